Context: an optimization exercise on an open-source flow, tuned for small area. The choices shown serve that exercise and are no tape-out recipe. Where RTL was checked, it was by simulation tests only, not by an equivalence proof against the original. The runs stand in the order in which they began. Some may have run side by side, so a run need not build on the results above it, and the first need not be the original design. Some runs may be left out. An edit can pass the tests and still lose a function that they never use. For runs 2 to 5, only the layout was checked, not whether the RTL still works. In runs 7 to 12 the design's own scripts or RTL, not TritonCTS, make the clock network. No driver is modelled on the clock port, so clock power and skew are understated where the tree is cut down; a real chip needs a root buffer or a tree. Power and IR drop assume default switching activity.

$ cat flow/config.mk
export PLATFORM = sky130hd
export DESIGN_NAME = parking_meter
export DESIGN_NICKNAME = parking_meter
export VERILOG_FILES = /design/flow/design.v
export SDC_FILE = /design/flow/constraint.sdc
export NUM_CORES = 4
export LEC_CHECK = 0
export CAP_MARGIN = 20
export CORE_MARGIN = 2
export CORE_UTILIZATION = 40
export SLEW_MARGIN = 20
$ cat flow/constraint.sdc
create_clock -name core_clock -period 20.0 [get_ports {clk}]
set_input_delay 4.0000 -clock core_clock [delete_from_list [all_inputs] [get_ports {clk}]]
set_output_delay 4.0000 -clock core_clock [all_outputs]
set_load 0.01 [all_outputs]
$ cat flow/design.v
module DFF(d,clk,rst,q,qn);
	input d;
	input clk;
	input rst;
	output reg q;
	output reg qn;
	always@(posedge clk)
	begin
	  if (rst) begin
	    q<=1'b0;
	    qn<=1'b1;
	  end
	  else begin
	    q<=d;
	    qn<=~d;
	  end
	end
endmodule
module debounce(clk,rst,in,out);
	input clk;
	input rst;
	input in;
	output out;
	wire q1;   
	wire q1n;  
	wire q2;   
	wire q2n;  
	DFF firstFlop(in,clk,rst,q1,q1n);
	DFF secondFlop(q1,clk,rst,q2,q2n);
	assign out = q2;
endmodule
module state_machine(f_clk, rst, s_clk, btnU, btnL, btnR, btnD, sw0, sw1, select);
	input btnU, btnL, btnR, btnD, sw0, sw1;
	input s_clk, f_clk;
	input rst;
	output wire [2:0] select;
	reg [3:0] state;
	assign select = state[2:0];
	always @ (posedge f_clk) begin
		if (rst) begin
			state <= 4'b0000;
		end
		else case(state)
		4'b0000:begin
			if(s_clk == 1 & !(btnU || btnL || btnR || btnD || sw0 || sw1)) begin 
				state <= 4'b0001;
			end
			else if(btnU == 1 & !(s_clk || btnL || btnR || btnD || sw0 || sw1)) begin 
				state <= 4'b0010;
			end
			else if(btnL == 1 & !(btnU || s_clk || btnR || btnD || sw0 || sw1)) begin 
				state <= 4'b0011;
			end
			else if(btnR == 1 & !(btnU || btnL || s_clk || btnD || sw0 || sw1)) begin 
				state <= 4'b0100;
			end
			else if(btnD == 1 & !(btnU || btnL || btnR || s_clk || sw0 || sw1)) begin 
				state <= 4'b0101;
			end
			else if(sw0 == 1  & !(btnU || btnL || btnR || btnD || s_clk || sw1)) begin 
				state <= 4'b0110;
			end
			else if(sw1 == 1 & !(btnU || btnL || btnR || btnD || sw0 || s_clk)) begin 
				state <= 4'b0111;
			end
			else begin
				state <= 4'b0000;
			end
		end
		4'b0001:begin
			state <= 4'b1000;
		end
		4'b0010:begin
			state <= 4'b1000;
		end
		4'b0011:begin
			state <= 4'b1000;
		end
		4'b0100:begin
			state <= 4'b1000;
		end
		4'b0101:begin
			state <= 4'b1000;
		end
		4'b0110:begin
			if(sw0 == 1) begin
				state <= 4'b0110;
			end 
			else begin
				state <= 4'b1000;
			end
		end
		4'b0111:begin
			if(sw1 == 1) begin
				state <= 4'b0111;
			end 
			else begin
				state <= 4'b1000;
			end
		end
		4'b1000:begin
			if(sw0 == 1 & !(btnU||btnL||btnR||btnD||s_clk)) begin
				state <= 4'b0110;
			end 
			else if(sw1 == 1 & !(btnU||btnL||btnR||btnD||s_clk)) begin
				state <= 4'b0111;
			end
			else if(btnU||btnL||btnR||btnD||s_clk) begin
				state <= 4'b1000;
			end
			else begin
				state <= 4'b0000;
			end
		end
		default: begin
			state <= 4'b1000;
		end
		endcase
	end
endmodule
module controller(f_clk, rst, s_clk,btnU,btnL,btnR,btnD,sw0,sw1,mode,times);
	input s_clk;
	input f_clk;
	input rst;
	input btnU;             
	input btnL;             
	input btnR;             
	input btnD;             
	input sw0;              
	input sw1;              
	output reg [1:0] mode;      
	output reg [15:0]times;   
	wire [2:0] select;
	wire btnUstable;         
	wire btnLstable;
	wire btnRstable;
	wire btnDstable;
	wire sw0;
	wire sw1;
	debounce up(f_clk,rst,btnU,btnUstable);
	debounce left(f_clk,rst,btnL,btnLstable);
	debounce right(f_clk,rst,btnR,btnRstable);
	debounce down(f_clk,rst,btnD,btnDstable);
    state_machine sm(f_clk, rst, s_clk, btnUstable, btnLstable, btnRstable, btnDstable, sw0, sw1, select);
    always @ (posedge f_clk) begin
        if (rst) begin
            times <= 0;
        end
        else case(select) 
        0:  begin
                times <= times;
            end
        1:  begin
                if(times == 0) begin
                    times <= 0;
                end
                else begin
                    times <= times - 1;  
                end
            end
        2:  begin
                times <= (times + 50) - ((times + 50)/9999)*((times + 50)%9999);
            end
        3:  begin
                times <= (times + 150) - ((times + 150)/9999)*((times + 150)%9999);
            end
        4:  begin
                times <= (times + 200) - ((times + 200)/9999)*((times + 200)%9999);
            end
        5:  begin
                times <= (times + 500) - ((times + 500)/9999)*((times + 500)%9999);
            end
        6:  begin
                times <= 10;
            end
        7:  begin
                times <= 205;
            end
        endcase
    end
	always @ (*) begin
		if(times == 0) begin
			mode = 2'b10;
		end
		else if((times<=200)&&(times>0)) begin
			mode=2'b11;  
		end
		else if(times>200) begin
			mode=2'b01;  
		end
		else begin  
			mode=2'b00;
		end
	end
endmodule
module binToBCD(timer,digit1,digit2,digit3,digit4);
	input [15:0]timer;
	output reg [3:0]digit1;
	output reg [3:0]digit2;
	output reg [3:0]digit3;
	output reg [3:0]digit4;
	integer i;
	always@(timer)
	begin
        digit4=0;  
        digit3=0;  
        digit2=0;  
        digit1=0;  
        for(i=15; i>=0; i=i-1)	begin
            if(digit4 >=5)
                digit4=digit4+3;
            else
                digit4=digit4;
            if(digit3>=5)
                digit3=digit3+3;
            else
                digit3=digit3;
            if(digit2>=5)
                digit2=digit2+3;
            else
                digit2=digit2;
            if(digit1>=5)
                digit1=digit1+3;
            else
                digit1=digit1;
            digit4={digit4[2:0], digit3[3]};
            digit3={digit3[2:0], digit2[3]};
            digit2={digit2[2:0], digit1[3]};
            digit1={digit1[2:0], timer[i]};
        end
	end
endmodule
module seven_seg_display(s_clk, f_clk, rst, mode, seg1, seg2, seg3, seg4, anode, cathodes);
	input s_clk, f_clk;
	input rst;
	input [1:0] mode;
	input [3:0] seg1, seg2, seg3, seg4;  
	output wire [3:0] anode;  
	output reg [6:0] cathodes;  
	reg [1:0] sequence_count;  
	reg s_clk_prev;  
	wire [3:0] seq_1Hz, seq_05Hz;  
	reg anode_seq_output;  
	reg [3:0] anode_cycle_output;  
	reg [2:0] anode_cycle;
	wire [2:0] anode_cycle_next = anode_cycle + 3'd1;
	function [6:0] seg_ROM;
		input [3:0] digit;
		begin
			case(digit)
			4'd0: seg_ROM = 7'b1000000;
			4'd1: seg_ROM = 7'b1111001;
			4'd2: seg_ROM = 7'b0100100;
			4'd3: seg_ROM = 7'b0110000;
			4'd4: seg_ROM = 7'b0011001;
			4'd5: seg_ROM = 7'b0010010;
			4'd6: seg_ROM = 7'b0000010;
			4'd7: seg_ROM = 7'b1111000;
			4'd8: seg_ROM = 7'b0000000;
			4'd9: seg_ROM = 7'b0011000;
			default: seg_ROM = 7'b0000000;
			endcase
		end
	endfunction
	assign seq_1Hz = 4'b0101;
	assign seq_05Hz = 4'b0011;
	always @ (posedge f_clk) begin
		if (rst) begin
			sequence_count <= 2'b00;
			s_clk_prev <= 1'b0;
		end
		else begin
			s_clk_prev <= s_clk;
			if (s_clk && !s_clk_prev)
				sequence_count <= sequence_count + 1;  
		end
	end
	always @ (*) begin
		case(mode) 
			2'b00: begin 
				anode_seq_output = 1'b1;
			end
			2'b01: begin 
				anode_seq_output = 1'b0;
			end
			2'b10: begin
				anode_seq_output = seq_05Hz[sequence_count];
			end
			default: begin
				anode_seq_output = seq_1Hz[sequence_count];
			end
		endcase
	end
	always @ (posedge f_clk) begin
		if (rst) begin
			anode_cycle <= 3'b000;
			anode_cycle_output <= 4'b0000;
			cathodes <= 7'b1111111;
		end
		else begin
			case(anode_cycle_next)
			0: begin
				cathodes <= seg_ROM(seg1);
				anode_cycle_output <= 4'b1111;
			end
			1: begin
				anode_cycle_output <= 4'b1110;
			end
			2: begin
				cathodes <= seg_ROM(seg2);
				anode_cycle_output <= 4'b1111;
			end
			3: begin
				anode_cycle_output <= 4'b1101;
			end
			4: begin
				cathodes <= seg_ROM(seg3);
				anode_cycle_output <= 4'b1111;
			end
			5: begin
				anode_cycle_output <= 4'b1011;
			end
			6: begin
				cathodes <= seg_ROM(seg4);
				anode_cycle_output <= 4'b1111;
			end
			default: begin
				anode_cycle_output <= 4'b0111;
			end
			endcase
			anode_cycle <= anode_cycle_next;
		end
	end
    assign anode[0] = anode_seq_output || anode_cycle_output[0];
    assign anode[1] = anode_seq_output || anode_cycle_output[1];
    assign anode[2] = anode_seq_output || anode_cycle_output[2];
    assign anode[3] = anode_seq_output || anode_cycle_output[3];
endmodule
module parking_meter(clk, rst, buttonU, buttonR, buttonL, buttonD, switch0, switch1, s_clk, seg_anode, seg_cathodes);
	input clk, rst;
	input buttonU, buttonR, buttonL, buttonD, switch0, switch1, s_clk;
	output wire [3:0] seg_anode;
	output wire [6:0] seg_cathodes;
	wire [1:0] mode;
	wire [15:0] counter;
	wire [3:0] digit1, digit2, digit3, digit4;
	controller main(clk, rst, s_clk, buttonU, buttonL, buttonR, buttonD, switch0, switch1, mode, counter);
	binToBCD convert(counter, digit1, digit2, digit3, digit4);
	seven_seg_display seg(s_clk, clk, rst, mode, digit1, digit2, digit3, digit4, seg_anode, seg_cathodes);
endmodule
$ cat flow/run.sh
#!/bin/bash
# synth_recipe.tcl (not shown) runs the flow's synth.tcl, then flattens the netlist and writes it again
# the make line also repeats each setting of config.mk as NAME=value (left out here)
make -C /OpenROAD-flow-scripts/flow DESIGN_CONFIG=/design/flow/config.mk WORK_HOME=/design/flow/orfs CLKGATE_MAP_FILE= SYNTH_SCRIPT=/design/flow/synth_recipe.tcl finish
==> reports/results.tsv, run 1 <==
stage	metric	value	unit
synth	netlist_instances	3479	
critical_path	arrival	17.17	ns
critical_path	crit-reg2reg-launch	main.times[14]$_SDFFE_PP0P_	
run	max_cap_violations	0	
timing	final.setup.tns	0	ns
critical_path	endpoint_kind	flip-flop	
placement	place.gp.congestion	0.933	
finish	layout_commonest_cell	inv_1	
route	routed_wl	73800	microns
clock_network	cts_tree	yes	
critical_path	worstSetupPathType	flip-flop to flip-flop	
min_path	hold_end	main.left.secondFlop.q$_SDFF_PP0_	
placement	hpwl	60600	microns
finish	fin_cells	4304	
floorplan	fp-row-count	93	
timing	period_share	84.9	%
global_routing	grt_pass1_wl	120000	microns
critical_path	reg2reg_slack	3.02	ns
finish	final_area	0.0274	sq mm
global_routing	grt_pass1_vias	22700	
clock_network	clk_pin_slew	0.07	ns
route	drt-wirelength-per-cell	17.1	microns
global_routing	gr-total-overflow	0	
floorplan	core-area	0.0645	sq mm
timing	max_freq	58.9	MHz
route	vias_per_cell	5.59	
timing	worst_pin_slew	1.09	ns
synth	syn_area	0.0261	sq mm
critical_path	crit_top_cell	ha_1	
timing	finalHoldViolations	0	
timing	rsz0062_at_grt	false	
min_path	hold_path_depth	1	
floorplan	ioPinCount	20	
critical_path	startpoint	main.times[14]$_SDFFE_PP0P_	
critical_path	required	20.19	ns
synth	synth-edff-count	0	
timing	fin_worst_skew	0.00755	ns
floorplan	die_x	259	microns
critical_path	cpPeakStageDelay	0.66	ns
min_path	hold_path_class	flip-flop to flip-flop	
finish	nets	3997	
clock_network	post_cts_buffers	0	
synth	synth.distinct_cells	128	
clock_network	htreeDepth	2	
finish	num_antenna_cells	0	
clock_network	clock_latency	0.30	ns
global_routing	grt_usage	21.7	%
timing	slew_headroom	26.7	%
timing	setup_viol	0	
min_path	hp-start	main.left.firstFlop.q$_SDFF_PP0_	
finish	drive_gt1_share	6.26	%
clock_network	postCtsHoldBufs	0	
critical_path	path_max_fanout	11	
placement	port_buffers	19	
route	drc_errors	0	
finish	final_cell_mix	437 x inv_1, 392 x ha_1, 376 x nor2_1	
finish	num-fill-cells	6689	
clock_network	cts_made_buffers	5	
critical_path	start_kind	flip-flop	
synth	yosysWarnings	5	
timing	slew_violations	0	
global_routing	grt_max_degree	45	
clock_network	cts_resized	0	
synth	synthArstFlopShare	0	%
finish	multiInputGateArea	0.0231	sq mm
synth	ys_seq_elements	45	
synth	syn-num-nets	4028	
floorplan	die_h	259	microns
timing	fin_hold_ws	0.432	ns
synth	yosys_most_used_dff	dfxtp_1	
floorplan	die_area	0.0673	sq mm
route	drtPass1Iterations	7	
timing	min_period	16.98	ns
route	drtIter0Drc	1682	
critical_path	reg2regPathDepth	73	
run_status	status	finished clean	
placement	dpl_cell_area	0.0272	sq mm
placement	dp.cells	4296	
clock_network	clk_path_buf_depth	2	
floorplan	initial_core_util	40.5	%
synth	yosysSeqAreaShare	3.45	%
route	ant_nets	0	
global_routing	grt_antenna_before_repair	0	
synth	syn_avg_cell_area	7.50	sq um
critical_path	crit_slowest_cell	mux2i_1	
finish	seqCellArea	901	sq um
clock_network	root_buffer	clkbuf_16	
clock_network	clock_sinks	45	
route	route.vias.total	24000	
critical_path	r2r-end	seg.cathodes[6]$_SDFFE_PP1P_	
finish	area_delta_synth_final	5.00	%
layer usage:
layer,up-vias,global-route usage [%],routed length [microns]
met5,-,0,0
met4,0,5.40,1990
met3,128,2.98,4510
met2,672,35.3,32700
met1,11300,30.1,34600
li1,12000,-,-
state kept, by name, summed over array words and instances, names as in the netlist:
name,flops
seg.anode_cycle_output,4
main.right.secondFlop.q,1
seg.cathodes,7
seg.s_clk_prev,1
seg.sequence_count,2
main.up.firstFlop.q,1
main.times,16
main.sm.state,4
main.up.secondFlop.q,1
main.left.secondFlop.q,1
main.left.firstFlop.q,1
main.down.secondFlop.q,1
main.right.firstFlop.q,1
main.down.firstFlop.q,1
seg.anode_cycle,3
per-stage QoR:
step,worst slack (ns),util (%)
2_1_floorplan,5.61,-
3_3_place_gp,3.74,42.2
3_5_place_dp,3.27,42.2
4_1_cts,3.18,42.5
5_1_grt,1.37,42.5
6_report,3.02,42.5
layout make-up:
cell class	count	share of cell area, %
clock inverter	2	0.137
inverter	456	6.25
multi-input combinational	2887	84.3
sequential	45	3.29
clock buffer	6	0.507
tap	855	3.91
timing repair buffer	53	1.61
critical path: cells and delay by family, from the launching register on:
| family | cells | cell delay (ns) |
|---|---|---|
| mux | 1 | 0.66 |
| xor+xnor | 6 | 1.82 |
| compound gates | 24 | 5.96 |
| buf+inv | 8 | 0.92 |
| simple gates | 22 | 3.83 |
| fa+ha+maj | 12 | 3.03 |
| flops | 1 | 0.61 |
worst max path at each step:
stage,endpoint,slack [ns],cells after the start
global route,seg.cathodes[6]$_SDFFE_PP1P_,1.37,73
global placement,seg.cathodes[6]$_SDFFE_PP1P_,3.74,73
finish,seg.cathodes[6]$_SDFFE_PP1P_,3.02,73
detailed placement,seg.cathodes[6]$_SDFFE_PP1P_,3.27,73
floorplan,seg.cathodes[6]$_SDFFE_PP1P_,5.61,71
CTS,seg.cathodes[6]$_SDFFE_PP1P_,3.18,73
cells by family (layout without fill, tap and decap cells):
family                     Yosys count  in the layout  share of synthesized area (%)
AOI/OAI and AO/OA                  760            760                           20.7
DFF                                 45             45                           3.45
adders and majority gates          542            542                           30.2
xor gates and xnor gates           378            378                           12.9
muxes                               79             79                           3.36
buffers and inverters              547            517                           8.08
and+or+nand+nor                   1128           1128                           21.2
synthesized netlist by cell type, types with 21 or more instances:
cell type  instances  area [sq um]
ha_1             392          4900
nor2b_1           51           319
a21o_1            48           360
nand2b_1          75           469
dfxtp_1           45           901
o211ai_1          33           248
mux2_2            29           327
fa_1             148          2960
o21a_1            32           240
nand3_1           75           375
clkbuf_1          57           214
nor4_1            21           131
nor3_1            84           420
inv_1            437          1640
or3_1             34           213
o21ai_0          111           556
nor2_1           376          1410
mux2i_1           40           400
xor2_1            94           823
xnor2_1          279          2440
a21oi_1          163           816
nand2_1          223           837
and2_1            42           263
and3_1            22           138
or2_2             40           250
a211oi_1          44           330
o21bai_1          28           210
a31oi_1           38           238
Power of run 1 is not shown: default switching activity piles up to over one toggle a cycle in this logic, so the estimate is an artifact.
==> inputs of run 2 (changes only) <==
==> flow/design.v (replaced) <==
module parking_meter(clk, rst, buttonU, buttonR, buttonL, buttonD, switch0, switch1, s_clk, seg_anode, seg_cathodes);
	input clk, rst;
	input buttonU, buttonR, buttonL, buttonD, switch0, switch1, s_clk;
	output wire [3:0] seg_anode;
	output wire [6:0] seg_cathodes;
	reg [3:0] b1, b2;            
	always @(posedge clk) begin
		if (rst) begin
			b1 <= 4'd0;
			b2 <= 4'd0;
		end else begin
			b1 <= {buttonD, buttonR, buttonL, buttonU};
			b2 <= b1;
		end
	end
	wire U = b2[0], L = b2[1], R = b2[2], D = b2[3];
	wire s = s_clk, w0 = switch0, w1 = switch1;
	reg [3:0] st;
	wire bs = U | L | R | D | s;
	reg [3:0] st_n;
	always @(*) begin
		case (st)
		4'd0: begin
			if (s & ~(U|L|R|D|w0|w1)) st_n = 4'd1;
			else if (U & ~(s|L|R|D|w0|w1)) st_n = 4'd2;
			else if (L & ~(U|s|R|D|w0|w1)) st_n = 4'd3;
			else if (R & ~(U|L|s|D|w0|w1)) st_n = 4'd4;
			else if (D & ~(U|L|R|s|w0|w1)) st_n = 4'd5;
			else if (w0 & ~(U|L|R|D|s|w1)) st_n = 4'd6;
			else if (w1 & ~(U|L|R|D|w0|s)) st_n = 4'd7;
			else st_n = 4'd0;
		end
		4'd6: st_n = w0 ? 4'd6 : 4'd8;
		4'd7: st_n = w1 ? 4'd7 : 4'd8;
		4'd8: begin
			if (w0 & ~bs) st_n = 4'd6;
			else if (w1 & ~bs) st_n = 4'd7;
			else if (bs) st_n = 4'd8;
			else st_n = 4'd0;
		end
		default: st_n = 4'd8;
		endcase
	end
	always @(posedge clk) begin
		if (rst) st <= 4'd0;
		else st <= st_n;
	end
	reg [3:0] t0, t1, t2, t3;
	wire [2:0] sel = st[2:0];
	wire zero = (t0 == 4'd0) & (t1 == 4'd0) & (t2 == 4'd0) & (t3 == 4'd0);
	wire [3:0] k1 = (sel == 3'd2 || sel == 3'd3) ? 4'd5 : 4'd0;
	wire [3:0] k2 = (sel == 3'd3) ? 4'd1 : (sel == 3'd4) ? 4'd2 : (sel == 3'd5) ? 4'd5 : 4'd0;
	wire [4:0] s1 = t1 + k1;
	wire c2 = s1 >= 5'd10;
	wire [3:0] a1 = c2 ? s1 - 5'd10 : s1[3:0];
	wire [4:0] s2 = t2 + k2 + c2;
	wire c3 = s2 >= 5'd10;
	wire [3:0] a2 = c3 ? s2 - 5'd10 : s2[3:0];
	wire c4 = c3 & (t3 == 4'd9);
	wire [3:0] a3 = t3 + c3;
	wire z0 = t0 == 4'd0, z1 = t1 == 4'd0, z2 = t2 == 4'd0;
	wire [3:0] d0 = z0 ? 4'd9 : t0 - 4'd1;
	wire [3:0] d1 = z0 ? (z1 ? 4'd9 : t1 - 4'd1) : t1;
	wire [3:0] d2 = (z0 & z1) ? (z2 ? 4'd9 : t2 - 4'd1) : t2;
	wire [3:0] d3 = (z0 & z1 & z2) ? t3 - 4'd1 : t3;
	always @(posedge clk) begin
		if (rst) begin
			t0 <= 4'd0; t1 <= 4'd0; t2 <= 4'd0; t3 <= 4'd0;
		end else case (sel)
		3'd0: ;
		3'd1: if (!zero) begin
			t0 <= d0; t1 <= d1; t2 <= d2; t3 <= d3;
		end
		3'd6: begin
			t0 <= 4'd0; t1 <= 4'd1; t2 <= 4'd0; t3 <= 4'd0;
		end
		3'd7: begin
			t0 <= 4'd5; t1 <= 4'd0; t2 <= 4'd2; t3 <= 4'd0;
		end
		default: begin
			if (c4) begin
				t0 <= 4'd9; t1 <= 4'd9; t2 <= 4'd9; t3 <= 4'd9;
			end else begin
				t1 <= a1; t2 <= a2; t3 <= a3;
			end
		end
		endcase
	end
	reg [1:0] seq;
	reg sp;
	always @(posedge clk) begin
		if (rst) begin
			seq <= 2'd0;
			sp <= 1'b0;
		end else begin
			sp <= s;
			if (s & ~sp) seq <= seq + 2'd1;
		end
	end
	wire le200 = (t3 == 4'd0) & ((t2 < 4'd2) | ((t2 == 4'd2) & (t1 == 4'd0) & (t0 == 4'd0)));
	wire blank = zero ? ~seq[1] : le200 ? ~seq[0] : 1'b0;
	reg [2:0] ac;
	reg [3:0] hd;       
	reg [3:0] dsel;
	always @(*) begin
		case (ac[2:1])
		2'd0: dsel = t1;
		2'd1: dsel = t2;
		2'd2: dsel = t3;
		default: dsel = t0;
		endcase
	end
	always @(posedge clk) begin
		if (rst) begin
			ac <= 3'd0;
			hd <= 4'd15;
		end else begin
			ac <= ac + 3'd1;
			if (ac[0]) hd <= dsel;
		end
	end
	assign seg_anode[0] = blank | ~(ac[0] & (ac[2:1] == 2'd0));
	assign seg_anode[1] = blank | ~(ac[0] & (ac[2:1] == 2'd1));
	assign seg_anode[2] = blank | ~(ac[0] & (ac[2:1] == 2'd2));
	assign seg_anode[3] = blank | ~(ac[0] & (ac[2:1] == 2'd3));
	reg [6:0] cat;
	always @(*) begin
		case (hd)
		4'd0: cat = 7'b1000000;
		4'd1: cat = 7'b1111001;
		4'd2: cat = 7'b0100100;
		4'd3: cat = 7'b0110000;
		4'd4: cat = 7'b0011001;
		4'd5: cat = 7'b0010010;
		4'd6: cat = 7'b0000010;
		4'd7: cat = 7'b1111000;
		4'd8: cat = 7'b0000000;
		4'd9: cat = 7'b0011000;
		4'd15: cat = 7'b1111111;
		default: cat = 7'bxxxxxxx;
		endcase
	end
	assign seg_cathodes = cat;
endmodule
==> run 2 against run 1 <==
Effect of this change:
- area after synthesis down 89%
- global-route usage down 3.3 points
- via count down 89%
- cell count down 89%
- worst hold slack better by 0.0089 ns
- setup slack better by 10 ns
- utilization up 4.0 points
- maximum frequency up 150%
- sequential cell count unchanged
- critical path depth down 64
- clock skew up 0.00076 ns
- final area down 88%
==> reports/results.tsv, run 2 <==
stage	metric	value	unit	change
run_status	status	finished clean		unchanged
run	max_cap_violations	0		unchanged
floorplan	ioPinCount	20		unchanged
critical_path	reg2regPathDepth	22		was 73
timing	slew_headroom	53.2	%	was 26.7%
power_and_ir_drop	power_density	91.2	mW/mm^2	
timing	rsz0062_at_grt	false		unchanged
synth	yosysTopAreaCell	dfxtp_1		was ha_1
critical_path	endpoint_kind	output pin		was flip-flop
placement	port_buffers	19		unchanged
finish	drive_gt1_share	9.47	%	was 6.26%
finish	nets	390		was 3997
timing	max_freq	145	MHz	was 58.9 MHz
critical_path	path_max_fanout	7		was 11
timing	setup_viol	0		unchanged
synth	ys_seq_elements	45		unchanged
power_and_ir_drop	irDropWorstVdd	0.0000309	V	
finish	final_area	0.00336	sq mm	was 0.0274 sq mm
timing	fin_worst_skew	0.00831	ns	was 0.00755 ns
route	routed_wl	7260	microns	was 73800 microns
floorplan	core-area	0.00721	sq mm	was 0.0645 sq mm
timing	final.setup.tns	0	ns	unchanged
finish	area_delta_synth_final	13.2	%	was 5.00%
finish	num_antenna_cells	0		unchanged
finish	final_core_util	46.5	%	was 42.5%
critical_path	worstSetupPathType	flip-flop to output pin		was flip-flop to flip-flop
timing	finalHoldViolations	0		unchanged
synth	synth-edff-count	0		unchanged
synth	synth.cells.most_frequent	45 x dfxtp_1, 26 x nor2_1, 25 x nand2_1		was 437 x inv_1, 392 x ha_1, 376 x nor2_1
floorplan	die_area	0.00812	sq mm	was 0.0673 sq mm
finish	final_cell_mix	45 x dfxtp_1, 26 x nor2_1, 25 x nand2_1		was 437 x inv_1, 392 x ha_1, 376 x nor2_1
synth	yosysWarnings	1		was 5
power_and_ir_drop	p_total	0.306	mW	
route	vias_per_cell	5.63		was 5.59
synth	netlist_instances	349		was 3479
critical_path	required	16.00	ns	was 20.19 ns
finish	layout_commonest_cell	dfxtp_1		was inv_1
synth	synth_area_leaders	dfxtp_1 30%, ha_1 8.9%, o21ai_0 3.9%, nor2b_1 3.8%, nor2_1 3.3%		was ha_1 19%, fa_1 11%, xnor2_1 9.4%, inv_1 6.3%, nor2_1 5.4%
min_path	hold_path_class	flip-flop to flip-flop		unchanged
critical_path	arrival	2.87	ns	was 17.17 ns
clock_network	cts_tree	yes		unchanged
global_routing	grt_pass1_vias	2469		was 22700
timing	layout_setup_ws	13.13	ns	was 3.02 ns
synth	syn_avg_cell_area	8.50	sq um	was 7.50 sq um
clock_network	cts_made_buffers	5		unchanged
timing	fin_hold_ws	0.441	ns	was 0.432 ns
synth	synth.distinct_cells	66		was 128
synth	synth_most_common_cell	dfxtp_1		was inv_1
placement	hpwl	5350	microns	was 60600 microns
clock_network	post_cts_buffers	0		unchanged
floorplan	fp-row-count	31		was 93
timing	min_period	6.87	ns	was 16.98 ns
placement	dp.cells	450		was 4296
synth	synth_top_area_share	30.4	%	was 18.8%
route	route.vias.total	2579		was 24000
clock_network	clock_latency	0.30	ns	about the same
floorplan	initial_core_util	41.1	%	was 40.5%
floorplan	die_x	90.1	microns	was 259 microns
min_path	hold_path_depth	1		unchanged
synth	yosysSeqAreaShare	30.4	%	was 3.45%
synth	syn-num-nets	381		was 4028
synth	synthArstFlopShare	0	%	unchanged
global_routing	grt_pass1_wl	12300	microns	was 120000 microns
timing	worst_pin_slew	0.698	ns	was 1.09 ns
route	drt-wirelength-per-cell	15.8	microns	was 17.1 microns
finish	largest_reg_flops	7		was 16
clock_network	root_buffer	clkbuf_8		was clkbuf_16
global_routing	grt_usage	18.4	%	was 21.7%
global_routing	grt_max_degree	32		was 45
clock_network	clock_sinks	45		unchanged
floorplan	die_h	90.1	microns	was 259 microns
critical_path	start_kind	flip-flop		unchanged
global_routing	gr-total-overflow	0		unchanged
synth	syn_area	0.00297	sq mm	was 0.0261 sq mm
clock_network	htreeDepth	2		unchanged
synth	yosys_most_used_dff	dfxtp_1		unchanged
clock_network	clk_pin_slew	0.09	ns	was 0.07 ns
power_and_ir_drop	p_leak	1.33	nW	
clock_network	clk_path_buf_depth	2		unchanged
route	drtPass1Iterations	4		was 7
placement	place.gp.congestion	0.856		was 0.933
timing	period_share	34.4	%	was 84.9%
global_routing	grt_antenna_before_repair	0		unchanged
timing	slew_violations	0		unchanged
route	drc_errors	0		unchanged
route	drtIter0Drc	226		was 1682
clock_network	postCtsHoldBufs	0		unchanged
placement	dp_slack	13.51	ns	was 3.27 ns
clock_network	cts_resized	0		unchanged
finish	fin_cells	458		was 4304
route	ant_nets	0		unchanged
placement	dpl_cell_area	0.00322	sq mm	was 0.0272 sq mm
## run 2: cell types whose count changed after synthesis, moves of 48 or more
| cell | before | now |
|---|---|---|
| a21o_1 | 48 | 0 |
| a21oi_1 | 163 | 18 |
| fa_1 | 148 | 2 |
| ha_1 | 392 | 21 |
| inv_1 | 437 | 20 |
| nand2_1 | 223 | 25 |
| nand2b_1 | 75 | 3 |
| nand3_1 | 75 | 5 |
| nor2_1 | 376 | 26 |
| nor3_1 | 84 | 13 |
| o21ai_0 | 111 | 23 |
| xnor2_1 | 279 | 8 |
| xor2_1 | 94 | 5 |
## run 2: final timing paths
| path | start | endpoint | slack (ns) |
|---|---|---|---|
| worst max-delay path | t1[0]$_SDFFE_PP0P_ | seg_anode[0] | 13.13 |
| worst min-delay path | b1[2]$_SDFF_PP0_ | b2[2]$_SDFF_PP0_ | 0.44 |
| worst max register to register | st[1]$_SDFF_PP0_ | t3[2]$_SDFFE_PP0P_ | 15.10 |
| worst min register to register | b1[2]$_SDFF_PP0_ | b2[2]$_SDFF_PP0_ | 0.44 |
## run 2: kinds of logic after synthesis
logic type / share of synthesized area, %
mux: 5.82
flops: 30.4
compound gates: 21.8
simple gates: 22.4
buf+inv: 5.10
fa+ha+maj: 10.2
xor+xnor: 4.39
## run 2: critical path, stage by stage, from the launching register on
cell             delay, ns
dfxtp_1               0.36
inv_1                 0.12
ha_1                  0.21
nor3b_2               0.38
nand2_1               0.13
nor2_1                0.14
xnor2_1               0.07
a31oi_1               0.29
or3b_1                0.38
clkdlybuf4s50_1       0.49
## run 2: power breakdown
group / leakage [nW] / internal [mW] / total [mW] / switching [mW]
sequential: 0.371 / 0.0999 / 0.116 / 0.0160
combinational: 0.885 / 0.0494 / 0.107 / 0.0574
clock: 0.0687 / 0.0503 / 0.0835 / 0.0332
total: 1.33 / 0.200 / 0.306 / 0.107
## run 2: metal layers
metal / global-route usage [%] / wire, microns / vias to the layer above
met5: 0 / 0 / -
met4: 4.10 / 114 / 0
met3: 3.02 / 316 / 10
met2: 29.9 / 3290 / 59
met1: 25.6 / 3540 / 1231
li1: - / - / 1279
## run 2: final cells by class
type	instances	area (sq um)
Clock buffer	5	68.8
Clock inverter	3	68.8
Fill cell	719	3860
Inverter	22	82.6
Multi-Input combinational cell	264	1910
Sequential cell	45	901
Tap cell	99	124
Timing Repair Buffer	20	198
==> inputs of run 3 (changes only) <==
==> flow/design.v (replaced) <==
module parking_meter(clk, rst, buttonU, buttonR, buttonL, buttonD, switch0, switch1, s_clk, seg_anode, seg_cathodes);
	input clk, rst;
	input buttonU, buttonR, buttonL, buttonD, switch0, switch1, s_clk;
	output wire [3:0] seg_anode;
	output wire [6:0] seg_cathodes;
	function [3:0] bcd_dec;    
		input [3:0] x;
		bcd_dec = {(~x[0] & ~x[1] & ~x[2] & ~x[3]) | (x[0] & x[3]),
		           (~x[0] & x[3]) | (x[0] & x[2]) | (x[1] & x[2]),
		           (~x[0] & x[3]) | (x[0] & x[1]) | (~x[0] & ~x[1] & x[2]),
		           ~x[0]};
	endfunction
	function [3:0] bcd_inc;    
		input [3:0] x;
		bcd_inc = {(~x[0] & x[3]) | (x[0] & x[1] & x[2]),
		           (x[0] & x[1] & ~x[2]) | (~x[1] & x[2]) | (~x[0] & x[2]),
		           (x[0] & ~x[1] & ~x[3]) | (~x[0] & x[1]),
		           ~x[0]};
	endfunction
	function [3:0] bcd_add2;   
		input [3:0] x;
		bcd_add2 = {x[1] & x[2], x[1] ^ x[2], ~x[1] & ~x[3], x[0]};
	endfunction
	function [3:0] bcd_add5;   
		input [3:0] x;
		bcd_add5 = {(x[0] & x[1] & ~x[2]) | (~x[0] & ~x[1] & x[2]),
		            (~x[0] & ~x[2] & ~x[3]) | (x[0] & ~x[1] & ~x[2]),
		            (~x[0] & x[3]) | (x[0] & ~x[1] & ~x[2] & ~x[3]) | (~x[0] & x[1] & ~x[2]) | (x[0] & x[1] & x[2]),
		            ~x[0]};
	endfunction
	reg [3:0] b1, b2;            
	always @(posedge clk) begin
		if (rst) begin
			b1 <= 4'd0;
			b2 <= 4'd0;
		end else begin
			b1 <= {buttonD, buttonR, buttonL, buttonU};
			b2 <= b1;
		end
	end
	wire U = b2[0], L = b2[1], R = b2[2], D = b2[3];
	wire s = s_clk, w0 = switch0, w1 = switch1;
	reg [3:0] st;
	wire bs = U | L | R | D | s;
	reg [3:0] st_n;
	always @(*) begin
		case (st)
		4'd0: begin
			if (s & ~(U|L|R|D|w0|w1)) st_n = 4'd1;
			else if (U & ~(s|L|R|D|w0|w1)) st_n = 4'd2;
			else if (L & ~(U|s|R|D|w0|w1)) st_n = 4'd3;
			else if (R & ~(U|L|s|D|w0|w1)) st_n = 4'd4;
			else if (D & ~(U|L|R|s|w0|w1)) st_n = 4'd5;
			else if (w0 & ~(U|L|R|D|s|w1)) st_n = 4'd6;
			else if (w1 & ~(U|L|R|D|w0|s)) st_n = 4'd7;
			else st_n = 4'd0;
		end
		4'd6: st_n = w0 ? 4'd6 : 4'd8;
		4'd7: st_n = w1 ? 4'd7 : 4'd8;
		4'd8: begin
			if (w0 & ~bs) st_n = 4'd6;
			else if (w1 & ~bs) st_n = 4'd7;
			else if (bs) st_n = 4'd8;
			else st_n = 4'd0;
		end
		default: st_n = 4'd8;
		endcase
	end
	always @(posedge clk) begin
		if (rst) st <= 4'd0;
		else st <= st_n;
	end
	reg [3:0] t0, t1, t2, t3;
	wire [2:0] sel = st[2:0];
	wire z0 = ~|t0, z1 = ~|t1, z2 = ~|t2, z3 = ~|t3;
	wire zero = z0 & z1 & z2 & z3;
	wire e_dec = sel == 3'd1;
	wire e_50 = sel == 3'd2;
	wire e_150 = sel == 3'd3;
	wire e_200 = sel == 3'd4;
	wire e_500 = sel == 3'd5;
	wire e_10 = sel == 3'd6;
	wire e_205 = sel == 3'd7;
	wire c2 = (e_50 | e_150) & (t1[3] | (t1[2] & (t1[1] | t1[0])));    
	wire [3:0] a1 = (e_50 | e_150) ? bcd_add5(t1) : t1;
	wire m1 = (e_50 & c2) | (e_150 & ~c2);
	wire m2 = e_200 | (e_150 & c2);
	wire m5 = e_500;
	wire c3 = (m1 & t2[3] & t2[0]) | (m2 & t2[3]) | (m5 & (t2[3] | (t2[2] & (t2[1] | t2[0]))));
	wire [3:0] a2 = m1 ? bcd_inc(t2) : m2 ? bcd_add2(t2) : m5 ? bcd_add5(t2) : t2;
	wire sat = c3 & t3[3] & t3[0];
	wire [3:0] a3 = c3 ? bcd_inc(t3) : t3;
	wire dn = e_dec & ~zero;
	always @(posedge clk) begin
		if (rst) begin
			t0 <= 4'd0; t1 <= 4'd0; t2 <= 4'd0; t3 <= 4'd0;
		end else if (dn) begin
			t0 <= bcd_dec(t0);
			if (z0) t1 <= bcd_dec(t1);
			if (z0 & z1) t2 <= bcd_dec(t2);
			if (z0 & z1 & z2) t3 <= bcd_dec(t3);
		end else if (e_10) begin
			t0 <= 4'd0; t1 <= 4'd1; t2 <= 4'd0; t3 <= 4'd0;
		end else if (e_205) begin
			t0 <= 4'd5; t1 <= 4'd0; t2 <= 4'd2; t3 <= 4'd0;
		end else if (sat) begin
			t0 <= 4'd9; t1 <= 4'd9; t2 <= 4'd9; t3 <= 4'd9;
		end else begin
			t1 <= a1; t2 <= a2; t3 <= a3;
		end
	end
	reg [1:0] seq;
	reg sp;
	always @(posedge clk) begin
		if (rst) begin
			seq <= 2'd0;
			sp <= 1'b0;
		end else begin
			sp <= s;
			if (s & ~sp) seq <= {seq[1] ^ seq[0], ~seq[0]};
		end
	end
	wire le200 = z3 & ((~t2[3] & ~t2[2] & ~t2[1]) | (~t2[3] & ~t2[2] & t2[1] & ~t2[0] & z1 & z0));
	wire blank = zero ? ~seq[1] : le200 ? ~seq[0] : 1'b0;
	reg [2:0] ac;
	reg [3:0] hd;       
	reg [3:0] dsel;
	always @(*) begin
		case (ac[2:1])
		2'd0: dsel = t1;
		2'd1: dsel = t2;
		2'd2: dsel = t3;
		default: dsel = t0;
		endcase
	end
	always @(posedge clk) begin
		if (rst) begin
			ac <= 3'd0;
			hd <= 4'd15;
		end else begin
			ac <= {ac[2] ^ (ac[1] & ac[0]), ac[1] ^ ac[0], ~ac[0]};
			if (ac[0]) hd <= dsel;
		end
	end
	assign seg_anode[0] = blank | ~(ac[0] & ~ac[1] & ~ac[2]);
	assign seg_anode[1] = blank | ~(ac[0] & ac[1] & ~ac[2]);
	assign seg_anode[2] = blank | ~(ac[0] & ~ac[1] & ac[2]);
	assign seg_anode[3] = blank | ~(ac[0] & ac[1] & ac[2]);
	wire h0 = hd[0], h1 = hd[1], h2 = hd[2], h3 = hd[3];
	assign seg_cathodes[0] = (h0 & ~h1 & ~h2 & ~h3) | (~h0 & ~h1 & h2) | (h2 & h3);
	assign seg_cathodes[1] = (h0 & ~h1 & h2) | (~h0 & h1 & h2) | (h1 & h3);
	assign seg_cathodes[2] = (~h0 & h1 & ~h2) | (h1 & h3);
	assign seg_cathodes[3] = (h0 & ~h1 & ~h2) | (~h0 & ~h1 & h2) | (h0 & h1 & h2);
	assign seg_cathodes[4] = h0 | (~h1 & h2);
	assign seg_cathodes[5] = (h0 & ~h2 & ~h3) | (h1 & ~h2) | (h0 & h1);
	assign seg_cathodes[6] = (~h1 & ~h2 & ~h3) | (h0 & h1 & h2);
endmodule
--- a/flow/config.mk
+++ b/flow/config.mk
@@ -8,4 +8,6 @@
 export CAP_MARGIN = 20
 export CORE_MARGIN = 2
-export CORE_UTILIZATION = 40
+export CORE_UTILIZATION = 70
+export CTS_CLUSTER_DIAMETER = 300
+export CTS_CLUSTER_SIZE = 50
 export SLEW_MARGIN = 20
==> run 3 against run 2 <==
Effect of this change:
- utilization rose by 34 points
- sequential share of layout area fell by 1.4 points
- non-clock buffer count did not move
- worst hold slack improved by 0.020 ns
- wire length fell by 3.7%
- setup slack improved by 0.0026 ns
- total power fell by 27%
- critical path type unchanged
==> reports/results.tsv, run 3 <==
stage	metric	value	unit	change
clock_network	root_buffer	clkbuf_8		unchanged
floorplan	initial_core_util	73.8	%	was 41.1%
timing	finalHoldViolations	0		unchanged
floorplan	die_area	0.00441	sq mm	was 0.00812 sq mm
run	max_cap_violations	0		unchanged
min_path	hold_path_depth	1		unchanged
critical_path	worstSetupPathType	flip-flop to output pin		unchanged
timing	rsz0062_at_grt	false		unchanged
floorplan	die_x	66.4	microns	was 90.1 microns
run_status	status	finished clean		unchanged
finish	num_antenna_cells	0		unchanged
synth	yosys.area_share.adder	2.30	%	was 10.2%
route	vias_per_cell	6.69		was 5.63
route	route.vias.total	2717		was 2579
power_and_ir_drop	intPower	0.155	mW	was 0.200 mW
clock_network	clk_path_buf_depth	2		unchanged
finish	area_delta_synth_final	9.65	%	was 13.2%
synth	syn-num-nets	371		was 381
synth	synthMuxAreaShare	6.61	%	was 5.82%
synth	ys_seq_elements	38		was 45
floorplan	fp-row-count	22		was 31
clock_network	clock_sinks	38		was 45
clock_network	postCtsHoldBufs	0		unchanged
global_routing	grt_usage	34.3	%	was 18.4%
timing	final.setup.tns	0	ns	unchanged
placement	place.gp.congestion	0.933		was 0.856
clock_network	cts_tree	yes		unchanged
global_routing	grt_pass1_wl	11600	microns	was 12300 microns
min_path	hold_path_class	flip-flop to flip-flop		unchanged
clock_network	cts_resized	0		unchanged
finish	final_cell_mix	38 x nor2_1, 38 x dfxtp_1, 34 x nand2_1		was 45 x dfxtp_1, 26 x nor2_1, 25 x nand2_1
clock_network	clk_pin_slew	0.08	ns	was 0.09 ns
timing	max_freq	146	MHz	was 145 MHz
finish	num-fill-cells	265		was 719
global_routing	grt_pass1_vias	2419		was 2469
clock_network	cts_made_buffers	5		unchanged
critical_path	required	16.00	ns	about the same
placement	hpwl	4770	microns	was 5350 microns
synth	synthArstFlopShare	0	%	unchanged
synth	yosys_most_used_dff	dfxtp_1		unchanged
timing	setup_viol	0		unchanged
critical_path	crit_slowest_cell	or4_1		was clkdlybuf4s50_1
route	routed_wl	6990	microns	was 7260 microns
critical_path	start_kind	flip-flop		unchanged
synth	synth.cells.most_frequent	38 x dfxtp_1, 38 x nor2_1, 34 x nand2_1		was 45 x dfxtp_1, 26 x nor2_1, 25 x nand2_1
power_and_ir_drop	swShare	30.8	%	was 34.8%
synth	synth_area_leaders	dfxtp_1 28%, a21oi_1 5.5%, nor2_1 5.2%, o21ai_0 5.1%, nand2_1 4.7%		was dfxtp_1 30%, ha_1 8.9%, o21ai_0 3.9%, nor2b_1 3.8%, nor2_1 3.3%
route	drt-wirelength-per-cell	17.2	microns	was 15.8 microns
power_and_ir_drop	irDropWorstVdd	0.0000597	V	was 0.0000309 V
synth	yosysWarnings	1		unchanged
power_and_ir_drop	seqPwrFrac	41.1	%	was 37.8%
synth	yosysTopAreaCell	dfxtp_1		unchanged
synth	synth_xor_area_share	1.61	%	was 4.39%
floorplan	ioPinCount	20		unchanged
min_path	hold_end	b2[2]$_SDFF_PP0_		unchanged
power_and_ir_drop	switchingPower	0.0689	mW	was 0.107 mW
power_and_ir_drop	p_comb_share	22.9	%	was 34.9%
synth	synth_top_area_share	27.9	%	was 30.4%
finish	nets	371		was 390
synth	synth-edff-count	0		unchanged
timing	fin_worst_skew	0.00922	ns	was 0.00831 ns
power_and_ir_drop	clock_power_share	36.0	%	was 27.3%
synth	netlist_instances	357		was 349
global_routing	grt_max_degree	30		was 32
timing	min_period	6.87	ns	about the same
synth	syn_area	0.00272	sq mm	was 0.00297 sq mm
finish	drive_gt1_share	8.38	%	was 9.47%
route	drtPass1Iterations	5		was 4
critical_path	r2r-end	t2[2]$_SDFFE_PP0P_		was t3[2]$_SDFFE_PP0P_
synth	synth.distinct_cells	61		was 66
timing	slew_headroom	52.9	%	was 53.2%
critical_path	cpPeakStageDelay	0.59	ns	was 0.49 ns
timing	slew_violations	0		unchanged
synth	syn_avg_cell_area	7.63	sq um	was 8.50 sq um
critical_path	startpoint	t1[0]$_SDFFE_PP0P_		unchanged
synth	yosysSeqAreaShare	27.9	%	was 30.4%
timing	worst_pin_slew	0.703	ns	was 0.698 ns
route	ant_nets	0		unchanged
critical_path	reg2regPathDepth	6		was 22
route	drtIter0Drc	349		was 226
synth	synth-compound-area-share	27.9	%	was 21.8%
min_path	hp-start	b1[2]$_SDFF_PP0_		unchanged
synth	synth_top_family_by_area	compound AO/OA/AOI/OAI gates		was simple AND/OR/NAND/NOR gates
power_and_ir_drop	p_leak	1.09	nW	was 1.33 nW
route	drc_errors	0		unchanged
clock_network	clock_latency	0.30	ns	about the same
clock_network	post_cts_buffers	0		unchanged
critical_path	arrival	2.87	ns	about the same
critical_path	reg2reg_slack	16.94	ns	was 15.10 ns
placement	port_buffers	19		unchanged
global_routing	grt_antenna_before_repair	0		unchanged
power_and_ir_drop	power_density	74.9	mW/mm^2	was 91.2 mW/mm^2
clock_network	htreeDepth	2		unchanged
timing	period_share	34.4	%	about the same
critical_path	crit-reg2reg-launch	st[0]$_SDFF_PP0_		was st[1]$_SDFF_PP0_
floorplan	die_h	66.4	microns	was 90.1 microns
critical_path	path_max_fanout	17		was 7
critical_path	cp_cell_sequence	or4_1 > nor3_1 > xor2_1 > o21ai_0 > nand4_1 > nand2_1 > clkdlybuf4s50_1		was inv_1 > ha_1 > nor3b_2 > nand2_1 > nor2_1 > xnor2_1 > a31oi_1 > or3b_1 > clkdlybuf4s50_1
floorplan	core-area	0.00369	sq mm	was 0.00721 sq mm
critical_path	endpoint_kind	output pin		unchanged
synth	synth-simple-area-share	26.9	%	was 22.4%
global_routing	gr-total-overflow	0		unchanged
power_and_ir_drop	p_total	0.224	mW	was 0.306 mW
## run 3: cell types whose count changed in the layout (fill, tap and decap cells not counted), sizes merged, moves of 6 or more
cell	delta
xnor2	-6
dfxtp	-7
nor2	+12
nand3	+7
nand2	+8
inv	-9
nor3b	-6
ha	-16
a21oi	+14
## run 3: per-stage QoR
step                cell area, sq um  worst slack (ns)  cells  hold WS (ns)  utilization [%]
global placement                2850             13.63    398         0.423             77.2
global route                    2990             12.96    406         0.466             81.0
floorplan                       2720             14.23    357         0.414                -
finish                          2990             13.13    406         0.461             81.0
detailed placement              2850             13.58    398         0.438             77.2
CTS                             2990             13.17    406         0.461             81.0
## run 3: final cells by class
cell class / count / area [sq um] / area share [%]
Multi-Input combinational cell: 278 / 1780 / 59.5
Sequential cell: 38 / 761 / 25.5
Timing Repair Buffer: 20 / 198 / 6.62
Clock buffer: 5 / 68.8 / 2.30
Clock inverter: 3 / 68.8 / 2.30
Tap cell: 48 / 60.1 / 2.01
Inverter: 14 / 52.6 / 1.76
## run 3: worst max path at each step
| stage | end | slack, ns |
|---|---|---|
| floorplan | seg_anode[0] | 14.23 |
| global placement | seg_anode[2] | 13.63 |
| detailed placement | seg_anode[2] | 13.58 |
| CTS | seg_anode[1] | 13.17 |
| global route | seg_anode[1] | 12.96 |
| finish | seg_anode[1] | 13.13 |
## run 3: metal layers
metal / global-route usage (%) / part of all wire (%)
met1: 44.8 / 43
met2: 53.8 / 46
met3: 10.1 / 8.9
met4: 12.0 / 2.3
met5: 0 / 0
## run 3: cell families (layout without fill, tap and decap cells)
| family | after synthesis | in the layout |
|---|---|---|
| AND/OR/NAND/NOR | 142 | 142 |
| adder cells (fa/ha/maj) | 5 | 5 |
| AO/OA/AOI/OAI | 113 | 113 |
| buffers and inverters | 41 | 42 |
| XOR/XNOR | 5 | 5 |
| multiplexers | 13 | 13 |
| flip-flops | 38 | 38 |
## run 3: power groups by stage
| stage | logic, mW | registers [mW] | clock network [mW] |
|---|---|---|---|
| 5_1_grt | 0.0562 | 0.0931 | 0.0839 |
| 2_1_floorplan | 0.0436 | 0.0852 | 0 |
| 4_1_cts | 0.0507 | 0.0914 | 0.0799 |
| 3_5_place_dp | 0.0498 | 0.0933 | 0 |
| 3_3_place_gp | 0.0484 | 0.0928 | 0 |
| 6_report | 0.0513 | 0.0919 | 0.0804 |
## run 3: worst max-delay path, delay by kind of cell, from the launching register on
family                 cells  cell delay (ns)
AND/OR/NAND/NOR            4             1.23
buffers and inverters      1             0.56
XOR/XNOR                   1             0.13
flip-flops                 1             0.47
AO/OA/AOI/OAI              1             0.19
==> inputs of run 4 (changes only) <==
==> flow/design.v (replaced) <==
module parking_meter(clk, rst, buttonU, buttonR, buttonL, buttonD, switch0, switch1, s_clk, seg_anode, seg_cathodes);
	input clk, rst;
	input buttonU, buttonR, buttonL, buttonD, switch0, switch1, s_clk;
	output wire [3:0] seg_anode;
	output wire [6:0] seg_cathodes;
	function [2:0] rinc;  input [2:0] x; rinc = {(x[1]), (x[0]), (~x[1] & ~x[2])}; endfunction
	function [2:0] rinc2; input [2:0] x; rinc2 = {(x[0]), (~x[1] & ~x[2]), (~x[0] & ~x[1])}; endfunction
	function [2:0] rdec;  input [2:0] x; rdec = {(~x[0] & ~x[1]), (x[2]), (x[1])}; endfunction
	function ris0; input [2:0] x; ris0 = (~x[0] & ~x[2]); endfunction
	function ris4; input [2:0] x; ris4 = (~x[1] & x[2]); endfunction
	function rge3; input [2:0] x; rge3 = (x[2]); endfunction
	function rle1; input [2:0] x; rle1 = (~x[1] & ~x[2]); endfunction
	function ris2; input [2:0] x; ris2 = (x[1] & ~x[2]); endfunction
	reg [3:0] b1, b2;            
	always @(posedge clk) begin
		if (rst) begin
			b1 <= 4'd0;
			b2 <= 4'd0;
		end else begin
			b1 <= {buttonD, buttonR, buttonL, buttonU};
			b2 <= b1;
		end
	end
	wire U = b2[0], L = b2[1], R = b2[2], D = b2[3];
	wire s = s_clk, w0 = switch0, w1 = switch1;
	reg [3:0] st;
	wire bs = U | L | R | D | s;
	reg [3:0] st_n;
	always @(*) begin
		case (st)
		4'd0: begin
			if (s & ~(U|L|R|D|w0|w1)) st_n = 4'd1;
			else if (U & ~(s|L|R|D|w0|w1)) st_n = 4'd2;
			else if (L & ~(U|s|R|D|w0|w1)) st_n = 4'd3;
			else if (R & ~(U|L|s|D|w0|w1)) st_n = 4'd4;
			else if (D & ~(U|L|R|s|w0|w1)) st_n = 4'd5;
			else if (w0 & ~(U|L|R|D|s|w1)) st_n = 4'd6;
			else if (w1 & ~(U|L|R|D|w0|s)) st_n = 4'd7;
			else st_n = 4'd0;
		end
		4'd6: st_n = w0 ? 4'd6 : 4'd8;
		4'd7: st_n = w1 ? 4'd7 : 4'd8;
		4'd8: begin
			if (w0 & ~bs) st_n = 4'd6;
			else if (w1 & ~bs) st_n = 4'd7;
			else if (bs) st_n = 4'd8;
			else st_n = 4'd0;
		end
		default: st_n = 4'd8;
		endcase
	end
	always @(posedge clk) begin
		if (rst) st <= 4'd0;
		else st <= st_n;
	end
	wire [2:0] sel = st[2:0];
	wire e_dec = sel == 3'd1;
	wire e_50 = sel == 3'd2;
	wire e_150 = sel == 3'd3;
	wire e_200 = sel == 3'd4;
	wire e_500 = sel == 3'd5;
	wire e_10 = sel == 3'd6;
	wire e_205 = sel == 3'd7;
	reg q0, q1, q2, q3;
	reg [2:0] r0, r1, r2, r3;
	wire z0 = ~q0 & ris0(r0), z1 = ~q1 & ris0(r1), z2 = ~q2 & ris0(r2), z3 = ~q3 & ris0(r3);
	wire zero = z0 & z1 & z2 & z3;
	wire dn = e_dec & ~zero;
	wire add1 = (e_50 & q1) | (e_150 & ~q1);
	wire add2 = e_200 | (e_150 & q1);
	wire c3 = q2 & ((add1 & ris4(r2)) | (add2 & rge3(r2)) | e_500);
	wire sat = c3 & q3 & ris4(r3);
	always @(posedge clk) begin
		if (rst) begin
			q0 <= 1'b0; r0 <= 3'd0; q1 <= 1'b0; r1 <= 3'd0;
			q2 <= 1'b0; r2 <= 3'd0; q3 <= 1'b0; r3 <= 3'd0;
		end else if (dn) begin
			r0 <= rdec(r0); q0 <= q0 ^ ris0(r0);
			if (z0) begin r1 <= rdec(r1); q1 <= q1 ^ ris0(r1); end
			if (z0 & z1) begin r2 <= rdec(r2); q2 <= q2 ^ ris0(r2); end
			if (z0 & z1 & z2) begin r3 <= rdec(r3); q3 <= q3 ^ ris0(r3); end
		end else if (e_10) begin
			q0 <= 1'b0; r0 <= 3'd0; q1 <= 1'b0; r1 <= 3'd1;
			q2 <= 1'b0; r2 <= 3'd0; q3 <= 1'b0; r3 <= 3'd0;
		end else if (e_205) begin
			q0 <= 1'b1; r0 <= 3'd0; q1 <= 1'b0; r1 <= 3'd0;
			q2 <= 1'b0; r2 <= 3'd3; q3 <= 1'b0; r3 <= 3'd0;
		end else if (sat) begin
			q0 <= 1'b1; r0 <= 3'd4; q1 <= 1'b1; r1 <= 3'd4;
			q2 <= 1'b1; r2 <= 3'd4; q3 <= 1'b1; r3 <= 3'd4;
		end else begin
			if (e_50 | e_150) q1 <= ~q1;
			if (add1) begin r2 <= rinc(r2); q2 <= q2 ^ ris4(r2); end
			if (add2) begin r2 <= rinc2(r2); q2 <= q2 ^ rge3(r2); end
			if (e_500) q2 <= ~q2;
			if (c3) begin r3 <= rinc(r3); q3 <= q3 ^ ris4(r3); end
		end
	end
	reg [1:0] seq;
	reg sp;
	always @(posedge clk) begin
		if (rst) begin
			seq <= 2'd0;
			sp <= 1'b0;
		end else begin
			sp <= s;
			if (s & ~sp) seq <= {seq[1] ^ seq[0], ~seq[0]};
		end
	end
	wire le200 = z3 & ~q2 & (rle1(r2) | (ris2(r2) & z1 & z0));
	wire blank = zero ? ~seq[1] : le200 ? ~seq[0] : 1'b0;
	reg [2:0] ac;
	reg [3:0] hd;       
	reg [3:0] dsel;
	always @(*) begin
		case (ac[2:1])
		2'd0: dsel = {q1, r1};
		2'd1: dsel = {q2, r2};
		2'd2: dsel = {q3, r3};
		default: dsel = {q0, r0};
		endcase
	end
	always @(posedge clk) begin
		if (rst) begin
			ac <= 3'd0;
			hd <= 4'd5;
		end else begin
			ac <= {ac[2] ^ (ac[1] & ac[0]), ac[1] ^ ac[0], ~ac[0]};
			if (ac[0]) hd <= dsel;
		end
	end
	assign seg_anode[0] = blank | ~(ac[0] & ~ac[1] & ~ac[2]);
	assign seg_anode[1] = blank | ~(ac[0] & ac[1] & ~ac[2]);
	assign seg_anode[2] = blank | ~(ac[0] & ~ac[1] & ac[2]);
	assign seg_anode[3] = blank | ~(ac[0] & ac[1] & ac[2]);
	wire h0 = hd[0], h1 = hd[1], h2 = hd[2], h3 = hd[3];
	assign seg_cathodes[0] = ~((~h0 & ~h2) | (h1) | (h3));
	assign seg_cathodes[1] = (h0 & h2) | (~h1 & ~h2 & h3);
	assign seg_cathodes[2] = (h0 & h2) | (h1 & ~h2 & ~h3);
	assign seg_cathodes[3] = (h0 & ~h1 & ~h3) | (~h1 & h2) | (h1 & ~h2 & h3);
	assign seg_cathodes[4] = (h0 & ~h1 & ~h3) | (h2 & ~h3) | (~h0 & ~h1 & h3) | (h1 & ~h2 & h3);
	assign seg_cathodes[5] = (h0 & ~h3) | (h1 & ~h3) | (h1 & ~h2);
	assign seg_cathodes[6] = ~((h1 & ~h3) | (~h0 & h2) | (~h1 & h3));
endmodule
==> flow/flow/run.sh (new file) <==
#!/bin/bash
export BUFFER_PORTS_ARGS="-buffer_cell sky130_fd_sc_hd__buf_1"
export CTS_ARGS="-sink_clustering_enable -repair_clock_nets -dont_use_dummy_load -sink_clustering_size 40 -sink_clustering_max_diameter 200"
export RECOVER_POWER=100
bash standard.sh > standard.log 2>&1
==> flow/standard.sh (new file) <==
#!/bin/bash
# synth_recipe.tcl (not shown) runs the flow's synth.tcl, then flattens the netlist and writes it again
# the make line also repeats each setting of config.mk as NAME=value (left out here)
make -C /OpenROAD-flow-scripts/flow DESIGN_CONFIG=/design/flow/config.mk WORK_HOME=/design/flow/orfs CLKGATE_MAP_FILE= SYNTH_SCRIPT=/design/flow/synth_recipe.tcl "${@:-finish}"
--- a/flow/config.mk
+++ b/flow/config.mk
@@ -9,5 +9,3 @@
 export CORE_MARGIN = 2
 export CORE_UTILIZATION = 70
-export CTS_CLUSTER_DIAMETER = 300
-export CTS_CLUSTER_SIZE = 50
 export SLEW_MARGIN = 20
removed: flow/run.sh
==> run 4 against run 3 <==
Effect of this change:
- non-clock buffer count is the same
- utilization fell by 7.3 points
- critical path type unchanged
- clock power is 58% lower
- sequential cell count is the same
- sequential share of layout area is 6.0 points higher
- highest routed layer unchanged
- critical endpoint is now seg_anode[2]
- sequential power increased by 4.7%
==> reports/results.tsv, run 4 <==
stage	metric	value	unit	change
run_status	status	finished clean		unchanged
synth	yosysWarnings	1		unchanged
timing	fin_worst_skew	0.0281	ns	was 0.00922 ns
finish	layout_commonest_cell	nor2_1		
finish	num_antenna_cells	0		unchanged
route	routed_wl	4970	microns	was 6990 microns
synth	netlist_instances	280		was 357
route	drtPass1Iterations	4		was 5
critical_path	startpoint	r0[2]$_SDFFE_PP0P_		was t1[0]$_SDFFE_PP0P_
synth	synth-edff-count	0		unchanged
clock_network	clock_latency	0.35	ns	was 0.30 ns
synth	synth_most_common_cell	nor2_1		
placement	hpwl	3750	microns	was 4770 microns
floorplan	ioPinCount	20		unchanged
placement	dp_slack	14.44	ns	was 13.58 ns
synth	syn_area	0.00235	sq mm	was 0.00272 sq mm
critical_path	required	16.00	ns	about the same
finish	final_area	0.00242	sq mm	was 0.00299 sq mm
synth	synth.cells.most_frequent	40 x nor2_1, 38 x dfxtp_1, 25 x nand2_1		was 38 x dfxtp_1, 38 x nor2_1, 34 x nand2_1
route	vias_per_cell	6.10		was 6.69
critical_path	arrival	2.07	ns	was 2.87 ns
route	drt-wirelength-per-cell	14.8	microns	was 17.2 microns
min_path	hold_path_depth	1		unchanged
timing	layout_setup_ws	13.93	ns	was 13.13 ns
power_and_ir_drop	p_leak	0.880	nW	was 1.09 nW
global_routing	grt_pass1_vias	1695		was 2419
min_path	hold_path_class	flip-flop to flip-flop		unchanged
synth	yosysTopAreaCell	dfxtp_1		unchanged
timing	fin_hold_ws	0.454	ns	was 0.461 ns
finish	drive_gt1_share	8.28	%	was 8.38%
critical_path	reg2reg_slack	17.45	ns	was 16.94 ns
clock_network	root_buffer	clkbuf_4		was clkbuf_8
clock_network	htreeDepth	2		unchanged
min_path	hp-start	b1[1]$_SDFF_PP0_		was b1[2]$_SDFF_PP0_
power_and_ir_drop	power_density	85.7	mW/mm^2	was 74.9 mW/mm^2
timing	finalHoldViolations	0		unchanged
route	route.vias.total	2048		was 2717
placement	place.gp.congestion	0.993		was 0.933
synth	yosysSeqAreaShare	32.4	%	was 27.9%
route	drtIter0Drc	162		was 349
synth	ys_seq_elements	38		unchanged
global_routing	gr-total-overflow	0		unchanged
critical_path	crit-reg2reg-launch	r0[2]$_SDFFE_PP0P_		was st[0]$_SDFF_PP0_
critical_path	cpPeakStageDelay	0.38	ns	was 0.59 ns
timing	slew_violations	0		unchanged
placement	port_buffers	19		unchanged
global_routing	grt_max_degree	22		was 30
critical_path	r2r-end	r1[0]$_SDFFE_PP0P_		was t2[2]$_SDFFE_PP0P_
clock_network	cts_tree	yes		unchanged
power_and_ir_drop	irDropWorstVdd	0.0000636	V	was 0.0000597 V
finish	final_cell_mix	40 x nor2_1, 38 x dfxtp_1, 25 x nand2_1		was 38 x nor2_1, 38 x dfxtp_1, 34 x nand2_1
clock_network	clock_sinks	38		unchanged
global_routing	grt_antenna_before_repair	0		unchanged
critical_path	crit_slowest_cell	a31oi_1		was or4_1
global_routing	grt_pass1_wl	7940	microns	was 11600 microns
critical_path	start_kind	flip-flop		unchanged
min_path	hold_end	b2[1]$_SDFF_PP0_		was b2[2]$_SDFF_PP0_
critical_path	cp_cell_sequence	nor2_1 > ha_1 > nand4_1 > a31oi_1 > nand3_1 > buf_1		was or4_1 > nor3_1 > xor2_1 > o21ai_0 > nand4_1 > nand2_1 > clkdlybuf4s50_1
floorplan	initial_core_util	71.5	%	was 73.8%
synth	synth_area_leaders	dfxtp_1 32%, nor2_1 6.4%, ha_1 4.3%, nand2_1 4.0%, mux4_2 3.8%		was dfxtp_1 28%, a21oi_1 5.5%, nor2_1 5.2%, o21ai_0 5.1%, nand2_1 4.7%
clock_network	post_cts_buffers	0		unchanged
timing	worst_pin_slew	0.910	ns	was 0.703 ns
route	drc_errors	0		unchanged
floorplan	fp-row-count	21		was 22
synth	synth.distinct_cells	58		was 61
finish	final_core_util	73.7	%	was 81.0%
timing	period_share	30.3	%	was 34.4%
floorplan	die_h	61.9	microns	was 66.4 microns
floorplan	die_x	61.9	microns	was 66.4 microns
clock_network	cts_made_buffers	5		unchanged
run	max_cap_violations	0		unchanged
clock_network	cts_resized	0		unchanged
timing	setup_viol	0		unchanged
clock_network	postCtsHoldBufs	0		unchanged
critical_path	worstSetupPathType	flip-flop to output pin		unchanged
timing	min_period	6.07	ns	was 6.87 ns
clock_network	clk_path_buf_depth	2		unchanged
clock_network	clk_pin_slew	0.12	ns	was 0.08 ns
synth	syn_avg_cell_area	8.39	sq um	was 7.63 sq um
finish	area_delta_synth_final	3.04	%	was 9.65%
placement	dpl_cell_area	0.00241	sq mm	was 0.00285 sq mm
global_routing	grt_usage	28.7	%	was 34.3%
timing	max_freq	165	MHz	was 146 MHz
finish	nets	309		was 371
critical_path	endpoint_kind	output pin		unchanged
synth	synthArstFlopShare	0	%	unchanged
floorplan	core-area	0.00328	sq mm	was 0.00369 sq mm
floorplan	die_area	0.00383	sq mm	was 0.00441 sq mm
timing	slew_headroom	39.4	%	was 52.9%
synth	synth_top_area_share	32.4	%	was 27.9%
timing	rsz0062_at_grt	false		unchanged
route	ant_nets	0		unchanged
critical_path	path_max_fanout	8		was 17
synth	yosys_most_used_dff	dfxtp_1		unchanged
timing	final.setup.tns	0	ns	unchanged
synth	syn-num-nets	297		was 371
critical_path	reg2regPathDepth	8		was 6
-- run 4: cell types whose count changed after synthesis, moves of 5 or more --
cell,delta
a21oi_1,-14
clkbuf_1,-9
nand2_1,-9
o21ai_0,-13
mux2i_1,-5
nor3_1,-6
nand3_1,-6
-- run 4: per-stage QoR --
step	cells	total power, mW
2_1_floorplan	280	0.159
3_3_place_gp	331	0.174
3_5_place_dp	331	0.175
4_1_cts	336	0.209
5_1_grt	336	0.221
6_report	336	0.207
-- run 4: critical path, delay by kind of cell, from the launching register on --
kind,cells,cell delay [ns]
AND/OR/NAND/NOR,3,0.56
AO/OA/AOI/OAI,1,0.38
flip-flops,1,0.34
adder cells (fa/ha/maj),1,0.32
buffers and inverters,1,0.14
-- run 4: worst max path at each step --
| stage | cells past startpoint | end |
|---|---|---|
| floorplan | 7 | seg_anode[0] |
| global placement | 7 | seg_anode[2] |
| detailed placement | 6 | seg_anode[2] |
| CTS | 7 | seg_anode[2] |
| global route | 6 | seg_anode[0] |
| finish | 6 | seg_anode[2] |
-- run 4: cell families (layout without fill, tap and decap cells) --
family	count (synthesis)	in the layout	synth area share (%)
muxes	8	8	5.54
buffers and inverters	28	38	5.38
DFF	38	38	32.4
xor gates and xnor gates	7	7	2.61
adders and majority gates	8	8	4.26
AOI/OAI and AO/OA	78	78	25.7
and+or+nand+nor	113	113	24.1
-- run 4: per-layer routing --
layer  share of wire [%]  GRT usage (%)
met1                  47           41.1
met3                 6.2           6.00
met4                 1.4           9.42
met2                  46           43.3
met5                   0              0
-- run 4: power by group --
group	internal, mW	switching, mW
clock	0.0117	0.0224
combinational	0.0319	0.0450
sequential	0.0833	0.0128
-- run 4: cell type report --
cell class	instances	area, sq um
inverter	13	48.8
multi-input combinational	214	1440
fill	276	865
tap	46	57.6
sequential	38	761
timing repair buffer	20	75.1
clock buffer	5	37.5
==> inputs of run 5 (changes only) <==
==> flow/flow/run.sh (replaced) <==
#!/bin/bash
export BUFFER_PORTS_ARGS="-buffer_cell sky130_fd_sc_hd__buf_1"
export CTS_ARGS="-sink_clustering_enable -repair_clock_nets -dont_use_dummy_load"
export RECOVER_POWER=100
bash standard.sh > standard.log 2>&1
==> run 5 against run 4 <==
Effect of this change:
- still clean
- setup slack did not move
- sequential cell count stayed put
- sequential share of layout area is the same
- cell count stayed put
- final area unchanged
- via count is the same
- register-to-register slack about the same
- area after synthesis did not move
- critical path depth is the same
- die area did not move
- non-clock buffer count is the same
- worst hold slack did not move
- largest power group unchanged
==> reports/results.tsv, run 5 <==
stage	metric	value	unit	change
run_status	status	finished clean		unchanged
placement	dpl_cell_area	0.00241	sq mm	unchanged
route	ant_nets	0		unchanged
min_path	hold_path_depth	1		unchanged
synth	synth_area_leaders	dfxtp_1 32%, nor2_1 6.4%, ha_1 4.3%, nand2_1 4.0%, mux4_2 3.8%		unchanged
clock_network	post_cts_buffers	0		unchanged
route	dr_wl_met2	2260	microns	unchanged
clock_network	postCtsHoldBufs	0		unchanged
critical_path	path_max_fanout	8		unchanged
clock_network	cts_resized	0		unchanged
timing	worst_pin_slew	0.910	ns	unchanged
route	met3_length	308	microns	unchanged
synth	synth-simple-area-share	24.1	%	unchanged
clock_network	htreeDepth	2		unchanged
route	drtPass1Iterations	4		unchanged
placement	place.gp.congestion	0.993		unchanged
global_routing	grt_usage	28.7	%	unchanged
synth	yosysTopAreaCell	dfxtp_1		unchanged
floorplan	initial_core_util	71.5	%	unchanged
synth	synthMuxAreaShare	5.54	%	unchanged
critical_path	worstSetupPathType	flip-flop to output pin		unchanged
finish	num_antenna_cells	0		unchanged
min_path	hp-start	b1[1]$_SDFF_PP0_		unchanged
synth	synth_most_common_cell	nor2_1		unchanged
synth	synth-compound-area-share	25.7	%	unchanged
synth	yosysSeqAreaShare	32.4	%	unchanged
timing	period_share	30.3	%	unchanged
finish	multiInputGateArea	0.00144	sq mm	unchanged
critical_path	arrival	2.07	ns	about the same
critical_path	crit_slowest_cell	a31oi_1		unchanged
route	highest_layer	met4		unchanged
synth	synth.distinct_cells	58		unchanged
placement	port_buffers	19		unchanged
floorplan	die_h	61.9	microns	unchanged
synth	yosys.area_share.adder	4.26	%	unchanged
synth	syn_avg_cell_area	8.39	sq um	unchanged
timing	min_period	6.07	ns	unchanged
critical_path	crit-reg2reg-launch	r0[2]$_SDFFE_PP0P_		unchanged
critical_path	r2r-end	r1[0]$_SDFFE_PP0P_		unchanged
timing	max_freq	165	MHz	unchanged
timing	slew_headroom	39.4	%	unchanged
synth	synth.cells.most_frequent	40 x nor2_1, 38 x dfxtp_1, 25 x nand2_1		unchanged
min_path	hold_path_class	flip-flop to flip-flop		unchanged
global_routing	grt_antenna_before_repair	0		unchanged
route	vias_per_cell	6.10		unchanged
route	drc_errors	0		unchanged
min_path	hold_end	b2[1]$_SDFF_PP0_		unchanged
clock_network	clock_sinks	38		unchanged
route	routed_wl	4970	microns	unchanged
floorplan	die_area	0.00383	sq mm	unchanged
route	drt-wirelength-per-cell	14.8	microns	unchanged
placement	hpwl	3750	microns	unchanged
synth	synthArstFlopShare	0	%	unchanged
timing	fin_hold_ws	0.454	ns	unchanged
finish	final_cell_mix	40 x nor2_1, 38 x dfxtp_1, 25 x nand2_1		unchanged
power_and_ir_drop	p_leak	0.880	nW	unchanged
floorplan	die_x	61.9	microns	unchanged
critical_path	cp_top_family	simple AND/OR/NAND/NOR gates		unchanged
critical_path	start_kind	flip-flop		unchanged
finish	area_delta_synth_final	3.04	%	unchanged
floorplan	ioPinCount	20		unchanged
timing	final.setup.tns	0	ns	unchanged
route	route.vias.total	2048		unchanged
power_and_ir_drop	power_density	85.7	mW/mm^2	unchanged
synth	yosysWarnings	1		unchanged
timing	rsz0062_at_grt	false		unchanged
synth	yosys_most_used_dff	dfxtp_1		unchanged
finish	final_core_util	73.7	%	unchanged
route	met1_length	2330	microns	unchanged
synth	synth_top_family_by_area	compound AO/OA/AOI/OAI gates		unchanged
finish	layout_commonest_cell	nor2_1		unchanged
synth	synth-edff-count	0		unchanged
timing	layout_setup_ws	13.93	ns	unchanged
finish	nets	309		unchanged
critical_path	required	16.00	ns	about the same
finish	drive_gt1_share	8.28	%	unchanged
finish	num-fill-cells	276		unchanged
synth	netlist_instances	280		unchanged
clock_network	root_buffer	clkbuf_4		unchanged
critical_path	cpPeakStageDelay	0.38	ns	about the same
global_routing	grt_pass1_wl	7940	microns	unchanged
synth	syn-num-nets	297		unchanged
timing	fin_worst_skew	0.0281	ns	unchanged
timing	slew_violations	0		unchanged
synth	synth_top_area_share	32.4	%	unchanged
synth	synth_xor_area_share	2.61	%	unchanged
timing	setup_viol	0		unchanged
finish	final_area	0.00242	sq mm	unchanged
run	max_cap_violations	0		unchanged
synth	syn_area	0.00235	sq mm	unchanged
finish	seqCellArea	761	sq um	unchanged
clock_network	cts_made_buffers	5		unchanged
floorplan	fp-row-count	21		unchanged
clock_network	cts_tree	yes		unchanged
critical_path	reg2regPathDepth	8		unchanged
clock_network	clk_path_buf_depth	2		unchanged
global_routing	grt_max_degree	22		unchanged
global_routing	grt_pass1_vias	1695		unchanged
power_and_ir_drop	irDropWorstVdd	0.0000636	V	unchanged
critical_path	path_buf_inv	1		unchanged
critical_path	reg2reg_slack	17.45	ns	about the same
clock_network	clk_pin_slew	0.12	ns	about the same
synth	ys_seq_elements	38		unchanged
floorplan	core-area	0.00328	sq mm	unchanged
timing	finalHoldViolations	0		unchanged
placement	dp_slack	14.44	ns	unchanged
critical_path	endpoint_kind	output pin		unchanged
global_routing	gr-total-overflow	0		unchanged
route	drtIter0Drc	162		unchanged
critical_path	cp_cell_sequence	nor2_1 > ha_1 > nand4_1 > a31oi_1 > nand3_1 > buf_1		unchanged
clock_network	clock_latency	0.35	ns	about the same
run 5: kinds of logic (layout without fill, tap and decap cells):
kind of cell | count (synthesis) | in the layout
AO/OA/AOI/OAI | 78 | 78
XOR/XNOR | 7 | 7
adder cells (fa/ha/maj) | 8 | 8
flip-flops | 38 | 38
multiplexers | 8 | 8
buffers and inverters | 28 | 38
AND/OR/NAND/NOR | 113 | 113
run 5: worst max path at each step:
stage,startpoint,endpoint,slack [ns],cells past startpoint
6_report,r0[2]$_SDFFE_PP0P_,seg_anode[2],13.93,6
5_1_grt,r0[2]$_SDFFE_PP0P_,seg_anode[0],13.72,6
3_5_place_dp,r0[2]$_SDFFE_PP0P_,seg_anode[2],14.44,6
4_1_cts,q2$_SDFFE_PP0P_,seg_anode[2],14.02,7
2_1_floorplan,r2[2]$_SDFFE_PP0P_,seg_anode[0],14.61,7
3_3_place_gp,q2$_SDFFE_PP0P_,seg_anode[2],14.48,7
run 5: metrics by stage:
| step | power (mW) | instances |
|---|---|---|
| 2_1_floorplan | 0.159 | 280 |
| 3_3_place_gp | 0.174 | 331 |
| 3_5_place_dp | 0.175 | 331 |
| 4_1_cts | 0.209 | 336 |
| 5_1_grt | 0.221 | 336 |
| 6_report | 0.207 | 336 |
run 5: power breakdown:
group	internal (mW)	switching [mW]
Clock	0.0117	0.0224
Combinational	0.0319	0.0450
Sequential	0.0833	0.0128
Total	0.127	0.0803
run 5: metal layers:
metal	track usage, %	vias to the layer above
met3	6.00	5
li1	-	1029
met4	9.42	0
met2	43.3	68
met5	0	-
met1	41.1	946
run 5: final cells by class:
type                            count  share of cell area (%)
Inverter                           13                    2.02
Clock buffer                        5                    1.55
Sequential cell                    38                    31.4
Timing Repair Buffer               20                    3.10
Tap cell                           46                    2.38
Multi-Input combinational cell    214                    59.5
run 5: worst reg2reg max path, cell delays in order (launching register included):
cell,delay (ns)
dfxtp_1,0.34
nor2_1,0.12
ha_1,0.32
nand4_1,0.32
and2_1,0.38
a21oi_2,0.42
o21ai_0,0.24
a21oi_1,0.19
a311oi_1,0.06
==> inputs of run 6 (changes only) <==
--- a/flow/design.v
+++ b/flow/design.v
@@ -12,29 +12,30 @@
 	function rle1; input [2:0] x; rle1 = (~x[1] & ~x[2]); endfunction
 	function ris2; input [2:0] x; ris2 = (x[1] & ~x[2]); endfunction
-	reg [3:0] b1, b2;            
+	reg [2:0] b1, b2;
+	wire [2:0] benc = {(buttonU & buttonL) | buttonR | buttonD,
+	                   buttonU | buttonL | (buttonR & buttonD),
+	                   buttonL | buttonD};
 	always @(posedge clk) begin
 		if (rst) begin
-			b1 <= 4'd0;
-			b2 <= 4'd0;
+			b1 <= 3'd0;
+			b2 <= 3'd0;
 		end else begin
-			b1 <= {buttonD, buttonR, buttonL, buttonU};
+			b1 <= benc;
 			b2 <= b1;
 		end
 	end
-	wire U = b2[0], L = b2[1], R = b2[2], D = b2[3];
 	wire s = s_clk, w0 = switch0, w1 = switch1;
+	wire b_any = |b2;                   
+	wire b_one = b2[2] ^ b2[1];         
 	reg [3:0] st;
-	wire bs = U | L | R | D | s;
+	wire bs = b_any | s;
 	reg [3:0] st_n;
 	always @(*) begin
 		case (st)
 		4'd0: begin
-			if (s & ~(U|L|R|D|w0|w1)) st_n = 4'd1;
-			else if (U & ~(s|L|R|D|w0|w1)) st_n = 4'd2;
-			else if (L & ~(U|s|R|D|w0|w1)) st_n = 4'd3;
-			else if (R & ~(U|L|s|D|w0|w1)) st_n = 4'd4;
-			else if (D & ~(U|L|R|s|w0|w1)) st_n = 4'd5;
-			else if (w0 & ~(U|L|R|D|s|w1)) st_n = 4'd6;
-			else if (w1 & ~(U|L|R|D|w0|s)) st_n = 4'd7;
+			if (s & ~(b_any|w0|w1)) st_n = 4'd1;
+			else if (b_one & ~(s|w0|w1)) st_n = {1'b0, b2};
+			else if (w0 & ~(b_any|s|w1)) st_n = 4'd6;
+			else if (w1 & ~(b_any|s|w0)) st_n = 4'd7;
 			else st_n = 4'd0;
 		end
==> flow/flow/run.sh (replaced) <==
#!/bin/bash
# Own layout flow: the standard synthesis, then the combinational logic
# re-mapped for area with ABC (registers untouched; several random seeds,
# smallest kept), then the standard ORFS steps with 1x port buffers, no
# dummy clock loads and area (power) recovery after global routing.
set -euo pipefail
here=$(pwd)
res=$here/orfs/results/$FLOW_PLATFORM/parking_meter/base
lib=$FLOW_HOME/platforms/$FLOW_PLATFORM/lib/sky130_fd_sc_hd__tt_025C_1v80.lib

bash standard.sh synth > synth.log 2>&1

cp $res/1_2_yosys.v $here/standard_1_2_yosys.v
du=$(grep -o -- '-dont_use [a-z0-9_]*' orfs/logs/$FLOW_PLATFORM/parking_meter/base/1_2_yosys.log | sort -u | tr '\n' ' ')
mkdir -p remap
for s in 1 2 3 4; do
  printf 'strash\n&get -n\n&deepsyn -T 60 -S %s\n&put\ndch -f\namap\n' $s > remap/s$s.abc
  sed -e "s#{LIB}#$lib#g" -e "s#{NETLIST_IN}#$here/standard_1_2_yosys.v#" \
      -e "s#{NETLIST_OUT}#$here/remap/s$s.v#" -e "s#{TOP}#$FLOW_TOP#" \
      -e "s#{ABC_SCRIPT}#$here/remap/s$s.abc#" -e "s#{DONT_USE}#$du#" \
      -e "s#{STAT}#$here/remap/s$s.stat#" flow/remap.ys > remap/s$s.ys
  (yosys -s remap/s$s.ys > remap_s$s.log 2>&1 || true) &
done
wait
best=""; barea=""
for s in 1 2 3 4; do
  a=$(grep -s 'Chip area' remap/s$s.stat | awk '{print $NF}') || true
  [[ -n "$a" && -s remap/s$s.v ]] || continue
  if [[ -z "$barea" ]] || awk "BEGIN{exit !($a < $barea)}"; then best=$s; barea=$a; fi
done
echo "remap: best seed $best area $barea" | tee remap.log
if [[ -n "$best" ]]; then
  cp remap/s$best.v $res/1_2_yosys.v
  rm -f $res/1_synth.odb $res/1_synth.sdc
fi

export BUFFER_PORTS_ARGS="-buffer_cell sky130_fd_sc_hd__buf_1"
export CTS_ARGS="-sink_clustering_enable -repair_clock_nets -dont_use_dummy_load"
export RECOVER_POWER=100
bash standard.sh > standard.log 2>&1
==> flow/flow/remap.ys (new file) <==
# Re-map the combinational logic of the standard synthesis for area.
# Flip-flops are kept as black boxes, so every register keeps its name and cell.
read_liberty -ignore_miss_func {LIB}
read_verilog {NETLIST_IN}
hierarchy -top {TOP}
setattr -mod -set blackbox 1 sky130_fd_sc_hd__df*
flatten
opt_clean
abc -script {ABC_SCRIPT} -liberty {LIB} {DONT_USE}
opt_clean -purge
tee -o {STAT} stat -liberty {LIB}
write_verilog -noattr -nohex -nodec {NETLIST_OUT}
--- a/flow/config.mk
+++ b/flow/config.mk
@@ -8,4 +8,4 @@
 export CAP_MARGIN = 20
 export CORE_MARGIN = 2
-export CORE_UTILIZATION = 70
+export CORE_UTILIZATION = 40
 export SLEW_MARGIN = 20
==> run 6 against run 5 <==
Effect of this change:
- setup slack worse by 0.046 ns
- sequential cell count shrank 2
- clock power is 31% higher
- total power fell by 22%
- global-route usage down 10 points
- synthesized cell count shrank 11%
- register-to-register slack lost 0.57 ns
- still clean
- wire length is 19% lower
- maximum frequency down 0.75%
- first-iteration DRC count down 31%
- worst hold slack lost 0.014 ns
- cell count fell by 3.3%
==> reports/results.tsv, run 6 <==
stage	metric	value	unit	change
run_status	status	finished clean		unchanged
timing	final.setup.tns	0	ns	unchanged
floorplan	die_area	0.00496	sq mm	was 0.00383 sq mm
min_path	hold_path_class	flip-flop to flip-flop		unchanged
timing	setup_viol	0		unchanged
finish	num-fill-cells	459		was 276
power_and_ir_drop	p_total	0.162	mW	was 0.207 mW
route	vias_per_cell	5.38		was 6.10
route	drc_errors	0		unchanged
clock_network	clk_path_buf_depth	2		unchanged
floorplan	die_h	70.5	microns	was 61.9 microns
route	drtPass1Iterations	4		unchanged
finish	num_antenna_cells	0		unchanged
synth	syn-num-nets	258		was 297
floorplan	fp-row-count	24		was 21
placement	place.gp.congestion	0.856		was 0.993
finish	multiInputGateArea	911	sq um	was 0.00144 sq mm
clock_network	postCtsHoldBufs	0		unchanged
floorplan	die_x	70.5	microns	was 61.9 microns
floorplan	ioPinCount	20		unchanged
placement	hpwl	3210	microns	was 3750 microns
synth	syn_area	0.00177	sq mm	was 0.00235 sq mm
power_and_ir_drop	p_leak	0.695	nW	was 0.880 nW
finish	nets	284		was 309
timing	fin_hold_ws	0.440	ns	was 0.454 ns
timing	max_freq	164	MHz	was 165 MHz
global_routing	grt_pass1_wl	7240	microns	was 7940 microns
finish	seqCellArea	721	sq um	was 761 sq um
placement	dp.cells	320		was 331
timing	finalHoldViolations	0		unchanged
critical_path	worstSetupPathType	flip-flop to output pin		unchanged
timing	fin_worst_skew	0.0105	ns	was 0.0281 ns
finish	final_cell_mix	60 x nor2_1, 36 x clkinv_1, 36 x dfxtp_1		was 40 x nor2_1, 38 x dfxtp_1, 25 x nand2_1
finish	layout_commonest_cell	nor2_1		unchanged
critical_path	start_kind	flip-flop		unchanged
finish	top_regs	hd x4, st x4		
clock_network	clock_latency	0.29	ns	was 0.35 ns
route	drtIter0Drc	112		was 162
clock_network	root_buffer	clkbuf_8		was clkbuf_4
route	drt-wirelength-per-cell	12.4	microns	was 14.8 microns
clock_network	cts_resized	0		unchanged
power_and_ir_drop	irDropWorstVdd	0.0000374	V	was 0.0000636 V
finish	area_delta_synth_final	11.6	%	was 3.04%
clock_network	post_cts_buffers	0		unchanged
global_routing	grt_pass1_vias	1612		was 1695
finish	fin_cells	325		was 336
floorplan	initial_core_util	41.1	%	was 71.5%
placement	port_buffers	19		unchanged
timing	worst_pin_slew	0.853	ns	was 0.910 ns
critical_path	path_max_fanout	4		was 8
timing	slew_headroom	43.1	%	was 39.4%
timing	period_share	30.6	%	was 30.3%
timing	slew_violations	0		unchanged
critical_path	required	16.00	ns	about the same
global_routing	grt_max_degree	19		was 22
global_routing	gr-total-overflow	0		unchanged
synth	yosysWarnings	1		unchanged
clock_network	clock_sinks	36		was 38
timing	min_period	6.11	ns	was 6.07 ns
critical_path	endpoint_kind	output pin		unchanged
clock_network	clk_pin_slew	0.07	ns	was 0.12 ns
floorplan	core-area	0.00429	sq mm	was 0.00328 sq mm
finish	drive_gt1_share	1.83	%	was 8.28%
global_routing	grt_antenna_before_repair	0		unchanged
route	route.vias.total	1747		was 2048
clock_network	htreeDepth	2		unchanged
critical_path	arrival	2.11	ns	was 2.07 ns
run	max_cap_violations	0		unchanged
power_and_ir_drop	power_density	82.0	mW/mm^2	was 85.7 mW/mm^2
global_routing	grt_usage	18.3	%	was 28.7%
route	ant_nets	0		unchanged
timing	rsz0062_at_grt	false		unchanged
synth	netlist_instances	249		was 280
route	routed_wl	4040	microns	was 4970 microns
clock_network	cts_made_buffers	5		unchanged
clock_network	cts_tree	yes		unchanged
synth	syn_avg_cell_area	7.10	sq um	was 8.39 sq um
==> run 6: critical path: stages, from the launching register on <==
cell and delay (ns):
dfxtp_1 0.35, nor2_1 0.14, clkinv_1 0.10, nor3_1 0.29, nand2_1 0.15, o22a_1 0.17, o31ai_1 0.32, or3_1 0.16
buf_1 0.14
==> run 6: cell type report <==
type / instances / area share (%)
Sequential cell: 36 / 36.5
Multi-Input combinational cell: 177 / 46.2
Tap cell: 52 / 3.30
Clock buffer: 5 / 3.49
Inverter: 36 / 6.85
Timing Repair Buffer: 19 / 3.62
==> run 6: through the flow <==
step	setup slack [ns]	utilization, %	instance area, sq um
finish	13.89	45.9	1970
global route	13.65	45.9	1970
CTS	13.89	45.9	1970
detailed placement	14.21	44.3	1900
global placement	14.26	44.3	1900
floorplan	14.48	-	1770
==> run 6: final timing paths <==
| path | from | to | slack (ns) | cells after the start |
|---|---|---|---|---|
| min reg2reg | b1[2]$_SDFF_PP0_ | b2[2]$_SDFF_PP0_ | 0.44 | 1 |
| min | b1[2]$_SDFF_PP0_ | b2[2]$_SDFF_PP0_ | 0.44 | 1 |
| max reg2reg | st[0]$_SDFF_PP0_ | q0$_SDFFE_PP0P_ | 16.88 | 12 |
| max | r1[2]$_SDFFE_PP0P_ | seg_anode[2] | 13.89 | 8 |
==> run 6: power by group <==
| part | switching [mW] | total (mW) | internal [mW] |
|---|---|---|---|
| combinational | 0.0229 | 0.0356 | 0.0127 |
| sequential | 0.00430 | 0.0813 | 0.0770 |
| clock | 0.0223 | 0.0447 | 0.0224 |
| total | 0.0494 | 0.162 | 0.112 |
==> run 6: layer usage <==
layer	part of all wire, %	wire length, microns	track usage (%)
met2	44	1760	28.0
met3	6.8	275	4.33
met4	0.89	36	5.98
met5	0	0	0
met1	49	1970	25.2
==> inputs of run 7 (changes only) <==
==> flow/flow/run.sh (replaced) <==
#!/bin/bash
# Own layout flow: the standard synthesis, then the combinational logic
# re-mapped for area with ABC (registers untouched; several random seeds,
# smallest kept), then the standard ORFS steps with 1x port buffers, a
# small clock distribution of its own and area (power) recovery after
# global routing.
set -euo pipefail
here=$(pwd)
res=$here/orfs/results/$FLOW_PLATFORM/parking_meter/base
lib=$FLOW_HOME/platforms/$FLOW_PLATFORM/lib/sky130_fd_sc_hd__tt_025C_1v80.lib

bash standard.sh synth > synth.log 2>&1

cp $res/1_2_yosys.v $here/standard_1_2_yosys.v
du=$(grep -o -- '-dont_use [a-z0-9_]*' orfs/logs/$FLOW_PLATFORM/parking_meter/base/1_2_yosys.log | sort -u | tr '\n' ' ')
mkdir -p remap
runs=""
for s in 1 2 3 4; do
  printf 'strash\n&get -n\n&deepsyn -T 60 -S %s\n&put\ndch -f\namap\n' $s > remap/a$s.abc
  printf 'strash\n&get -n\n&deepsyn -T 60 -S %s\n&put\n&get -n\n&dch -f\n&nf -R 1000\n&put\n' $s > remap/n$s.abc
  runs="$runs a$s n$s"
done
for r in $runs; do
  sed -e "s#{LIB}#$lib#g" -e "s#{NETLIST_IN}#$here/standard_1_2_yosys.v#" \
      -e "s#{NETLIST_OUT}#$here/remap/$r.v#" -e "s#{TOP}#$FLOW_TOP#" \
      -e "s#{ABC_SCRIPT}#$here/remap/$r.abc#" -e "s#{DONT_USE}#$du#" \
      -e "s#{STAT}#$here/remap/$r.stat#" flow/remap.ys > remap/$r.ys
done
for s in 1 2 3 4; do
  ( (yosys -s remap/a$s.ys > remap_a$s.log 2>&1 || true); (yosys -s remap/n$s.ys > remap_n$s.log 2>&1 || true) ) &
done
wait
best=""; barea=""
for r in $runs; do
  a=$(grep -s 'Chip area' remap/$r.stat | awk '{print $NF}') || true
  [[ -n "$a" && -s remap/$r.v ]] || continue
  if [[ -z "$barea" ]] || awk "BEGIN{exit !($a < $barea)}"; then best=$r; barea=$a; fi
done
echo "remap: best run $best area $barea" | tee remap.log
if [[ -n "$best" ]]; then
  cp remap/$best.v $res/1_2_yosys.v
  rm -f $res/1_synth.odb $res/1_synth.sdc
fi

export BUFFER_PORTS_ARGS="-buffer_cell sky130_fd_sc_hd__buf_1"
export RECOVER_POWER=100
bash standard.sh place > place.log 2>&1

export OWN_CTS_TCL=$here/flow/owncts.tcl
export FLOW_CLK=$(grep -o 'create_clock.*get_ports {*[A-Za-z0-9_]*' constraint.sdc | sed 's/.*get_ports {*//')
export PROBE_ODB=$res/3_place.odb PROBE_SDC=$res/3_place.sdc
chosen=""
for cand in "sky130_fd_sc_hd__clkbuf_4 3" "sky130_fd_sc_hd__clkbuf_16 1" "sky130_fd_sc_hd__clkbuf_8 2" \
            "sky130_fd_sc_hd__clkbuf_4 4" "sky130_fd_sc_hd__clkbuf_8 3" "sky130_fd_sc_hd__clkbuf_8 4"; do
  set -- $cand
  log=cts_probe_${1##*__}_$2.log
  OWN_CTS_CELL=$1 OWN_CTS_K=$2 openroad -no_init -exit flow/cts_probe.tcl > $log 2>&1 || true
  w=$(grep -o 'PROBE_WORST_SLEW [0-9.e-]*' $log | awk '{print $2}') || true
  echo "cts probe $cand: worst slew $w" >> cts_choice.log
  if [[ -n "$w" ]] && awk "BEGIN{exit !($w <= 0.100)}"; then chosen="$cand"; break; fi
done
echo "chosen: $chosen" >> cts_choice.log
if [[ -n "$chosen" ]]; then
  set -- $chosen
  export OWN_CTS_CELL=$1 OWN_CTS_K=$2
  rm -rf $here/scripts_own
  cp -r $FLOW_HOME/scripts $here/scripts_own
  python3 - $here/scripts_own/cts.tcl <<'PY'
import sys
p = sys.argv[1]
s = open(p).read()
old = "log_cmd clock_tree_synthesis {*}$cts_args"
assert old in s
s = s.replace(old, "source $::env(OWN_CTS_TCL)\nown_clock_tree $::env(OWN_CTS_CELL) $::env(OWN_CTS_K)\nset_propagated_clock [all_clocks]")
open(p, "w").write(s)
PY
  bash standard.sh SCRIPTS_DIR=$here/scripts_own cts > cts.log 2>&1
else
  export CTS_ARGS="-sink_clustering_enable -repair_clock_nets -dont_use_dummy_load"
fi
bash standard.sh > standard.log 2>&1
==> flow/flow/cts_probe.tcl (new file) <==
# Try one clock-buffer choice on the placed design; print the worst
# register clock-pin slew (placement parasitics).
set P $::env(FLOW_HOME)/platforms/$::env(FLOW_PLATFORM)
read_lef $P/lef/sky130_fd_sc_hd.tlef
read_lef $P/lef/sky130_fd_sc_hd_merged.lef
read_liberty $P/lib/sky130_fd_sc_hd__tt_025C_1v80.lib
read_db $::env(PROBE_ODB)
read_sdc $::env(PROBE_SDC)
source $P/setRC.tcl
source $::env(OWN_CTS_TCL)
own_clock_tree $::env(OWN_CTS_CELL) $::env(OWN_CTS_K)
detailed_placement
set_propagated_clock [all_clocks]
estimate_parasitics -placement
set worst 0
foreach p [get_pins -hierarchical */CLK] {
  set v [get_property $p slew_max]
  if { $v > $worst } { set worst $v }
}
puts "PROBE_WORST_SLEW $worst"
==> flow/flow/owncts.tcl (new file) <==
# Own clock distribution: K buffers, each driving one geometric cluster of
# register clock pins, all driven straight from the clock port.
proc own_clock_tree { cell k } {
  set block [ord::get_db_block]
  set port_net [get_nets [[[$block findBTerm $::env(FLOW_CLK)] getNet] getName]]
  set pins {}
  foreach p [get_pins -of_objects $port_net] {
    if { [get_property $p direction] == "input" } { lappend pins $p }
  }
  set pts {}
  foreach p $pins {
    set inst [[sta::sta_to_db_pin $p] getInst]
    set b [$inst getBBox]
    lappend pts [list $p [expr {([$b xMin] + [$b xMax]) / 2.0}] [expr {([$b yMin] + [$b yMax]) / 2.0}]]
  }
  # k-means, seeded by sorting on x
  set sorted [lsort -real -index 1 $pts]
  set n [llength $sorted]
  set cents {}
  for {set i 0} {$i < $k} {incr i} {
    set q [lindex $sorted [expr {int(($i + 0.5) * $n / $k)}]]
    lappend cents [list [lindex $q 1] [lindex $q 2]]
  }
  for {set it 0} {$it < 50} {incr it} {
    set groups {}
    for {set i 0} {$i < $k} {incr i} { lappend groups {} }
    foreach q $pts {
      set bi 0; set bd 1e30
      for {set i 0} {$i < $k} {incr i} {
        set c [lindex $cents $i]
        set d [expr {abs([lindex $q 1] - [lindex $c 0]) + abs([lindex $q 2] - [lindex $c 1])}]
        if { $d < $bd } { set bd $d; set bi $i }
      }
      lset groups $bi [concat [lindex $groups $bi] [list $q]]
    }
    set cents {}
    foreach g $groups {
      set sx 0; set sy 0
      foreach q $g { set sx [expr {$sx + [lindex $q 1]}]; set sy [expr {$sy + [lindex $q 2]}] }
      set m [llength $g]
      if { $m == 0 } { set m 1 }
      lappend cents [list [expr {$sx / $m}] [expr {$sy / $m}]]
    }
  }
  set dbu [$block getDbUnitsPerMicron]
  for {set i 0} {$i < $k} {incr i} {
    set g [lindex $groups $i]
    if { [llength $g] == 0 } { continue }
    set lp {}
    foreach q $g { lappend lp [lindex $q 0] }
    set c [lindex $cents $i]
    puts "own_clock_tree: buffer $i ($cell) drives [llength $lp] clock pins"
    insert_buffer -buffer_cell $cell -net [get_full_name $port_net] -load_pins $lp \
      -location [list [expr {[lindex $c 0] / $dbu}] [expr {[lindex $c 1] / $dbu}]] \
      -buffer_name clkbuf_own_$i -net_name clknet_own_$i
  }
}
==> run 7 against run 6 <==
Effect of this change:
- critical path depth unchanged
- area after synthesis fell by 1.9%
- cell count shrank 10%
- clock skew grew 0.0095 ns
- combinational power rose by 33%
- sequential cell count unchanged
==> reports/results.tsv, run 7 <==
stage	metric	value	unit	change
floorplan	ioPinCount	20		unchanged
floorplan	die_h	69.8	microns	was 70.5 microns
critical_path	reg2reg_slack	16.99	ns	was 16.88 ns
critical_path	endpoint	seg_anode[3]		was seg_anode[2]
power_and_ir_drop	irDropWorstVdd	0.0000361	V	was 0.0000374 V
finish	drive_gt1_share	1.65	%	was 1.83%
critical_path	worstSetupPathType	flip-flop to output pin		unchanged
critical_path	arrival	1.77	ns	was 2.11 ns
clock_network	clk_pin_slew	0.09	ns	was 0.07 ns
timing	setup_viol	0		unchanged
critical_path	startpoint	r0[0]$_SDFFE_PP0P_		was r1[2]$_SDFFE_PP0P_
critical_path	path_max_fanout	6		was 4
global_routing	grt_pass1_vias	1483		was 1612
floorplan	initial_core_util	42.4	%	was 41.1%
finish	final_cell_mix	37 x nor2_1, 36 x dfxtp_1, 24 x a21oi_1		was 60 x nor2_1, 36 x clkinv_1, 36 x dfxtp_1
placement	hpwl	2980	microns	was 3210 microns
min_path	hp-start	b1[2]$_SDFF_PP0_		unchanged
critical_path	crit_slowest_cell	nor4_1		was dfxtp_1
placement	dpl_cell_area	0.00187	sq mm	was 0.00190 sq mm
timing	max_freq	173	MHz	was 164 MHz
floorplan	core-area	0.00409	sq mm	was 0.00429 sq mm
floorplan	fp-row-count	23		was 24
synth	syn_area	0.00173	sq mm	was 0.00177 sq mm
clock_network	post_cts_buffers	0		unchanged
timing	period_share	28.9	%	was 30.6%
run_status	status	finished clean		unchanged
critical_path	crit_top_cell	nand2_1		
timing	fin_worst_skew	0.0200	ns	was 0.0105 ns
finish	final_area	0.00192	sq mm	was 0.00197 sq mm
critical_path	required	16.00	ns	about the same
placement	port_buffers	19		unchanged
timing	finalHoldViolations	0		unchanged
route	ant_nets	0		unchanged
finish	final_core_util	46.9	%	was 45.9%
power_and_ir_drop	power_density	89.3	mW/mm^2	was 82.0 mW/mm^2
finish	layout_commonest_cell	nor2_1		unchanged
global_routing	gr-total-overflow	0		unchanged
timing	slew_headroom	39.0	%	was 43.1%
route	drtIter0Drc	128		was 112
critical_path	cp_cell_sequence	nor4_1 > nand2_1 > nor2_1 > nand2_1 > o21ai_0 > a21oi_1 > nand3_1 > buf_1		was nor2_1 > clkinv_1 > nor3_1 > nand2_1 > o22a_1 > o31ai_1 > or3_1 > buf_1
critical_path	start_kind	flip-flop		unchanged
synth	netlist_instances	219		was 249
route	routed_wl	3940	microns	was 4040 microns
route	route.vias.total	1655		was 1747
synth	syn-num-nets	228		was 258
timing	final.setup.tns	0	ns	unchanged
route	drt-wirelength-per-cell	13.5	microns	was 12.4 microns
global_routing	grt_usage	15.9	%	was 18.3%
timing	worst_pin_slew	0.915	ns	was 0.853 ns
global_routing	grt_pass1_wl	6830	microns	was 7240 microns
min_path	hold_path_class	flip-flop to flip-flop		unchanged
floorplan	die_area	0.00487	sq mm	was 0.00496 sq mm
route	drc_errors	0		unchanged
synth	yosysWarnings	1		unchanged
critical_path	endpoint_kind	output pin		unchanged
global_routing	grt_max_degree	23		was 19
finish	area_delta_synth_final	10.7	%	was 11.6%
global_routing	grt_antenna_before_repair	0		unchanged
timing	rsz0062_at_grt	false		unchanged
timing	slew_violations	0		unchanged
route	drtPass1Iterations	6		was 4
timing	layout_setup_ws	14.23	ns	was 13.89 ns
min_path	hold_path_depth	1		unchanged
floorplan	die_x	69.8	microns	was 70.5 microns
route	vias_per_cell	5.67		was 5.38
critical_path	crit-reg2reg-launch	st[0]$_SDFF_PP0_		unchanged
timing	min_period	5.77	ns	was 6.11 ns
critical_path	cpPeakStageDelay	0.40	ns	was 0.35 ns
critical_path	reg2regPathDepth	12		unchanged
clock_network	clock_latency	0.15	ns	was 0.29 ns
placement	place.gp.congestion	0.808		was 0.856
clock_network	postCtsHoldBufs	0		unchanged
placement	dp_slack	14.38	ns	was 14.21 ns
finish	nets	253		was 284
finish	top_regs	hd x4, st x4		unchanged
finish	num_antenna_cells	0		unchanged
power_and_ir_drop	p_leak	0.692	nW	was 0.695 nW
run	max_cap_violations	0		unchanged
clock_network	cts_resized	0		unchanged
critical_path	r2r-end	r2[0]$_SDFFE_PP0P_		was q0$_SDFFE_PP0P_
synth	syn_avg_cell_area	7.91	sq um	was 7.10 sq um
-- run 7: how the worst min path moves through the flow --
stage,slack [ns],to
after floorplan,0.41,b2[0]$_SDFF_PP0_
after global placement,0.42,b2[2]$_SDFF_PP0_
after detailed placement,0.43,b2[2]$_SDFF_PP0_
after CTS,0.45,b2[2]$_SDFF_PP0_
after global routing,0.47,b2[1]$_SDFF_PP0_
final,0.44,b2[2]$_SDFF_PP0_
-- run 7: critical path: cells and delay by family, from the launching register on --
family / cells / cell delay (ns)
flops: 1 / 0.36
simple gates: 5 / 0.89
buf+inv: 1 / 0.16
compound gates: 2 / 0.25
-- run 7: metal layers --
layer | GRT usage [%] | part of all wire (%) | vias up
met4 | 2.14 | 1.5 | 0
met3 | 1.45 | 4.0 | 7
met2 | 25.9 | 44 | 34
li1 | - | - | 858
met5 | 0 | 0 | -
met1 | 23.4 | 51 | 756
-- run 7: layout make-up, clock buffers not listed --
type	instances	area (sq um)
fill	422	2170
multi-input combinational	177	996
sequential	36	721
timing repair buffer	20	75.1
tap	50	62.6
inverter	6	22.5
-- run 7: stage by stage --
| step | hold slack, ns | std cells | power, mW |
|---|---|---|---|
| after global routing | 0.472 | 292 | 0.185 |
| final | 0.443 | 292 | 0.171 |
| after CTS | 0.447 | 292 | 0.173 |
| after floorplan | 0.414 | 219 | 0.128 |
| after detailed placement | 0.425 | 289 | 0.142 |
| after global placement | 0.421 | 289 | 0.142 |
-- run 7: power breakdown --
part	leakage (nW)	internal (mW)	switching (mW)	total, mW
combinational	0.375	0.0204	0.0272	0.0475
clock	0.0216	0.0137	0.0169	0.0306
sequential	0.295	0.0800	0.0132	0.0932
total	0.692	0.114	0.0573	0.171
==> inputs of run 8 (changes only) <==
--- a/flow/config.mk
+++ b/flow/config.mk
@@ -8,4 +8,4 @@
 export CAP_MARGIN = 20
 export CORE_MARGIN = 2
-export CORE_UTILIZATION = 40
+export CORE_UTILIZATION = 50
 export SLEW_MARGIN = 20
==> run 8 against run 7 <==
Effect of this change:
- critical path type unchanged
- still clean on timing, DRC and antenna
- die area down 19%
- total power rose by 1.8%
- cell count is 1.0% lower
- global-route usage increased by 5.3 points
- largest power group unchanged
- combinational power grew 2%
==> reports/results.tsv, run 8 <==
stage	metric	value	unit	change
finish	layout_commonest_cell	nor2_1		unchanged
timing	setup_viol	0		unchanged
synth	yosysWarnings	1		unchanged
finish	top_regs	hd x4, st x4		unchanged
finish	nets	254		was 253
global_routing	grt_max_degree	23		unchanged
timing	max_freq	166	MHz	was 173 MHz
global_routing	grt_antenna_before_repair	0		unchanged
run	max_cap_violations	0		unchanged
synth	netlist_instances	220		was 219
critical_path	required	16.00	ns	about the same
placement	dp.cells	286		was 289
synth	syn_avg_cell_area	7.90	sq um	was 7.91 sq um
floorplan	ioPinCount	20		unchanged
timing	period_share	30.1	%	was 28.9%
min_path	hold_path_depth	1		unchanged
min_path	hold_path_class	flip-flop to flip-flop		unchanged
placement	dpl_cell_area	0.00187	sq mm	unchanged
critical_path	endpoint_kind	output pin		unchanged
clock_network	clock_latency	0.14	ns	was 0.15 ns
power_and_ir_drop	power_density	91.3	mW/mm^2	was 89.3 mW/mm^2
floorplan	core-area	0.00334	sq mm	was 0.00409 sq mm
floorplan	die_h	63.0	microns	was 69.8 microns
finish	fin_cells	289		was 292
timing	rsz0062_at_grt	false		unchanged
min_path	hold_end	b2[2]$_SDFF_PP0_		unchanged
power_and_ir_drop	p_total	0.175	mW	was 0.171 mW
floorplan	die_area	0.00396	sq mm	was 0.00487 sq mm
synth	syn-num-nets	229		was 228
global_routing	gr-total-overflow	0		unchanged
route	drtIter0Drc	87		was 128
timing	worst_pin_slew	1.04	ns	was 0.915 ns
critical_path	reg2regPathDepth	10		was 12
synth	syn_area	0.00174	sq mm	was 0.00173 sq mm
clock_network	clk_pin_slew	0.08	ns	was 0.09 ns
clock_network	post_cts_buffers	0		unchanged
min_path	hp-start	b1[2]$_SDFF_PP0_		unchanged
critical_path	crit_slowest_cell	a21boi_0		was nor4_1
route	ant_nets	0		unchanged
critical_path	cp_cell_sequence	nor4_1 > nand2_1 > nor2_1 > mux2i_1 > a21boi_0 > nand3_1 > buf_1		was nor4_1 > nand2_1 > nor2_1 > nand2_1 > o21ai_0 > a21oi_1 > nand3_1 > buf_1
placement	port_buffers	19		unchanged
timing	finalHoldViolations	0		unchanged
critical_path	cpPeakStageDelay	0.39	ns	was 0.40 ns
power_and_ir_drop	p_leak	0.720	nW	was 0.692 nW
route	routed_wl	4070	microns	was 3940 microns
placement	place.gp.congestion	0.871		was 0.808
floorplan	fp-row-count	21		was 23
clock_network	cts_resized	0		unchanged
critical_path	reg2reg_slack	16.87	ns	was 16.99 ns
run_status	status	finished clean		unchanged
route	route.vias.total	1685		was 1655
finish	num_antenna_cells	0		unchanged
route	drc_errors	0		unchanged
global_routing	grt_pass1_vias	1653		was 1483
timing	min_period	6.03	ns	was 5.77 ns
timing	final.setup.tns	0	ns	unchanged
critical_path	path_max_fanout	6		unchanged
floorplan	initial_core_util	52.1	%	was 42.4%
global_routing	grt_usage	21.2	%	was 15.9%
critical_path	start_kind	flip-flop		unchanged
power_and_ir_drop	irDropWorstVdd	0.0000567	V	was 0.0000361 V
timing	layout_setup_ws	13.97	ns	was 14.23 ns
floorplan	die_x	63.0	microns	was 69.8 microns
placement	dp_slack	14.17	ns	was 14.38 ns
finish	drive_gt1_share	1.23	%	was 1.65%
critical_path	r2r-end	r1[0]$_SDFFE_PP0P_		was r2[0]$_SDFFE_PP0P_
timing	slew_headroom	30.0	%	was 39.0%
finish	area_delta_synth_final	10.0	%	was 10.7%
global_routing	grt_pass1_wl	7110	microns	was 6830 microns
placement	hpwl	3110	microns	was 2980 microns
route	drt-wirelength-per-cell	14.1	microns	was 13.5 microns
route	drtPass1Iterations	4		was 6
critical_path	arrival	2.03	ns	was 1.77 ns
clock_network	postCtsHoldBufs	0		unchanged
timing	slew_violations	0		unchanged
finish	final_cell_mix	37 x nor2_1, 36 x dfxtp_1, 24 x nand2_1		was 37 x nor2_1, 36 x dfxtp_1, 24 x a21oi_1
finish	final_area	0.00191	sq mm	was 0.00192 sq mm
critical_path	crit-reg2reg-launch	r0[0]$_SDFFE_PP0P_		was st[0]$_SDFF_PP0_
route	vias_per_cell	5.83		was 5.67
critical_path	worstSetupPathType	flip-flop to output pin		unchanged
timing	fin_worst_skew	0.00964	ns	was 0.0200 ns
[run 8: layout make-up, clock buffers not listed]
| type | count | area (sq um) |
|---|---|---|
| Inverter | 7 | 26.3 |
| Tap cell | 46 | 57.6 |
| Multi-Input combinational cell | 177 | 991 |
| Sequential cell | 36 | 721 |
| Timing Repair Buffer | 20 | 75.1 |
| Fill cell | 351 | 1430 |
[run 8: worst max-delay path by stage]
stage | startpoint | to | slack, ns
final | r0[0]$_SDFFE_PP0P_ | seg_anode[3] | 13.97
after global routing | r0[0]$_SDFFE_PP0P_ | seg_anode[3] | 13.80
after CTS | r0[0]$_SDFFE_PP0P_ | seg_anode[3] | 13.99
after detailed placement | r0[0]$_SDFFE_PP0P_ | seg_anode[3] | 14.17
after global placement | r0[0]$_SDFFE_PP0P_ | seg_anode[3] | 14.20
after floorplan | r0[0]$_SDFFE_PP0P_ | seg_anode[3] | 14.47
[run 8: per-stage QoR]
stage / utilization [%] / hold slack [ns]
after floorplan: - / 0.414
after global routing: 57.3 / 0.463
after detailed placement: 56.2 / 0.437
after CTS: 57.4 / 0.460
final: 57.3 / 0.453
after global placement: 56.2 / 0.452
[run 8: routing by layer]
metal	track usage [%]	vias up	part of all wire, %
li1	-	851	-
met1	26.5	781	45
met2	39.5	47	49
met3	2.34	6	5.2
met4	3.33	0	1.1
met5	0	-	0
[run 8: power by group]
group / internal, mW / switching (mW) / leakage, nW / total, mW
clock: 0.0137 / 0.0175 / 0.0216 / 0.0312
combinational: 0.0204 / 0.0282 / 0.403 / 0.0486
sequential: 0.0806 / 0.0140 / 0.296 / 0.0947
total: 0.115 / 0.0597 / 0.720 / 0.175
[run 8: worst max-delay path, delay by kind of cell (launching register included)]
kind | cells | cell delay, ns
AND/OR/NAND/NOR | 4 | 0.87
AO/OA/AOI/OAI | 1 | 0.39
flip-flops | 1 | 0.37
buffers and inverters | 1 | 0.15
multiplexers | 1 | 0.10
==> inputs of run 9 (changes only) <==
--- a/flow/design.v
+++ b/flow/design.v
@@ -4,7 +4,7 @@
 	output wire [3:0] seg_anode;
 	output wire [6:0] seg_cathodes;
-	function [2:0] rinc;  input [2:0] x; rinc = {(x[1]), (x[0]), (~x[1] & ~x[2])}; endfunction
-	function [2:0] rinc2; input [2:0] x; rinc2 = {(x[0]), (~x[1] & ~x[2]), (~x[0] & ~x[1])}; endfunction
-	function [2:0] rdec;  input [2:0] x; rdec = {(~x[0] & ~x[1]), (x[2]), (x[1])}; endfunction
+	function [2:0] rinc;  input [2:0] x; rinc = {(x[1]), (x[0] & ~x[2]), (~x[2])}; endfunction
+	function [2:0] rinc2; input [2:0] x; rinc2 = {(x[0] & ~x[2]), (~x[1] & ~x[2]), (~x[1])}; endfunction
+	function [2:0] rdec;  input [2:0] x; rdec = {(~x[0]), (x[2]), (x[1]) | (x[2])}; endfunction
 	function ris0; input [2:0] x; ris0 = (~x[0] & ~x[2]); endfunction
 	function ris4; input [2:0] x; ris4 = (~x[1] & x[2]); endfunction
@@ -125,5 +125,5 @@
 		if (rst) begin
 			ac <= 3'd0;
-			hd <= 4'd5;
+			hd <= 4'd10;
 		end else begin
 			ac <= {ac[2] ^ (ac[1] & ac[0]), ac[1] ^ ac[0], ~ac[0]};
@@ -136,10 +136,10 @@
 	assign seg_anode[3] = blank | ~(ac[0] & ac[1] & ac[2]);
 	wire h0 = hd[0], h1 = hd[1], h2 = hd[2], h3 = hd[3];
-	assign seg_cathodes[0] = ~((~h0 & ~h2) | (h1) | (h3));
-	assign seg_cathodes[1] = (h0 & h2) | (~h1 & ~h2 & h3);
-	assign seg_cathodes[2] = (h0 & h2) | (h1 & ~h2 & ~h3);
-	assign seg_cathodes[3] = (h0 & ~h1 & ~h3) | (~h1 & h2) | (h1 & ~h2 & h3);
-	assign seg_cathodes[4] = (h0 & ~h1 & ~h3) | (h2 & ~h3) | (~h0 & ~h1 & h3) | (h1 & ~h2 & h3);
-	assign seg_cathodes[5] = (h0 & ~h3) | (h1 & ~h3) | (h1 & ~h2);
-	assign seg_cathodes[6] = ~((h1 & ~h3) | (~h0 & h2) | (~h1 & h3));
+	assign seg_cathodes[0] = ~((~h0 & ~h1 & ~h2) | (h0 & h1) | (~h1 & h3));
+	assign seg_cathodes[1] = ~((~h3) | (h0 & h1) | (h2));
+	assign seg_cathodes[2] = ~((~h1) | (h0 & h3) | (h2));
+	assign seg_cathodes[3] = (h0 & ~h1 & ~h3) | (h1 & ~h2 & h3) | (~h0 & h2);
+	assign seg_cathodes[4] = (h0 & ~h1 & ~h3) | (h2 & ~h3) | (~h0 & h3) | (h1 & ~h2 & h3);
+	assign seg_cathodes[5] = (h0 & ~h3) | (h1 & ~h2);
+	assign seg_cathodes[6] = ~((h1 & ~h3) | (h2) | (~h1 & h3));
 endmodule
--- a/flow/flow/run.sh
+++ b/flow/flow/run.sh
@@ -16,7 +16,7 @@
 mkdir -p remap
 runs=""
-for s in 1 2 3 4; do
-  printf 'strash\n&get -n\n&deepsyn -T 60 -S %s\n&put\ndch -f\namap\n' $s > remap/a$s.abc
-  printf 'strash\n&get -n\n&deepsyn -T 60 -S %s\n&put\n&get -n\n&dch -f\n&nf -R 1000\n&put\n' $s > remap/n$s.abc
+for s in 1 2 3 4 5 6; do
+  printf 'strash\n&get -n\n&deepsyn -T 90 -S %s\n&put\ndch -f\namap\n' $s > remap/a$s.abc
+  printf 'strash\n&get -n\n&deepsyn -T 90 -S %s\n&put\n&get -n\n&dch -f\n&nf -R 1000\n&put\n' $s > remap/n$s.abc
   runs="$runs a$s n$s"
 done
@@ -27,8 +27,6 @@
       -e "s#{STAT}#$here/remap/$r.stat#" flow/remap.ys > remap/$r.ys
 done
-for s in 1 2 3 4; do
-  ( (yosys -s remap/a$s.ys > remap_a$s.log 2>&1 || true); (yosys -s remap/n$s.ys > remap_n$s.log 2>&1 || true) ) &
-done
-wait
+printf '%s\n' $runs | xargs -P 4 -I R sh -c 'yosys -s remap/R.ys > remap_R.log 2>&1 || true'
+
 best=""; barea=""
 for r in $runs; do
==> run 9 against run 8 <==
Effect of this change:
- still clean on timing, DRC and antenna
- setup slack got worse by 0.16 ns
- critical path depth grew 1
- register-to-register slack gained 0.51 ns
- critical path type unchanged
==> reports/results.tsv, run 9 <==
stage	metric	value	unit	change
finish	top_regs	hd x4, st x4		unchanged
finish	multiInputGateArea	966	sq um	was 991 sq um
clock_network	cts_resized	0		unchanged
placement	place.gp.congestion	0.852		was 0.871
critical_path	reg2reg_slack	17.38	ns	was 16.87 ns
finish	drive_gt1_share	1.66	%	was 1.23%
clock_network	post_cts_buffers	0		unchanged
floorplan	core-area	0.00331	sq mm	was 0.00334 sq mm
min_path	hold_end	b2[1]$_SDFF_PP0_		was b2[2]$_SDFF_PP0_
floorplan	die_x	62.5	microns	was 63.0 microns
timing	min_period	6.18	ns	was 6.03 ns
timing	slew_headroom	43.1	%	was 30.0%
finish	seqCellArea	721	sq um	unchanged
min_path	hold_path_class	flip-flop to flip-flop		unchanged
clock_network	postCtsHoldBufs	0		unchanged
clock_network	clock_latency	0.14	ns	about the same
global_routing	grt_usage	19.5	%	was 21.2%
timing	max_freq	162	MHz	was 166 MHz
critical_path	start_kind	flip-flop		unchanged
critical_path	crit-reg2reg-launch	r0[0]$_SDFFE_PP0P_		unchanged
critical_path	cp_cell_sequence	or4_1 > or3_1 > nor2_1 > nand2_1 > o21ai_0 > a21oi_1 > nand3_1 > buf_1		was nor4_1 > nand2_1 > nor2_1 > mux2i_1 > a21boi_0 > nand3_1 > buf_1
timing	rsz0062_at_grt	false		unchanged
critical_path	worstSetupPathType	flip-flop to output pin		unchanged
critical_path	r2r-end	r3[0]$_SDFFE_PP0P_		was r1[0]$_SDFFE_PP0P_
min_path	hold_path_depth	1		unchanged
floorplan	die_area	0.00391	sq mm	was 0.00396 sq mm
critical_path	arrival	2.18	ns	was 2.03 ns
global_routing	grt_antenna_before_repair	0		unchanged
global_routing	grt_pass1_wl	6440	microns	was 7110 microns
power_and_ir_drop	power_density	86.6	mW/mm^2	was 91.3 mW/mm^2
route	ant_nets	0		unchanged
timing	slew_violations	0		unchanged
finish	nets	252		was 254
finish	num_antenna_cells	0		unchanged
critical_path	required	16.00	ns	about the same
critical_path	cpPeakStageDelay	0.52	ns	was 0.39 ns
floorplan	ioPinCount	20		unchanged
finish	num-fill-cells	315		was 351
power_and_ir_drop	irDropWorstVdd	0.0000475	V	was 0.0000567 V
route	vias_per_cell	5.88		was 5.83
floorplan	die_h	62.5	microns	was 63.0 microns
critical_path	endpoint_kind	output pin		unchanged
synth	netlist_instances	217		was 220
global_routing	gr-total-overflow	0		unchanged
run	max_cap_violations	0		unchanged
global_routing	grt_max_degree	23		unchanged
critical_path	path_buf_inv	1		unchanged
clock_network	clk_pin_slew	0.08	ns	about the same
floorplan	fp-row-count	21		unchanged
route	drtIter0Drc	88		was 87
finish	layout_commonest_cell	dfxtp_1		was nor2_1
critical_path	reg2regPathDepth	12		was 10
power_and_ir_drop	p_leak	0.683	nW	was 0.720 nW
timing	fin_worst_skew	0.0240	ns	was 0.00964 ns
timing	fin_hold_ws	0.457	ns	was 0.453 ns
route	route.vias.total	1687		was 1685
synth	syn-num-nets	226		was 229
floorplan	initial_core_util	51.7	%	was 52.1%
run_status	status	finished clean		unchanged
min_path	hp-start	b1[1]$_SDFF_PP0_		was b1[2]$_SDFF_PP0_
critical_path	cp_top_family	simple AND/OR/NAND/NOR gates		unchanged
route	drt-wirelength-per-cell	13.7	microns	was 14.1 microns
synth	syn_avg_cell_area	7.89	sq um	was 7.90 sq um
critical_path	path_max_fanout	6		unchanged
timing	worst_pin_slew	0.853	ns	was 1.04 ns
route	drtPass1Iterations	5		was 4
timing	setup_viol	0		unchanged
finish	final_cell_mix	36 x dfxtp_1, 28 x nor2_1, 21 x nand2_1, 21 x a21oi_1, 18 x buf_1		was 37 x nor2_1, 36 x dfxtp_1, 24 x nand2_1
critical_path	crit_slowest_cell	or4_1		was a21boi_0
timing	period_share	30.9	%	was 30.1%
global_routing	grt_pass1_vias	1434		was 1653
route	routed_wl	3930	microns	was 4070 microns
finish	final_core_util	57.4	%	was 57.3%
placement	hpwl	3030	microns	was 3110 microns
route	drc_errors	0		unchanged
synth	syn_area	0.00171	sq mm	was 0.00174 sq mm
finish	area_delta_synth_final	11.0	%	was 10.0%
synth	yosysWarnings	1		unchanged
placement	port_buffers	19		unchanged
timing	finalHoldViolations	0		unchanged
timing	final.setup.tns	0	ns	unchanged
## run 9: how the worst max path moves through the flow
stage / startpoint / to / slack, ns / cells after the start
finish: r0[0]$_SDFFE_PP0P_ / seg_anode[3] / 13.82 / 8
global route: r0[0]$_SDFFE_PP0P_ / seg_anode[2] / 13.57 / 8
CTS: r0[0]$_SDFFE_PP0P_ / seg_anode[3] / 13.83 / 8
detailed placement: r0[0]$_SDFFE_PP0P_ / seg_anode[3] / 13.99 / 8
global placement: r0[0]$_SDFFE_PP0P_ / seg_anode[3] / 14.06 / 8
floorplan: r0[0]$_SDFFE_PP0P_ / seg_anode[3] / 14.24 / 7
## run 9: through the flow
stage	cell area, sq um	total power, mW	instances	worst slack (ns)
2_1_floorplan	1710	0.118	217	14.24
3_3_place_gp	1850	0.128	283	14.06
3_5_place_dp	1850	0.130	283	13.99
4_1_cts	1900	0.165	287	13.83
5_1_grt	1900	0.175	287	13.57
6_report	1900	0.165	287	13.82
## run 9: layout make-up, clock buffers not listed
cell class                      instances  share of cell area (%)
Inverter                                7                    1.38
Multi-Input combinational cell        174                    50.8
Sequential cell                        36                    37.9
Tap cell                               46                    3.03
Timing Repair Buffer                   20                    3.95
## run 9: power by group
group,switching [mW],internal [mW]
Sequential,0.0104,0.0787
Clock,0.0176,0.0181
Combinational,0.0232,0.0165
Total,0.0512,0.113
## run 9: per-layer routing
layer	up-vias	GRT usage [%]	share of wire, %
met2	44	36.4	49
met1	770	23.7	44
met5	-	0	0
met4	0	4.72	2.7
met3	11	1.98	4.7
li1	862	-	-
==> inputs of run 10 (changes only) <==
--- a/flow/flow/run.sh
+++ b/flow/flow/run.sh
@@ -56,5 +56,5 @@
   w=$(grep -o 'PROBE_WORST_SLEW [0-9.e-]*' $log | awk '{print $2}') || true
   echo "cts probe $cand: worst slew $w" >> cts_choice.log
-  if [[ -n "$w" ]] && awk "BEGIN{exit !($w <= 0.100)}"; then chosen="$cand"; break; fi
+  if [[ -n "$w" ]] && awk "BEGIN{exit !($w <= 0.125)}"; then chosen="$cand"; break; fi
 done
 echo "chosen: $chosen" >> cts_choice.log
==> run 10 against run 9 <==
Effect of this change:
- still clean on timing, DRC and antenna
- wire length down 0.61%
- setup slack worse by 0.038 ns
- register-to-register slack worse by 0.02 ns
- critical path depth unchanged
- total power down 5.8%
- via count about the same
- utilization down 0.68 points
- critical endpoint unchanged
- largest power group unchanged
- highest routed layer unchanged
==> reports/results.tsv, run 10 <==
stage	metric	value	unit	change
placement	hpwl	3030	microns	unchanged
floorplan	ioPinCount	20		unchanged
finish	top_regs	hd x4, st x4		unchanged
placement	dp.cells	283		unchanged
timing	slew_violations	0		unchanged
critical_path	r2r-end	r3[0]$_SDFFE_PP0P_		unchanged
critical_path	cpPeakStageDelay	0.52	ns	about the same
power_and_ir_drop	irDropWorstVdd	0.0000511	V	was 0.0000475 V
finish	drive_gt1_share	1.66	%	unchanged
timing	setup_viol	0		unchanged
critical_path	endpoint_kind	output pin		unchanged
synth	netlist_instances	217		unchanged
power_and_ir_drop	clock_power_share	16.9	%	was 21.7%
run	max_cap_violations	0		unchanged
global_routing	grt_max_degree	23		unchanged
placement	place.gp.congestion	0.852		unchanged
critical_path	reg2reg_slack	17.36	ns	was 17.38 ns
global_routing	gr-total-overflow	0		unchanged
timing	fin_worst_skew	0.0320	ns	was 0.0240 ns
finish	layout_commonest_cell	dfxtp_1		unchanged
run_status	status	finished clean		unchanged
route	drtIter0Drc	75		was 88
critical_path	crit-reg2reg-launch	r0[0]$_SDFFE_PP0P_		unchanged
floorplan	die_x	62.5	microns	unchanged
route	ant_nets	0		unchanged
critical_path	start_kind	flip-flop		unchanged
power_and_ir_drop	p_comb_share	25.6	%	was 24.1%
power_and_ir_drop	intPower	0.105	mW	was 0.113 mW
clock_network	post_cts_buffers	0		unchanged
floorplan	fp-row-count	21		unchanged
global_routing	grt_usage	19.3	%	was 19.5%
min_path	hold_path_depth	1		unchanged
timing	final.setup.tns	0	ns	unchanged
route	vias_per_cell	5.85		was 5.88
synth	syn-num-nets	226		unchanged
min_path	hp-start	b1[1]$_SDFF_PP0_		unchanged
critical_path	crit_slowest_cell	or4_1		unchanged
finish	area_delta_synth_final	9.64	%	was 11.0%
route	drc_errors	0		unchanged
finish	fin_cells	288		was 287
route	routed_wl	3910	microns	was 3930 microns
clock_network	clock_latency	0.17	ns	was 0.14 ns
clock_network	cts_resized	0		unchanged
finish	num-fill-cells	319		was 315
timing	slew_headroom	43.4	%	was 43.1%
power_and_ir_drop	p_leak	0.673	nW	was 0.683 nW
synth	syn_avg_cell_area	7.89	sq um	unchanged
route	drt-wirelength-per-cell	13.6	microns	was 13.7 microns
global_routing	grt_antenna_before_repair	1		was 0
min_path	hold_end	b2[1]$_SDFF_PP0_		unchanged
timing	worst_pin_slew	0.849	ns	was 0.853 ns
global_routing	grt_pass1_wl	6390	microns	was 6440 microns
clock_network	postCtsHoldBufs	0		unchanged
floorplan	initial_core_util	51.7	%	unchanged
synth	syn_area	0.00171	sq mm	unchanged
power_and_ir_drop	power_density	82.5	mW/mm^2	was 86.6 mW/mm^2
floorplan	die_h	62.5	microns	unchanged
critical_path	path_buf_inv	1		unchanged
timing	rsz0062_at_grt	false		unchanged
min_path	hold_path_class	flip-flop to flip-flop		unchanged
route	drtPass1Iterations	5		unchanged
critical_path	arrival	2.22	ns	was 2.18 ns
global_routing	grt_pass1_vias	1439		was 1434
finish	nets	252		unchanged
finish	final_cell_mix	36 x dfxtp_1, 28 x nor2_1, 21 x nand2_1, 21 x a21oi_1, 18 x buf_1		unchanged
floorplan	die_area	0.00391	sq mm	unchanged
synth	yosysWarnings	1		unchanged
critical_path	worstSetupPathType	flip-flop to output pin		unchanged
critical_path	required	16.00	ns	about the same
critical_path	cp_cell_sequence	or4_1 > or3_1 > nor2_1 > nand2_1 > o21ai_0 > a21oi_1 > nand3_1 > buf_1		unchanged
route	route.vias.total	1686		was 1687
timing	period_share	31.1	%	was 30.9%
critical_path	reg2regPathDepth	12		unchanged
power_and_ir_drop	switchingPower	0.0503	mW	was 0.0512 mW
power_and_ir_drop	seqPwrFrac	57.5	%	was 54.2%
clock_network	clk_pin_slew	0.11	ns	was 0.08 ns
timing	min_period	6.22	ns	was 6.18 ns
critical_path	cp_top_family	simple AND/OR/NAND/NOR gates		unchanged
power_and_ir_drop	swShare	32.5	%	was 31.1%
critical_path	crit_cells	8		unchanged
placement	port_buffers	19		unchanged
floorplan	core-area	0.00331	sq mm	unchanged
timing	finalHoldViolations	0		unchanged
timing	max_freq	161	MHz	was 162 MHz
critical_path	path_max_fanout	6		unchanged
## run 10: worst max-delay path by stage
stage / start / endpoint
after floorplan: r0[0]$_SDFFE_PP0P_ / seg_anode[3]
after global placement: r0[0]$_SDFFE_PP0P_ / seg_anode[3]
after detailed placement: r0[0]$_SDFFE_PP0P_ / seg_anode[3]
after CTS: r0[0]$_SDFFE_PP0P_ / seg_anode[3]
after global routing: r0[0]$_SDFFE_PP0P_ / seg_anode[2]
final: r0[0]$_SDFFE_PP0P_ / seg_anode[3]
## run 10: cell type report, clock buffers not listed
cell class	count	area, sq um	share of cell area [%]
Multi-Input combinational cell	174	966	51.4
Sequential cell	36	721	38.4
Timing Repair Buffer	20	75.1	4.00
Tap cell	46	57.6	3.06
Inverter	7	26.3	1.40
Antenna cell	1	2.50	0.133
## run 10: through the flow
stage / power, mW / util (%) / setup slack, ns / hold slack, ns / cell area (sq um)
after floorplan: 0.118 / - / 14.24 / 0.414 / 1710
after global placement: 0.128 / 55.9 / 14.06 / 0.442 / 1850
after detailed placement: 0.130 / 55.9 / 13.99 / 0.443 / 1850
after CTS: 0.156 / 56.8 / 13.78 / 0.469 / 1880
after global routing: 0.166 / 56.7 / 13.51 / 0.472 / 1880
final: 0.155 / 56.7 / 13.78 / 0.462 / 1880
## run 10: power groups by stage
stage                     registers [mW]  clock network (mW)  logic, mW
after floorplan                   0.0873                   0     0.0305
after global placement            0.0902                   0     0.0382
after detailed placement          0.0906                   0     0.0396
after CTS                         0.0889              0.0275     0.0397
after global routing              0.0904              0.0306     0.0446
final                             0.0891              0.0262     0.0397
## run 10: metal layers
layer,vias up,GRT usage (%),part of all wire [%]
met5,-,0,0
met1,767,23.2,42
met4,0,4.72,2.8
li1,863,-,-
met3,10,1.98,4.8
met2,46,36.6,50
==> inputs of run 11 (changes only) <==
--- a/flow/flow/run.sh
+++ b/flow/flow/run.sh
@@ -56,5 +56,5 @@
   w=$(grep -o 'PROBE_WORST_SLEW [0-9.e-]*' $log | awk '{print $2}') || true
   echo "cts probe $cand: worst slew $w" >> cts_choice.log
-  if [[ -n "$w" ]] && awk "BEGIN{exit !($w <= 0.125)}"; then chosen="$cand"; break; fi
+  if [[ -n "$w" ]] && awk "BEGIN{exit !($w <= 0.112)}"; then chosen="$cand"; break; fi
 done
 echo "chosen: $chosen" >> cts_choice.log
--- a/flow/config.mk
+++ b/flow/config.mk
@@ -9,3 +9,4 @@
 export CORE_MARGIN = 2
 export CORE_UTILIZATION = 50
+export PLACE_DENSITY = 0.9
 export SLEW_MARGIN = 20
==> run 11 against run 10 <==
Effect of this change:
- maximum frequency is essentially flat
- synthesized cell count is the same
- worst hold slack lost 0.020 ns
- sequential share of layout area grew 0.051 points
- sequential cell count is the same
- critical path type unchanged
- die area is the same
- cell count shrank 0.35%
- largest cell class unchanged
- combinational power is essentially flat
==> reports/results.tsv, run 11 <==
stage	metric	value	unit	change
finish	num_antenna_cells	0		was 1
floorplan	fp-row-count	21		unchanged
floorplan	core-area	0.00331	sq mm	unchanged
critical_path	endpoint_kind	output pin		unchanged
clock_network	cts_resized	0		unchanged
run_status	status	finished clean		unchanged
timing	max_freq	161	MHz	about the same
floorplan	initial_core_util	51.7	%	unchanged
finish	area_delta_synth_final	9.50	%	was 9.64%
power_and_ir_drop	intPower	0.105	mW	about the same
floorplan	die_area	0.00391	sq mm	unchanged
route	routed_wl	3720	microns	was 3910 microns
power_and_ir_drop	p_leak	0.673	nW	about the same
route	vias_per_cell	5.83		was 5.85
timing	final.setup.tns	0	ns	unchanged
power_and_ir_drop	power_density	82.7	mW/mm^2	was 82.5 mW/mm^2
critical_path	start_kind	flip-flop		unchanged
timing	min_period	6.22	ns	about the same
timing	setup_viol	0		unchanged
route	drtIter0Drc	136		was 75
global_routing	grt_pass1_wl	6460	microns	was 6390 microns
power_and_ir_drop	clock_power_share	17.2	%	was 16.9%
critical_path	required	16.00	ns	about the same
global_routing	grt_max_degree	23		unchanged
placement	dp_slack	13.96	ns	was 13.99 ns
timing	fin_worst_skew	0.0185	ns	was 0.0320 ns
power_and_ir_drop	p_comb_share	25.6	%	about the same
timing	worst_pin_slew	0.857	ns	was 0.849 ns
timing	rsz0062_at_grt	false		unchanged
route	drtPass1Iterations	4		was 5
global_routing	grt_usage	19.3	%	about the same
power_and_ir_drop	switchingPower	0.0504	mW	was 0.0503 mW
global_routing	gr-total-overflow	0		unchanged
timing	slew_headroom	42.9	%	was 43.4%
timing	period_share	31.1	%	about the same
power_and_ir_drop	seqPwrFrac	57.2	%	was 57.5%
floorplan	ioPinCount	20		unchanged
finish	nets	252		unchanged
finish	final_core_util	56.7	%	about the same
critical_path	arrival	2.22	ns	about the same
synth	yosysWarnings	1		unchanged
placement	place.gp.congestion	0.973		was 0.852
synth	syn_avg_cell_area	7.89	sq um	unchanged
route	drc_errors	0		unchanged
critical_path	path_max_fanout	6		unchanged
power_and_ir_drop	p_total	0.155	mW	about the same
power_and_ir_drop	swShare	32.5	%	about the same
synth	syn-num-nets	226		unchanged
clock_network	clk_pin_slew	0.09	ns	was 0.11 ns
timing	layout_setup_ws	13.78	ns	about the same
timing	fin_hold_ws	0.441	ns	was 0.462 ns
route	drt-wirelength-per-cell	13.0	microns	was 13.6 microns
global_routing	grt_antenna_before_repair	0		was 1
power_and_ir_drop	irDropWorstVdd	0.0000506	V	was 0.0000511 V
finish	drive_gt1_share	1.66	%	unchanged
placement	port_buffers	19		unchanged
floorplan	die_h	62.5	microns	unchanged
route	route.vias.total	1674		was 1686
global_routing	grt_pass1_vias	1464		was 1439
clock_network	post_cts_buffers	0		unchanged
finish	layout_commonest_cell	dfxtp_1		unchanged
clock_network	postCtsHoldBufs	0		unchanged
timing	finalHoldViolations	0		unchanged
min_path	hold_path_class	flip-flop to flip-flop		unchanged
route	ant_nets	0		unchanged
clock_network	clock_latency	0.17	ns	about the same
timing	slew_violations	0		unchanged
placement	hpwl	2830	microns	was 3030 microns
synth	syn_area	0.00171	sq mm	unchanged
run	max_cap_violations	0		unchanged
floorplan	die_x	62.5	microns	unchanged
finish	final_cell_mix	36 x dfxtp_1, 28 x nor2_1, 21 x nand2_1, 21 x a21oi_1, 18 x buf_1		unchanged
synth	netlist_instances	217		unchanged
finish	top_regs	hd x4, st x4		unchanged
critical_path	worstSetupPathType	flip-flop to output pin		unchanged
## run 11: final timing paths
kind	from	to	slack [ns]	depth (start not counted)
max reg2reg	r0[0]$_SDFFE_PP0P_	r3[1]$_SDFFE_PP0P_	17.39	12
min reg2reg	b1[0]$_SDFF_PP0_	b2[0]$_SDFF_PP0_	0.44	1
min	b1[0]$_SDFF_PP0_	b2[0]$_SDFF_PP0_	0.44	1
max	r0[0]$_SDFFE_PP0P_	seg_anode[3]	13.78	8
## run 11: per-layer routing
layer  routed length [microns]  global-route usage [%]
met5                         0                       0
met4                        83                    4.17
met3                       195                    1.80
met2                      1750                    33.3
met1                      1690                    26.2
## run 11: power by group through the flow
| stage | clock network (mW) | logic [mW] | registers [mW] |
|---|---|---|---|
| after global placement | 0 | 0.0381 | 0.0899 |
| final | 0.0267 | 0.0397 | 0.0887 |
| after global routing | 0.0290 | 0.0456 | 0.0903 |
| after CTS | 0.0272 | 0.0397 | 0.0886 |
| after detailed placement | 0 | 0.0395 | 0.0902 |
| after floorplan | 0 | 0.0305 | 0.0873 |
## run 11: layout make-up, clock buffers not listed
cell class                      count  area, sq um
Inverter                            7         26.3
Timing Repair Buffer               20         75.1
Tap cell                           46         57.6
Fill cell                         322         1440
Multi-Input combinational cell    174          966
Sequential cell                    36          721
## run 11: metrics by stage
step	instances	cell area, sq um
5_1_grt	287	1880
6_report	287	1880
4_1_cts	287	1880
3_3_place_gp	283	1850
2_1_floorplan	217	1710
3_5_place_dp	283	1850
## run 11: critical path: stages, from the launching register on
cell	delay [ns]
dfxtp_1	0.36
or4_1	0.52
or3_1	0.36
nor2_1	0.18
nand2_1	0.11
o21ai_0	0.18
a21oi_1	0.11
nand3_1	0.10
buf_1	0.15
==> inputs of run 12 (changes only) <==
--- a/flow/design.v
+++ b/flow/design.v
@@ -30,24 +30,21 @@
 	reg [3:0] st;
 	wire bs = b_any | s;
+	wire st_i = (~st[3]), st_w = (~st[0] & ~st[1] & ~st[2] & st[3]), st_p6 = (~st[0] & st[1] & st[2]), st_p7 = (st[0] & st[1] & st[2]);
 	reg [3:0] st_n;
 	always @(*) begin
-		case (st)
-		4'd0: begin
-			if (s & ~(b_any|w0|w1)) st_n = 4'd1;
-			else if (b_one & ~(s|w0|w1)) st_n = {1'b0, b2};
-			else if (w0 & ~(b_any|s|w1)) st_n = 4'd6;
-			else if (w1 & ~(b_any|s|w0)) st_n = 4'd7;
+		if (st_i) begin
+			if (s & ~(b_any|w0|w1)) st_n = 4'd9;
+			else if (b_one & ~(s|w0|w1)) st_n = (b2 == 3'd2) ? 4'd12 : (b2 == 3'd3) ? 4'd13 : (b2 == 3'd4) ? 4'd10 : 4'd11;
+			else if (w0 & ~(b_any|s|w1)) st_n = 4'd14;
+			else if (w1 & ~(b_any|s|w0)) st_n = 4'd15;
 			else st_n = 4'd0;
-		end
-		4'd6: st_n = w0 ? 4'd6 : 4'd8;
-		4'd7: st_n = w1 ? 4'd7 : 4'd8;
-		4'd8: begin
-			if (w0 & ~bs) st_n = 4'd6;
-			else if (w1 & ~bs) st_n = 4'd7;
+		end else if (st_p6) st_n = w0 ? 4'd14 : 4'd8;
+		else if (st_p7) st_n = w1 ? 4'd15 : 4'd8;
+		else if (st_w) begin
+			if (w0 & ~bs) st_n = 4'd14;
+			else if (w1 & ~bs) st_n = 4'd15;
 			else if (bs) st_n = 4'd8;
 			else st_n = 4'd0;
-		end
-		default: st_n = 4'd8;
-		endcase
+		end else st_n = 4'd8;
 	end
 	always @(posedge clk) begin
@@ -55,12 +52,12 @@
 		else st <= st_n;
 	end
-	wire [2:0] sel = st[2:0];
-	wire e_dec = sel == 3'd1;
-	wire e_50 = sel == 3'd2;
-	wire e_150 = sel == 3'd3;
-	wire e_200 = sel == 3'd4;
-	wire e_500 = sel == 3'd5;
-	wire e_10 = sel == 3'd6;
-	wire e_205 = sel == 3'd7;
+	wire e_dec = (st[0] & ~st[1] & ~st[2]);
+	wire e_50 = (~st[0] & ~st[1] & st[2]);
+	wire e_150 = (st[0] & ~st[1] & st[2]);
+	wire e_200 = (~st[0] & st[1] & ~st[2]);
+	wire e_500 = (st[0] & st[1] & ~st[2]);
+	wire e_10 = (~st[0] & st[1] & st[2]);
+	wire e_205 = (st[0] & st[1] & st[2]);
+	wire e_5x = (~st[1] & st[2]);
 	reg q0, q1, q2, q3;
 	reg [2:0] r0, r1, r2, r3;
@@ -91,5 +88,5 @@
 			q2 <= 1'b1; r2 <= 3'd4; q3 <= 1'b1; r3 <= 3'd4;
 		end else begin
-			if (e_50 | e_150) q1 <= ~q1;
+			if (e_5x) q1 <= ~q1;
 			if (add1) begin r2 <= rinc(r2); q2 <= q2 ^ ris4(r2); end
 			if (add2) begin r2 <= rinc2(r2); q2 <= q2 ^ rge3(r2); end
--- a/flow/flow/run.sh
+++ b/flow/flow/run.sh
@@ -1,8 +1,3 @@
 #!/bin/bash
-# Own layout flow: the standard synthesis, then the combinational logic
-# re-mapped for area with ABC (registers untouched; several random seeds,
-# smallest kept), then the standard ORFS steps with 1x port buffers, a
-# small clock distribution of its own and area (power) recovery after
-# global routing.
 set -euo pipefail
 here=$(pwd)
@@ -15,27 +10,32 @@
 du=$(grep -o -- '-dont_use [a-z0-9_]*' orfs/logs/$FLOW_PLATFORM/parking_meter/base/1_2_yosys.log | sort -u | tr '\n' ' ')
 mkdir -p remap
-runs=""
-for s in 1 2 3 4 5 6; do
-  printf 'strash\n&get -n\n&deepsyn -T 90 -S %s\n&put\ndch -f\namap\n' $s > remap/a$s.abc
-  printf 'strash\n&get -n\n&deepsyn -T 90 -S %s\n&put\n&get -n\n&dch -f\n&nf -R 1000\n&put\n' $s > remap/n$s.abc
-  runs="$runs a$s n$s"
+cp $here/standard_1_2_yosys.v remap/best.v
+best=""; barea=1e9; seed=1
+for round in $(seq 1 12); do
+  runs=""
+  for j in 1 2 3 4; do
+    r=r${round}_$j
+    if (( j % 2 )); then
+      printf 'strash\n&get -n\n&deepsyn -T 30 -S %s\n&put\n&get -n\n&dch -f\n&nf -R 1000\n&put\n' $seed > remap/$r.abc
+    else
+      printf 'strash\n&get -n\n&deepsyn -T 30 -S %s\n&put\ndch -f\namap\n' $seed > remap/$r.abc
+    fi
+    seed=$((seed + 1))
+    sed -e "s#{LIB}#$lib#g" -e "s#{NETLIST_IN}#$here/remap/best.v#" \
+        -e "s#{NETLIST_OUT}#$here/remap/$r.v#" -e "s#{TOP}#$FLOW_TOP#" \
+        -e "s#{ABC_SCRIPT}#$here/remap/$r.abc#" -e "s#{DONT_USE}#$du#" \
+        -e "s#{STAT}#$here/remap/$r.stat#" flow/remap.ys > remap/$r.ys
+    runs="$runs $r"
+  done
+  printf '%s\n' $runs | xargs -P 4 -I R sh -c 'yosys -s remap/R.ys > remap/R.log 2>&1 || true'
+  for r in $runs; do
+    a=$(grep -s 'Chip area' remap/$r.stat | awk '{print $NF}') || true
+    [[ -n "$a" && -s remap/$r.v ]] || continue
+    if awk "BEGIN{exit !($a < $barea)}"; then best=$r; barea=$a; cp remap/$r.v remap/best.v; fi
+  done
+  echo "remap round $round: best $best area $barea" >> remap.log
 done
-for r in $runs; do
-  sed -e "s#{LIB}#$lib#g" -e "s#{NETLIST_IN}#$here/standard_1_2_yosys.v#" \
-      -e "s#{NETLIST_OUT}#$here/remap/$r.v#" -e "s#{TOP}#$FLOW_TOP#" \
-      -e "s#{ABC_SCRIPT}#$here/remap/$r.abc#" -e "s#{DONT_USE}#$du#" \
-      -e "s#{STAT}#$here/remap/$r.stat#" flow/remap.ys > remap/$r.ys
-done
-printf '%s\n' $runs | xargs -P 4 -I R sh -c 'yosys -s remap/R.ys > remap_R.log 2>&1 || true'
-
-best=""; barea=""
-for r in $runs; do
-  a=$(grep -s 'Chip area' remap/$r.stat | awk '{print $NF}') || true
-  [[ -n "$a" && -s remap/$r.v ]] || continue
-  if [[ -z "$barea" ]] || awk "BEGIN{exit !($a < $barea)}"; then best=$r; barea=$a; fi
-done
-echo "remap: best run $best area $barea" | tee remap.log
 if [[ -n "$best" ]]; then
-  cp remap/$best.v $res/1_2_yosys.v
+  cp remap/best.v $res/1_2_yosys.v
   rm -f $res/1_synth.odb $res/1_synth.sdc
 fi
==> run 12 against run 11 <==
Effect of this change:
- utilization down 0.42 points
- sequential share of layout area up 0.60 points
- area after synthesis down 2.3%
- sequential power about the same
- critical path type unchanged
- largest cell class unchanged
==> reports/results.tsv, run 12 <==
stage	metric	value	unit	change
floorplan	fp-row-count	21		unchanged
floorplan	core-area	0.00328	sq mm	was 0.00331 sq mm
critical_path	r2r-end	r2[1]$_SDFFE_PP0P_		was r3[1]$_SDFFE_PP0P_
global_routing	grt_antenna_before_repair	0		unchanged
timing	finalHoldViolations	0		unchanged
global_routing	grt_pass1_vias	1576		was 1464
timing	final.setup.tns	0	ns	unchanged
route	drt-wirelength-per-cell	14.5	microns	was 13.0 microns
clock_network	cts_resized	0		unchanged
timing	min_period	6.03	ns	was 6.22 ns
clock_network	post_cts_buffers	0		unchanged
power_and_ir_drop	irDropWorstVdd	0.0000544	V	was 0.0000506 V
floorplan	die_x	61.8	microns	was 62.5 microns
synth	yosysWarnings	1		unchanged
placement	port_buffers	19		unchanged
finish	nets	245		was 252
min_path	hold_path_depth	1		unchanged
timing	fin_worst_skew	0.00518	ns	was 0.0185 ns
critical_path	arrival	2.03	ns	was 2.22 ns
placement	place.gp.congestion	0.901		was 0.973
placement	dpl_cell_area	0.00181	sq mm	was 0.00185 sq mm
clock_network	postCtsHoldBufs	0		unchanged
critical_path	path_max_fanout	6		unchanged
timing	worst_pin_slew	0.897	ns	was 0.857 ns
synth	syn_avg_cell_area	7.93	sq um	was 7.89 sq um
timing	rsz0062_at_grt	false		unchanged
critical_path	endpoint_kind	output pin		unchanged
finish	num-fill-cells	314		was 322
finish	area_delta_synth_final	10.4	%	was 9.50%
finish	top_regs	hd x4, st x4		unchanged
min_path	hp-start	b1[1]$_SDFF_PP0_		was b1[0]$_SDFF_PP0_
critical_path	worstSetupPathType	flip-flop to output pin		unchanged
critical_path	start_kind	flip-flop		unchanged
floorplan	initial_core_util	50.9	%	was 51.7%
synth	netlist_instances	211		was 217
critical_path	endpoint	seg_anode[0]		was seg_anode[3]
route	drc_errors	0		unchanged
critical_path	startpoint	r0[2]$_SDFFE_PP0P_		was r0[0]$_SDFFE_PP0P_
run	max_cap_violations	0		unchanged
finish	layout_commonest_cell	dfxtp_1		unchanged
power_and_ir_drop	p_total	0.165	mW	was 0.155 mW
critical_path	required	16.00	ns	about the same
timing	layout_setup_ws	13.97	ns	was 13.78 ns
synth	syn_area	0.00167	sq mm	was 0.00171 sq mm
critical_path	crit-reg2reg-launch	r0[2]$_SDFFE_PP0P_		was r0[0]$_SDFFE_PP0P_
power_and_ir_drop	power_density	89.1	mW/mm^2	was 82.7 mW/mm^2
route	vias_per_cell	6.05		was 5.83
finish	final_cell_mix	36 x dfxtp_1, 25 x nor2_1, 25 x nand2_1		was 36 x dfxtp_1, 28 x nor2_1, 21 x nand2_1, 21 x a21oi_1, 18 x buf_1
timing	max_freq	166	MHz	was 161 MHz
floorplan	ioPinCount	20		unchanged
global_routing	grt_usage	22.9	%	was 19.3%
route	ant_nets	0		unchanged
timing	slew_headroom	40.2	%	was 42.9%
min_path	hold_path_class	flip-flop to flip-flop		unchanged
finish	final_area	0.00185	sq mm	was 0.00188 sq mm
run_status	status	finished clean		unchanged
finish	num_antenna_cells	0		unchanged
global_routing	gr-total-overflow	0		unchanged
global_routing	grt_pass1_wl	6800	microns	was 6460 microns
timing	fin_hold_ws	0.446	ns	was 0.441 ns
timing	setup_viol	0		unchanged
critical_path	reg2regPathDepth	9		was 12
floorplan	die_area	0.00382	sq mm	was 0.00391 sq mm
clock_network	clock_latency	0.14	ns	was 0.17 ns
finish	drive_gt1_share	1.28	%	was 1.66%
placement	hpwl	2920	microns	was 2830 microns
floorplan	die_h	61.8	microns	was 62.5 microns
route	routed_wl	4060	microns	was 3720 microns
power_and_ir_drop	p_leak	0.669	nW	was 0.673 nW
clock_network	clk_pin_slew	0.08	ns	was 0.09 ns
route	drtIter0Drc	132		was 136
route	drtPass1Iterations	5		was 4
timing	slew_violations	0		unchanged
critical_path	reg2reg_slack	17.30	ns	was 17.39 ns
global_routing	grt_max_degree	20		was 23
placement	dp_slack	14.20	ns	was 13.96 ns
route	route.vias.total	1693		was 1674
timing	period_share	30.1	%	was 31.1%
synth	syn-num-nets	220		was 226
[run 12: stage by stage]
step                      util [%]  cells
after CTS                     56.3    280
after global routing          56.2    280
after global placement        55.1    277
after detailed placement      55.1    277
after floorplan                  -    211
final                         56.2    280
[run 12: worst min path at each step]
stage                        to  slack, ns
2_1_floorplan  b2[0]$_SDFF_PP0_       0.41
3_3_place_gp   b2[1]$_SDFF_PP0_       0.42
3_5_place_dp   b2[2]$_SDFF_PP0_       0.42
4_1_cts        b2[0]$_SDFF_PP0_       0.45
5_1_grt        b2[2]$_SDFF_PP0_       0.46
6_report       b2[1]$_SDFF_PP0_       0.45
[run 12: critical path: stages (launching register included)]
cell	delay [ns]
dfxtp_1	0.38
nor3_1	0.43
nand3_1	0.30
a221oi_1	0.29
o21ai_0	0.23
nand2_1	0.12
buf_1	0.15
[run 12: power by group]
group | internal (mW) | total (mW) | switching [mW]
clock | 0.0138 | 0.0321 | 0.0184
sequential | 0.0786 | 0.0887 | 0.0101
combinational | 0.0167 | 0.0437 | 0.0270
[run 12: layout make-up, clock buffers not listed]
cell class / instances / area (sq um) / area share (%)
well taps: 46 / 57.6 / 3.12
flip-flops and latches: 36 / 721 / 39.0
multi-input cells: 165 / 915 / 49.5
inverters: 10 / 37.5 / 2.03
repair buffers: 20 / 75.1 / 4.07
[run 12: per-layer routing]
| layer | wire length, microns | vias up | GRT usage (%) |
|---|---|---|---|
| li1 | - | 833 | - |
| met4 | 86 | 0 | 8.51 |
| met2 | 2040 | 102 | 41.7 |
| met3 | 303 | 8 | 2.48 |
| met1 | 1630 | 750 | 27.6 |
| met5 | 0 | - | 0 |

re-timing with driven ports:
The results above use ideal ports. As a check the final layouts listed here were re-extracted and re-timed, cells and wires unchanged. Step 1 assumes that a clkbuf_16 drives the clock port and a buf_2 every other input. Step 2, shift: input delay + t, output delay - t, t = (earliest + latest rising clock arrival at the registers) / 2. This alone moves slack from input paths to output paths. a / b / c = no drivers / after step 1 / after step 2; a / b = the first two.
run | shift t [ns] | slack for setup (ns) | worst slew at a driven data input, ns
run 1 | 0.337 | 3.022 / 3.022 / 3.022 | 0.05
run 2 | 0.326 | 13.127 / 13.098 / 13.424 | 0.03
run 3 | 0.325 | 13.130 / 13.102 / 13.426 | 0.03
run 4 | 0.365 | 13.933 / 13.907 / 14.114 | 0.03
run 5 | 0.365 | 13.933 / 13.907 / 14.114 | 0.03
run 6 | 0.302 | 13.887 / 13.864 / 14.167 | 0.03
run 7 | 0.182 | 14.228 / 14.182 / 14.270 | 0.03
run 8 | 0.179 | 13.974 / 13.933 / 14.112 | 0.03
run 9 | 0.183 | 13.817 / 13.762 / 13.945 | 0.03
run 10 | 0.203 | 13.779 / 13.730 / 13.933 | 0.03
run 11 | 0.202 | 13.783 / 13.738 / 13.939 | 0.03
run 12 | 0.182 | 13.971 / 13.927 / 13.946 | 0.03
After both steps setup and hold are still met in every run listed. The setup slack of run 12, which loses most, moves by -0.044 ns with the drivers and by -0.025 ns with both steps.
